What follows belongs to an exercise in optimizing a design on an open flow for small area; a production flow would make more cautious choices.
At most, simulation tests tie the RTL to the original design; equivalence was not proved.
The runs stand in the order in which they began. Some may have run side by side, so a run need not build on the results above it, and the first need not be the original design.
Not every run is shown, and edits may drop behaviour that the tests do not exercise.
Only the layout flow was run in run 3; the RTL was not checked for function there.
In runs 6 to 10 the design's own scripts or RTL, not TritonCTS, make the clock network.
The clock input has no modelled driver; a real chip could not lean on it and would need a root buffer or a full tree.
No activity file was given, so power comes from the tool's default toggle rates.

### flow/run.sh
#!/bin/bash
# synth_recipe.tcl (not shown) runs the flow's synth.tcl, then flattens the netlist and writes it again
# the make line also repeats each setting of config.mk as NAME=value (left out here)
make -C /OpenROAD-flow-scripts/flow DESIGN_CONFIG=/design/flow/config.mk WORK_HOME=/design/flow/orfs CLKGATE_MAP_FILE= SYNTH_SCRIPT=/design/flow/synth_recipe.tcl finish
### flow/config.mk
export PLATFORM = sky130hd
export DESIGN_NAME = bombMatrixBitMap
export DESIGN_NICKNAME = bombMatrixBitMap
export VERILOG_FILES = /design/flow/design.v
export SDC_FILE = /design/flow/constraint.sdc
export NUM_CORES = 4
export LEC_CHECK = 0
export CAP_MARGIN = 20
export CORE_MARGIN = 2
export CORE_UTILIZATION = 40
export SLEW_MARGIN = 20
### flow/constraint.sdc
create_clock -name core_clock -period 10.0 [get_ports {clk}]
set_input_delay 2.0000 -clock core_clock [delete_from_list [all_inputs] [get_ports {clk}]]
set_output_delay 2.0000 -clock core_clock [all_outputs]
set_load 0.01 [all_outputs]
### flow/design.v
module	bombMatrixBitMap	(	
					input	logic	clk,
					input	logic	resetN,
					input logic	[10:0] offsetX, 
					input logic	[10:0] offsetY,
					input	logic	InsideRectangle,  
					input logic enter_hit,  
					input	 logic signed 	[10:0]	topLeftX,  
					input	 logic signed	[10:0]	topLeftY,   
					input logic OneSecPulse, 
					input logic addBombCollected,
					output logic [3:0] explosionIndexX,
					output logic [3:0] explosionIndexY,
					output logic explodeBomb,  
					output	logic	drawingRequest,  
					output	logic	[7:0] RGBout   
 ) ;
localparam logic [7:0] TRANSPARENT_ENCODING = 8'hFF ; 
	localparam logic [3:0] bomb_timer = 4'd3;
	logic [3:0] max_bomb_limit_p;  
	logic [3:0] max_bomb_limit_n;
   logic [3:0] bomb_counter_p;
	logic [3:0] bomb_counter_n;
	logic [3:0] remaining_time;
	logic bomb_placement_executed_p;
	logic bomb_placement_executed_n;
	logic [3:0] explosionIndexX_n;
	logic [3:0] explosionIndexY_n;
	logic explodeBomb_n;
	logic [0:15] [0:15] [3:0]  bombBitMapMask_p;
	logic [0:15] [0:15] [3:0]  bombBitMapMask_n;
	localparam logic [8191:0] bomb_a = {
	{8'hff,8'hff,8'hff,8'hff,8'hff,8'hff,8'hff,8'hff,8'hff,8'hff,8'hff,8'hff,8'hff,8'hff,8'hff,8'hff,8'hff,8'hff,8'hff,8'hff,8'hff,8'hff,8'hff,8'hff,8'hff,8'hff,8'hff,8'hff,8'hff,8'hff,8'hff,8'hff},
	{8'hff,8'hff,8'hff,8'hff,8'hff,8'hff,8'hff,8'hff,8'hff,8'hff,8'hff,8'hff,8'hff,8'hff,8'hff,8'hff,8'hff,8'hff,8'hff,8'hff,8'hff,8'hff,8'hff,8'hff,8'hff,8'hff,8'hff,8'hff,8'hff,8'hff,8'hff,8'hff},
	{8'hff,8'hff,8'hff,8'hff,8'hff,8'hff,8'hff,8'hff,8'hff,8'hff,8'hff,8'hff,8'hff,8'hff,8'hff,8'hff,8'hff,8'hff,8'hff,8'hf9,8'hfc,8'hfc,8'hf8,8'hff,8'hff,8'hff,8'hff,8'hff,8'hff,8'hff,8'hff,8'hff},
	{8'hff,8'hff,8'hff,8'hff,8'hff,8'hff,8'hff,8'hff,8'hff,8'hff,8'hff,8'hff,8'hff,8'hff,8'hff,8'hff,8'hff,8'hff,8'hff,8'hf9,8'he4,8'he0,8'hf8,8'hff,8'hff,8'hff,8'hff,8'hff,8'hff,8'hff,8'hff,8'hff},
	{8'hff,8'hff,8'hff,8'hff,8'hff,8'hff,8'hff,8'hff,8'hff,8'hff,8'hff,8'hff,8'hff,8'hff,8'hff,8'hff,8'hff,8'h00,8'hf9,8'hf8,8'hf4,8'hf4,8'hf8,8'hf8,8'hff,8'hff,8'hff,8'hff,8'hff,8'hff,8'hff,8'hff},
	{8'hff,8'hff,8'hff,8'hff,8'hff,8'hff,8'hff,8'hff,8'hff,8'hff,8'hff,8'hff,8'hff,8'hff,8'hff,8'hff,8'h00,8'hff,8'hff,8'hff,8'hf9,8'hf8,8'hff,8'hff,8'hff,8'hff,8'hff,8'hff,8'hff,8'hff,8'hff,8'hff},
	{8'hff,8'hff,8'hff,8'hff,8'hff,8'hff,8'hff,8'hff,8'hff,8'hff,8'hff,8'hff,8'hff,8'hff,8'hff,8'hff,8'hff,8'hff,8'hff,8'hff,8'hff,8'hff,8'hff,8'hff,8'hff,8'hff,8'hff,8'hff,8'hff,8'hff,8'hff,8'hff},
	{8'hff,8'hff,8'hff,8'hff,8'hff,8'hff,8'hff,8'hff,8'hff,8'hff,8'hff,8'hff,8'hff,8'hff,8'hff,8'h8d,8'hff,8'hff,8'hff,8'hff,8'hff,8'hff,8'hff,8'hff,8'hff,8'hff,8'hff,8'hff,8'hff,8'hff,8'hff,8'hff},
	{8'hff,8'hff,8'hff,8'hff,8'hff,8'hff,8'hff,8'hff,8'hff,8'hff,8'hff,8'hff,8'hff,8'hff,8'hff,8'h00,8'hff,8'hff,8'hff,8'hff,8'hff,8'hff,8'hff,8'hff,8'hff,8'hff,8'hff,8'hff,8'hff,8'hff,8'hff,8'hff},
	{8'hff,8'hff,8'hff,8'hff,8'hff,8'hff,8'hff,8'hff,8'hff,8'hff,8'hff,8'hff,8'hff,8'hff,8'hff,8'h00,8'hff,8'hff,8'hff,8'hff,8'hff,8'hff,8'hff,8'hff,8'hff,8'hff,8'hff,8'hff,8'hff,8'hff,8'hff,8'hff},
	{8'hff,8'hff,8'hff,8'hff,8'hff,8'hff,8'hff,8'hff,8'hff,8'hff,8'hff,8'hff,8'h20,8'h00,8'h00,8'h00,8'h00,8'h00,8'h00,8'h20,8'hff,8'hff,8'hff,8'hff,8'hff,8'hff,8'hff,8'hff,8'hff,8'hff,8'hff,8'hff},
	{8'hff,8'hff,8'hff,8'hff,8'hff,8'hff,8'hff,8'hff,8'hff,8'hff,8'hff,8'hff,8'h20,8'h00,8'h64,8'h64,8'h64,8'h64,8'h20,8'h20,8'hff,8'hff,8'hff,8'hff,8'hff,8'hff,8'hff,8'hff,8'hff,8'hff,8'hff,8'hff},
	{8'hff,8'hff,8'hff,8'hff,8'hff,8'hff,8'hff,8'hff,8'hff,8'hff,8'h20,8'h20,8'h00,8'h00,8'h00,8'h00,8'h00,8'h00,8'h00,8'h00,8'h00,8'h00,8'hff,8'hff,8'hff,8'hff,8'hff,8'hff,8'hff,8'hff,8'hff,8'hff},
	{8'hff,8'hff,8'hff,8'hff,8'hff,8'hff,8'hff,8'hff,8'h20,8'h20,8'h00,8'h64,8'h64,8'h64,8'h64,8'h64,8'h64,8'h64,8'h64,8'h64,8'h64,8'h00,8'h20,8'h20,8'hff,8'hff,8'hff,8'hff,8'hff,8'hff,8'hff,8'hff},
	{8'hff,8'hff,8'hff,8'hff,8'hff,8'hff,8'hff,8'h00,8'h00,8'h64,8'h64,8'h64,8'hff,8'hff,8'hff,8'h64,8'h64,8'h64,8'h64,8'h64,8'h64,8'h64,8'h00,8'h20,8'h00,8'hff,8'hff,8'hff,8'hff,8'hff,8'hff,8'hff},
	{8'hff,8'hff,8'hff,8'hff,8'hff,8'hff,8'h00,8'h20,8'h64,8'h64,8'h64,8'hff,8'hff,8'hff,8'hff,8'h64,8'h64,8'h64,8'h64,8'h64,8'h64,8'h64,8'h24,8'h24,8'h00,8'h00,8'hff,8'hff,8'hff,8'hff,8'hff,8'hff},
	{8'hff,8'hff,8'hff,8'hff,8'hff,8'hff,8'h20,8'h20,8'h64,8'h64,8'h24,8'hff,8'hff,8'hff,8'hff,8'h64,8'h64,8'h64,8'h64,8'h64,8'h64,8'h64,8'h24,8'h24,8'h00,8'h20,8'hff,8'hff,8'hff,8'hff,8'hff,8'hff},
	{8'hff,8'hff,8'hff,8'hff,8'hff,8'h20,8'h00,8'h64,8'h65,8'h24,8'hff,8'hff,8'hff,8'hff,8'h64,8'h64,8'h64,8'h64,8'h64,8'h64,8'h64,8'h64,8'h64,8'h24,8'h24,8'h00,8'h20,8'hff,8'hff,8'hff,8'hff,8'hff},
	{8'hff,8'hff,8'hff,8'hff,8'h00,8'h00,8'h64,8'h64,8'h64,8'hff,8'hff,8'hff,8'h64,8'h64,8'h64,8'h64,8'h64,8'h64,8'h64,8'h64,8'h64,8'h64,8'h64,8'h24,8'h24,8'h24,8'h00,8'h00,8'hff,8'hff,8'hff,8'hff},
	{8'hff,8'hff,8'hff,8'hff,8'h00,8'h00,8'h64,8'h64,8'h64,8'hff,8'hff,8'h64,8'h64,8'h64,8'h64,8'h64,8'h64,8'h64,8'h64,8'h64,8'h64,8'h64,8'h64,8'h24,8'h24,8'h24,8'h00,8'h00,8'hff,8'hff,8'hff,8'hff},
	{8'hff,8'hff,8'hff,8'hff,8'h00,8'h24,8'h64,8'h64,8'h64,8'h64,8'h64,8'h64,8'h64,8'h64,8'h64,8'h64,8'h64,8'h64,8'h64,8'h64,8'h64,8'h64,8'h64,8'h24,8'h24,8'h24,8'h00,8'h00,8'hff,8'hff,8'hff,8'hff},
	{8'hff,8'hff,8'hff,8'hff,8'h00,8'h00,8'h64,8'h64,8'hff,8'hff,8'h64,8'h64,8'h64,8'h64,8'h64,8'h64,8'h64,8'h64,8'h64,8'h64,8'h64,8'h64,8'h24,8'h24,8'h24,8'h24,8'h00,8'h00,8'hff,8'hff,8'hff,8'hff},
	{8'hff,8'hff,8'hff,8'hff,8'h20,8'h00,8'h64,8'hff,8'hff,8'hff,8'h64,8'h64,8'h64,8'h64,8'h64,8'h64,8'h64,8'h64,8'h64,8'h64,8'h64,8'h24,8'h24,8'h24,8'h24,8'h24,8'h00,8'h00,8'hff,8'hff,8'hff,8'hff},
	{8'hff,8'hff,8'hff,8'hff,8'hff,8'h20,8'h24,8'h64,8'h64,8'h64,8'h64,8'h64,8'h64,8'h64,8'h64,8'h64,8'h64,8'h64,8'h64,8'h64,8'h24,8'h24,8'h24,8'h24,8'h24,8'h24,8'h00,8'hff,8'hff,8'hff,8'hff,8'hff},
	{8'hff,8'hff,8'hff,8'hff,8'hff,8'h20,8'h24,8'h64,8'h64,8'h64,8'h64,8'h64,8'h64,8'h64,8'h64,8'h64,8'h64,8'h64,8'h64,8'h64,8'h24,8'h24,8'h24,8'h24,8'h24,8'h24,8'h20,8'hff,8'hff,8'hff,8'hff,8'hff},
	{8'hff,8'hff,8'hff,8'hff,8'hff,8'h00,8'h00,8'h64,8'h64,8'h64,8'h64,8'h64,8'h64,8'h64,8'h64,8'h64,8'h64,8'h64,8'h24,8'h24,8'h24,8'h24,8'h24,8'h24,8'h64,8'h00,8'h00,8'hff,8'hff,8'hff,8'hff,8'hff},
	{8'hff,8'hff,8'hff,8'hff,8'hff,8'hff,8'h20,8'h00,8'h24,8'h24,8'h24,8'h24,8'h64,8'h64,8'h64,8'h24,8'h24,8'h24,8'h24,8'h24,8'h24,8'h24,8'h24,8'h24,8'h00,8'h20,8'hff,8'hff,8'hff,8'hff,8'hff,8'hff},
	{8'hff,8'hff,8'hff,8'hff,8'hff,8'hff,8'hff,8'h20,8'h00,8'h24,8'h24,8'h24,8'h24,8'h24,8'h24,8'h24,8'h24,8'h24,8'h24,8'h24,8'h24,8'h24,8'h24,8'h00,8'h20,8'hff,8'hff,8'hff,8'hff,8'hff,8'hff,8'hff},
	{8'hff,8'hff,8'hff,8'hff,8'hff,8'hff,8'hff,8'hff,8'hff,8'h20,8'h20,8'h00,8'h24,8'h24,8'h24,8'h24,8'h24,8'h24,8'h24,8'h24,8'h20,8'h20,8'h20,8'hff,8'hff,8'hff,8'hff,8'hff,8'hff,8'hff,8'hff,8'hff},
	{8'hff,8'hff,8'hff,8'hff,8'hff,8'hff,8'hff,8'hff,8'hff,8'hff,8'hff,8'hff,8'h20,8'h00,8'h00,8'h00,8'h00,8'h00,8'h00,8'h20,8'hff,8'hff,8'hff,8'hff,8'hff,8'hff,8'hff,8'hff,8'hff,8'hff,8'hff,8'hff},
	{8'hff,8'hff,8'hff,8'hff,8'hff,8'hff,8'hff,8'hff,8'hff,8'hff,8'hff,8'hff,8'hff,8'hff,8'hff,8'hff,8'hff,8'hff,8'hff,8'hff,8'hff,8'hff,8'hff,8'hff,8'hff,8'hff,8'hff,8'hff,8'hff,8'hff,8'hff,8'hff},
	{8'hff,8'hff,8'hff,8'hff,8'hff,8'hff,8'hff,8'hff,8'hff,8'hff,8'hff,8'hff,8'hff,8'hff,8'hff,8'hff,8'hff,8'hff,8'hff,8'hff,8'hff,8'hff,8'hff,8'hff,8'hff,8'hff,8'hff,8'hff,8'hff,8'hff,8'hff,8'hff}
	};
	localparam logic [8191:0] bomb_b = {	
	{8'hff,8'hff,8'hff,8'hff,8'hff,8'hff,8'hff,8'hff,8'hff,8'hff,8'hff,8'hff,8'hff,8'hff,8'hff,8'hff,8'hff,8'hff,8'hff,8'hff,8'hff,8'hff,8'hff,8'hff,8'hff,8'hff,8'hff,8'hff,8'hff,8'hff,8'hff,8'hff},
	{8'hff,8'hff,8'hff,8'hff,8'hff,8'hff,8'hff,8'hff,8'hff,8'hff,8'hff,8'hff,8'hff,8'hff,8'hff,8'hff,8'hff,8'hff,8'hff,8'hff,8'hff,8'hff,8'hff,8'hff,8'hff,8'hff,8'hff,8'hff,8'hff,8'hff,8'hff,8'hff},
	{8'hff,8'hff,8'hff,8'hff,8'hff,8'hff,8'hff,8'hff,8'hff,8'hff,8'hff,8'hff,8'hff,8'hff,8'hff,8'hff,8'hff,8'hff,8'hff,8'hfd,8'hfc,8'hfc,8'hfc,8'hff,8'hff,8'hff,8'hff,8'hff,8'hff,8'hff,8'hff,8'hff},
	{8'hff,8'hff,8'hff,8'hff,8'hff,8'hff,8'hff,8'hff,8'hff,8'hff,8'hff,8'hff,8'hff,8'hff,8'hff,8'hff,8'hff,8'hff,8'hff,8'hfd,8'he4,8'he4,8'hfc,8'hff,8'hff,8'hff,8'hff,8'hff,8'hff,8'hff,8'hff,8'hff},
	{8'hff,8'hff,8'hff,8'hff,8'hff,8'hff,8'hff,8'hff,8'hff,8'hff,8'hff,8'hff,8'hff,8'hff,8'hff,8'hff,8'hff,8'h00,8'hfd,8'hfc,8'hf8,8'hf8,8'hfc,8'hfc,8'hff,8'hff,8'hff,8'hff,8'hff,8'hff,8'hff,8'hff},
	{8'hff,8'hff,8'hff,8'hff,8'hff,8'hff,8'hff,8'hff,8'hff,8'hff,8'hff,8'hff,8'hff,8'hff,8'hff,8'hff,8'h20,8'hff,8'hff,8'hff,8'hfd,8'hfc,8'hff,8'hff,8'hff,8'hff,8'hff,8'hff,8'hff,8'hff,8'hff,8'hff},
	{8'hff,8'hff,8'hff,8'hff,8'hff,8'hff,8'hff,8'hff,8'hff,8'hff,8'hff,8'hff,8'hff,8'hff,8'hff,8'hff,8'hff,8'hff,8'hff,8'hff,8'hff,8'hff,8'hff,8'hff,8'hff,8'hff,8'hff,8'hff,8'hff,8'hff,8'hff,8'hff},
	{8'hff,8'hff,8'hff,8'hff,8'hff,8'hff,8'hff,8'hff,8'hff,8'hff,8'hff,8'hff,8'hff,8'hff,8'hff,8'had,8'hff,8'hff,8'hff,8'hff,8'hff,8'hff,8'hff,8'hff,8'hff,8'hff,8'hff,8'hff,8'hff,8'hff,8'hff,8'hff},
	{8'hff,8'hff,8'hff,8'hff,8'hff,8'hff,8'hff,8'hff,8'hff,8'hff,8'hff,8'hff,8'hff,8'hff,8'hff,8'h20,8'hff,8'hff,8'hff,8'hff,8'hff,8'hff,8'hff,8'hff,8'hff,8'hff,8'hff,8'hff,8'hff,8'hff,8'hff,8'hff},
	{8'hff,8'hff,8'hff,8'hff,8'hff,8'hff,8'hff,8'hff,8'hff,8'hff,8'hff,8'hff,8'hff,8'hff,8'hff,8'h20,8'hff,8'hff,8'hff,8'hff,8'hff,8'hff,8'hff,8'hff,8'hff,8'hff,8'hff,8'hff,8'hff,8'hff,8'hff,8'hff},
	{8'hff,8'hff,8'hff,8'hff,8'hff,8'hff,8'hff,8'hff,8'hff,8'hff,8'hff,8'hff,8'h20,8'h20,8'h20,8'h20,8'h20,8'h20,8'h20,8'h20,8'hff,8'hff,8'hff,8'hff,8'hff,8'hff,8'hff,8'hff,8'hff,8'hff,8'hff,8'hff},
	{8'hff,8'hff,8'hff,8'hff,8'hff,8'hff,8'hff,8'hff,8'hff,8'hff,8'hff,8'hff,8'h20,8'h20,8'h84,8'h84,8'h84,8'h84,8'h20,8'h20,8'hff,8'hff,8'hff,8'hff,8'hff,8'hff,8'hff,8'hff,8'hff,8'hff,8'hff,8'hff},
	{8'hff,8'hff,8'hff,8'hff,8'hff,8'hff,8'hff,8'hff,8'hff,8'hff,8'h20,8'h20,8'h20,8'h20,8'h20,8'h20,8'h20,8'h20,8'h20,8'h20,8'h20,8'h20,8'hff,8'hff,8'hff,8'hff,8'hff,8'hff,8'hff,8'hff,8'hff,8'hff},
	{8'hff,8'hff,8'hff,8'hff,8'hff,8'hff,8'hff,8'hff,8'h20,8'h20,8'h20,8'h84,8'h84,8'h84,8'h84,8'h84,8'h84,8'h84,8'h84,8'h84,8'h84,8'h20,8'h20,8'h20,8'hff,8'hff,8'hff,8'hff,8'hff,8'hff,8'hff,8'hff},
	{8'hff,8'hff,8'hff,8'hff,8'hff,8'hff,8'hff,8'h20,8'h20,8'h84,8'h84,8'h84,8'hff,8'hff,8'hff,8'h84,8'h84,8'h84,8'h84,8'h84,8'h84,8'h85,8'h20,8'h20,8'h20,8'hff,8'hff,8'hff,8'hff,8'hff,8'hff,8'hff},
	{8'hff,8'hff,8'hff,8'hff,8'hff,8'hff,8'h00,8'h20,8'h84,8'h84,8'h84,8'hff,8'hff,8'hff,8'hff,8'h84,8'h84,8'h84,8'h84,8'h84,8'h84,8'h84,8'h64,8'h64,8'h20,8'h00,8'hff,8'hff,8'hff,8'hff,8'hff,8'hff},
	{8'hff,8'hff,8'hff,8'hff,8'hff,8'hff,8'h20,8'h20,8'h84,8'h85,8'h64,8'hff,8'hff,8'hff,8'hff,8'h84,8'h84,8'h84,8'h84,8'h84,8'h84,8'h84,8'h64,8'h64,8'h20,8'h20,8'hff,8'hff,8'hff,8'hff,8'hff,8'hff},
	{8'hff,8'hff,8'hff,8'hff,8'hff,8'h20,8'h20,8'h84,8'h8d,8'h64,8'hff,8'hff,8'hff,8'hff,8'h84,8'h84,8'h84,8'h84,8'h84,8'h84,8'h84,8'h84,8'h84,8'h64,8'h64,8'h20,8'h20,8'hff,8'hff,8'hff,8'hff,8'hff},
	{8'hff,8'hff,8'hff,8'hff,8'h20,8'h20,8'h84,8'h84,8'h84,8'hff,8'hff,8'hff,8'h85,8'h84,8'h84,8'h84,8'h84,8'h84,8'h84,8'h84,8'h84,8'h84,8'h84,8'h64,8'h64,8'h64,8'h20,8'h20,8'hff,8'hff,8'hff,8'hff},
	{8'hff,8'hff,8'hff,8'hff,8'h20,8'h20,8'h84,8'h84,8'h84,8'hff,8'hff,8'h84,8'h84,8'h84,8'h84,8'h84,8'h84,8'h84,8'h84,8'h84,8'h84,8'h84,8'h84,8'h64,8'h64,8'h64,8'h20,8'h20,8'hff,8'hff,8'hff,8'hff},
	{8'hff,8'hff,8'hff,8'hff,8'h20,8'h64,8'h84,8'h84,8'h84,8'h85,8'h84,8'h84,8'h84,8'h84,8'h84,8'h84,8'h84,8'h84,8'h84,8'h84,8'h84,8'h84,8'h84,8'h64,8'h64,8'h64,8'h20,8'h20,8'hff,8'hff,8'hff,8'hff},
	{8'hff,8'hff,8'hff,8'hff,8'h20,8'h20,8'h84,8'h84,8'hff,8'hff,8'h84,8'h84,8'h84,8'h84,8'h84,8'h84,8'h84,8'h84,8'h84,8'h84,8'h84,8'h84,8'h64,8'h64,8'h64,8'h64,8'h20,8'h20,8'hff,8'hff,8'hff,8'hff},
	{8'hff,8'hff,8'hff,8'hff,8'h20,8'h20,8'h84,8'hff,8'hff,8'hff,8'h84,8'h84,8'h84,8'h84,8'h84,8'h84,8'h84,8'h84,8'h84,8'h84,8'h84,8'h64,8'h64,8'h64,8'h64,8'h64,8'h20,8'h20,8'hff,8'hff,8'hff,8'hff},
	{8'hff,8'hff,8'hff,8'hff,8'hff,8'h20,8'h64,8'h84,8'h84,8'h84,8'h84,8'h84,8'h84,8'h84,8'h84,8'h84,8'h84,8'h84,8'h84,8'h84,8'h64,8'h64,8'h64,8'h64,8'h64,8'h64,8'h20,8'hff,8'hff,8'hff,8'hff,8'hff},
	{8'hff,8'hff,8'hff,8'hff,8'hff,8'h20,8'h64,8'h84,8'h84,8'h84,8'h84,8'h84,8'h84,8'h84,8'h84,8'h84,8'h84,8'h84,8'h84,8'h84,8'h64,8'h64,8'h64,8'h64,8'h64,8'h64,8'h20,8'hff,8'hff,8'hff,8'hff,8'hff},
	{8'hff,8'hff,8'hff,8'hff,8'hff,8'h00,8'h20,8'h84,8'h84,8'h84,8'h84,8'h84,8'h84,8'h84,8'h84,8'h84,8'h84,8'h84,8'h64,8'h64,8'h64,8'h64,8'h64,8'h64,8'h84,8'h20,8'h00,8'hff,8'hff,8'hff,8'hff,8'hff},
	{8'hff,8'hff,8'hff,8'hff,8'hff,8'hff,8'h20,8'h20,8'h64,8'h64,8'h64,8'h64,8'h84,8'h84,8'h84,8'h64,8'h64,8'h64,8'h64,8'h64,8'h64,8'h64,8'h64,8'h64,8'h20,8'h20,8'hff,8'hff,8'hff,8'hff,8'hff,8'hff},
	{8'hff,8'hff,8'hff,8'hff,8'hff,8'hff,8'hff,8'h20,8'h20,8'h64,8'h64,8'h64,8'h64,8'h64,8'h64,8'h64,8'h64,8'h64,8'h64,8'h64,8'h64,8'h64,8'h64,8'h20,8'h20,8'hff,8'hff,8'hff,8'hff,8'hff,8'hff,8'hff},
	{8'hff,8'hff,8'hff,8'hff,8'hff,8'hff,8'hff,8'hff,8'hff,8'h20,8'h20,8'h20,8'h64,8'h64,8'h64,8'h64,8'h64,8'h64,8'h64,8'h64,8'h20,8'h20,8'h20,8'hff,8'hff,8'hff,8'hff,8'hff,8'hff,8'hff,8'hff,8'hff},
	{8'hff,8'hff,8'hff,8'hff,8'hff,8'hff,8'hff,8'hff,8'hff,8'hff,8'hff,8'hff,8'h20,8'h20,8'h20,8'h20,8'h20,8'h20,8'h20,8'h64,8'hff,8'hff,8'hff,8'hff,8'hff,8'hff,8'hff,8'hff,8'hff,8'hff,8'hff,8'hff},
	{8'hff,8'hff,8'hff,8'hff,8'hff,8'hff,8'hff,8'hff,8'hff,8'hff,8'hff,8'hff,8'hff,8'hff,8'hff,8'hff,8'hff,8'hff,8'hff,8'hff,8'hff,8'hff,8'hff,8'hff,8'hff,8'hff,8'hff,8'hff,8'hff,8'hff,8'hff,8'hff},
	{8'hff,8'hff,8'hff,8'hff,8'hff,8'hff,8'hff,8'hff,8'hff,8'hff,8'hff,8'hff,8'hff,8'hff,8'hff,8'hff,8'hff,8'hff,8'hff,8'hff,8'hff,8'hff,8'hff,8'hff,8'hff,8'hff,8'hff,8'hff,8'hff,8'hff,8'hff,8'hff}
	};
	localparam logic [16383:0] object_colors = { bomb_b, bomb_a};
	logic [9:0] pixel_index;
	assign pixel_index = 10'd1023 - {offsetY[4:0], offsetX[4:0]};
	assign remaining_time = bombBitMapMask_p[offsetY[8:5] ][offsetX[8:5]];
always_ff@(posedge clk or negedge resetN)
begin
	if(!resetN) begin
		RGBout <= TRANSPARENT_ENCODING ;
		bomb_counter_p <= 0;
	   bombBitMapMask_p <= '0;
		bomb_placement_executed_p <= 0;
		explodeBomb <= 0;
		explosionIndexX <= 0;
		explosionIndexY <= 0;
		max_bomb_limit_p <= 3;
	end
	else begin
		RGBout <= TRANSPARENT_ENCODING ;  
      bomb_counter_p <= bomb_counter_n;
		bombBitMapMask_p <= bombBitMapMask_n;
		bomb_placement_executed_p <= bomb_placement_executed_n;
		explosionIndexX <= explosionIndexX_n;
		explosionIndexY <= explosionIndexY_n;
		explodeBomb <= explodeBomb_n;
		max_bomb_limit_p <= max_bomb_limit_n;
		if ((InsideRectangle == 1'b1 ) && (remaining_time > 4'h00 ))    
						RGBout <= object_colors[{remaining_time[0], pixel_index, 3'b000} +: 8] ; 
		end 
end
always_comb begin
	bomb_counter_n = bomb_counter_p;
	bombBitMapMask_n = bombBitMapMask_p;
	bomb_placement_executed_n = bomb_placement_executed_p;
	explosionIndexX_n = explosionIndexX;
	explosionIndexY_n = explosionIndexY;
	explodeBomb_n = explodeBomb;
	max_bomb_limit_n = max_bomb_limit_p;	
	if( (enter_hit == 1'b1) && (bomb_counter_p < max_bomb_limit_p) && (!bomb_placement_executed_p )
		  && (bombBitMapMask_n[topLeftY[8:5] ][topLeftX[8:5]] == 0)	)	begin 	
				bomb_counter_n = bomb_counter_p + 3'b001;
				bombBitMapMask_n[topLeftY[8:5] ][topLeftX[8:5]] = bomb_timer; 
				bomb_placement_executed_n = 1'b1;
	end
		if(addBombCollected) begin
			max_bomb_limit_n = 4;  
		end
		if ( OneSecPulse ) begin 
			explodeBomb_n = 0;
			bomb_placement_executed_n = 1'b0;
			for (int i = 0; i <= 15; i++) begin
				for (int j = 0; j <= 15; j++) begin
						if ( bombBitMapMask_p[i][j] == 4'b0001) begin  
								bomb_counter_n = bomb_counter_p - 3'b001;
								explosionIndexX_n = j;
								explosionIndexY_n = i;
								explodeBomb_n = 1;
						end 
						if( bombBitMapMask_p[i][j] > 4'b0000) begin
								bombBitMapMask_n[i][j] = bombBitMapMask_p[i][j] - 1;  
						end 
				end 
			end 
		end  
end  
assign drawingRequest = (RGBout != TRANSPARENT_ENCODING ) ? 1'b1 : 1'b0 ;  
endmodule
==> results of run 1 <==
## state kept, by name (all words and copies together) (netlist names)
signal and count:
RGBout 8, explosionIndexX 4, bomb_placement_executed_p 1, explosionIndexY 4, max_bomb_limit_p 2, bombBitMapMask_p 1024, bomb_counter_p 4, explodeBomb 1
## through the flow
stage | hold WS, ps | cell area [um^2] | std cells
floorplan | 440 | 79900 | 9533
global placement | 454 | 83700 | 12000
detailed placement | 459 | 83700 | 12000
CTS | 472 | 88200 | 12200
global route | 495 | 88300 | 12200
finish | 473 | 88300 | 12200
## cells by family after synthesis
logic type	count (synthesis)	synth area share (%)
AOI/OAI and AO/OA	2890	22.8
xor gates and xnor gates	269	2.95
and+or+nand+nor	3456	20.9
DFF	1048	32.8
adders and majority gates	533	8.35
buffers and inverters	1065	5.38
muxes	272	6.78
## worst reg2reg max path, cell delays in order, from the launching register on
cell       delay [ps]
dfrtp_1           600
or3_1             220
nor2_1             60
mux4_2            440
mux2i_1           540
o2111ai_1         280
and3_1            290
o31a_1            610
o21ai_4           960
buf_4             560
o21ai_0           250
## final timing paths
path | to | slack [ps] | depth (start not counted)
worst max-delay path | bombBitMapMask_p[509] | 3050 | 13
worst min-delay path | max_bomb_limit_p[2] | 470 | 1
worst max register to register | bombBitMapMask_p[509] | 5050 | 10
worst min register to register | max_bomb_limit_p[2] | 470 | 1
max in group asynchronous | bombBitMapMask_p[3] | 6660 | 3
min in group asynchronous | bombBitMapMask_p[807] | 1240 | 1
## per-layer routing
| metal | GRT usage, % | up-vias | wire length [um] |
|---|---|---|---|
| met5 | 0 | - | 111 |
| met4 | 16.9 | 18 | 20900 |
| met3 | 8.33 | 849 | 38600 |
| met2 | 46.4 | 4289 | 140000 |
| met1 | 44.5 | 38800 | 138000 |
| li1 | - | 34700 | - |
## layout by cell type, fill, tap and decap left out, types with 34 or more instances in the layout
cell type	count
nand2_1	1157
a31oi_1	151
nand3_1	108
buf_4	193
a32oi_1	34
a211oi_1	62
o21ai_0	493
or3_1	109
a22oi_1	83
mux2i_1	45
nor3b_1	157
nor3_1	273
nor2_1	821
and3_1	99
clkdlybuf4s50_1	37
a2111oi_0	52
a31o_2	181
mux4_2	214
o22ai_1	37
nor2b_1	44
inv_1	585
ha_1	533
nor4_1	150
a41oi_1	39
nand3b_1	36
a21oi_1	1101
o211ai_1	73
nand2b_1	201
dfrtp_1	1039
xnor2_1	266
or2_2	45
or4_1	106
clkbuf_16	138
o31ai_1	276
## cell type report
type / count / area (um^2)
diodes: 6 / 15.0
inverters: 591 / 2230
fillers: 19400 / 111000
well taps: 2656 / 3320
clock inverters: 50 / 524
multi-input cells: 7420 / 49600
clock buffers: 192 / 3980
repair buffers: 260 / 2330
flip-flops and latches: 1048 / 26200
## power by group through the flow
stage	logic, mW	clock network [mW]	registers, mW
3_3_place_gp	14.7	0	9.24
2_1_floorplan	10.8	0	8.45
3_5_place_dp	15.0	0	9.34
6_report	15.6	5.12	9.42
5_1_grt	17.0	5.34	9.80
4_1_cts	15.1	5.16	9.30
==> notes.md, run 1 <==
- Sw frac: between 40% and 50%
- Worst slack, placed: 2510 ps
- Die area: 203,000 um^2
- WP buf/inv: 4
- Clock latency on the worst-skew pair: 830 ps
- Yosys cell types: 92
- DP HPWL: 238 mm
- Yosys warns: 1
- Pwr Total: around 30 mW
- Crit path launch type: input port
- Largest net degree at the start of global routing: roughly 180
- DRC violations left: 0
- Unrepaired setup endpoints after global routing: false
- Worst path cell trace: buf_6 -> buf_4 -> nand2b_1 -> nor3_1 -> o311ai_0 -> a21oi_1 -> nor4_1 -> a21oi_1 -> and3_1 -> buf_4 -> o21ai_4 -> buf_4 -> o21ai_0
- Ys async rst share: 100%
- Ports: 68
- Area Overhead vs Synth: 10.5%
- Post-synth top area cell: dfrtp_1
- Post-CTS Setup Bufs: 0
- Peak supply drop: ~0.21 mV
- Worst r2r src: bombBitMapMask_p[400]
- Post-synth top area share: roughly a third
- Slew HR: about 13%
- CP Class: in -> reg
- Count leader, synth: nand2_1
- Worst hold start: max_bomb_limit_p[2]
- Clock sink count: roughly 1,000
- CP Max Fanout: 44
- Core ar.: 199,000 um^2
- Tot GR Track Use: about 32%
- Period utilization: a little over two thirds
- Vias in the first global route: 71,300
- Grt total ovfl: 0
- Clock Tree Buf Depth: 3
- Reg power frac: a little under a third
- Initial cell density of the core: 40.1%
- DRT iter0 DRCs: 10,300
- 1st-pass router iterations: 8
- Final ANT Viol Nets: 0
- Slowest-stage cell, CP: o311ai_0
- Cells after synthesis: 9,533
- Family with the most delay on the worst path: compound AO/OA/AOI/OAI gates
- Fmax: 144 MHz
- WL/cell: 27.7 um
- Vias: 78,700
- Worst setup margin: 3050 ps
- Max-cap violations: 0
- Clock share of power: 17.0%
- Top post-synthesis cells by count: nand2_1, a21oi_1, dfrtp_1
- Worst Setup SP: topLeftX[6]
- Hold-fix buffers, CTS: 0
- Worst slew pin tran: 1300 ps
- WP data required: 10,690 ps
- Final Util: 44.3%
- Buffers on Ports: 49
- Layout Nets: 10,000
- Post-CTS sizing: 0
- Crit. End Element: flop
- Fin crit period: 6950 ps
- Synthesized area: 79,900 um^2
- CTS tree: yes
- Setup-failing EPs final: 0
- Register area share after synthesis: between 30% and 40%
- Slowest cell delay on critical path: about 970 ps
- GPL Wtd Cong: 1.06
- Clock transition at path regs: 60 ps
- # rows: 164
- Status: finished clean
- First-pass GRT wire length: 491 mm
- DRT Wirelength: 338 mm
- Final hold vios: 0
- Net Sw Power: 14.2 mW
- Top_reg_cell synth: dfrtp_1
- Die H: 451 um
- Cells taking the most area after synthesis: dfrtp_1, ha_1, a21oi_1
- Flops & latches, synth: 1,048
- H-tree Lvls: 4
- Cts bufs inserted: 135
- Pleak: 36.4 nW
- Most common cell on crit path: buf_4
- Synthesized net count: 10,100
- Initial antenna violation count: 21
- Internal power: 15.8 mW
- Final-report max-slew violation count: 0
- Logic pwr share: 51.7%
- Share of cells above drive strength 1: 10.4%
- Arr. time, crit path: 7640 ps
- Avg Cell Area, Syn: roughly 8.4 um^2
- Clock Skew: 39.5 ps
- P per Cell Area: 341 nW/um^2
- Setup tns final: 0 ps
- Avg Vias per Cell: 6.44
- Clk root buf: clkbuf_16
- Post-synth EDFFs: 0
- Die W: 451 um
- Hold Crit Class: reg -> reg
==> run 2, diff against run 1 <==
--- a/flow/design.v
+++ b/flow/design.v
@@ -1,4 +1,4 @@
-module	bombMatrixBitMap	(	
+module	bombMatrixBitMap	(
 					input	logic	clk,
 					input	logic	resetN,
 					input logic	[10:0] offsetX, 
@@ -7,28 +7,15 @@
 					input logic enter_hit,  
 					input	 logic signed 	[10:0]	topLeftX,  
 					input	 logic signed	[10:0]	topLeftY,   
-					input logic OneSecPulse, 
+					input logic OneSecPulse,
 					input logic addBombCollected,
 					output logic [3:0] explosionIndexX,
 					output logic [3:0] explosionIndexY,
-					output logic explodeBomb,  
+					output logic explodeBomb,
 					output	logic	drawingRequest,  
 					output	logic	[7:0] RGBout   
  ) ;
-localparam logic [7:0] TRANSPARENT_ENCODING = 8'hFF ; 
-	localparam logic [3:0] bomb_timer = 4'd3;
-	logic [3:0] max_bomb_limit_p;  
-	logic [3:0] max_bomb_limit_n;
-   logic [3:0] bomb_counter_p;
-	logic [3:0] bomb_counter_n;
-	logic [3:0] remaining_time;
-	logic bomb_placement_executed_p;
-	logic bomb_placement_executed_n;
-	logic [3:0] explosionIndexX_n;
-	logic [3:0] explosionIndexY_n;
-	logic explodeBomb_n;
-	logic [0:15] [0:15] [3:0]  bombBitMapMask_p;
-	logic [0:15] [0:15] [3:0]  bombBitMapMask_n;
+localparam logic [7:0] TRANSPARENT_ENCODING = 8'hFF ;
 	localparam logic [8191:0] bomb_a = {
 	{8'hff,8'hff,8'hff,8'hff,8'hff,8'hff,8'hff,8'hff,8'hff,8'hff,8'hff,8'hff,8'hff,8'hff,8'hff,8'hff,8'hff,8'hff,8'hff,8'hff,8'hff,8'hff,8'hff,8'hff,8'hff,8'hff,8'hff,8'hff,8'hff,8'hff,8'hff,8'hff},
 	{8'hff,8'hff,8'hff,8'hff,8'hff,8'hff,8'hff,8'hff,8'hff,8'hff,8'hff,8'hff,8'hff,8'hff,8'hff,8'hff,8'hff,8'hff,8'hff,8'hff,8'hff,8'hff,8'hff,8'hff,8'hff,8'hff,8'hff,8'hff,8'hff,8'hff,8'hff,8'hff},
@@ -98,68 +85,80 @@
 	{8'hff,8'hff,8'hff,8'hff,8'hff,8'hff,8'hff,8'hff,8'hff,8'hff,8'hff,8'hff,8'hff,8'hff,8'hff,8'hff,8'hff,8'hff,8'hff,8'hff,8'hff,8'hff,8'hff,8'hff,8'hff,8'hff,8'hff,8'hff,8'hff,8'hff,8'hff,8'hff}
 	};
 	localparam logic [16383:0] object_colors = { bomb_b, bomb_a};
+	logic [7:0] pos0, pos1, pos2, pos3;  
+	logic v0, v1, v2, v3;                
+	logic a1, a2;                        
+	logic [3:0] bomb_counter;
+	logic limit4;                        
+	logic [7:0] player_sq, pixel_sq;
+	assign player_sq = {topLeftY[8:5], topLeftX[8:5]};
+	assign pixel_sq  = {offsetY[8:5], offsetX[8:5]};
+	logic occupied, below_limit, place;
+	assign occupied = (v0 && pos0 == player_sq) || (v1 && pos1 == player_sq) ||
+	                  (v2 && pos2 == player_sq) || (v3 && pos3 == player_sq);
+	assign below_limit = bomb_counter < (limit4 ? 4'd4 : 4'd3);
+	assign place = enter_hit && below_limit && !v3 && !occupied;
+	logic c0, c1, any_t1, pick0;
+	assign c0 = v0;
+	assign c1 = v1 && !a1;
+	assign any_t1 = c0 || c1;
+	assign pick0 = c0 && (!c1 || pos0 > pos1);
+	logic [7:0] pos3_n;
+	assign pos3_n = v3 ? pos3 : player_sq;
+	logic h0, h1, h2, h3, hit, even;
+	assign h0 = v0 && pos0 == pixel_sq;
+	assign h1 = v1 && pos1 == pixel_sq;
+	assign h2 = v2 && pos2 == pixel_sq;
+	assign h3 = v3 && pos3 == pixel_sq;
+	assign hit = h0 || h1 || h2 || h3;
+	assign even = (h1 && a1) || (h2 && !a2);
 	logic [9:0] pixel_index;
 	assign pixel_index = 10'd1023 - {offsetY[4:0], offsetX[4:0]};
-	assign remaining_time = bombBitMapMask_p[offsetY[8:5] ][offsetX[8:5]];
 always_ff@(posedge clk or negedge resetN)
 begin
 	if(!resetN) begin
-		RGBout <= TRANSPARENT_ENCODING ;
-		bomb_counter_p <= 0;
-	   bombBitMapMask_p <= '0;
-		bomb_placement_executed_p <= 0;
+		RGBout <= TRANSPARENT_ENCODING;
+		bomb_counter <= 0;
+		v0 <= 0; v1 <= 0; v2 <= 0; v3 <= 0;
 		explodeBomb <= 0;
 		explosionIndexX <= 0;
 		explosionIndexY <= 0;
-		max_bomb_limit_p <= 3;
+		limit4 <= 0;
 	end
 	else begin
-		RGBout <= TRANSPARENT_ENCODING ;  
-      bomb_counter_p <= bomb_counter_n;
-		bombBitMapMask_p <= bombBitMapMask_n;
-		bomb_placement_executed_p <= bomb_placement_executed_n;
-		explosionIndexX <= explosionIndexX_n;
-		explosionIndexY <= explosionIndexY_n;
-		explodeBomb <= explodeBomb_n;
-		max_bomb_limit_p <= max_bomb_limit_n;
-		if ((InsideRectangle == 1'b1 ) && (remaining_time > 4'h00 ))    
-						RGBout <= object_colors[{remaining_time[0], pixel_index, 3'b000} +: 8] ; 
-		end 
+		if (addBombCollected) limit4 <= 1'b1;
+		if (OneSecPulse) begin
+			v0 <= v1 && a1;
+			v1 <= v2;
+			v2 <= v3 || place;
+			v3 <= 1'b0;
+			explodeBomb <= any_t1;
+			if (any_t1) begin
+				{explosionIndexY, explosionIndexX} <= pick0 ? pos0 : pos1;
+				bomb_counter <= bomb_counter - 4'd1;
+			end
+			else if (place) bomb_counter <= bomb_counter + 4'd1;
+		end
+		else begin
+			v3 <= v3 || place;
+			if (place) bomb_counter <= bomb_counter + 4'd1;
+		end
+		if (InsideRectangle && hit)
+			RGBout <= object_colors[{!even, pixel_index, 3'b000} +: 8];
+		else
+			RGBout <= TRANSPARENT_ENCODING;
+	end
 end
-always_comb begin
-	bomb_counter_n = bomb_counter_p;
-	bombBitMapMask_n = bombBitMapMask_p;
-	bomb_placement_executed_n = bomb_placement_executed_p;
-	explosionIndexX_n = explosionIndexX;
-	explosionIndexY_n = explosionIndexY;
-	explodeBomb_n = explodeBomb;
-	max_bomb_limit_n = max_bomb_limit_p;	
-	if( (enter_hit == 1'b1) && (bomb_counter_p < max_bomb_limit_p) && (!bomb_placement_executed_p )
-		  && (bombBitMapMask_n[topLeftY[8:5] ][topLeftX[8:5]] == 0)	)	begin 	
-				bomb_counter_n = bomb_counter_p + 3'b001;
-				bombBitMapMask_n[topLeftY[8:5] ][topLeftX[8:5]] = bomb_timer; 
-				bomb_placement_executed_n = 1'b1;
+always_ff@(posedge clk)
+begin
+	pos3 <= pos3_n;
+	if (OneSecPulse) begin
+		pos0 <= pos1;
+		pos1 <= pos2;
+		pos2 <= pos3_n;
+		a1 <= a2;
+		a2 <= !v3;
 	end
-		if(addBombCollected) begin
-			max_bomb_limit_n = 4;  
-		end
-		if ( OneSecPulse ) begin 
-			explodeBomb_n = 0;
-			bomb_placement_executed_n = 1'b0;
-			for (int i = 0; i <= 15; i++) begin
-				for (int j = 0; j <= 15; j++) begin
-						if ( bombBitMapMask_p[i][j] == 4'b0001) begin  
-								bomb_counter_n = bomb_counter_p - 3'b001;
-								explosionIndexX_n = j;
-								explosionIndexY_n = i;
-								explodeBomb_n = 1;
-						end 
-						if( bombBitMapMask_p[i][j] > 4'b0000) begin
-								bombBitMapMask_n[i][j] = bombBitMapMask_p[i][j] - 1;  
-						end 
-				end 
-			end 
-		end  
-end  
-assign drawingRequest = (RGBout != TRANSPARENT_ENCODING ) ? 1'b1 : 1'b0 ;  
+end
+assign drawingRequest = (RGBout != TRANSPARENT_ENCODING);
 endmodule
==> run 2 against run 1 <==
  * Largest power group is now sequential cells
  * Non-clock buffer count is 203 lower
  * Combinational power is 98% lower
  * Clock skew is 33 ps lower
  * Sequential power is 96% lower
  * Core utilization is 1.6 points higher
  * Critical path type unchanged
==> notes.md, run 2 <==
- Status: finished clean
- Setup-failing EPs final: 0 (unchanged)
- Cells taking the most area after synthesis: edfxtp_1, dfrtp_1, xnor2_1
- Synthesized area: 5870 um^2 (-93%)
- Clock share of power: 31.6% (+15 points)
- Buffers on Ports: 49 (unchanged)
- # rows: 44 (-73%)
- Die H: 125 um (-72%)
- GPL Wtd Cong: 0.954 (-10%)
- Setup tns final: 0 ps (unchanged)
- Final non-filler cell total: 904 (-93%)
- DRT iter0 DRCs: 808 (-92%)
- Fillers: 1,440 (-93%)
- Yosys cell types: 83 (-9.8%)
- Hold Crit Class: reg -> reg
- Antenna cell count: 0 (-6)
- Clock Skew: 6.61 ps (-32.9 ps)
- Final-report max-slew violation count: 0 (unchanged)
- Clk root buf: clkbuf_16
- CP Max Fanout: 12 (-73%)
- Synth Area in XOR/XNOR: 8.95% (+6.0 points)
- Reg power frac: 35.6% (+4.3 points)
- Largest family of logic cells by synthesized area: compound AO/OA/AOI/OAI gates
- Most common cell after layout, fill and taps aside: o21ai_0
- Ys async rst share: 43.3% (-57 points)
- Core ar.: 14,400 um^2 (-93%)
- Top_reg_cell synth: edfxtp_1
- Vias: 5,918 (-92%)
- Largest net degree at the start of global routing: 70 (-60%)
- WL/cell: 22.3 um (-19%)
- Post-CTS sizing: 0 (unchanged)
- 1st-pass router iterations: 5 (-3)
- Worst r2r src: pos1[7]
- Die area: 15,700 um^2 (-92%)
- Arr. time, crit path: 5420 ps (-2220 ps)
- Period utilization: 52.3% (-17 points)
- Worst hold start: explosionIndexY[0]
- Cts bufs inserted: 9 (-93%)
- Most frequent cells in the layout: o21ai_0, nand2_1, clkdlybuf4s50_1
- Count leader, synth: o21ai_0
- First-pass GRT wire length: 31.7 mm (-94%)
- P per Cell Area: 157 nW/um^2 (-54%)
- Sw frac: 33.5% (-14 points)
- Clock Tree Buf Depth: 2 (-1)
- H-tree Lvls: 3 (-1)
- R2r setup slk: 7450 ps (+2400 ps)
- Peak supply drop: 0.109 mV (-48%)
- CP endpoint: RGBout[7]
- Slew HR: 45.6% (+33 points)
- Net Sw Power: 0.347 mW (-98%)
- Hold-fix buffers, CTS: 0 (unchanged)
- Synthesized net count: 782 (-92%)
- WP data required: 10,190 ps (-500 ps)
- Layout Nets: 789 (-92%)
- DRT Wirelength: 20.2 mm (-94%)
- Ports: 68 (unchanged)
- Post-synth top area share: 13.3% (-19 points)
- Logic pwr share: 32.8% (-19 points)
- CTS tree: yes
- Final ANT Viol Nets: 0 (unchanged)
- Fmax: 191 MHz (+33%)
- Worst r2r dst: RGBout[7]
- Die W: 125 um (-72%)
- Register area share after synthesis: 27.3% (-5.6 points)
- Dpl cells: 888 (-93%)
- DRC violations left: 0 (unchanged)
- Area Overhead vs Synth: 12.7%
- CP Class: in -> reg
- Avg Cell Area, Syn: 8.30 um^2 (-1.0%)
- Flops & latches, synth: 60 (-94%)
- Share of cells above drive strength 1: 8.06% (-2.4 points)
- Max-cap violations: 0 (unchanged)
- Avg Vias per Cell: 6.55 (+1.7%)
- Initial antenna violation count: 0 (-100%)
- Worst slew pin tran: 814 ps (-488 ps)
- Final hold vios: 0 (unchanged)
- Cells after synthesis: 708 (-93%)
- Crit path launch type: input port
- Tot GR Track Use: 25.2% (-7.1 points)
- Pleak: 2.46 nW (-93%)
- Crit. End Element: flop
- FF-to-FF path depth: 6 (-4)
- Post-Synth Simple-Gate Area: 19.4% (-1.6 points)
- DP HPWL: 14.3 mm (-94%)
- Post-synth EDFFs: 26 (+26)
- Internal power: 0.689 mW (-96%)
- Top post-synthesis cells by count: o21ai_0, nand2_1, a21oi_1, xnor2_1, nor2_1
- Yosys warns: 1 (unchanged)
- Post-synth top area cell: edfxtp_1
- Pwr Total: 1.04 mW (-97%)
- Grt total ovfl: 0 (unchanged)
- Vias in the first global route: 5,751 (-92%)
- Clock sink count: 60 (-94%)
- Fin crit period: 5230 ps (-1730 ps)
- Post-CTS Setup Bufs: 0 (unchanged)
- Initial cell density of the core: 40.7% (+0.58 points)
- Worst Setup SP: offsetX[1]
- Unrepaired setup endpoints after global routing: false
- Clock transition at path regs: 50 ps (about the same)
- Post-synthesis adder-cell area fraction: 5.11% (-3.2 points)
- Mux contribution to synthesized area: 3.94% (-2.8 points)
- Synth Area in Compound Gates: 27.7% (+4.9 points)
- Clock latency on the worst-skew pair: 330 ps (-500 ps)
-- run 2: worst max-delay path: stages --
cell	delay (ps)
clkdlybuf4s50_1	650
inv_1	340
ha_1	580
and2b_1	270
o22ai_1	290
a22oi_1	110
a21oi_1	420
o31a_4	240
nor2_1	60
a2111oi_1	460
-- run 2: cells by family (layout without fill, tap and decap cells) --
kind of cell / after synthesis / count (layout)
compound gates: 235 / 235
xor+xnor: 60 / 60
fa+ha+maj: 24 / 24
buf+inv: 94 / 106
flops: 60 / 60
mux: 22 / 22
simple gates: 213 / 213
-- run 2: worst min-delay path by stage --
stage / endpoint / slack (ps) / depth (start not counted)
after global routing: explosionIndexY[0] / 510 / 2
final: explosionIndexY[0] / 480 / 2
after detailed placement: explosionIndexY[0] / 470 / 2
after floorplan: a1 / 430 / 0
after global placement: bomb_counter[3] / 460 / 1
after CTS: explosionIndexY[0] / 480 / 2
-- run 2: stage by stage --
stage | worst slack, ps | hold WS (ps) | util, % | area [um^2]
2_1_floorplan | 5980 | 427 | - | 5870
3_3_place_gp | 4560 | 464 | 43.7 | 6310
3_5_place_dp | 4590 | 470 | 43.7 | 6300
4_1_cts | 4900 | 482 | 45.9 | 6620
5_1_grt | 4690 | 509 | 45.9 | 6620
6_report | 4770 | 477 | 45.9 | 6620
-- run 2: layout make-up --
type	count	area (um^2)	area share, %
clock buffers	10	239	3.61
clock inverters	6	77.6	1.17
inverters	33	124	1.87
multi-input cells	554	3820	57.7
flip-flops and latches	60	1600	24.2
well taps	184	230	3.48
repair buffers	57	526	7.94
-- run 2: power by group through the flow --
| stage | combinational (mW) | sequential, mW | clock, mW |
|---|---|---|---|
| after floorplan | 0.221 | 0.362 | 0 |
| after global placement | 0.331 | 0.369 | 0 |
| after detailed placement | 0.336 | 0.372 | 0 |
| after CTS | 0.336 | 0.369 | 0.332 |
| after global routing | 0.372 | 0.377 | 0.344 |
| final | 0.340 | 0.369 | 0.328 |
-- run 2: layer usage --
metal,vias up,track usage (%),part of all wire [%]
met3,57,5.61,11
met2,374,36.7,43
li1,2661,-,-
met4,0,9.54,3.2
met5,-,0,0
met1,2826,36.5,44
==> run 3, diff against run 2 <==
==> flow/design.v (replaced) <==
module	bombMatrixBitMap	(
					input	logic	clk,
					input	logic	resetN,
					input logic	[10:0] offsetX, 
					input logic	[10:0] offsetY,
					input	logic	InsideRectangle,  
					input logic enter_hit,  
					input	 logic signed 	[10:0]	topLeftX,  
					input	 logic signed	[10:0]	topLeftY,   
					input logic OneSecPulse,
					input logic addBombCollected,
					output logic [3:0] explosionIndexX,
					output logic [3:0] explosionIndexY,
					output logic explodeBomb,
					output	logic	drawingRequest,  
					output	logic	[7:0] RGBout   
 ) ;
	logic [7:0] pos0, pos1, pos2, pos3;  
	logic v0, v1, v2, v3;                
	logic a1, a2;                        
	logic [3:0] bomb_counter;
	logic limit4;                        
	logic [3:0] k_q;                     
	logic odd_q;                         
	logic [7:0] player_sq, pixel_sq;
	assign player_sq = {topLeftY[8:5], topLeftX[8:5]};
	assign pixel_sq  = {offsetY[8:5], offsetX[8:5]};
	logic occupied, below_limit, place;
	assign occupied = (v0 && pos0 == player_sq) || (v1 && pos1 == player_sq) ||
	                  (v2 && pos2 == player_sq);
	assign below_limit = bomb_counter < (limit4 ? 4'd4 : 4'd3);
	assign place = enter_hit && below_limit && !v3 && !occupied;
	logic c0, c1, any_t1, pick0;
	assign c0 = v0;
	assign c1 = v1 && !a1;
	assign any_t1 = c0 || c1;
	assign pick0 = c0 && (!c1 || pos0 > pos1);
	logic [7:0] pos3_n;
	assign pos3_n = v3 ? pos3 : player_sq;
	logic h0, h1, h2, h3, hit, even;
	assign h0 = v0 && pos0 == pixel_sq;
	assign h1 = v1 && pos1 == pixel_sq;
	assign h2 = v2 && pos2 == pixel_sq;
	assign h3 = v3 && pos3 == pixel_sq;
	assign hit = h0 || h1 || h2 || h3;
	assign even = (h1 && a1) || (h2 && !a2);
	logic [3:0] k;
	bomb_shape shape (.y(offsetY[4:0]), .x(offsetX[4:0]), .k(k));
always_ff@(posedge clk or negedge resetN)
begin
	if(!resetN) begin
		k_q <= 4'd0;
		odd_q <= 1'b0;
		bomb_counter <= 0;
		v0 <= 0; v1 <= 0; v2 <= 0; v3 <= 0;
		explodeBomb <= 0;
		explosionIndexX <= 0;
		explosionIndexY <= 0;
		limit4 <= 0;
	end
	else begin
		if (addBombCollected) limit4 <= 1'b1;
		if (OneSecPulse) begin
			v0 <= v1 && a1;
			v1 <= v2;
			v2 <= v3 || place;
			v3 <= 1'b0;
			explodeBomb <= any_t1;
			if (any_t1) begin
				{explosionIndexY, explosionIndexX} <= pick0 ? pos0 : pos1;
				bomb_counter <= bomb_counter - 4'd1;
			end
			else if (place) bomb_counter <= bomb_counter + 4'd1;
		end
		else begin
			v3 <= v3 || place;
			if (place) bomb_counter <= bomb_counter + 4'd1;
		end
		k_q <= (InsideRectangle && hit) ? k : 4'd0;
		odd_q <= !even;
	end
end
always_ff@(posedge clk)
begin
	pos3 <= pos3_n;
	if (OneSecPulse) begin
		pos0 <= pos1;
		pos1 <= pos2;
		pos2 <= pos3_n;
		a1 <= a2;
		a2 <= !v3;
	end
end
	always_comb
		case ({odd_q, k_q})
			5'd0: RGBout = 8'hff;
			5'd16: RGBout = 8'hff;
			5'd1: RGBout = 8'h64;
			5'd17: RGBout = 8'h85;
			5'd2: RGBout = 8'h24;
			5'd18: RGBout = 8'h64;
			5'd3: RGBout = 8'h8d;
			5'd19: RGBout = 8'had;
			5'd4: RGBout = 8'h20;
			5'd20: RGBout = 8'h64;
			5'd5: RGBout = 8'hf4;
			5'd21: RGBout = 8'hf8;
			5'd6: RGBout = 8'he4;
			5'd22: RGBout = 8'he4;
			5'd7: RGBout = 8'hf9;
			5'd23: RGBout = 8'hfd;
			5'd8: RGBout = 8'h00;
			5'd24: RGBout = 8'h20;
			5'd9: RGBout = 8'hfc;
			5'd25: RGBout = 8'hfc;
			5'd10: RGBout = 8'h65;
			5'd26: RGBout = 8'h8d;
			5'd11: RGBout = 8'h00;
			5'd27: RGBout = 8'h00;
			5'd12: RGBout = 8'he0;
			5'd28: RGBout = 8'he4;
			5'd13: RGBout = 8'hf8;
			5'd29: RGBout = 8'hfc;
			5'd14: RGBout = 8'h64;
			5'd30: RGBout = 8'h84;
			5'd15: RGBout = 8'h20;
			5'd31: RGBout = 8'h20;
			default: RGBout = 8'hff;
		endcase
assign drawingRequest = (k_q != 4'd0);
endmodule
module bomb_shape (input logic [4:0] y, input logic [4:0] x, output logic [3:0] k);
	always_comb
		case ({y, x})
			10'd83: k = 4'd7;
			10'd84: k = 4'd9;
			10'd85: k = 4'd9;
			10'd86: k = 4'd13;
			10'd115: k = 4'd7;
			10'd116: k = 4'd6;
			10'd117: k = 4'd12;
			10'd118: k = 4'd13;
			10'd145: k = 4'd11;
			10'd146: k = 4'd7;
			10'd147: k = 4'd13;
			10'd148: k = 4'd5;
			10'd149: k = 4'd5;
			10'd150: k = 4'd13;
			10'd151: k = 4'd13;
			10'd176: k = 4'd8;
			10'd180: k = 4'd7;
			10'd181: k = 4'd13;
			10'd239: k = 4'd3;
			10'd271: k = 4'd8;
			10'd303: k = 4'd8;
			10'd332: k = 4'd15;
			10'd333: k = 4'd8;
			10'd334: k = 4'd8;
			10'd335: k = 4'd8;
			10'd336: k = 4'd8;
			10'd337: k = 4'd8;
			10'd338: k = 4'd8;
			10'd339: k = 4'd15;
			10'd364: k = 4'd15;
			10'd365: k = 4'd8;
			10'd366: k = 4'd14;
			10'd367: k = 4'd14;
			10'd368: k = 4'd14;
			10'd369: k = 4'd14;
			10'd370: k = 4'd15;
			10'd371: k = 4'd15;
			10'd394: k = 4'd15;
			10'd395: k = 4'd15;
			10'd396: k = 4'd8;
			10'd397: k = 4'd8;
			10'd398: k = 4'd8;
			10'd399: k = 4'd8;
			10'd400: k = 4'd8;
			10'd401: k = 4'd8;
			10'd402: k = 4'd8;
			10'd403: k = 4'd8;
			10'd404: k = 4'd8;
			10'd405: k = 4'd8;
			10'd424: k = 4'd15;
			10'd425: k = 4'd15;
			10'd426: k = 4'd8;
			10'd427: k = 4'd14;
			10'd428: k = 4'd14;
			10'd429: k = 4'd14;
			10'd430: k = 4'd14;
			10'd431: k = 4'd14;
			10'd432: k = 4'd14;
			10'd433: k = 4'd14;
			10'd434: k = 4'd14;
			10'd435: k = 4'd14;
			10'd436: k = 4'd14;
			10'd437: k = 4'd8;
			10'd438: k = 4'd15;
			10'd439: k = 4'd15;
			10'd455: k = 4'd8;
			10'd456: k = 4'd8;
			10'd457: k = 4'd14;
			10'd458: k = 4'd14;
			10'd459: k = 4'd14;
			10'd463: k = 4'd14;
			10'd464: k = 4'd14;
			10'd465: k = 4'd14;
			10'd466: k = 4'd14;
			10'd467: k = 4'd14;
			10'd468: k = 4'd14;
			10'd469: k = 4'd1;
			10'd470: k = 4'd8;
			10'd471: k = 4'd15;
			10'd472: k = 4'd8;
			10'd486: k = 4'd11;
			10'd487: k = 4'd15;
			10'd488: k = 4'd14;
			10'd489: k = 4'd14;
			10'd490: k = 4'd14;
			10'd495: k = 4'd14;
			10'd496: k = 4'd14;
			10'd497: k = 4'd14;
			10'd498: k = 4'd14;
			10'd499: k = 4'd14;
			10'd500: k = 4'd14;
			10'd501: k = 4'd14;
			10'd502: k = 4'd2;
			10'd503: k = 4'd2;
			10'd504: k = 4'd8;
			10'd505: k = 4'd11;
			10'd518: k = 4'd15;
			10'd519: k = 4'd15;
			10'd520: k = 4'd14;
			10'd521: k = 4'd1;
			10'd522: k = 4'd2;
			10'd527: k = 4'd14;
			10'd528: k = 4'd14;
			10'd529: k = 4'd14;
			10'd530: k = 4'd14;
			10'd531: k = 4'd14;
			10'd532: k = 4'd14;
			10'd533: k = 4'd14;
			10'd534: k = 4'd2;
			10'd535: k = 4'd2;
			10'd536: k = 4'd8;
			10'd537: k = 4'd15;
			10'd549: k = 4'd15;
			10'd550: k = 4'd8;
			10'd551: k = 4'd14;
			10'd552: k = 4'd10;
			10'd553: k = 4'd2;
			10'd558: k = 4'd14;
			10'd559: k = 4'd14;
			10'd560: k = 4'd14;
			10'd561: k = 4'd14;
			10'd562: k = 4'd14;
			10'd563: k = 4'd14;
			10'd564: k = 4'd14;
			10'd565: k = 4'd14;
			10'd566: k = 4'd14;
			10'd567: k = 4'd2;
			10'd568: k = 4'd2;
			10'd569: k = 4'd8;
			10'd570: k = 4'd15;
			10'd580: k = 4'd8;
			10'd581: k = 4'd8;
			10'd582: k = 4'd14;
			10'd583: k = 4'd14;
			10'd584: k = 4'd14;
			10'd588: k = 4'd1;
			10'd589: k = 4'd14;
			10'd590: k = 4'd14;
			10'd591: k = 4'd14;
			10'd592: k = 4'd14;
			10'd593: k = 4'd14;
			10'd594: k = 4'd14;
			10'd595: k = 4'd14;
			10'd596: k = 4'd14;
			10'd597: k = 4'd14;
			10'd598: k = 4'd14;
			10'd599: k = 4'd2;
			10'd600: k = 4'd2;
			10'd601: k = 4'd2;
			10'd602: k = 4'd8;
			10'd603: k = 4'd8;
			10'd612: k = 4'd8;
			10'd613: k = 4'd8;
			10'd614: k = 4'd14;
			10'd615: k = 4'd14;
			10'd616: k = 4'd14;
			10'd619: k = 4'd14;
			10'd620: k = 4'd14;
			10'd621: k = 4'd14;
			10'd622: k = 4'd14;
			10'd623: k = 4'd14;
			10'd624: k = 4'd14;
			10'd625: k = 4'd14;
			10'd626: k = 4'd14;
			10'd627: k = 4'd14;
			10'd628: k = 4'd14;
			10'd629: k = 4'd14;
			10'd630: k = 4'd14;
			10'd631: k = 4'd2;
			10'd632: k = 4'd2;
			10'd633: k = 4'd2;
			10'd634: k = 4'd8;
			10'd635: k = 4'd8;
			10'd644: k = 4'd8;
			10'd645: k = 4'd2;
			10'd646: k = 4'd14;
			10'd647: k = 4'd14;
			10'd648: k = 4'd14;
			10'd649: k = 4'd1;
			10'd650: k = 4'd14;
			10'd651: k = 4'd14;
			10'd652: k = 4'd14;
			10'd653: k = 4'd14;
			10'd654: k = 4'd14;
			10'd655: k = 4'd14;
			10'd656: k = 4'd14;
			10'd657: k = 4'd14;
			10'd658: k = 4'd14;
			10'd659: k = 4'd14;
			10'd660: k = 4'd14;
			10'd661: k = 4'd14;
			10'd662: k = 4'd14;
			10'd663: k = 4'd2;
			10'd664: k = 4'd2;
			10'd665: k = 4'd2;
			10'd666: k = 4'd8;
			10'd667: k = 4'd8;
			10'd676: k = 4'd8;
			10'd677: k = 4'd8;
			10'd678: k = 4'd14;
			10'd679: k = 4'd14;
			10'd682: k = 4'd14;
			10'd683: k = 4'd14;
			10'd684: k = 4'd14;
			10'd685: k = 4'd14;
			10'd686: k = 4'd14;
			10'd687: k = 4'd14;
			10'd688: k = 4'd14;
			10'd689: k = 4'd14;
			10'd690: k = 4'd14;
			10'd691: k = 4'd14;
			10'd692: k = 4'd14;
			10'd693: k = 4'd14;
			10'd694: k = 4'd2;
			10'd695: k = 4'd2;
			10'd696: k = 4'd2;
			10'd697: k = 4'd2;
			10'd698: k = 4'd8;
			10'd699: k = 4'd8;
			10'd708: k = 4'd15;
			10'd709: k = 4'd8;
			10'd710: k = 4'd14;
			10'd714: k = 4'd14;
			10'd715: k = 4'd14;
			10'd716: k = 4'd14;
			10'd717: k = 4'd14;
			10'd718: k = 4'd14;
			10'd719: k = 4'd14;
			10'd720: k = 4'd14;
			10'd721: k = 4'd14;
			10'd722: k = 4'd14;
			10'd723: k = 4'd14;
			10'd724: k = 4'd14;
			10'd725: k = 4'd2;
			10'd726: k = 4'd2;
			10'd727: k = 4'd2;
			10'd728: k = 4'd2;
			10'd729: k = 4'd2;
			10'd730: k = 4'd8;
			10'd731: k = 4'd8;
			10'd741: k = 4'd15;
			10'd742: k = 4'd2;
			10'd743: k = 4'd14;
			10'd744: k = 4'd14;
			10'd745: k = 4'd14;
			10'd746: k = 4'd14;
			10'd747: k = 4'd14;
			10'd748: k = 4'd14;
			10'd749: k = 4'd14;
			10'd750: k = 4'd14;
			10'd751: k = 4'd14;
			10'd752: k = 4'd14;
			10'd753: k = 4'd14;
			10'd754: k = 4'd14;
			10'd755: k = 4'd14;
			10'd756: k = 4'd2;
			10'd757: k = 4'd2;
			10'd758: k = 4'd2;
			10'd759: k = 4'd2;
			10'd760: k = 4'd2;
			10'd761: k = 4'd2;
			10'd762: k = 4'd8;
			10'd773: k = 4'd15;
			10'd774: k = 4'd2;
			10'd775: k = 4'd14;
			10'd776: k = 4'd14;
			10'd777: k = 4'd14;
			10'd778: k = 4'd14;
			10'd779: k = 4'd14;
			10'd780: k = 4'd14;
			10'd781: k = 4'd14;
			10'd782: k = 4'd14;
			10'd783: k = 4'd14;
			10'd784: k = 4'd14;
			10'd785: k = 4'd14;
			10'd786: k = 4'd14;
			10'd787: k = 4'd14;
			10'd788: k = 4'd2;
			10'd789: k = 4'd2;
			10'd790: k = 4'd2;
			10'd791: k = 4'd2;
			10'd792: k = 4'd2;
			10'd793: k = 4'd2;
			10'd794: k = 4'd15;
			10'd805: k = 4'd11;
			10'd806: k = 4'd8;
			10'd807: k = 4'd14;
			10'd808: k = 4'd14;
			10'd809: k = 4'd14;
			10'd810: k = 4'd14;
			10'd811: k = 4'd14;
			10'd812: k = 4'd14;
			10'd813: k = 4'd14;
			10'd814: k = 4'd14;
			10'd815: k = 4'd14;
			10'd816: k = 4'd14;
			10'd817: k = 4'd14;
			10'd818: k = 4'd2;
			10'd819: k = 4'd2;
			10'd820: k = 4'd2;
			10'd821: k = 4'd2;
			10'd822: k = 4'd2;
			10'd823: k = 4'd2;
			10'd824: k = 4'd14;
			10'd825: k = 4'd8;
			10'd826: k = 4'd11;
			10'd838: k = 4'd15;
			10'd839: k = 4'd8;
			10'd840: k = 4'd2;
			10'd841: k = 4'd2;
			10'd842: k = 4'd2;
			10'd843: k = 4'd2;
			10'd844: k = 4'd14;
			10'd845: k = 4'd14;
			10'd846: k = 4'd14;
			10'd847: k = 4'd2;
			10'd848: k = 4'd2;
			10'd849: k = 4'd2;
			10'd850: k = 4'd2;
			10'd851: k = 4'd2;
			10'd852: k = 4'd2;
			10'd853: k = 4'd2;
			10'd854: k = 4'd2;
			10'd855: k = 4'd2;
			10'd856: k = 4'd8;
			10'd857: k = 4'd15;
			10'd871: k = 4'd15;
			10'd872: k = 4'd8;
			10'd873: k = 4'd2;
			10'd874: k = 4'd2;
			10'd875: k = 4'd2;
			10'd876: k = 4'd2;
			10'd877: k = 4'd2;
			10'd878: k = 4'd2;
			10'd879: k = 4'd2;
			10'd880: k = 4'd2;
			10'd881: k = 4'd2;
			10'd882: k = 4'd2;
			10'd883: k = 4'd2;
			10'd884: k = 4'd2;
			10'd885: k = 4'd2;
			10'd886: k = 4'd2;
			10'd887: k = 4'd8;
			10'd888: k = 4'd15;
			10'd905: k = 4'd15;
			10'd906: k = 4'd15;
			10'd907: k = 4'd8;
			10'd908: k = 4'd2;
			10'd909: k = 4'd2;
			10'd910: k = 4'd2;
			10'd911: k = 4'd2;
			10'd912: k = 4'd2;
			10'd913: k = 4'd2;
			10'd914: k = 4'd2;
			10'd915: k = 4'd2;
			10'd916: k = 4'd15;
			10'd917: k = 4'd15;
			10'd918: k = 4'd15;
			10'd940: k = 4'd15;
			10'd941: k = 4'd8;
			10'd942: k = 4'd8;
			10'd943: k = 4'd8;
			10'd944: k = 4'd8;
			10'd945: k = 4'd8;
			10'd946: k = 4'd8;
			10'd947: k = 4'd4;
			default: k = 4'd0;
		endcase
endmodule
==> flow/flow/run.sh (new file) <==
#!/bin/bash
set -e
export BUFFER_PORTS_ARGS="-buffer_cell sky130_fd_sc_hd__buf_1"
bash standard.sh > standard.log 2>&1
==> flow/standard.sh (new file) <==
#!/bin/bash
# synth_recipe.tcl (not shown) runs the flow's synth.tcl, then flattens the netlist and writes it again
# the make line also repeats each setting of config.mk as NAME=value (left out here)
make -C /OpenROAD-flow-scripts/flow DESIGN_CONFIG=/design/flow/config.mk WORK_HOME=/design/flow/orfs CLKGATE_MAP_FILE= SYNTH_SCRIPT=/design/flow/synth_recipe.tcl "${@:-finish}"
--- a/flow/config.mk
+++ b/flow/config.mk
@@ -7,5 +7,6 @@
 export LEC_CHECK = 0
 export CAP_MARGIN = 20
 export CORE_MARGIN = 2
-export CORE_UTILIZATION = 40
+export CORE_UTILIZATION = 60
+export CTS_BUF_LIST = sky130_fd_sc_hd__clkbuf_8
 export SLEW_MARGIN = 20
removed: flow/run.sh
==> run 3 against run 2 <==
  * Still clean on timing, DRC and antenna
  * Clock-buffer cell count unchanged
  * Synthesized area decreased by 8.2%
  * Clock power decreased by about 20%
  * Total power decreased by 14%
  * Largest power group unchanged
  * Global-route usage increased by 6.6 points
==> notes.md, run 3 <==
- Net Sw Power: 0.303 mW (-13%)
- GPL Wtd Cong: 1.02 (+7.3%)
- Clock sink count: 57 (-5.0%)
- DRC violations left: 0 (unchanged)
- Yosys warns: 2 (+1)
- Clock share of power: 29.7% (-1.9 points)
- Post-synth top area cell: edfxtp_1
- Crit. End Element: flop
- Cells after synthesis: 647 (-8.6%)
- Vias: 5,193 (-12%)
- Slew HR: 34.5% (-11 points)
- Vias in the first global route: 4,747 (-17%)
- Hold Crit Class: reg -> reg
- Max-cap violations: 0 (unchanged)
- Fillers: 753 (-48%)
- 1st-pass router iterations: 6 (+1)
- Worst hold margin: 463 ps (-14.0 ps)
- Top_reg_cell synth: edfxtp_1
- Unrepaired setup endpoints after global routing: false
- Hold Crit Depth: 0 (-2)
- Die W: 98.8 um (-21%)
- Core ar.: 8720 um^2 (-40%)
- CTS tree: yes
- R2r setup slk: 7700 ps (+250 ps)
- WL/cell: 19.8 um (-11%)
- Yosys cell types: 77 (-7.2%)
- Final ANT Viol Nets: 0 (unchanged)
- Peak supply drop: 0.155 mV (+43%)
- First-pass GRT wire length: 24.9 mm (-22%)
- Grt total ovfl: 0 (unchanged)
- Pleak: 2.20 nW (-11%)
- P per Cell Area: 154 nW/um^2 (-1.4%)
- Logic pwr share: 30.8% (-2.0 points)
- Buffers on Ports: 49 (unchanged)
- Pwr Total: 0.890 mW (-14%)
- Initial cell density of the core: 61.8% (+21 points)
- Worst r2r src: pos0[5]
- Top post-synthesis cells by count: nand2_1, o21ai_0, nor2_1
- Tot GR Track Use: 31.8% (+6.6 points)
- Most frequent cells in the layout: nand2_1, o21ai_0, buf_1
- Most common cell after layout, fill and taps aside: nand2_1
- DP HPWL: 10.9 mm (-24%)
- Dpl cells: 760 (-14%)
- Fin crit period: 4470 ps (-756 ps)
- DP Area: 5520 um^2 (-12%)
- Worst hold start: a2
- Avg Cell Area, Syn: 8.33 um^2 (+0.45%)
- Register area share after synthesis: 28.1% (+0.86 points)
- FF-to-FF path depth: 7 (+1)
- Cts bufs inserted: 9 (unchanged)
- Worst hold endpoint: a1
- Synthesized net count: 728 (-6.9%)
- Avg Vias per Cell: 6.69 (+2.2%)
- Synthesized area: 5390 um^2 (-8.2%)
- DRT Wirelength: 15.4 mm (-24%)
- # rows: 34 (-23%)
- Internal power: 0.587 mW (-15%)
- Worst r2r dst: explosionIndexX[3]
- Layout Nets: 744 (-5.7%)
- Post-CTS sizing: 0 (unchanged)
- Antenna cell count: 0 (unchanged)
- Clk root buf: clkbuf_8
- Die area: 9760 um^2 (-38%)
- Clock Skew: 10.7 ps (+4.07 ps)
- Largest net degree at the start of global routing: 60 (-14%)
- Clock Tree Buf Depth: 2 (unchanged)
- Clock transition at path regs: 70 ps (+20 ps)
- Final hold vios: 0 (unchanged)
- Post-CTS Setup Bufs: 0 (unchanged)
- WP data required: 10,240 ps (+50 ps)
- Count leader, synth: nand2_1
- Arr. time, crit path: 4710 ps (-710 ps)
- CP Class: in -> reg
- Worst slew pin tran: 982 ps (+167 ps)
- Hold-fix buffers, CTS: 0 (unchanged)
- Initial antenna violation count: 0 (unchanged)
- Ports: 68 (unchanged)
- Status: finished clean
- Reg power frac: 39.5% (+3.9 points)
- Share of cells above drive strength 1: 7.19% (-0.87 points)
- Area Overhead vs Synth: 6.89%
- H-tree Lvls: 3 (unchanged)
- Post-synth top area share: 14.5% (+1.2 points)
- Design area: 5760 um^2 (-13%)
- Post-synth EDFFs: 26 (unchanged)
- Ys async rst share: 40.4% (-3.0 points)
- CP Max Fanout: 11 (-1)
- Die H: 98.8 um (-21%)
- Cells taking the most area after synthesis: edfxtp_1, dfrtp_1, ha_1
- Fmax: 224 MHz (+17%)
- Setup-failing EPs final: 0 (unchanged)
- Crit path launch type: input port
- DRT iter0 DRCs: 745 (-7.8%)
- Final non-filler cell total: 776 (-14%)
- Setup tns final: 0 ps (unchanged)
- Clock latency on the worst-skew pair: 350 ps (+20 ps)
- Final-report max-slew violation count: 0 (unchanged)
- Flops & latches, synth: 57 (-5.0%)
- Period utilization: 44.7% (-7.6 points)
- Sw frac: 34.0% (+0.53 points)
-- run 3: changes by cell type in the layout (fill, tap and decap cells not counted), moves of 6 or more --
cell             change
nand2_1             +10
ha_1                 +7
nor4_1               -6
a211oi_1             -7
o221ai_1             -6
clkbuf_16            -9
dfstp_2              -8
a21oi_1             -17
xnor2_1              -9
clkbuf_8             +9
buf_1               +46
xor2_1               +9
clkdlybuf4s50_1     -44
-- run 3: area by class of cell --
type                    instances  area [um^2]  share of cell area [%]
well taps                     108          135                    2.34
inverters                      30          113                    1.95
clock inverters                 6          105                    1.82
clock buffers                  10          138                    2.39
flip-flops and latches         57         1520                    26.3
repair buffers                 57          248                    4.30
multi-input cells             508         3510                    60.9
-- run 3: stage by stage --
stage | utilization, % | worst slack (ps)
floorplan | - | 5900
global placement | 63.3 | 5350
detailed placement | 63.3 | 5260
CTS | 66.1 | 5610
global route | 66.1 | 5430
finish | 66.1 | 5530
-- run 3: critical path, stage by stage --
cell	delay, ps
buf_1	370
inv_1	240
ha_1	410
and2b_1	280
nor3_1	50
or4_1	500
a311o_1	300
a211o_1	320
a311oi_2	250
-- run 3: how the worst max path moves through the flow --
stage                        end  slack (ps)        from  depth (start not counted)
after floorplan           k_q[3]        5900  offsetX[2]                         10
after global placement    k_q[3]        5350  offsetX[1]                          9
after detailed placement  k_q[3]        5260  offsetX[1]                          9
after CTS                 k_q[3]        5610  offsetX[1]                          9
after global routing      k_q[3]        5430  offsetX[1]                          9
final                     k_q[3]        5530  offsetX[1]                          9
-- run 3: routing by layer --
| metal | up-vias | global-route usage [%] | wire length (um) |
|---|---|---|---|
| met2 | 364 | 45.3 | 6630 |
| met1 | 2386 | 46.2 | 6600 |
| met4 | 0 | 10.5 | 354 |
| met5 | - | 0 | 0 |
| met3 | 33 | 9.72 | 1770 |
| li1 | 2410 | - | - |
-- run 3: power by group through the flow --
| stage | clock (mW) | sequential (mW) | combinational (mW) |
|---|---|---|---|
| after floorplan | 0 | 0.349 | 0.193 |
| after global routing | 0.278 | 0.359 | 0.304 |
| final | 0.264 | 0.351 | 0.274 |
| after global placement | 0 | 0.352 | 0.258 |
| after detailed placement | 0 | 0.355 | 0.269 |
| after CTS | 0.268 | 0.350 | 0.272 |
-- run 3: cells by family after synthesis --
group / after synthesis / share of synthesized area, %
buffers and inverters: 82 / 6.80
and+or+nand+nor: 212 / 20.3
DFF: 57 / 28.1
xor gates and xnor gates: 60 / 9.74
adders and majority gates: 31 / 7.19
AOI/OAI and AO/OA: 182 / 23.1
muxes: 23 / 4.73
==> run 4, diff against run 3 <==
==> flow/design.v (replaced) <==
module	bombMatrixBitMap	(
					input	logic	clk,
					input	logic	resetN,
					input logic	[10:0] offsetX, 
					input logic	[10:0] offsetY,
					input	logic	InsideRectangle,  
					input logic enter_hit,  
					input	 logic signed 	[10:0]	topLeftX,  
					input	 logic signed	[10:0]	topLeftY,   
					input logic OneSecPulse,
					input logic addBombCollected,
					output logic [3:0] explosionIndexX,
					output logic [3:0] explosionIndexY,
					output logic explodeBomb,
					output	logic	drawingRequest,  
					output	logic	[7:0] RGBout   
 ) ;
	logic [7:0] pos0, pos1, pos2, pos3;  
	logic v0, v1, v2, v3;                
	logic a1, a2;                        
	logic [3:0] bomb_counter;
	logic limit4;                        
	logic [3:0] k_q;                     
	logic odd_q;                         
	logic [7:0] player_sq, pixel_sq;
	assign player_sq = {topLeftY[8:5], topLeftX[8:5]};
	assign pixel_sq  = {offsetY[8:5], offsetX[8:5]};
	logic occupied, below_limit, place;
	assign occupied = (v0 && pos0 == player_sq) || (v1 && pos1 == player_sq) ||
	                  (v2 && pos2 == player_sq);
	assign below_limit = bomb_counter < (limit4 ? 4'd4 : 4'd3);
	assign place = enter_hit && below_limit && !v3 && !occupied;
	logic c0, c1, any_t1, pick0;
	assign c0 = v0;
	assign c1 = v1 && !a1;
	assign any_t1 = c0 || c1;
	assign pick0 = c0 && (!c1 || pos0 > pos1);
	logic [7:0] pos3_n;
	assign pos3_n = v3 ? pos3 : player_sq;
	logic h0, h1, h2, h3, hit, even;
	assign h0 = v0 && pos0 == pixel_sq;
	assign h1 = v1 && pos1 == pixel_sq;
	assign h2 = v2 && pos2 == pixel_sq;
	assign h3 = v3 && pos3 == pixel_sq;
	assign hit = h0 || h1 || h2 || h3;
	assign even = (h1 && a1) || (h2 && !a2);
	logic [3:0] k;
	bomb_shape shape (.y(offsetY[4:0]), .x(offsetX[4:0]), .k(k));
always_ff@(posedge clk or negedge resetN)
begin
	if(!resetN) begin
		k_q <= 4'd0;
		odd_q <= 1'b0;
		bomb_counter <= 0;
		v0 <= 0; v1 <= 0; v2 <= 0; v3 <= 0;
		explodeBomb <= 0;
		explosionIndexX <= 0;
		explosionIndexY <= 0;
		limit4 <= 0;
	end
	else begin
		if (addBombCollected) limit4 <= 1'b1;
		if (OneSecPulse) begin
			v0 <= v1 && a1;
			v1 <= v2;
			v2 <= v3 || place;
			v3 <= 1'b0;
			explodeBomb <= any_t1;
			if (any_t1) begin
				{explosionIndexY, explosionIndexX} <= pick0 ? pos0 : pos1;
				bomb_counter <= bomb_counter - 4'd1;
			end
			else if (place) bomb_counter <= bomb_counter + 4'd1;
		end
		else begin
			v3 <= v3 || place;
			if (place) bomb_counter <= bomb_counter + 4'd1;
		end
		k_q <= (InsideRectangle && hit) ? k : 4'd0;
		odd_q <= !even;
	end
end
always_ff@(posedge clk)
begin
	pos3 <= pos3_n;
	if (OneSecPulse) begin
		pos0 <= pos1;
		pos1 <= pos2;
		pos2 <= pos3_n;
		a1 <= a2;
		a2 <= !v3;
	end
end
	always_comb
		case ({odd_q, k_q})
			5'd0: RGBout = 8'hff;
			5'd16: RGBout = 8'hff;
			5'd1: RGBout = 8'h00;
			5'd17: RGBout = 8'h00;
			5'd2: RGBout = 8'h8d;
			5'd18: RGBout = 8'had;
			5'd3: RGBout = 8'h64;
			5'd19: RGBout = 8'h85;
			5'd4: RGBout = 8'he0;
			5'd20: RGBout = 8'he4;
			5'd5: RGBout = 8'hf4;
			5'd21: RGBout = 8'hf8;
			5'd6: RGBout = 8'h20;
			5'd22: RGBout = 8'h64;
			5'd7: RGBout = 8'h24;
			5'd23: RGBout = 8'h64;
			5'd8: RGBout = 8'hf9;
			5'd24: RGBout = 8'hfd;
			5'd9: RGBout = 8'h65;
			5'd25: RGBout = 8'h8d;
			5'd10: RGBout = 8'h00;
			5'd26: RGBout = 8'h20;
			5'd11: RGBout = 8'hfc;
			5'd27: RGBout = 8'hfc;
			5'd12: RGBout = 8'hf8;
			5'd28: RGBout = 8'hfc;
			5'd13: RGBout = 8'he4;
			5'd29: RGBout = 8'he4;
			5'd14: RGBout = 8'h20;
			5'd30: RGBout = 8'h20;
			5'd15: RGBout = 8'h64;
			5'd31: RGBout = 8'h84;
			default: RGBout = 8'hff;
		endcase
assign drawingRequest = (k_q != 4'd0);
endmodule
module bomb_shape (input logic [4:0] y, input logic [4:0] x, output logic [3:0] k);
	logic _000_;
	logic _001_;
	logic _002_;
	logic _003_;
	logic _004_;
	logic _005_;
	logic _006_;
	logic _007_;
	logic _008_;
	logic _009_;
	logic _010_;
	logic _011_;
	logic _012_;
	logic _013_;
	logic _014_;
	logic _015_;
	logic _016_;
	logic _017_;
	logic _018_;
	logic _019_;
	logic _020_;
	logic _021_;
	logic _022_;
	logic _023_;
	logic _024_;
	logic _025_;
	logic _026_;
	logic _027_;
	logic _028_;
	logic _029_;
	logic _030_;
	logic _031_;
	logic _032_;
	logic _033_;
	logic _034_;
	logic _035_;
	logic _036_;
	logic _037_;
	logic _038_;
	logic _039_;
	logic _040_;
	logic _041_;
	logic _042_;
	logic _043_;
	logic _044_;
	logic _045_;
	logic _046_;
	logic _047_;
	logic _048_;
	logic _049_;
	logic _050_;
	logic _051_;
	logic _052_;
	logic _053_;
	logic _054_;
	logic _055_;
	logic _056_;
	logic _057_;
	logic _058_;
	logic _059_;
	logic _060_;
	logic _061_;
	logic _062_;
	logic _063_;
	logic _064_;
	logic _065_;
	logic _066_;
	logic _067_;
	logic _068_;
	logic _069_;
	logic _070_;
	logic _071_;
	logic _072_;
	logic _073_;
	logic _074_;
	logic _075_;
	logic _076_;
	logic _077_;
	logic _078_;
	logic _079_;
	logic _080_;
	logic _081_;
	logic _082_;
	logic _083_;
	logic _084_;
	logic _085_;
	logic _086_;
	logic _087_;
	logic _088_;
	logic _089_;
	logic _090_;
	logic _091_;
	logic _092_;
	logic _093_;
	logic _094_;
	logic _095_;
	logic _096_;
	logic _097_;
	logic _098_;
	logic _099_;
	logic _100_;
	logic _101_;
	logic _102_;
	logic _103_;
	logic _104_;
	logic _105_;
	logic _106_;
	logic _107_;
	logic _108_;
	logic _109_;
	logic _110_;
	logic _111_;
	logic _112_;
	logic _113_;
	logic _114_;
	logic _115_;
	logic _116_;
	logic _117_;
	logic _118_;
	logic _119_;
	logic _120_;
	logic _121_;
	logic _122_;
	logic _123_;
	logic _124_;
	logic _125_;
	logic _126_;
	logic _127_;
	logic _128_;
	logic _129_;
	logic _130_;
	logic _131_;
	logic _132_;
	logic _133_;
	logic _134_;
	logic _135_;
	logic _136_;
	logic _137_;
	logic _138_;
	logic _139_;
	logic _140_;
	logic _141_;
	logic _142_;
	logic _143_;
	logic _144_;
	logic _145_;
	logic _146_;
	logic _147_;
	logic _148_;
	logic _149_;
	logic _150_;
	logic _151_;
	logic _152_;
	logic _153_;
	logic _154_;
	logic _155_;
	logic _156_;
	logic _157_;
	logic _158_;
	logic _159_;
	logic _160_;
	logic _161_;
	logic _162_;
	logic _163_;
	logic _164_;
	logic _165_;
	logic _166_;
	logic _167_;
	logic _168_;
	logic _169_;
	logic _170_;
	logic _171_;
	logic _172_;
	logic _173_;
	logic _174_;
	logic _175_;
	logic _176_;
	logic _177_;
	logic _178_;
	logic _179_;
	logic _180_;
	logic _181_;
	logic _182_;
	logic _183_;
	logic _184_;
	logic _185_;
	logic _186_;
	logic _187_;
	logic _188_;
	logic _189_;
	logic _190_;
	logic _191_;
	logic _192_;
	logic _193_;
	logic _194_;
	logic _195_;
	logic _196_;
	logic _197_;
	logic _198_;
	logic _199_;
	logic _200_;
	logic _201_;
	logic _202_;
	logic _203_;
	logic _204_;
	logic _205_;
	logic _206_;
	logic _207_;
	logic _208_;
	logic _209_;
	logic _210_;
	logic _211_;
	logic _212_;
	logic _213_;
	logic _214_;
	logic _215_;
	logic _216_;
	logic _217_;
	logic _218_;
	logic _219_;
	logic _220_;
	logic _221_;
	logic _222_;
	logic _223_;
	logic _224_;
	logic _225_;
	logic _226_;
	logic _227_;
	logic _228_;
	logic _229_;
	logic _230_;
	logic _231_;
	logic _232_;
	logic _233_;
	assign _050_ = ~y[4];
	assign _060_ = ~y[3];
	assign _071_ = y[1] | ~(y[2]);
	assign _082_ = x[0] & x[1];
	assign _093_ = x[2] & ~(_082_);
	assign _104_ = ~x[4];
	assign _114_ = x[0] & ~(y[0]);
	assign _125_ = _114_ | _104_;
	assign _135_ = ~(x[0] & y[0]);
	assign _146_ = ~_135_;
	assign _157_ = x[4] | x[2];
	assign _160_ = x[1] & ~(_157_);
	assign _161_ = ~((_160_ & _146_) | (_125_ & _093_));
	assign _162_ = ~x[3];
	assign _163_ = ~y[0];
	assign _164_ = ~(x[0] | x[1]);
	assign _165_ = ~((_164_ & _163_) | x[4]);
	assign _166_ = ~y[2];
	assign _167_ = ~(x[0] | y[0]);
	assign _168_ = x[2] & x[1];
	assign _169_ = ~((_168_ & _167_) | _166_);
	assign _170_ = ~((_165_ | _162_) & _169_);
	assign _171_ = _170_ | ~(_161_);
	assign _172_ = ~y[1];
	assign _173_ = x[0] ? x[2] : x[3];
	assign _174_ = x[1] ? x[2] : x[3];
	assign _175_ = _173_ & ~(_174_);
	assign _176_ = ~(x[4] ^ x[3]);
	assign _177_ = _176_ | _163_;
	assign _178_ = ~((_177_ | _175_) & _172_);
	assign _179_ = ~_178_;
	assign _180_ = y[0] | ~(y[1]);
	assign _181_ = ~x[1];
	assign _182_ = x[0] | ~(x[2]);
	assign _183_ = x[4] & x[0];
	assign _184_ = _176_ & ~(_183_);
	assign _185_ = ~((_179_ | _184_) & (_182_ | _181_));
	assign _186_ = _185_ | _180_;
	assign _187_ = ~x[2];
	assign _188_ = _165_ | _187_;
	assign _189_ = x[2] ? _082_ : _164_;
	assign _190_ = ~(x[0] & x[1]);
	assign _191_ = x[3] & ~(_190_);
	assign _192_ = x[4] ? x[3] : x[2];
	assign _193_ = _192_ & ~(_191_);
	assign _194_ = ~((_189_ | _163_) & _193_);
	assign _195_ = _188_ & ~(_194_);
	assign _196_ = _176_ & ~(_195_);
	assign _197_ = _196_ | _060_;
	assign _198_ = _186_ & ~(_197_);
	assign _199_ = x[3] | ~(x[4]);
	assign _200_ = ~(x[2] | x[0]);
	assign _201_ = _200_ | _199_;
	assign _202_ = x[2] | x[1];
	assign _203_ = _202_ & ~(_201_);
	assign _204_ = ~((_203_ & _179_) | _198_);
	assign _205_ = ~((_171_ & _071_) | _204_);
	assign _206_ = y[1] & ~(y[2]);
	assign _207_ = x[3] & x[2];
	assign _208_ = ~_207_;
	assign _209_ = ~((_208_ & _082_) | (_164_ & x[3]));
	assign _210_ = x[4] | ~(x[2]);
	assign _211_ = _181_ & ~(_210_);
	assign _212_ = ~((_211_ | _163_) & _209_);
	assign _213_ = x[4] ^ x[2];
	assign _214_ = _213_ & ~(_176_);
	assign _215_ = _214_ & ~(_060_);
	assign _216_ = ~(_213_ | _189_);
	assign _217_ = ~(x[1] | y[0]);
	assign _218_ = _217_ | _199_;
	assign _219_ = _060_ & ~(_218_);
	assign _220_ = ~((_219_ & _216_) | (_215_ & _212_));
	assign _221_ = _206_ & ~(_220_);
	assign _222_ = y[0] | ~(x[1]);
	assign _223_ = ~((_222_ | _157_) & _179_);
	assign _224_ = ~((_223_ | _060_) & (_221_ | _205_));
	assign _225_ = x[3] & ~(x[4]);
	assign _226_ = x[4] & ~(x[3]);
	assign _227_ = _226_ | _225_;
	assign _228_ = ~((_210_ | _181_) & (_202_ | _104_));
	assign _229_ = x[2] & ~(x[0]);
	assign _230_ = ~((_228_ | _227_) & (_229_ | x[4]));
	assign _231_ = ~x[0];
	assign _232_ = y[1] | y[0];
	assign _233_ = ~(y[1] & y[0]);
	assign _000_ = ~(_233_ & _232_);
	assign _001_ = ~((_180_ & _231_) | _210_);
	assign _002_ = ~((_000_ | _231_) & _001_);
	assign _003_ = _002_ & _230_;
	assign _004_ = x[3] | ~(x[2]);
	assign _005_ = ~(x[4] | x[2]);
	assign _006_ = x[3] & ~(x[1]);
	assign _007_ = ~(_006_ & _005_);
	assign _008_ = ~(_007_ & _004_);
	assign _009_ = _114_ | _082_;
	assign _010_ = ~((_009_ & _228_) | (_008_ & _146_));
	assign _011_ = ~((_004_ | _222_) & _199_);
	assign _012_ = x[4] | ~(x[3]);
	assign _013_ = _182_ & ~(_012_);
	assign _014_ = ~((_013_ & _167_) | _011_);
	assign _015_ = ~((_200_ & x[4]) | (_225_ & _168_));
	assign _016_ = y[0] & ~(_015_);
	assign _017_ = _014_ & ~(_016_);
	assign _018_ = x[4] & x[3];
	assign _019_ = _018_ | _178_;
	assign _020_ = ~((_017_ & _010_) | _019_);
	assign _021_ = ~((_002_ & _230_) | _231_);
	assign _022_ = ~(x[2] & x[1]);
	assign _023_ = _022_ & ~(_006_);
	assign _024_ = _184_ & ~(_173_);
	assign _025_ = ~((_024_ | _023_) & _233_);
	assign _026_ = y[1] & y[0];
	assign _027_ = _182_ & ~(_183_);
	assign _028_ = _214_ | _166_;
	assign _029_ = ~((_027_ & _026_) | _028_);
	assign _030_ = ~((_025_ | _021_) & _029_);
	assign _031_ = ~((_030_ | _020_) & (_157_ | x[3]));
	assign _032_ = _208_ | _165_;
	assign _033_ = _164_ | x[2];
	assign _034_ = ~((_135_ & _104_) | _181_);
	assign _035_ = ~(_034_ | _033_);
	assign _036_ = y[1] & ~(_035_);
	assign _037_ = ~((_036_ & _032_) | y[2]);
	assign _038_ = ~((_031_ & _003_) | _037_);
	assign _039_ = x[4] & y[1];
	assign _040_ = ~((_039_ | _038_) & (_228_ | _227_));
	assign _041_ = ~(_017_ & _010_);
	assign _042_ = y[2] | y[1];
	assign _043_ = _042_ | ~(_041_);
	assign _044_ = y[2] & ~(_003_);
	assign _045_ = _044_ | ~(_043_);
	assign _046_ = _040_ & ~(_045_);
	assign _047_ = _046_ | y[3];
	assign _048_ = _233_ | _213_;
	assign _049_ = _189_ & ~(_048_);
	assign _051_ = _166_ & ~(_049_);
	assign _052_ = _232_ | _176_;
	assign _053_ = _214_ & ~(y[1]);
	assign _054_ = ~_053_;
	assign _055_ = _209_ ? _052_ : _054_;
	assign _056_ = _051_ | ~(_055_);
	assign _057_ = ~((_056_ & _198_) | _050_);
	assign k[2] = ~((_057_ & _047_) | (_224_ & _050_));
	assign _058_ = ~(x[3] | x[2]);
	assign _059_ = ~((_058_ | _207_) & (_206_ | _191_));
	assign _061_ = y[1] & ~(_161_);
	assign _062_ = _172_ & ~(_207_);
	assign _063_ = _062_ & _174_;
	assign _064_ = _063_ & _177_;
	assign _065_ = ~((_048_ | _022_) & y[2]);
	assign _066_ = _065_ | _064_;
	assign _067_ = ~((_066_ | _061_) & _059_);
	assign _068_ = _176_ & ~(_228_);
	assign _069_ = ~((_183_ & x[3]) | _068_);
	assign _070_ = ~((_069_ & _067_) | _060_);
	assign _072_ = _050_ & ~(_070_);
	assign _073_ = _114_ & ~(_210_);
	assign _074_ = _052_ & ~(_073_);
	assign _075_ = _074_ | _071_;
	assign _076_ = _068_ | ~(_206_);
	assign _077_ = ~((_076_ | _216_) & _060_);
	assign _078_ = _077_ | ~(_075_);
	assign _079_ = _160_ & ~(_167_);
	assign _080_ = _163_ & ~(_013_);
	assign _081_ = _042_ | _211_;
	assign _083_ = ~((_080_ & _199_) | _081_);
	assign _084_ = _083_ & ~(_079_);
	assign _085_ = _084_ & ~(_196_);
	assign _086_ = ~(_085_ | _078_);
	assign _087_ = ~((_086_ & _040_) | _050_);
	assign _088_ = _067_ | _162_;
	assign _089_ = x[4] & ~(_202_);
	assign _090_ = _168_ & ~(_012_);
	assign _091_ = ~((_090_ | _089_) & _026_);
	assign _092_ = ~(_004_ | _222_);
	assign _094_ = _063_ | _092_;
	assign _095_ = ~((_091_ & _170_) | _094_);
	assign _096_ = ~(_095_ & _185_);
	assign _097_ = _088_ & ~(_096_);
	assign _098_ = _089_ & ~(_232_);
	assign _099_ = _176_ & ~(_098_);
	assign _100_ = _051_ & ~(_099_);
	assign _101_ = _100_ | _060_;
	assign _102_ = _043_ & ~(_101_);
	assign _103_ = ~((_097_ | _054_) & _102_);
	assign _105_ = ~(y[3] | x[1]);
	assign _106_ = ~(_105_ & _135_);
	assign _107_ = ~(_106_ | _201_);
	assign _108_ = _107_ & ~(_037_);
	assign _109_ = _097_ ? y[3] : _108_;
	assign k[0] = _087_ ? _103_ : _109_;
	assign _110_ = ~((k[0] & _226_) | _072_);
	assign _111_ = ~(x[4] & x[2]);
	assign _112_ = _111_ | ~(_217_);
	assign _113_ = ~((_112_ | _076_) & _060_);
	assign _115_ = _058_ & ~(y[1]);
	assign _116_ = ~((_115_ & _164_) | _191_);
	assign _117_ = y[0] & ~(_116_);
	assign _118_ = ~((_117_ & _044_) | _113_);
	assign _119_ = _078_ | _064_;
	assign _120_ = _119_ | ~(_043_);
	assign _121_ = _068_ | y[2];
	assign _122_ = _121_ | _196_;
	assign _123_ = ~(x[2] | y[0]);
	assign _124_ = ~((_175_ | _226_) & _123_);
	assign _126_ = _073_ | _225_;
	assign _127_ = ~((_228_ & y[0]) | _126_);
	assign _128_ = ~((_127_ & _124_) | _042_);
	assign _129_ = _216_ & ~(_075_);
	assign _130_ = _129_ | _060_;
	assign _131_ = _130_ | _128_;
	assign _132_ = _054_ & ~(_131_);
	assign _133_ = ~((_132_ & _122_) | _050_);
	assign _134_ = ~((_120_ | _038_) & _133_);
	assign k[1] = ~((_118_ | _110_) & _134_);
	assign _136_ = ~_072_;
	assign _137_ = ~((_187_ | _231_) & _206_);
	assign _138_ = x[1] & y[0];
	assign _139_ = _138_ | _071_;
	assign _140_ = ~((_139_ | _218_) & (_137_ | _201_));
	assign _141_ = _035_ | ~(_140_);
	assign _142_ = _141_ & ~(_113_);
	assign _143_ = ~_031_;
	assign _144_ = ~_210_;
	assign _145_ = y[0] & ~(_082_);
	assign _147_ = ~(_145_ & _157_);
	assign _148_ = _164_ | ~(_062_);
	assign _149_ = ~((_226_ & _022_) | (_164_ & _005_));
	assign _150_ = ~((_148_ | _147_) & _149_);
	assign _151_ = _150_ | _098_;
	assign _152_ = ~((_041_ & _144_) | _151_);
	assign _153_ = ~((_037_ | _189_) & _152_);
	assign _154_ = ~((_153_ & _143_) | _113_);
	assign _155_ = _051_ & _194_;
	assign _156_ = ~((_145_ | _016_) & _214_);
	assign _158_ = ~((_156_ | _071_) & (_155_ | _076_));
	assign _159_ = ~((_158_ | _131_) & y[4]);
	assign k[3] = ~((_159_ | _154_) & (_142_ | _136_));
endmodule
==> flow/flow/run.sh (replaced) <==
#!/bin/bash
# The standard layout (standard.sh), with two changes:
# - ports are buffered with buf_1 instead of the default port buffer cell;
# - clock tree synthesis without dummy load cells.
set -e
export BUFFER_PORTS_ARGS="-buffer_cell sky130_fd_sc_hd__buf_1"
export CTS_ARGS="-sink_clustering_enable -repair_clock_nets -dont_use_dummy_load -buf_list sky130_fd_sc_hd__clkbuf_8"
bash standard.sh > standard.log 2>&1
--- a/flow/config.mk
+++ b/flow/config.mk
@@ -5,6 +5,7 @@
 export SDC_FILE = /design/flow/constraint.sdc
 export NUM_CORES = 4
 export LEC_CHECK = 0
+export ABC_AREA = 1
 export CAP_MARGIN = 20
 export CORE_MARGIN = 2
 export CORE_UTILIZATION = 60
==> run 4 against run 3 <==
  * Still clean on timing, DRC and antenna
  * Final cell count fell by 1.4%
  * Design area fell by 15%
  * Via count down 8.8%
  * Fmax is essentially flat
  * First-iteration DRC count shrank 13%
  * Register-to-register slack worse by 270 ps
  * Worst setup slack gained 3.9 ps
  * Synthesized area down 16%
  * Critical path depth grew 12
  * Total power fell by 13%
  * Non-clock buffer count fell by 6
  * Critical path type unchanged
  * Largest power group unchanged
==> notes.md, run 4 <==
- Status: finished clean
- Ys async rst share: 40.4% (unchanged)
- Initial cell density of the core: 62.0% (+0.14 points)
- Tot GR Track Use: 33.7% (+1.9 points)
- Cells after synthesis: 619 (-4.3%)
- Final ANT Viol Nets: 0 (unchanged)
- Post-synthesis adder-cell area fraction: 8.03% (+0.84 points)
- Cells taking the most area after synthesis: edfxtp_1, dfrtp_1, nand2_1
- Synthesized net count: 698 (-4.1%)
- Worst r2r src: pos1[3]
- Crit path launch type: input port
- GPL Wtd Cong: 0.975 (-4.8%)
- Ports: 68 (unchanged)
- H-tree Lvls: 3 (unchanged)
- Initial antenna violation count: 0 (unchanged)
- Yosys warns: 1 (-1)
- Arr. time, crit path: 4670 ps (-40 ps)
- Slowest-stage cell, CP: buf_1
- Worst r2r dst: explosionIndexY[1]
- Post-synth top area share: 17.3% (+2.8 points)
- Post-synth top area cell: edfxtp_1
- Area Overhead vs Synth: 8.14%
- Clk root buf: clkbuf_8
- DRC violations left: 0 (unchanged)
- Worst path cell trace: buf_1 -> inv_1 -> ha_1 -> inv_1 -> nor2_1 -> inv_1 -> nand3_1 -> inv_1 -> nand3_1 -> nand2_1 -> nand2_1 -> nand2_1 -> nand2_1 -> nand2_1 -> nand2_1 -> nand2_1 -> nand2_1 -> nand3_1 -> nand2_1 -> nand2_1 -> a21oi_1
- Worst slew pin tran: 899 ps (-83.3 ps)
- Mux contribution to synthesized area: 0% (-4.7 points)
- Design area: 4890 um^2 (-15%)
- Fin crit period: 4470 ps (-3.86 ps)
- Vias: 4,734 (-8.8%)
- WP data required: 10,200 ps (-40 ps)
- Worst hold start: pos2[3]
- Fmax: 224 MHz (about the same)
- Buffers on Ports: 49 (unchanged)
- 1st-pass router iterations: 6 (unchanged)
- Setup-failing EPs final: 0 (unchanged)
- Pleak: 2.29 nW (+3.9%)
- DRT iter0 DRCs: 648 (-13%)
- R2r setup slk: 7430 ps (-270 ps)
- DP Area: 4760 um^2 (-14%)
- Slowest cell delay on critical path: 640 ps (+140 ps)
- Layout Nets: 747 (+0.40%)
- Post-CTS Setup Bufs: 0 (unchanged)
- Avg Vias per Cell: 6.19 (-7.5%)
- Grt total ovfl: 0 (unchanged)
- CP Class: in -> reg
- Clock sink count: 57 (unchanged)
- Hold Crit Depth: 0 (unchanged)
- CTS tree: yes
- Count leader, synth: nand2_1
- Slew HR: 40.1% (+5.6 points)
- Worst hold endpoint: pos1[3]
- Clock Skew: 16.6 ps (+5.90 ps)
- Post-Synth Simple-Gate Area: 23.6% (+3.2 points)
- Synthesized area: 4520 um^2 (-16%)
- Sequential Area: 1520 um^2 (unchanged)
- Area of the multi-input gates: 2540 um^2 (-28%)
- Post-synth EDFFs: 26 (unchanged)
- P per Cell Area: 159 nW/um^2 (+3.2%)
- Peak supply drop: 0.148 mV (-5.0%)
- DRT Wirelength: 13.8 mm (-10%)
- Die H: 90.8 um (-8.1%)
- Share of cells above drive strength 1: 5.26% (-1.9 points)
- First-pass GRT wire length: 22.1 mm (-11%)
- Core ar.: 7290 um^2 (-16%)
- DP HPWL: 10.4 mm (-4.5%)
- Avg Cell Area, Syn: 7.30 um^2 (-12%)
- Top post-synthesis cells by count: nand2_1, inv_1, o21ai_0
- Vias in the first global route: 4,495 (-5.3%)
- Flops & latches, synth: 57 (unchanged)
- Crit. End Element: flop
- Most frequent cells in the layout: nand2_1, inv_1, o21ai_0
- Unrepaired setup endpoints after global routing: false
- Final hold vios: 0 (unchanged)
- Antenna cell count: 0 (unchanged)
- Pwr Total: 0.778 mW (-13%)
- Cts bufs inserted: 9 (unchanged)
- # rows: 31 (-8.8%)
- Hold-fix buffers, CTS: 0 (unchanged)
- Most common cell on crit path: nand2_1
- Largest net degree at the start of global routing: 33 (-45%)
- Clock latency on the worst-skew pair: 330 ps (-20 ps)
- WP buf/inv: 5 (+3)
- Register area share after synthesis: 33.6% (+5.4 points)
- Final-report max-slew violation count: 0 (unchanged)
- Yosys cell types: 47 (-39%)
- Hold Crit Class: reg -> reg
- Synth Area in XOR/XNOR: 3.68% (-6.1 points)
- Period utilization: 44.7% (about the same)
- FF-to-FF path depth: 12 (+5)
- Die W: 90.8 um (-8.1%)
- Max-cap violations: 0 (unchanged)
- Family with the most delay on the worst path: buffers and inverters
- Clock Tree Buf Depth: 2 (unchanged)
- Clock transition at path regs: 60 ps (about the same)
- Die area: 8240 um^2 (-16%)
- Top_reg_cell synth: edfxtp_1
- Fillers: 661 (-12%)
- Setup tns final: 0 ps (unchanged)
- Largest family of logic cells by synthesized area: simple AND/OR/NAND/NOR gates
- CP Max Fanout: 15 (+4)
- WL/cell: 18.0 um (-9.0%)
- Post-CTS sizing: 0 (unchanged)
- Synth Area in Compound Gates: 20.9% (-2.2 points)
- Most common cell after layout, fill and taps aside: nand2_1
run 4: changes by cell type in the layout (fill, tap and decap cells not counted), sizes merged, moves of 13 or more:
cell,change
nand2,+77
inv,+71
xnor2,-27
nor2,+20
nand2b,-19
o22ai,+17
nor2b,-14
xor2,-14
nand3,+13
run 4: cell type report:
cell class	count	share of cell area (%)
clock buffer	9	2.53
sequential	57	31.0
multi-input combinational	446	51.9
timing repair buffer	51	4.07
tap	99	2.53
inverter	103	7.91
run 4: power by group:
part	total (mW)	leakage [nW]	internal (mW)	switching, mW
clock	0.162	0.0647	0.0799	0.0822
combinational	0.254	1.62	0.0878	0.166
sequential	0.362	0.606	0.304	0.0585
total	0.778	2.29	0.472	0.307
run 4: worst max-delay path by stage:
| stage | cells after the start | endpoint | slack, ps | from |
|---|---|---|---|---|
| global route | 20 | k_q[1] | 5250 | offsetX[2] |
| global placement | 21 | k_q[1] | 5170 | offsetX[2] |
| floorplan | 22 | k_q[1] | 6130 | offsetY[0] |
| finish | 21 | k_q[1] | 5530 | offsetX[2] |
| CTS | 21 | k_q[1] | 5590 | offsetX[2] |
| detailed placement | 21 | k_q[1] | 5240 | offsetX[2] |
run 4: worst reg2reg max path: stages, from the launching register on:
cell,delay [ps]
edfxtp_1,470
inv_1,180
ha_1,270
a21oi_1,170
o21ai_0,110
a21oi_1,160
o211ai_1,110
o41ai_1,80
nand3_1,120
nand2_1,380
a21oi_1,150
o21ai_0,150
nand2_1,90
run 4: routing by layer:
metal | part of all wire (%) | wire length, um | global-route usage (%) | vias up
li1 | - | - | - | 2204
met1 | 41 | 5670 | 46.0 | 2133
met2 | 44 | 6090 | 52.9 | 337
met3 | 11 | 1570 | 8.51 | 60
met4 | 3.2 | 437 | 10.6 | 0
met5 | 0 | 0 | 0 | -
run 4: cells by family after synthesis:
family | count (synthesis)
buf+inv | 116
flops | 57
compound gates | 154
fa+ha+maj | 29
simple gates | 244
xor+xnor | 19
run 4: through the flow:
| stage | hold WS (ps) | utilization (%) | cells | setup slack [ps] |
|---|---|---|---|---|
| after floorplan | 421 | - | 619 | 6130 |
| after global placement | 444 | 65.3 | 756 | 5170 |
| after detailed placement | 452 | 65.3 | 756 | 5240 |
| after CTS | 468 | 67.0 | 765 | 5590 |
| after global routing | 493 | 67.0 | 765 | 5250 |
| final | 464 | 67.0 | 765 | 5530 |
==> run 5, diff against run 4 <==
--- a/flow/design.v
+++ b/flow/design.v
@@ -28,13 +28,23 @@
 	logic occupied, below_limit, place;
 	assign occupied = (v0 && pos0 == player_sq) || (v1 && pos1 == player_sq) ||
 	                  (v2 && pos2 == player_sq);
-	assign below_limit = bomb_counter < (limit4 ? 4'd4 : 4'd3);
+	assign below_limit = !bomb_counter[3] && !bomb_counter[2] &&
+	                     (limit4 || !(bomb_counter[1] && bomb_counter[0]));
 	assign place = enter_hit && below_limit && !v3 && !occupied;
+	logic pos0_gt_pos1;
+	always_comb begin
+		pos0_gt_pos1 = 1'b0;
+		for (int i = 0; i < 8; i++)
+			pos0_gt_pos1 = (pos0[i] ^ pos1[i]) ? pos0[i] : pos0_gt_pos1;
+	end
 	logic c0, c1, any_t1, pick0;
 	assign c0 = v0;
 	assign c1 = v1 && !a1;
 	assign any_t1 = c0 || c1;
-	assign pick0 = c0 && (!c1 || pos0 > pos1);
+	assign pick0 = c0 && (!c1 || pos0_gt_pos1);
+	logic [3:0] counter_inc, counter_dec;
+	assign counter_inc = bomb_counter ^ {&bomb_counter[2:0], &bomb_counter[1:0], bomb_counter[0], 1'b1};
+	assign counter_dec = bomb_counter ^ {~|bomb_counter[2:0], ~|bomb_counter[1:0], ~bomb_counter[0], 1'b1};
 	logic [7:0] pos3_n;
 	assign pos3_n = v3 ? pos3 : player_sq;
 	logic h0, h1, h2, h3, hit, even;
@@ -50,7 +60,6 @@
 begin
 	if(!resetN) begin
 		k_q <= 4'd0;
-		odd_q <= 1'b0;
 		bomb_counter <= 0;
 		v0 <= 0; v1 <= 0; v2 <= 0; v3 <= 0;
 		explodeBomb <= 0;
@@ -68,21 +77,21 @@
 			explodeBomb <= any_t1;
 			if (any_t1) begin
 				{explosionIndexY, explosionIndexX} <= pick0 ? pos0 : pos1;
-				bomb_counter <= bomb_counter - 4'd1;
+				bomb_counter <= counter_dec;
 			end
-			else if (place) bomb_counter <= bomb_counter + 4'd1;
+			else if (place) bomb_counter <= counter_inc;
 		end
 		else begin
 			v3 <= v3 || place;
-			if (place) bomb_counter <= bomb_counter + 4'd1;
+			if (place) bomb_counter <= counter_inc;
 		end
 		k_q <= (InsideRectangle && hit) ? k : 4'd0;
-		odd_q <= !even;
 	end
 end
 always_ff@(posedge clk)
 begin
 	pos3 <= pos3_n;
+	odd_q <= !even;   
 	if (OneSecPulse) begin
 		pos0 <= pos1;
 		pos1 <= pos2;
@@ -91,43 +100,7 @@
 		a2 <= !v3;
 	end
 end
-	always_comb
-		case ({odd_q, k_q})
-			5'd0: RGBout = 8'hff;
-			5'd16: RGBout = 8'hff;
-			5'd1: RGBout = 8'h00;
-			5'd17: RGBout = 8'h00;
-			5'd2: RGBout = 8'h8d;
-			5'd18: RGBout = 8'had;
-			5'd3: RGBout = 8'h64;
-			5'd19: RGBout = 8'h85;
-			5'd4: RGBout = 8'he0;
-			5'd20: RGBout = 8'he4;
-			5'd5: RGBout = 8'hf4;
-			5'd21: RGBout = 8'hf8;
-			5'd6: RGBout = 8'h20;
-			5'd22: RGBout = 8'h64;
-			5'd7: RGBout = 8'h24;
-			5'd23: RGBout = 8'h64;
-			5'd8: RGBout = 8'hf9;
-			5'd24: RGBout = 8'hfd;
-			5'd9: RGBout = 8'h65;
-			5'd25: RGBout = 8'h8d;
-			5'd10: RGBout = 8'h00;
-			5'd26: RGBout = 8'h20;
-			5'd11: RGBout = 8'hfc;
-			5'd27: RGBout = 8'hfc;
-			5'd12: RGBout = 8'hf8;
-			5'd28: RGBout = 8'hfc;
-			5'd13: RGBout = 8'he4;
-			5'd29: RGBout = 8'he4;
-			5'd14: RGBout = 8'h20;
-			5'd30: RGBout = 8'h20;
-			5'd15: RGBout = 8'h64;
-			5'd31: RGBout = 8'h84;
-			default: RGBout = 8'hff;
-		endcase
-assign drawingRequest = (k_q != 4'd0);
+	bomb_colour colour (.odd(odd_q), .k(k_q), .c(RGBout), .dr(drawingRequest));
 endmodule
 module bomb_shape (input logic [4:0] y, input logic [4:0] x, output logic [3:0] k);
 	logic _000_;
@@ -603,3 +576,72 @@
 	assign _159_ = ~((_158_ | _131_) & y[4]);
 	assign k[3] = ~((_159_ | _154_) & (_142_ | _136_));
 endmodule
+module bomb_colour (input logic odd, input logic [3:0] k, output logic [7:0] c, output logic dr);
+	logic _00_;
+	logic _01_;
+	logic _02_;
+	logic _03_;
+	logic _04_;
+	logic _05_;
+	logic _06_;
+	logic _07_;
+	logic _08_;
+	logic _09_;
+	logic _10_;
+	logic _11_;
+	logic _12_;
+	logic _13_;
+	logic _14_;
+	logic _15_;
+	logic _16_;
+	logic _17_;
+	logic _18_;
+	logic _19_;
+	logic _20_;
+	logic _21_;
+	logic _22_;
+	logic _23_;
+	logic _24_;
+	logic _25_;
+	logic _26_;
+	logic _27_;
+	logic _28_;
+	assign _00_ = ~k[1];
+	assign _01_ = k[2] | ~(k[0]);
+	assign _02_ = ~(_01_ & _00_);
+	assign _03_ = ~(k[3] & k[0]);
+	assign _04_ = ~((_03_ | odd) & (_01_ | _00_));
+	assign _05_ = k[3] | ~(odd);
+	assign _06_ = k[2] & ~(_05_);
+	assign _07_ = ~((_05_ & _04_) | _06_);
+	assign c[6] = ~(_07_ & _02_);
+	assign _08_ = k[0] | ~(odd);
+	assign _09_ = k[2] & ~(odd);
+	assign _10_ = _09_ | ~(_08_);
+	assign c[5] = _10_ | c[6];
+	assign _11_ = ~k[3];
+	assign _12_ = ~((_11_ & k[2]) | k[1]);
+	assign _13_ = k[3] & ~(k[2]);
+	assign _14_ = ~((_13_ | _00_) & k[0]);
+	assign _15_ = _12_ ? k[0] : _14_;
+	assign c[4] = ~_15_;
+	assign _16_ = ~(odd | k[3]);
+	assign _17_ = _09_ | k[3];
+	assign _18_ = _14_ & ~(_17_);
+	assign _19_ = ~((_18_ & _07_) | (_13_ & _00_));
+	assign c[3] = ~((_19_ | _04_) & (_16_ | _15_));
+	assign _20_ = _00_ & ~(_08_);
+	assign _21_ = _17_ ? k[0] : _14_;
+	assign c[2] = _21_ | _20_;
+	assign _22_ = k[0] | ~(_12_);
+	assign c[1] = _11_ & ~(_22_);
+	assign _23_ = ~(_18_ & _07_);
+	assign _24_ = ~(_13_ & _00_);
+	assign c[0] = ~(_24_ & _23_);
+	assign _25_ = ~odd;
+	assign _26_ = _01_ | _00_;
+	assign _27_ = ~((_26_ & _25_) | _03_);
+	assign _28_ = _02_ & ~(_27_);
+	assign c[7] = ~(_28_ & _23_);
+	assign dr = _22_ | k[3];
+endmodule
==> run 5 against run 4 <==
  * Still clean on timing, DRC and antenna
  * Fmax is 1.9% higher
  * Critical endpoint unchanged
  * Sequential cell count unchanged
  * First-iteration DRC count shrank 26%
  * Clock-buffer cell count unchanged
  * Die area is 5.2% lower
  * Global-route usage up 1.0 points
  * Largest power group unchanged
  * Critical path type unchanged
  * Critical path depth unchanged
  * Via count is 6.4% lower
==> notes.md, run 5 <==
- Post-synth EDFFs: 26 (unchanged)
- Clk root buf: clkbuf_8
- Routed length on met1: 5.62 mm (-0.95%)
- Clock Skew: 24.3 ps (+7.73 ps)
- DP Area: 4520 um^2 (-5.2%)
- Top post-synthesis cells by count: nand2_1, inv_1, nand3_1
- Unrepaired setup endpoints after global routing: false
- Buffers on Ports: 49 (unchanged)
- Final hold vios: 0 (unchanged)
- Synthesized net count: 664 (-4.9%)
- DRT Wirelength: 13.0 mm (-5.7%)
- DRC violations left: 0 (unchanged)
- Crit. End Element: flop
- Ys async rst share: 38.6% (-1.8 points)
- Vias in the first global route: 4,134 (-8.0%)
- Crit path launch type: input port
- WL/cell: 17.6 um (-2.3%)
- Top_reg_cell synth: edfxtp_1
- Cells taking the most area after synthesis: edfxtp_1, nand2_1, dfrtp_1
- H-tree Lvls: 3 (unchanged)
- Avg Vias per Cell: 5.99 (-3.1%)
- Peak supply drop: 0.136 mV (-7.6%)
- 1st-pass router iterations: 5 (-1)
- Clock transition at path regs: 60 ps (about the same)
- Clock share of power: 22.4% (+1.6 points)
- Sw frac: 36.7% (-2.7 points)
- DP HPWL: 9.95 mm (-4.6%)
- GPL Wtd Cong: 0.977 (+0.24%)
- Vias: 4,430 (-6.4%)
- Final-report max-slew violation count: 0 (unchanged)
- Internal power: 0.441 mW (-6.4%)
- Length of routed met3 wiring: 1.53 mm (-2.3%)
- Arr. time, crit path: 4590 ps (-80 ps)
- Period utilization: 43.8% (-0.83 points)
- Cells after synthesis: 598 (-3.4%)
- Count leader, synth: nand2_1
- Grt total ovfl: 0 (unchanged)
- Area Overhead vs Synth: 8.55%
- DRT iter0 DRCs: 477 (-26%)
- Avg Cell Area, Syn: 7.15 um^2 (-2.1%)
- Clock Tree Buf Depth: 2 (unchanged)
- Clock sink count: 57 (unchanged)
- CTS tree: yes
- Met2 wire length: 5.57 mm (-8.6%)
- Pwr Total: 0.697 mW (-10%)
- Logic pwr share: 30.9% (-1.7 points)
- Most common cell after layout, fill and taps aside: nand2_1
- Die area: 7810 um^2 (-5.2%)
- Fmax: 228 MHz (+1.9%)
- Register area share after synthesis: 35.4% (+1.8 points)
- Hold Crit Class: reg -> reg
- CP Max Fanout: 15 (unchanged)
- Top Metal Used: met5
- Ports: 68 (unchanged)
- Largest net degree at the start of global routing: 36 (+9.1%)
- Synthesized area: 4270 um^2 (-5.4%)
- Worst hold margin: 448 ps (-16.5 ps)
- Layout Nets: 711 (-4.8%)
- Reg power frac: 46.7% (about the same)
- Design area: 4640 um^2 (-5.1%)
- Final Util: 67.9% (+0.89 points)
- Pleak: 2.15 nW (-5.9%)
- P per Cell Area: 150 nW/um^2 (-5.7%)
- Setup tns final: 0 ps (unchanged)
- Yosys warns: 1 (unchanged)
- Final ANT Viol Nets: 0 (unchanged)
- Most frequent cells in the layout: nand2_1, inv_1, buf_1
- Tot GR Track Use: 34.7% (+1.0 points)
- Status: finished clean
- Initial cell density of the core: 62.6% (+0.59 points)
- Post-synth top area share: 18.3% (+0.99 points)
- Flops & latches, synth: 57 (unchanged)
- CP Class: in -> reg
- Max-cap violations: 0 (unchanged)
- WP data required: 10,200 ps (about the same)
- Net Sw Power: 0.256 mW (-17%)
- Hold-fix buffers, CTS: 0 (unchanged)
- Post-synth top area cell: edfxtp_1
- Post-CTS Setup Bufs: 0 (unchanged)
- Fin crit period: 4380 ps (-83.2 ps)
- Yosys cell types: 45 (-4.3%)
- Core ar.: 6830 um^2 (-6.3%)
- Die H: 88.4 um (-2.6%)
- Post-CTS sizing: 0 (unchanged)
- # rows: 30 (-3.2%)
- Clock latency on the worst-skew pair: 330 ps (about the same)
- Antenna cell count: 0 (unchanged)
- Cts bufs inserted: 9 (unchanged)
- Slew HR: 44.2% (+4.1 points)
- Setup-failing EPs final: 0 (unchanged)
- Worst slew pin tran: 837 ps (-61.4 ps)
- First-pass GRT wire length: 20.6 mm (-6.7%)
- Initial antenna violation count: 1 (+1)
- Die W: 88.4 um (-2.6%)
- Share of cells above drive strength 1: 5.91% (+0.65 points)
run 5: cell types whose count changed after synthesis, sizes merged, moves of 5 or more:
cell	delta
ha	-13
inv	-10
nand2	+24
nand3	+10
nor2	-9
nor3	-6
o2111ai	+5
o21ai	-14
xnor2	+6
run 5: final cells by class:
cell class	count	area [um^2]
well taps	96	120
fillers	581	2190
multi-input cells	432	2330
repair buffers	51	200
flip-flops and latches	57	1510
inverters	94	353
clock buffers	9	124
run 5: path summary, 6_finish.rpt:
path	from	to	slack [ps]	cells past startpoint
setup / recovery	offsetX[2]	k_q[1]	5620	21
hold / removal	a2	a1	450	0
setup reg to reg	pos2[2]	v2	7540	9
hold reg to reg	a2	a1	450	0
max in group asynchronous	resetN	v2	8100	2
min in group asynchronous	resetN	explosionIndexY[1]	1640	2
run 5: routing by layer:
layer / up-vias / GRT usage, %
li1: 2097 / -
met1: 1987 / 50.1
met2: 306 / 50.6
met3: 38 / 9.79
met4: 2 / 11.2
met5: - / 0
run 5: critical path, stage by stage:
cell and delay, ps:
buf_1 560, inv_1 270, ha_1 340, nand3_1 110
a21oi_1 70, nor2_1 100, nand2_1 150, nand2_1 110
nand3_1 70, nand2_1 100, nand2_1 60, nand2_1 70
nand2_1 60, nand2_1 70, nand2_1 70, nand2_1 70
nand2_1 60, nand3_1 70, nand2_1 50, nand2_1 70
a21oi_2 50
run 5: through the flow:
| stage | cells | setup slack [ps] |
|---|---|---|
| finish | 739 | 5620 |
| global route | 739 | 5330 |
| CTS | 739 | 5670 |
| detailed placement | 730 | 5320 |
| global placement | 730 | 5320 |
| floorplan | 598 | 6240 |
run 5: power by group through the flow:
stage,logic (mW),registers [mW],clock network (mW)
after CTS,0.211,0.324,0.158
after global placement,0.195,0.325,0
after detailed placement,0.208,0.327,0
final,0.215,0.326,0.156
after global routing,0.240,0.329,0.167
after floorplan,0.138,0.322,0
run 5: logic make-up after synthesis:
kind of cell | synth area share (%)
buffers and inverters | 10.1
AND/OR/NAND/NOR | 26.8
XOR/XNOR | 4.92
adder cells (fa/ha/maj) | 4.68
flip-flops | 35.4
AO/OA/AOI/OAI | 18.2
==> run 6, diff against run 5 <==
==> flow/flow/run.sh (replaced) <==
#!/bin/bash
# The standard layout (standard.sh), with two changes:
# - ports are buffered with buf_1 instead of the default port buffer cell;
# - the clock tree is two clkbuf_16 buffers fed by the clock port (clock_buffers.tcl,
#   run as ORFS's PRE_CTS_TCL hook) instead of TritonCTS's H-tree.
set -e
export BUFFER_PORTS_ARGS="-buffer_cell sky130_fd_sc_hd__buf_1"
export PRE_CTS_TCL="$(pwd)/flow/clock_buffers.tcl"
bash standard.sh > standard.log 2>&1
==> flow/flow/clock_buffers.tcl (new file) <==
# PRE_CTS_TCL hook: a flat clock distribution in place of TritonCTS's H-tree.
# The clock port drives two clkbuf_16 buffers; each drives half of the flip-flops
# (split by x position) and is placed at their centre (detailed placement, run
# after CTS in cts.tcl, legalizes it). Both buffers are alike and load-balanced, so
# every register's clock arrives at (nearly) the same time.
proc insert_clock_buffers { cell nbuf } {
  set block [ord::get_db_block]
  set master [[ord::get_db] findMaster $cell]
  set clknet [$block findNet clk]
  set sinks {}
  foreach it [$clknet getITerms] {
    set bb [[$it getInst] getBBox]
    lappend sinks [list [expr {([$bb xMin] + [$bb xMax]) / 2}] [expr {([$bb yMin] + [$bb yMax]) / 2}] $it]
  }
  set sinks [lsort -integer -index 0 $sinks]
  set n [llength $sinks]
  for {set g 0} {$g < $nbuf} {incr g} {
    set lo [expr {$g * $n / $nbuf}]
    set hi [expr {($g + 1) * $n / $nbuf - 1}]
    set grp [lrange $sinks $lo $hi]
    set inst [odb::dbInst_create $block $master clkbuf_leaf_$g]
    set net [odb::dbNet_create $block clknet_leaf_$g]
    $net setSigType CLOCK
    set xs 0; set ys 0
    foreach s $grp {
      set it [lindex $s 2]
      $it disconnect
      $it connect $net
      set xs [expr {$xs + [lindex $s 0]}]
      set ys [expr {$ys + [lindex $s 1]}]
    }
    [$inst findITerm A] connect $clknet
    [$inst findITerm X] connect $net
    set m [llength $grp]
    $inst setLocation [expr {$xs / $m}] [expr {$ys / $m}]
    $inst setPlacementStatus PLACED
    puts "clock buffer clkbuf_leaf_$g ($cell) drives $m clock pins"
  }
}

insert_clock_buffers sky130_fd_sc_hd__clkbuf_16 2

# cts.tcl calls clock_tree_synthesis next; the tree is already built.
rename clock_tree_synthesis tritoncts_clock_tree_synthesis
proc clock_tree_synthesis { args } {
  puts "clock_tree_synthesis skipped: clock buffers inserted by clock_buffers.tcl"
  set_propagated_clock [all_clocks]
}
--- a/flow/config.mk
+++ b/flow/config.mk
@@ -9,5 +9,4 @@
 export CAP_MARGIN = 20
 export CORE_MARGIN = 2
 export CORE_UTILIZATION = 60
-export CTS_BUF_LIST = sky130_fd_sc_hd__clkbuf_8
 export SLEW_MARGIN = 20
==> run 6 against run 5 <==
  * Still clean
  * Global-route usage is 1.9 points lower
  * Sequential cell count did not move
  * Worst hold slack better by 24 ps
  * Clock power down 39%
  * Routed wire length decreased by 2.1%
  * Synthesized area stayed put
  * Worst setup slack lost 170 ps
  * Clock skew down 14 ps
  * First-iteration DRC count rose by 21%
  * Design area down 1.6%
  * Core utilization is 1.1 points lower
  * Critical path type unchanged
  * Highest routed layer unchanged
==> notes.md, run 6 <==
- Status: finished clean
- Die area: 7810 um^2 (unchanged)
- Worst r2r dst: v2
- Avg Cell Area, Syn: 7.15 um^2 (unchanged)
- Final ANT Viol Nets: 0 (unchanged)
- Most common cell on crit path: nand2_1
- Internal power: 0.397 mW (-10%)
- Top post-synthesis cells by count: nand2_1, inv_1, nand3_1
- Arr. time, crit path: 4600 ps (about the same)
- Net Sw Power: 0.235 mW (-8.2%)
- 1st-pass router iterations: 6 (+1)
- Clock latency on the worst-skew pair: 170 ps (-160 ps)
- Count leader, synth: nand2_1
- Largest net degree at the start of global routing: 36 (unchanged)
- Sequential Area: 1510 um^2 (unchanged)
- Die W: 88.4 um (unchanged)
- Most common cell after layout, fill and taps aside: nand2_1
- Buffers on Ports: 49 (unchanged)
- Peak supply drop: 0.175 mV (+28%)
- Most frequent cells in the layout: nand2_1, inv_1, buf_1
- Slew HR: 44.4% (+0.22 points)
- Initial cell density of the core: 62.6% (unchanged)
- Die H: 88.4 um (unchanged)
- Ports: 68 (unchanged)
- Hold Crit Class: reg -> reg
- Clock transition at path regs: 110 ps (+50 ps)
- # rows: 30 (unchanged)
- GPL Wtd Cong: 0.977 (unchanged)
- Fillers: 598 (+2.9%)
- Yosys warns: 1 (unchanged)
- Ys async rst share: 38.6% (unchanged)
- WP buf/inv: 2 (unchanged)
- Slowest cell delay on critical path: 570 ps (about the same)
- CP Max Fanout: 15 (unchanged)
- R2r setup slk: 7620 ps (+80 ps)
- Grt total ovfl: 0 (unchanged)
- Family with the most delay on the worst path: simple AND/OR/NAND/NOR gates
- Area Overhead vs Synth: 6.82%
- Initial antenna violation count: 1 (unchanged)
- Crit. End Element: flop
- Worst slew pin tran: 834 ps (-3.30 ps)
- Worst r2r src: pos2[2]
- WL/cell: 17.4 um (-1.1%)
- Worst hold margin: 472 ps (+24.0 ps)
- Setup-failing EPs final: 0 (unchanged)
- P per Cell Area: 138 nW/um^2 (-7.8%)
- Fin crit period: 4550 ps (+169 ps)
- Fmax: 220 MHz (-3.7%)
- Unrepaired setup endpoints after global routing: false
- Cells after synthesis: 598 (unchanged)
- Sw frac: 37.1% (+0.47 points)
- Final-report max-slew violation count: 0 (unchanged)
- Final hold vios: 0 (unchanged)
- Worst setup margin: 5450 ps (-169 ps)
- Worst path cell trace: buf_1 -> inv_1 -> ha_1 -> nand3_1 -> a21oi_1 -> nor2_1 -> nand2_1 -> nand2_1 -> nand3_1 -> nand2_1 -> nand2_1 -> nand2_1 -> nand2_1 -> nand2_1 -> nand2_1 -> nand2_1 -> nand2_1 -> nand3_1 -> nand2_1 -> nand2_1 -> a21oi_2
- Flops & latches, synth: 57 (unchanged)
- Area of the multi-input gates: 2330 um^2 (unchanged)
- Max-cap violations: 0 (unchanged)
- Layout Nets: 704 (-0.98%)
- Tot GR Track Use: 32.9% (-1.9 points)
- Yosys cell types: 45 (unchanged)
- DRC violations left: 0 (unchanged)
- Synthesized area: 4270 um^2 (unchanged)
- Avg Vias per Cell: 6.04 (+0.82%)
- First-pass GRT wire length: 20.3 mm (-1.7%)
- Reg power frac: 51.4% (+4.7 points)
- CP endpoint: k_q[1]
- Post-synth top area cell: edfxtp_1
- Vias in the first global route: 4,100 (-0.82%)
- DRT Wirelength: 12.7 mm (-2.1%)
- Logic pwr share: 33.6% (+2.7 points)
- FF-to-FF path depth: 9 (unchanged)
- Register area share after synthesis: 35.4% (unchanged)
- Critical Path Stages: 21 (unchanged)
- Core ar.: 6830 um^2 (unchanged)
- WP data required: 10,050 ps (-150 ps)
- DP HPWL: 9.95 mm (unchanged)
- Worst Setup SP: offsetX[2]
- CP Class: in -> reg
- Worst hold start: a2
- Share of cells above drive strength 1: 4.87% (-1.0 points)
- Slowest-stage cell, CP: buf_1
- Clock share of power: 15.0% (-7.4 points)
- Setup tns final: 0 ps (unchanged)
- Post-CTS sizing: 0 (unchanged)
- Antenna cell count: 0 (unchanged)
- Synthesized net count: 664 (unchanged)
- Period utilization: 45.5% (+1.7 points)
- Worst slack, placed: 5320 ps (unchanged)
- Pleak: 2.11 nW (-1.9%)
- Post-CTS Setup Bufs: 0 (unchanged)
- Final non-filler cell total: 732 (-0.95%)
- Vias: 4,424 (-0.14%)
- Hold-fix buffers, CTS: 0 (unchanged)
- Top_reg_cell synth: edfxtp_1
- Post-synth top area share: 18.3% (unchanged)
- Post-synth EDFFs: 26 (unchanged)
- DRT iter0 DRCs: 577 (+21%)
- Crit path launch type: input port
- Dpl cells: 730 (unchanged)
- Clock Skew: 10.0 ps (-14.3 ps)
- Cells taking the most area after synthesis: edfxtp_1, nand2_1, dfrtp_1
==> run 6: logic make-up after synthesis <==
kind of cell	after synthesis	synth area share [%]
AND/OR/NAND/NOR	267	26.8
AO/OA/AOI/OAI	125	18.2
buffers and inverters	109	10.1
flip-flops	57	35.4
XOR/XNOR	24	4.92
adder cells (fa/ha/maj)	16	4.68
==> run 6: power groups by stage <==
stage	clock, mW	combinational (mW)	sequential (mW)
after floorplan	0	0.138	0.322
after CTS	0.0942	0.209	0.323
after global placement	0	0.195	0.325
after global routing	0.102	0.238	0.329
after detailed placement	0	0.208	0.327
final	0.0949	0.212	0.325
==> run 6: layout make-up <==
type / count / share of cell area, %
repair buffers: 51 / 4.38
flip-flops and latches: 57 / 33.1
multi-input cells: 432 / 51.1
inverters: 94 / 7.73
well taps: 96 / 2.63
plain buffers: 2 / 1.10
==> run 6: through the flow <==
| step | util (%) | instance area, um^2 | power (mW) |
|---|---|---|---|
| 6_report | 66.8 | 4570 | 0.632 |
| 5_1_grt | 66.8 | 4570 | 0.669 |
| 4_1_cts | 66.8 | 4570 | 0.626 |
| 3_5_place_dp | 66.1 | 4520 | 0.535 |
| 3_3_place_gp | 66.1 | 4520 | 0.520 |
| 2_1_floorplan | - | 4270 | 0.460 |
==> run 6: how the worst min path moves through the flow <==
stage / end / slack (ps) / cells past startpoint
after floorplan: a1 / 420 / 0
after global placement: a1 / 430 / 0
after detailed placement: a1 / 440 / 0
after CTS: a1 / 460 / 0
after global routing: a1 / 490 / 0
final: a1 / 470 / 0
==> run 6: metal layers <==
metal | vias up | part of all wire, % | GRT usage, %
met5 | - | 0.10 | 0
met4 | 2 | 1.3 | 6.20
met3 | 29 | 11 | 6.25
met2 | 274 | 43 | 49.8
met1 | 2035 | 44 | 49.4
li1 | 2084 | - | -
==> run 7, diff against run 6 <==
==> flow/design.v (replaced) <==
module	bombMatrixBitMap	(
					input	logic	clk,
					input	logic	resetN,
					input logic	[10:0] offsetX, 
					input logic	[10:0] offsetY,
					input	logic	InsideRectangle,  
					input logic enter_hit,  
					input	 logic signed 	[10:0]	topLeftX,  
					input	 logic signed	[10:0]	topLeftY,   
					input logic OneSecPulse,
					input logic addBombCollected,
					output logic [3:0] explosionIndexX,
					output logic [3:0] explosionIndexY,
					output logic explodeBomb,
					output	logic	drawingRequest,  
					output	logic	[7:0] RGBout   
 ) ;
	logic [7:0] pos0, pos1, pos2, pos3;  
	logic v0, v1, v2, v3;                
	logic a1, a2;                        
	logic [3:0] bomb_counter;
	logic limit4;                        
	logic [3:0] k_q;                     
	logic odd_q;                         
	logic [7:0] player_sq, pixel_sq;
	assign player_sq = {topLeftY[8:5], topLeftX[8:5]};
	assign pixel_sq  = {offsetY[8:5], offsetX[8:5]};
	logic occupied, below_limit, place;
	assign occupied = (v0 && pos0 == player_sq) || (v1 && pos1 == player_sq) ||
	                  (v2 && pos2 == player_sq);
	assign below_limit = !bomb_counter[3] && !bomb_counter[2] &&
	                     (limit4 || !(bomb_counter[1] && bomb_counter[0]));
	assign place = enter_hit && below_limit && !v3 && !occupied;
	logic pos0_gt_pos1;
	always_comb begin
		pos0_gt_pos1 = 1'b0;
		for (int i = 0; i < 8; i++)
			pos0_gt_pos1 = (pos0[i] ^ pos1[i]) ? pos0[i] : pos0_gt_pos1;
	end
	logic c0, c1, any_t1, pick0;
	assign c0 = v0;
	assign c1 = v1 && !a1;
	assign any_t1 = c0 || c1;
	assign pick0 = c0 && (!c1 || pos0_gt_pos1);
	logic [3:0] counter_inc, counter_dec;
	assign counter_inc = bomb_counter ^ {&bomb_counter[2:0], &bomb_counter[1:0], bomb_counter[0], 1'b1};
	assign counter_dec = bomb_counter ^ {~|bomb_counter[2:0], ~|bomb_counter[1:0], ~bomb_counter[0], 1'b1};
	logic [7:0] pos3_n;
	assign pos3_n = v3 ? pos3 : player_sq;
	logic h0, h1, h2, h3, hit, even;
	assign h0 = v0 && pos0 == pixel_sq;
	assign h1 = v1 && pos1 == pixel_sq;
	assign h2 = v2 && pos2 == pixel_sq;
	assign h3 = v3 && pos3 == pixel_sq;
	assign hit = h0 || h1 || h2 || h3;
	assign even = (h1 && a1) || (h2 && !a2);
	logic [3:0] k;
	bomb_shape shape (.y(offsetY[4:0]), .x(offsetX[4:0]), .k(k));
always_ff@(posedge clk or negedge resetN)
begin
	if(!resetN) begin
		k_q <= 4'd0;
		bomb_counter <= 0;
		v0 <= 0; v1 <= 0; v2 <= 0; v3 <= 0;
		explodeBomb <= 0;
		explosionIndexX <= 0;
		explosionIndexY <= 0;
		limit4 <= 0;
	end
	else begin
		if (addBombCollected) limit4 <= 1'b1;
		if (OneSecPulse) begin
			v0 <= v1 && a1;
			v1 <= v2;
			v2 <= v3 || place;
			v3 <= 1'b0;
			explodeBomb <= any_t1;
			if (any_t1) begin
				{explosionIndexY, explosionIndexX} <= pick0 ? pos0 : pos1;
				bomb_counter <= counter_dec;
			end
			else if (place) bomb_counter <= counter_inc;
		end
		else begin
			v3 <= v3 || place;
			if (place) bomb_counter <= counter_inc;
		end
		k_q <= (InsideRectangle && hit) ? k : 4'd0;
	end
end
always_ff@(posedge clk)
begin
	pos3 <= pos3_n;
	odd_q <= !even;   
	if (OneSecPulse) begin
		pos0 <= pos1;
		pos1 <= pos2;
		pos2 <= pos3_n;
		a1 <= a2;
		a2 <= !v3;
	end
end
	bomb_colour colour (.odd(odd_q), .k(k_q), .c(RGBout), .dr(drawingRequest));
endmodule
module bomb_shape (input logic [4:0] y, input logic [4:0] x, output logic [3:0] k);
	logic _000_;
	logic _001_;
	logic _002_;
	logic _003_;
	logic _004_;
	logic _005_;
	logic _006_;
	logic _007_;
	logic _008_;
	logic _009_;
	logic _010_;
	logic _011_;
	logic _012_;
	logic _013_;
	logic _014_;
	logic _015_;
	logic _016_;
	logic _017_;
	logic _018_;
	logic _019_;
	logic _020_;
	logic _021_;
	logic _022_;
	logic _023_;
	logic _024_;
	logic _025_;
	logic _026_;
	logic _027_;
	logic _028_;
	logic _029_;
	logic _030_;
	logic _031_;
	logic _032_;
	logic _033_;
	logic _034_;
	logic _035_;
	logic _036_;
	logic _037_;
	logic _038_;
	logic _039_;
	logic _040_;
	logic _041_;
	logic _042_;
	logic _043_;
	logic _044_;
	logic _045_;
	logic _046_;
	logic _047_;
	logic _048_;
	logic _049_;
	logic _050_;
	logic _051_;
	logic _052_;
	logic _053_;
	logic _054_;
	logic _055_;
	logic _056_;
	logic _057_;
	logic _058_;
	logic _059_;
	logic _060_;
	logic _061_;
	logic _062_;
	logic _063_;
	logic _064_;
	logic _065_;
	logic _066_;
	logic _067_;
	logic _068_;
	logic _069_;
	logic _070_;
	logic _071_;
	logic _072_;
	logic _073_;
	logic _074_;
	logic _075_;
	logic _076_;
	logic _077_;
	logic _078_;
	logic _079_;
	logic _080_;
	logic _081_;
	logic _082_;
	logic _083_;
	logic _084_;
	logic _085_;
	logic _086_;
	logic _087_;
	logic _088_;
	logic _089_;
	logic _090_;
	logic _091_;
	logic _092_;
	logic _093_;
	logic _094_;
	logic _095_;
	logic _096_;
	logic _097_;
	logic _098_;
	logic _099_;
	logic _100_;
	logic _101_;
	logic _102_;
	logic _103_;
	logic _104_;
	logic _105_;
	logic _106_;
	logic _107_;
	logic _108_;
	logic _109_;
	logic _110_;
	logic _111_;
	logic _112_;
	logic _113_;
	logic _114_;
	logic _115_;
	logic _116_;
	logic _117_;
	logic _118_;
	logic _119_;
	logic _120_;
	logic _121_;
	logic _122_;
	logic _123_;
	logic _124_;
	logic _125_;
	logic _126_;
	logic _127_;
	logic _128_;
	logic _129_;
	logic _130_;
	logic _131_;
	logic _132_;
	logic _133_;
	logic _134_;
	logic _135_;
	logic _136_;
	logic _137_;
	logic _138_;
	logic _139_;
	logic _140_;
	logic _141_;
	logic _142_;
	logic _143_;
	logic _144_;
	logic _145_;
	logic _146_;
	logic _147_;
	logic _148_;
	logic _149_;
	logic _150_;
	logic _151_;
	logic _152_;
	logic _153_;
	logic _154_;
	logic _155_;
	logic _156_;
	logic _157_;
	logic _158_;
	logic _159_;
	logic _160_;
	logic _161_;
	logic _162_;
	logic _163_;
	logic _164_;
	logic _165_;
	logic _166_;
	logic _167_;
	logic _168_;
	logic _169_;
	logic _170_;
	logic _171_;
	logic _172_;
	logic _173_;
	logic _174_;
	logic _175_;
	logic _176_;
	logic _177_;
	logic _178_;
	logic _179_;
	logic _180_;
	logic _181_;
	logic _182_;
	logic _183_;
	logic _184_;
	logic _185_;
	logic _186_;
	logic _187_;
	logic _188_;
	logic _189_;
	logic _190_;
	logic _191_;
	logic _192_;
	logic _193_;
	logic _194_;
	logic _195_;
	logic _196_;
	logic _197_;
	logic _198_;
	logic _199_;
	logic _200_;
	logic _201_;
	logic _202_;
	logic _203_;
	logic _204_;
	logic _205_;
	logic _206_;
	logic _207_;
	logic _208_;
	logic _209_;
	logic _210_;
	logic _211_;
	logic _212_;
	logic _213_;
	logic _214_;
	logic _215_;
	logic _216_;
	logic _217_;
	assign _050_ = ~(y[2] | y[1]);
	assign _060_ = x[1] | y[0];
	assign _071_ = x[2] & ~(x[3]);
	assign _082_ = _071_ & _060_;
	assign _093_ = x[4] ^ x[2];
	assign _103_ = x[1] | x[0];
	assign _114_ = ~(x[1] & x[0]);
	assign _125_ = _114_ & _103_;
	assign _136_ = ~(x[1] ^ x[2]);
	assign _143_ = ~((_136_ | _125_) & _093_);
	assign _144_ = _082_ & ~(_143_);
	assign _145_ = ~(x[1] | x[0]);
	assign _146_ = ~x[1];
	assign _147_ = y[0] & ~(x[0]);
	assign _148_ = _147_ | _146_;
	assign _149_ = x[4] | ~(y[0]);
	assign _150_ = ~((_149_ & _148_) | _145_);
	assign _151_ = x[3] & ~(x[2]);
	assign _152_ = _151_ & ~(_150_);
	assign _153_ = ~((_152_ | _144_) & _050_);
	assign _154_ = ~(x[4] & x[1]);
	assign _155_ = ~_154_;
	assign _156_ = y[4] & y[3];
	assign _157_ = ~(y[3] ^ x[0]);
	assign _158_ = y[4] & ~(x[1]);
	assign _159_ = _158_ & ~(_149_);
	assign _160_ = ~((_159_ & _157_) | (_156_ & _155_));
	assign _161_ = ~y[3];
	assign _162_ = y[2] & y[1];
	assign _163_ = ~y[0];
	assign _164_ = x[4] | ~(x[3]);
	assign _165_ = x[4] & ~(x[3]);
	assign _166_ = _164_ & ~(_165_);
	assign _167_ = ~((x[1] & x[0]) | y[0]);
	assign _168_ = _136_ | ~(_167_);
	assign _169_ = y[0] & x[0];
	assign _170_ = x[2] ? _147_ : _169_;
	assign _171_ = _170_ | ~(_168_);
	assign _172_ = ~((_171_ | _143_) & _166_);
	assign _173_ = _172_ | _143_;
	assign _174_ = _173_ | _163_;
	assign _175_ = _162_ & ~(_174_);
	assign _176_ = x[3] | ~(x[4]);
	assign _177_ = y[1] | ~(y[2]);
	assign _178_ = x[2] & ~(x[1]);
	assign _179_ = ~_178_;
	assign _180_ = _163_ & ~(_145_);
	assign _181_ = _179_ & ~(_180_);
	assign _182_ = _181_ | _177_;
	assign _183_ = ~x[2];
	assign _184_ = _147_ & ~(_183_);
	assign _185_ = y[2] | ~(y[1]);
	assign _186_ = ~_185_;
	assign _187_ = _167_ & ~(_183_);
	assign _188_ = ~((_187_ | _184_) & _186_);
	assign _189_ = ~((_188_ & _182_) | _176_);
	assign _190_ = ~y[2];
	assign _191_ = _164_ | _183_;
	assign _192_ = ~_191_;
	assign _193_ = y[2] & y[0];
	assign _194_ = _183_ & ~(_176_);
	assign _195_ = ~((_194_ & _190_) | (_193_ & _192_));
	assign _196_ = ~y[1];
	assign _197_ = _114_ | _196_;
	assign _198_ = ~((_197_ | _195_) & _161_);
	assign _199_ = ~((_198_ | _189_) & (_175_ | _161_));
	assign k[2] = ~((_199_ | y[4]) & (_160_ | _153_));
	assign _200_ = ~y[4];
	assign _201_ = _146_ & ~(_193_);
	assign _202_ = ~((y[2] | y[0]) & _201_);
	assign _203_ = ~((_202_ | _199_) & _200_);
	assign _204_ = ~_050_;
	assign _205_ = x[1] & y[0];
	assign _206_ = _183_ & ~(_205_);
	assign _207_ = ~(_114_ & _103_);
	assign _208_ = _207_ & ~(_136_);
	assign _209_ = _208_ | _093_;
	assign _210_ = _103_ | _163_;
	assign _211_ = _210_ & _209_;
	assign _212_ = _206_ & ~(_211_);
	assign _213_ = x[2] & ~(x[4]);
	assign _214_ = _114_ & ~(_205_);
	assign _215_ = _213_ & ~(_214_);
	assign _216_ = ~((_215_ | _212_) & x[3]);
	assign _217_ = y[0] & ~(_114_);
	assign _000_ = ~((_217_ & _071_) | _165_);
	assign _001_ = ~((_000_ & _216_) | _204_);
	assign _002_ = ~(x[1] | x[2]);
	assign _003_ = x[4] & x[3];
	assign _004_ = ~_003_;
	assign _005_ = ~x[4];
	assign _006_ = ~((_002_ & x[3]) | (_071_ & x[0]));
	assign _007_ = _006_ | y[0];
	assign _008_ = _007_ | _190_;
	assign _009_ = x[1] & x[2];
	assign _010_ = ~x[3];
	assign _011_ = y[0] & ~(y[1]);
	assign _012_ = ~((_011_ & _002_) | _010_);
	assign _013_ = _185_ | _145_;
	assign _014_ = _013_ | _217_;
	assign _015_ = ~((_014_ | x[2]) & (_012_ | _009_));
	assign _016_ = _008_ ? _015_ : y[1];
	assign _017_ = ~((_016_ & _005_) | _050_);
	assign _018_ = ~((_004_ | _002_) & _017_);
	assign _019_ = ~(_018_ & _161_);
	assign _020_ = ~((_019_ | _001_) & _203_);
	assign _021_ = ~(_209_ & y[0]);
	assign _022_ = _187_ | _164_;
	assign _023_ = _021_ & ~(_022_);
	assign _024_ = x[1] & x[0];
	assign _025_ = _024_ & ~(_191_);
	assign _026_ = _162_ & ~(_025_);
	assign _027_ = _023_ | ~(_026_);
	assign _028_ = ~(_174_ & _176_);
	assign _029_ = x[2] ? _164_ : _176_;
	assign _030_ = y[1] & ~(_029_);
	assign _031_ = _030_ | _025_;
	assign _032_ = _206_ & ~(_176_);
	assign _033_ = _164_ & ~(_032_);
	assign _034_ = _033_ | _208_;
	assign _035_ = _031_ & ~(_034_);
	assign _036_ = ~((_035_ | y[2]) & y[3]);
	assign _037_ = ~(_031_ & _190_);
	assign _038_ = ~(y[1] & y[0]);
	assign _039_ = _136_ & ~(_038_);
	assign _040_ = _039_ | _037_;
	assign _041_ = _103_ | x[4];
	assign _042_ = _154_ | _183_;
	assign _043_ = ~((_042_ & _041_) | y[0]);
	assign _044_ = ~((_043_ | _196_) & (_021_ | _166_));
	assign _045_ = ~(_044_ & _040_);
	assign _046_ = ~(_045_ | _036_);
	assign _047_ = ~((_028_ | _027_) & _046_);
	assign _048_ = _163_ & ~(_029_);
	assign _049_ = x[2] | x[3];
	assign _051_ = ~((_049_ | _114_) & y[2]);
	assign _052_ = _051_ & _172_;
	assign _053_ = _052_ | _048_;
	assign _054_ = _207_ & ~(_006_);
	assign _055_ = ~((_054_ & y[0]) | _166_);
	assign _056_ = ~((_055_ & _190_) | (_053_ & _196_));
	assign _057_ = _056_ & _203_;
	assign k[1] = ~((_057_ & y[3]) | (_047_ & _020_));
	assign _058_ = y[0] & ~(_093_);
	assign _059_ = ~_162_;
	assign _061_ = ~_054_;
	assign _062_ = _165_ & ~(_209_);
	assign _063_ = _061_ & ~(_062_);
	assign _064_ = ~((_063_ | _059_) & _040_);
	assign _065_ = _064_ & ~(_058_);
	assign _066_ = _177_ | _166_;
	assign _067_ = _093_ | y[0];
	assign _068_ = _067_ | ~(_136_);
	assign _069_ = ~(_068_ & _021_);
	assign _070_ = ~((_069_ | _066_) & y[3]);
	assign _072_ = ~((_210_ & _168_) | _177_);
	assign _073_ = _072_ & ~(_176_);
	assign _074_ = ~((_073_ | _198_) & (_070_ | _065_));
	assign _075_ = x[0] & ~(_209_);
	assign _076_ = ~((_075_ & _017_) | _155_);
	assign _077_ = ~((_076_ | x[2]) & (_017_ | _179_));
	assign _078_ = _050_ | ~(_049_);
	assign _079_ = ~((_170_ & _162_) | _078_);
	assign _080_ = _041_ | y[0];
	assign _081_ = _080_ & _153_;
	assign _083_ = _210_ | _005_;
	assign _084_ = ~((_083_ & _080_) | (_031_ & _190_));
	assign _085_ = _084_ | _217_;
	assign _086_ = ~((_085_ | _081_) & _161_);
	assign _087_ = ~((_079_ & _077_) | _086_);
	assign _088_ = ~((_018_ | _185_) & _173_);
	assign _089_ = _173_ | ~(_204_);
	assign _090_ = _089_ & ~(_055_);
	assign _091_ = _066_ | _048_;
	assign _092_ = _058_ | _054_;
	assign _094_ = _092_ | _091_;
	assign _095_ = ~(_094_ & y[3]);
	assign _096_ = ~((_090_ & _088_) | _095_);
	assign _097_ = _096_ | _200_;
	assign k[0] = ~((_097_ | _087_) & (_074_ | y[4]));
	assign _098_ = ~((_079_ & _077_) | _004_);
	assign _099_ = _017_ | x[2];
	assign _100_ = ~(_173_ & _154_);
	assign _101_ = _193_ | x[0];
	assign _102_ = ~((_101_ & _100_) | (_185_ & _177_));
	assign _104_ = _007_ & ~(_082_);
	assign _105_ = ~((_104_ & _017_) | (_102_ & _099_));
	assign _106_ = ~_060_;
	assign _107_ = ~((_054_ | _023_) & _106_);
	assign _108_ = ~((_150_ & x[2]) | _176_);
	assign _109_ = _108_ | _025_;
	assign _110_ = _174_ & ~(_109_);
	assign _111_ = ~((_110_ & _107_) | _204_);
	assign _112_ = y[1] & ~(_024_);
	assign _113_ = _112_ ? _180_ : _205_;
	assign _115_ = ~((_113_ & _213_) | y[3]);
	assign _116_ = _115_ & ~(_111_);
	assign _117_ = ~((_105_ | _098_) & _116_);
	assign _118_ = ~(_054_ & _186_);
	assign _119_ = ~((_118_ | _069_) & _156_);
	assign _120_ = _114_ ? _163_ : x[4];
	assign _121_ = _094_ | ~(_041_);
	assign _122_ = ~(_002_ & x[3]);
	assign _123_ = y[0] & ~(_122_);
	assign _124_ = _215_ | ~(_033_);
	assign _126_ = ~((_124_ | _123_) & (_187_ | _196_));
	assign _127_ = ~((_126_ | y[2]) & (_121_ | _120_));
	assign _128_ = x[2] | ~(y[1]);
	assign _129_ = _112_ & _180_;
	assign _130_ = _009_ & ~(_129_);
	assign _131_ = ~((_130_ | x[3]) & (_128_ | _103_));
	assign _132_ = ~(_131_ & x[4]);
	assign _133_ = ~(_131_ | _017_);
	assign _134_ = ~(_206_ | _164_);
	assign _135_ = ~((_134_ | y[1]) & (_133_ | _027_));
	assign _137_ = ~((_135_ & _132_) | _036_);
	assign _138_ = x[1] ? x[0] : x[2];
	assign _139_ = ~((_138_ & _186_) | _072_);
	assign _140_ = _176_ | y[3];
	assign _141_ = ~((_140_ | _139_) & _200_);
	assign _142_ = ~((_141_ | _137_) & (_127_ | _119_));
	assign k[3] = _117_ & ~(_142_);
endmodule
module bomb_colour (input logic odd, input logic [3:0] k, output logic [7:0] c, output logic dr);
	logic _00_;
	logic _01_;
	logic _02_;
	logic _03_;
	logic _04_;
	logic _05_;
	logic _06_;
	logic _07_;
	logic _08_;
	logic _09_;
	logic _10_;
	logic _11_;
	logic _12_;
	logic _13_;
	logic _14_;
	logic _15_;
	logic _16_;
	logic _17_;
	logic _18_;
	logic _19_;
	logic _20_;
	logic _21_;
	logic _22_;
	logic _23_;
	assign _00_ = k[3] | k[2];
	assign _01_ = ~(k[1] & odd);
	assign _02_ = ~(_01_ | _00_);
	assign _03_ = k[3] & k[2];
	assign _04_ = k[0] | k[1];
	assign _05_ = _04_ & ~(_03_);
	assign _06_ = odd | ~(k[1]);
	assign _07_ = ~odd;
	assign _08_ = ~(k[3] | k[0]);
	assign _09_ = ~((_08_ | _03_) & (k[1] | _07_));
	assign _10_ = ~(k[2] | odd);
	assign _11_ = ~((_10_ | k[0]) & _06_);
	assign _12_ = ~((_11_ & k[3]) | (_09_ & k[2]));
	assign _13_ = ~((_12_ | _06_) & _05_);
	assign c[6] = _13_ | _02_;
	assign _14_ = ~((k[1] | _07_) & _00_);
	assign c[5] = _14_ | _13_;
	assign _15_ = ~k[1];
	assign _16_ = ~((_08_ | _03_) & (k[0] | _15_));
	assign c[4] = ~_16_;
	assign _17_ = ~(_09_ & k[2]);
	assign c[3] = ~((_16_ & _17_) | (k[1] & _07_));
	assign _18_ = _01_ & ~(_08_);
	assign c[2] = ~((_18_ | k[2]) & _12_);
	assign c[1] = ~(_04_ | _00_);
	assign dr = ~c[1];
	assign _19_ = k[3] & ~(_01_);
	assign _20_ = ~(_19_ | k[2]);
	assign _21_ = ~(k[3] & k[2]);
	assign _22_ = ~((_21_ | _15_) & k[0]);
	assign c[0] = ~((_22_ | _20_) & dr);
	assign _23_ = _19_ | ~(_05_);
	assign c[7] = _23_ | c[3];
endmodule
==> flow/flow/run.sh (replaced) <==
#!/bin/bash
# The standard layout (standard.sh), with two changes:
# - ports are buffered with buf_1 instead of the default port buffer cell;
# - the clock tree is two clkbuf_16 buffers fed by the clock port (clock_buffers.tcl,
#   run as ORFS's PRE_CTS_TCL hook) instead of TritonCTS's H-tree;
# - before that, cells are downsized where slew and capacitance limits allow (downsize.tcl).
set -e
export BUFFER_PORTS_ARGS="-buffer_cell sky130_fd_sc_hd__buf_1"
export PRE_CTS_TCL="$(pwd)/flow/clock_buffers.tcl"
bash standard.sh > standard.log 2>&1
--- a/flow/flow/clock_buffers.tcl
+++ b/flow/flow/clock_buffers.tcl
@@ -1,4 +1,5 @@
-# PRE_CTS_TCL hook: a flat clock distribution in place of TritonCTS's H-tree.
+# PRE_CTS_TCL hook: area recovery (downsize.tcl), then a flat clock distribution
+# in place of TritonCTS's H-tree.
 # The clock port drives two clkbuf_16 buffers; each drives half of the flip-flops
 # (split by x position) and is placed at their centre (detailed placement, run
 # after CTS in cts.tcl, legalizes it). Both buffers are alike and load-balanced, so
@@ -38,6 +39,9 @@
   }
 }
 
+source [file join [file dirname [info script]] downsize.tcl]
+downsize_all
+
 insert_clock_buffers sky130_fd_sc_hd__clkbuf_16 2
 
 # cts.tcl calls clock_tree_synthesis next; the tree is already built.
==> flow/flow/downsize.tcl (new file) <==
# Area recovery before CTS: swap each combinational cell to the smallest drive
# strength of its function, then undo the swap on the driver of every pin that has a
# max-slew or max-capacitance violation, until none is left. Port buffers, clock
# buffers and flip-flops are left as they are.
proc downsize_violators { } {
  set rpt [report_check_types -max_slew -max_capacitance -violators]
  set drivers {}
  foreach line [split $rpt "\n"] {
    if {[regexp {^(\S+/\S+)\s+[-0-9.]+\s+[-0-9.]+\s+[-0-9.]+\s+\(VIOLATED\)} $line -> p]} {
      set pin [get_pins -quiet $p]
      if {$pin eq ""} { continue }
      foreach net [get_nets -quiet -of_objects $pin] {
        foreach d [get_pins -quiet -of_objects $net -filter "direction==output"] {
          lappend drivers [get_full_name [get_cells -of_objects $d]]
        }
      }
    }
  }
  return [lsort -unique $drivers]
}
proc downsize_all { } {
  set swapped [dict create]
  foreach inst [get_cells *] {
    set name [get_full_name $inst]
    if {[string match clkbuf_leaf_* $name] || [string match input* $name] || [string match output* $name]} { continue }
    set lc [get_property $inst ref_name]
    if {![regexp {^(sky130_fd_sc_hd__[a-z0-9]+)_([0-9]+)$} $lc -> base drv]} { continue }
    if {[string match *df* $base] || [string match *clk* $base] || [string match *dly* $base]} { continue }
    foreach d {0 1} {
      if {$d >= $drv} { break }
      set cand ${base}_$d
      if {[llength [get_lib_cells -quiet */$cand]] == 0} { continue }
      replace_cell $inst $cand
      dict set swapped $name $lc
      break
    }
  }
  puts "downsize: swapped [dict size $swapped] cells"
  for {set iter 0} {$iter < 20} {incr iter} {
    estimate_parasitics -placement
    set undo 0
    foreach name [downsize_violators] {
      if {[dict exists $swapped $name]} {
        replace_cell [get_cells $name] [dict get $swapped $name]
        dict unset swapped $name
        incr undo
      }
    }
    puts "downsize: pass $iter restored $undo cells"
    if {$undo == 0} { break }
  }
  puts "downsize: kept [dict size $swapped] swaps"
}
==> run 7 against run 6 <==
  * Sequential cell count did not move
  * Clock skew about the same
  * Clock power decreased by 3.1%
  * Synthesized area is 0.88% higher
  * Highest routed layer is now met4
  * Final cell count up 1.4%
  * Sequential share of layout area rose by 0.49 points
  * First-iteration DRC count down 5.4%
  * Critical endpoint unchanged
  * Core utilization decreased by 1.3 points
  * Worst hold slack worse by 24 ps
  * Critical path depth is 7 lower
==> notes.md, run 7 <==
- Die area: 7880 um^2 (+0.84%)
- CP Class: in -> reg
- Tot GR Track Use: 31.6% (-1.2 points)
- Count leader, synth: nand2_1
- Pleak: 2.09 nW (-1.2%)
- Unrepaired setup endpoints after global routing: false
- DRT Wirelength: 12.3 mm (-3.7%)
- Clock transition at path regs: 100 ps (about the same)
- Hold Crit Class: reg -> reg
- Grt total ovfl: 0 (unchanged)
- Setup tns final: 0 ps (unchanged)
- Post-CTS Setup Bufs: 0 (unchanged)
- Arr. time, crit path: 4590 ps (about the same)
- Worst slew pin tran: 812 ps (-22.1 ps)
- Post-CTS sizing: 0 (unchanged)
- Dpl cells: 740 (+1.4%)
- Worst hold margin: 448 ps (-23.7 ps)
- Design area: 4500 um^2 (-1.5%)
- Yosys cell types: 43 (-4.4%)
- FF-to-FF path depth: 8 (-1)
- Register area share after synthesis: 35.1% (-0.31 points)
- DRC violations left: 0 (unchanged)
- Initial cell density of the core: 62.8% (+0.20 points)
- Synthesized net count: 674 (+1.5%)
- Hold Crit Depth: 0 (unchanged)
- Cells taking the most area after synthesis: edfxtp_1, nand2_1, dfrtp_1
- 1st-pass router iterations: 5 (-1)
- Period utilization: 44.8% (-0.76 points)
- Ports: 68 (unchanged)
- Vias in the first global route: 4,002 (-2.4%)
- Largest net degree at the start of global routing: 36 (unchanged)
- Top post-synthesis cells by count: nand2_1, inv_1, nand3_1
- Slew HR: 45.9% (+1.5 points)
- Worst r2r src: v3
- Most common cell after layout, fill and taps aside: nand2_1
- Peak supply drop: 0.132 mV (-24%)
- Layout Nets: 716 (+1.7%)
- Fmax: 223 MHz (+1.7%)
- Final ANT Viol Nets: 0 (unchanged)
- Avg Cell Area, Syn: 7.11 um^2 (-0.45%)
- WP data required: 10,110 ps (+60 ps)
- Setup-failing EPs final: 0 (unchanged)
- GR Layer Usage met2: 48.2% (-1.6 points)
- Yosys warns: 1 (unchanged)
- Die H: 88.8 um (+0.42%)
- Cells after synthesis: 606 (+1.3%)
- Status: finished clean
- GPL Wtd Cong: 1.04 (+6.6%)
- Flops & latches, synth: 57 (unchanged)
- Initial antenna violation count: 0 (-1)
- Crit. End Element: flop
- CP Max Fanout: 16 (+1)
- Final non-filler cell total: 742 (+1.4%)
- Most frequent cells in the layout: nand2_1, inv_1, nand3_1
- DP Area: 4550 um^2 (+0.67%)
- Final-report max-slew violation count: 0 (unchanged)
- Crit path launch type: input port
- DP HPWL: 9.61 mm (-3.4%)
- Post-synth top area cell: edfxtp_1
- First-pass GRT wire length: 19.7 mm (-3.1%)
- Worst hold endpoint: a1
- Core ar.: 6870 um^2 (+0.55%)
- Share of cells above drive strength 1: 0.619% (-4.3 points)
- DRT iter0 DRCs: 546 (-5.4%)
- # rows: 30 (unchanged)
- Max-cap violations: 0 (unchanged)
- Top_reg_cell synth: edfxtp_1
- Met3 GRT Util: 4.48% (-1.8 points)
- Area of the multi-input gates: 2280 um^2 (-2.3%)
- Vias: 4,459 (+0.79%)
- Synthesized area: 4310 um^2 (+0.88%)
- Clock Skew: 10.2 ps (+0.160 ps)
- Area Overhead vs Synth: 4.35%
- Pwr Total: 0.646 mW (+2.2%)
- WL/cell: 16.5 um (-5.0%)
- Post-synth EDFFs: 26 (unchanged)
- R2r setup slk: 7920 ps (+300 ps)
- Hold-fix buffers, CTS: 0 (unchanged)
- Buffers on Ports: 49 (unchanged)
- Clock latency on the worst-skew pair: 170 ps (about the same)
- Ys async rst share: 38.6% (unchanged)
- Fillers: 684 (+14%)
- Sequential Area: 1510 um^2 (unchanged)
- Worst hold start: a2
- Fin crit period: 4480 ps (-76.1 ps)
- Post-synth top area share: 18.1% (-0.16 points)
- GR Util met1: 47.6% (-1.8 points)
- Most used routing layer: met2
- Antenna cell count: 0 (unchanged)
- Worst r2r dst: k_q[3]
- Die W: 88.8 um (+0.42%)
- Final hold vios: 0 (unchanged)
- Avg Vias per Cell: 6.01 (-0.57%)
- P per Cell Area: 144 nW/um^2 (+3.7%)
==> run 7: cell count changes in the layout (fill, tap and decap cells not counted), sizes merged, moves of 6 or more <==
cell	change
o21ai	+7
a21oi	+6
xor2	-10
nor3	+10
o22ai	+9
nand3	+9
==> run 7: worst max-delay path: stages <==
cell and delay [ps]:
buf_1 520, inv_1 430, nor2_1 250, nand2_1 120
nand3_1 140, nand3b_1 170, nor2_1 200, nand2_1 80
nand2_1 80, nand2_1 60, o21ai_0 190, o21ai_0 110
o21ai_0 80, and2_0 150
==> run 7: routing by layer <==
layer / wire, um / share of wire, %
met1: 5310 / 43
met2: 5430 / 44
met5: 0 / 0
met4: 235 / 1.9
met3: 1280 / 10
==> run 7: final cells by class <==
type,instances,share of cell area [%]
Buffer,2,1.11
Sequential cell,57,33.6
Tap cell,96,2.67
Multi-Input combinational cell,444,50.6
Timing Repair Buffer,50,4.23
Inverter,93,7.76
==> run 7: kinds of logic (layout without fill, tap and decap cells) <==
| kind of cell | Yosys count | count (layout) | share of synthesized area, % |
|---|---|---|---|
| and+or+nand+nor | 280 | 280 | 28.8 |
| AOI/OAI and AO/OA | 130 | 130 | 17.6 |
| buffers and inverters | 105 | 145 | 9.98 |
| DFF | 57 | 57 | 35.1 |
| adders and majority gates | 18 | 18 | 5.22 |
| xor gates and xnor gates | 16 | 16 | 3.25 |
==> run 7: power breakdown <==
part	switching, mW	leakage [nW]	internal [mW]
combinational	0.140	1.46	0.0777
clock	0.0550	0.0246	0.0370
sequential	0.0410	0.600	0.296
total	0.236	2.09	0.411
==> run 7: how the worst max path moves through the flow <==
stage / endpoint / from / cells after the start / slack, ps
floorplan: k_q[1] / offsetX[2] / 13 / 6480
global placement: k_q[3] / offsetX[2] / 12 / 5700
detailed placement: k_q[3] / offsetX[2] / 12 / 5700
CTS: k_q[1] / offsetX[2] / 14 / 5600
global route: k_q[1] / offsetY[0] / 14 / 5160
finish: k_q[1] / offsetY[0] / 14 / 5520
==> run 7: through the flow <==
| stage | utilization, % | setup WS, ps |
|---|---|---|
| 2_1_floorplan | - | 6480 |
| 3_3_place_gp | 66.2 | 5700 |
| 3_5_place_dp | 66.2 | 5700 |
| 4_1_cts | 65.5 | 5600 |
| 5_1_grt | 65.5 | 5160 |
| 6_report | 65.5 | 5520 |
==> run 8, diff against run 7 <==
==> flow/design.v (replaced) <==
module	bombMatrixBitMap	(
					input	logic	clk,
					input	logic	resetN,
					input logic	[10:0] offsetX, 
					input logic	[10:0] offsetY,
					input	logic	InsideRectangle,  
					input logic enter_hit,  
					input	 logic signed 	[10:0]	topLeftX,  
					input	 logic signed	[10:0]	topLeftY,   
					input logic OneSecPulse,
					input logic addBombCollected,
					output logic [3:0] explosionIndexX,
					output logic [3:0] explosionIndexY,
					output logic explodeBomb,
					output	logic	drawingRequest,  
					output	logic	[7:0] RGBout   
 ) ;
	logic [7:0] pos0, pos1, pos2, pos3;  
	logic v0, v1, v2, v3;                
	logic a1, a2;                        
	logic [3:0] bomb_counter;
	logic limit4;                        
	logic [3:0] k_q;                     
	logic odd_q;                         
	logic [7:0] player_sq, pixel_sq;
	assign player_sq = {topLeftY[8:5], topLeftX[8:5]};
	assign pixel_sq  = {offsetY[8:5], offsetX[8:5]};
	logic occupied, below_limit, place;
	assign occupied = (v0 && pos0 == player_sq) || (v1 && pos1 == player_sq) ||
	                  (v2 && pos2 == player_sq);
	assign below_limit = !bomb_counter[3] && !bomb_counter[2] &&
	                     (limit4 || !(bomb_counter[1] && bomb_counter[0]));
	assign place = enter_hit && below_limit && !v3 && !occupied;
	logic pos0_gt_pos1;
	always_comb begin
		pos0_gt_pos1 = 1'b0;
		for (int i = 0; i < 8; i++)
			pos0_gt_pos1 = (pos0[i] ^ pos1[i]) ? pos0[i] : pos0_gt_pos1;
	end
	logic c0, c1, any_t1, pick0;
	assign c0 = v0;
	assign c1 = v1 && !a1;
	assign any_t1 = c0 || c1;
	assign pick0 = c0 && (!c1 || pos0_gt_pos1);
	logic [3:0] counter_inc, counter_dec;
	assign counter_inc = bomb_counter ^ {&bomb_counter[2:0], &bomb_counter[1:0], bomb_counter[0], 1'b1};
	assign counter_dec = bomb_counter ^ {~|bomb_counter[2:0], ~|bomb_counter[1:0], ~bomb_counter[0], 1'b1};
	logic [7:0] pos3_n;
	assign pos3_n = v3 ? pos3 : player_sq;
	logic h0, h1, h2, h3, hit, even;
	assign h0 = v0 && pos0 == pixel_sq;
	assign h1 = v1 && pos1 == pixel_sq;
	assign h2 = v2 && pos2 == pixel_sq;
	assign h3 = v3 && pos3 == pixel_sq;
	assign hit = h0 || h1 || h2 || h3;
	assign even = (h1 && a1) || (h2 && !a2);
	logic [3:0] k;
	bomb_shape shape (.y(offsetY[4:0]), .x(offsetX[4:0]), .k(k));
always_ff@(posedge clk or negedge resetN)
begin
	if(!resetN) begin
		k_q <= 4'd0;
		bomb_counter <= 0;
		v0 <= 0; v1 <= 0; v2 <= 0; v3 <= 0;
		explodeBomb <= 0;
		explosionIndexX <= 0;
		explosionIndexY <= 0;
		limit4 <= 0;
	end
	else begin
		if (addBombCollected) limit4 <= 1'b1;
		if (OneSecPulse) begin
			v0 <= v1 && a1;
			v1 <= v2;
			v2 <= v3 || place;
			v3 <= 1'b0;
			explodeBomb <= any_t1;
			if (any_t1) begin
				{explosionIndexY, explosionIndexX} <= pick0 ? pos0 : pos1;
				bomb_counter <= counter_dec;
			end
			else if (place) bomb_counter <= counter_inc;
		end
		else begin
			v3 <= v3 || place;
			if (place) bomb_counter <= counter_inc;
		end
		k_q <= (InsideRectangle && hit) ? k : 4'd0;
	end
end
always_ff@(posedge clk)
begin
	pos3 <= pos3_n;
	odd_q <= !even;   
	if (OneSecPulse) begin
		pos0 <= pos1;
		pos1 <= pos2;
		pos2 <= pos3_n;
		a1 <= a2;
		a2 <= !v3;
	end
end
	bomb_colour colour (.odd(odd_q), .k(k_q), .c(RGBout), .dr(drawingRequest));
endmodule
module bomb_shape (input logic [4:0] y, input logic [4:0] x, output logic [3:0] k);
	logic _000_;
	logic _001_;
	logic _002_;
	logic _003_;
	logic _004_;
	logic _005_;
	logic _006_;
	logic _007_;
	logic _008_;
	logic _009_;
	logic _010_;
	logic _011_;
	logic _012_;
	logic _013_;
	logic _014_;
	logic _015_;
	logic _016_;
	logic _017_;
	logic _018_;
	logic _019_;
	logic _020_;
	logic _021_;
	logic _022_;
	logic _023_;
	logic _024_;
	logic _025_;
	logic _026_;
	logic _027_;
	logic _028_;
	logic _029_;
	logic _030_;
	logic _031_;
	logic _032_;
	logic _033_;
	logic _034_;
	logic _035_;
	logic _036_;
	logic _037_;
	logic _038_;
	logic _039_;
	logic _040_;
	logic _041_;
	logic _042_;
	logic _043_;
	logic _044_;
	logic _045_;
	logic _046_;
	logic _047_;
	logic _048_;
	logic _049_;
	logic _050_;
	logic _051_;
	logic _052_;
	logic _053_;
	logic _054_;
	logic _055_;
	logic _056_;
	logic _057_;
	logic _058_;
	logic _059_;
	logic _060_;
	logic _061_;
	logic _062_;
	logic _063_;
	logic _064_;
	logic _065_;
	logic _066_;
	logic _067_;
	logic _068_;
	logic _069_;
	logic _070_;
	logic _071_;
	logic _072_;
	logic _073_;
	logic _074_;
	logic _075_;
	logic _076_;
	logic _077_;
	logic _078_;
	logic _079_;
	logic _080_;
	logic _081_;
	logic _082_;
	logic _083_;
	logic _084_;
	logic _085_;
	logic _086_;
	logic _087_;
	logic _088_;
	logic _089_;
	logic _090_;
	logic _091_;
	logic _092_;
	logic _093_;
	logic _094_;
	logic _095_;
	logic _096_;
	logic _097_;
	logic _098_;
	logic _099_;
	logic _100_;
	logic _101_;
	logic _102_;
	logic _103_;
	logic _104_;
	logic _105_;
	logic _106_;
	logic _107_;
	logic _108_;
	logic _109_;
	logic _110_;
	logic _111_;
	logic _112_;
	logic _113_;
	logic _114_;
	logic _115_;
	logic _116_;
	logic _117_;
	logic _118_;
	logic _119_;
	logic _120_;
	logic _121_;
	logic _122_;
	logic _123_;
	logic _124_;
	logic _125_;
	logic _126_;
	logic _127_;
	logic _128_;
	logic _129_;
	logic _130_;
	logic _131_;
	logic _132_;
	logic _133_;
	logic _134_;
	logic _135_;
	logic _136_;
	logic _137_;
	logic _138_;
	logic _139_;
	logic _140_;
	logic _141_;
	logic _142_;
	logic _143_;
	logic _144_;
	logic _145_;
	logic _146_;
	logic _147_;
	logic _148_;
	logic _149_;
	logic _150_;
	logic _151_;
	logic _152_;
	logic _153_;
	logic _154_;
	logic _155_;
	logic _156_;
	logic _157_;
	logic _158_;
	logic _159_;
	logic _160_;
	logic _161_;
	logic _162_;
	logic _163_;
	logic _164_;
	logic _165_;
	logic _166_;
	logic _167_;
	logic _168_;
	logic _169_;
	logic _170_;
	logic _171_;
	logic _172_;
	logic _173_;
	logic _174_;
	logic _175_;
	logic _176_;
	logic _177_;
	logic _178_;
	logic _179_;
	logic _180_;
	logic _181_;
	logic _182_;
	logic _183_;
	logic _184_;
	logic _185_;
	logic _186_;
	logic _187_;
	logic _188_;
	logic _189_;
	logic _190_;
	logic _191_;
	logic _192_;
	logic _193_;
	logic _194_;
	logic _195_;
	logic _196_;
	logic _197_;
	logic _198_;
	logic _199_;
	logic _200_;
	logic _201_;
	logic _202_;
	logic _203_;
	logic _204_;
	logic _205_;
	logic _206_;
	logic _207_;
	logic _208_;
	logic _209_;
	logic _210_;
	logic _211_;
	logic _212_;
	logic _213_;
	logic _214_;
	logic _215_;
	logic _216_;
	logic _217_;
	logic _218_;
	logic _219_;
	logic _220_;
	assign _050_ = ~y[4];
	assign _061_ = ~(y[2] | y[1]);
	assign _071_ = ~y[0];
	assign _082_ = ~x[4];
	assign _093_ = x[1] & x[0];
	assign _104_ = ~(x[1] | x[0]);
	assign _114_ = _104_ | _093_;
	assign _125_ = ~(x[4] ^ x[2]);
	assign _136_ = x[4] | ~(x[3]);
	assign _146_ = x[3] | ~(x[4]);
	assign _147_ = ~(_146_ & _136_);
	assign _148_ = _147_ | _125_;
	assign _149_ = ~(_148_ | _114_);
	assign _150_ = ~x[1];
	assign _151_ = ~x[3];
	assign _152_ = x[2] | x[0];
	assign _153_ = _152_ | _151_;
	assign _154_ = _150_ & ~(_153_);
	assign _155_ = ~((_154_ & _082_) | _149_);
	assign _156_ = x[4] | ~(x[2]);
	assign _157_ = x[2] | ~(x[4]);
	assign _158_ = ~(_157_ & _156_);
	assign _159_ = x[3] & ~(x[4]);
	assign _160_ = _146_ & ~(_159_);
	assign _161_ = _158_ & ~(_160_);
	assign _162_ = _071_ & ~(_161_);
	assign _163_ = _157_ | x[1];
	assign _164_ = ~(x[1] & x[2]);
	assign _165_ = _164_ | x[4];
	assign _166_ = ~(_165_ & _163_);
	assign _167_ = _166_ & _162_;
	assign _168_ = ~(x[1] | x[2]);
	assign _169_ = ~(_168_ & x[0]);
	assign _170_ = ~(y[0] & x[0]);
	assign _171_ = ~(_170_ & _159_);
	assign _172_ = ~(_171_ | _169_);
	assign _173_ = ~(_172_ | _167_);
	assign _174_ = ~((_155_ | _071_) & _173_);
	assign _175_ = ~((_174_ & _061_) | _050_);
	assign _176_ = x[1] ^ x[2];
	assign _177_ = y[3] & ~(_176_);
	assign _178_ = ~_177_;
	assign _179_ = ~y[3];
	assign _180_ = _160_ | _071_;
	assign _181_ = ~((_180_ & _179_) | _050_);
	assign _182_ = ~(y[2] & y[1]);
	assign _183_ = _182_ | _071_;
	assign _184_ = _177_ & ~(_183_);
	assign _185_ = ~((_184_ & _149_) | (_181_ & _178_));
	assign _186_ = ~(x[1] | y[0]);
	assign _187_ = ~_186_;
	assign _188_ = x[2] & x[0];
	assign _189_ = x[4] ? _093_ : _104_;
	assign _190_ = _161_ & ~(_189_);
	assign _191_ = y[2] | ~(y[1]);
	assign _192_ = _191_ | _146_;
	assign _193_ = _192_ | _190_;
	assign _194_ = ~((_188_ & _187_) | _193_);
	assign _195_ = ~_164_;
	assign _196_ = x[0] | ~(x[1]);
	assign _197_ = ~(_196_ & _159_);
	assign _198_ = _195_ & ~(_197_);
	assign _199_ = _183_ | ~(_198_);
	assign _200_ = y[1] | ~(y[2]);
	assign _201_ = ~(_200_ | _146_);
	assign _202_ = ~(_186_ & _152_);
	assign _203_ = x[1] ^ y[0];
	assign _204_ = _203_ & ~(_168_);
	assign _205_ = _202_ & ~(_204_);
	assign _206_ = _205_ | ~(_201_);
	assign _207_ = ~(_206_ & _199_);
	assign _208_ = ~((_207_ | _194_) & _179_);
	assign k[2] = ~((_208_ & _185_) | _175_);
	assign _209_ = _125_ & ~(_176_);
	assign _210_ = ~((_209_ & y[0]) | _200_);
	assign _211_ = _210_ | ~(_183_);
	assign _212_ = y[0] | ~(x[1]);
	assign _213_ = ~((_104_ | _093_) & _212_);
	assign _214_ = _213_ | _136_;
	assign _215_ = _157_ | _150_;
	assign _216_ = x[4] & ~(x[3]);
	assign _217_ = _216_ & ~(_188_);
	assign _218_ = _215_ & ~(_217_);
	assign _219_ = ~(_218_ & _156_);
	assign _220_ = _214_ & ~(_219_);
	assign _000_ = _170_ & ~(_215_);
	assign _001_ = _000_ | _161_;
	assign _002_ = _146_ | y[0];
	assign _003_ = ~((_002_ & _165_) | _213_);
	assign _004_ = _156_ | y[0];
	assign _005_ = ~((_004_ | _114_) & (_186_ | _136_));
	assign _006_ = _005_ | _003_;
	assign _007_ = ~(_006_ | _001_);
	assign _008_ = ~((_007_ | _182_) & (_220_ | _191_));
	assign _009_ = ~((_006_ | _001_) & _211_);
	assign _010_ = _164_ & ~(x[3]);
	assign _011_ = ~((_010_ & _009_) | x[4]);
	assign _012_ = ~((_008_ | _211_) & _011_);
	assign _013_ = ~_061_;
	assign _014_ = x[3] | ~(x[2]);
	assign _015_ = _014_ | ~(_093_);
	assign _016_ = _015_ & ~(_154_);
	assign _017_ = _016_ | _071_;
	assign _018_ = ~(_197_ | _176_);
	assign _019_ = _176_ | _071_;
	assign _020_ = _212_ | _152_;
	assign _021_ = ~((_020_ & _019_) | _136_);
	assign _022_ = _021_ | _018_;
	assign _023_ = _017_ & ~(_022_);
	assign _024_ = _013_ & ~(_163_);
	assign _025_ = _179_ & ~(_216_);
	assign _026_ = _025_ & ~(_024_);
	assign _027_ = ~((_023_ | _013_) & _026_);
	assign _028_ = _027_ | ~(_012_);
	assign _029_ = ~_182_;
	assign _030_ = ~_152_;
	assign _031_ = x[3] ? _030_ : _188_;
	assign _032_ = ~((_031_ & y[0]) | _167_);
	assign _033_ = _149_ & ~(_013_);
	assign _034_ = ~(_191_ | _176_);
	assign _035_ = _032_ ? _033_ : _034_;
	assign _036_ = ~((_035_ | y[2]) & (_029_ | _125_));
	assign _037_ = ~(y[2] & y[0]);
	assign _038_ = ~((_093_ & x[4]) | _037_);
	assign _039_ = _147_ & ~(_038_);
	assign _040_ = _039_ & _036_;
	assign _041_ = y[4] & y[3];
	assign _042_ = ~((_032_ | _013_) & _041_);
	assign _043_ = _201_ & ~(_202_);
	assign _044_ = ~((_169_ & x[3]) | _082_);
	assign _045_ = ~(_171_ | x[2]);
	assign _046_ = ~((_014_ | _196_) & y[1]);
	assign _047_ = _046_ | _045_;
	assign _048_ = _047_ | _018_;
	assign _049_ = _048_ | _044_;
	assign _051_ = ~(y[3] & y[2]);
	assign _052_ = _049_ & ~(_051_);
	assign _053_ = ~(_209_ | _180_);
	assign _054_ = _053_ & ~(_220_);
	assign _055_ = ~y[1];
	assign _056_ = ~(_164_ & _216_);
	assign _057_ = _056_ & ~(y[0]);
	assign _058_ = _136_ | _104_;
	assign _059_ = _058_ & _057_;
	assign _060_ = ~((_059_ | _055_) & y[3]);
	assign _062_ = ~((_060_ | _054_) & (_052_ | _043_));
	assign _063_ = y[3] ? _176_ : _014_;
	assign _064_ = _063_ | _191_;
	assign _065_ = _054_ & ~(_064_);
	assign _066_ = _065_ | ~(_062_);
	assign _067_ = ~((_066_ | y[4]) & (_042_ | _040_));
	assign k[1] = _028_ & ~(_067_);
	assign _068_ = x[3] & ~(_215_);
	assign _069_ = ~y[2];
	assign _070_ = y[0] | x[0];
	assign _072_ = _069_ & ~(_070_);
	assign _073_ = _150_ & ~(_156_);
	assign _074_ = ~((_072_ | _012_) & _073_);
	assign _075_ = _074_ & ~(_068_);
	assign _076_ = _188_ | ~(_152_);
	assign _077_ = ~((_076_ | _183_) & _013_);
	assign _078_ = _172_ & ~(_200_);
	assign _079_ = _078_ | y[3];
	assign _080_ = _175_ & ~(_079_);
	assign _081_ = ~((_077_ | _075_) & _080_);
	assign _083_ = ~(_161_ & _071_);
	assign _084_ = ~(_083_ & _016_);
	assign _085_ = ~(_200_ | _160_);
	assign _086_ = ~((_158_ | _071_) & _085_);
	assign _087_ = ~(_086_ | _084_);
	assign _088_ = _087_ | ~(_041_);
	assign _089_ = ~(_209_ & _071_);
	assign _090_ = _159_ & ~(_186_);
	assign _091_ = _006_ | _001_;
	assign _092_ = _016_ | _216_;
	assign _094_ = ~((_092_ | _090_) & (_091_ | _002_));
	assign _095_ = ~((_094_ & _029_) | (_089_ & _085_));
	assign _096_ = _095_ | _054_;
	assign _097_ = _161_ & ~(_191_);
	assign _098_ = ~((_097_ & _019_) | (_198_ & _061_));
	assign _099_ = ~((_098_ & _096_) | (_193_ & _179_));
	assign _100_ = _164_ & ~(x[0]);
	assign _101_ = ~((_100_ & _203_) | (_186_ & x[2]));
	assign _102_ = _201_ & ~(_101_);
	assign _103_ = _199_ & ~(_102_);
	assign _105_ = ~((_103_ | y[3]) & _050_);
	assign _106_ = ~((_105_ | _099_) & (_088_ | _035_));
	assign k[0] = _081_ & ~(_106_);
	assign _107_ = _010_ | ~(_218_);
	assign _108_ = _107_ & ~(x[4]);
	assign _109_ = ~((_107_ | _082_) & _210_);
	assign _110_ = ~((_108_ & _074_) | _109_);
	assign _111_ = _018_ | _154_;
	assign _112_ = _057_ & ~(_111_);
	assign _113_ = ~(_165_ & y[0]);
	assign _115_ = ~((_113_ | _044_) & (_015_ | _082_));
	assign _116_ = _115_ | _013_;
	assign _117_ = ~(_116_ | _112_);
	assign _118_ = _117_ | _008_;
	assign _119_ = ~((_118_ | _110_) & y[4]);
	assign _120_ = _159_ | _071_;
	assign _121_ = ~(_120_ | _166_);
	assign _122_ = ~((_190_ & y[1]) | _198_);
	assign _123_ = ~((_122_ | _121_) & _069_);
	assign _124_ = _179_ & ~(_102_);
	assign _126_ = _168_ | _136_;
	assign _127_ = ~(_126_ | _162_);
	assign _128_ = _093_ & ~(_004_);
	assign _129_ = ~(_128_ | _045_);
	assign _130_ = ~((_070_ | _146_) & _029_);
	assign _131_ = _130_ | ~(_129_);
	assign _132_ = ~((_131_ | _111_) & (_127_ | y[1]));
	assign _133_ = ~((_132_ & _056_) | _124_);
	assign _134_ = ~(_164_ & _179_);
	assign _135_ = ~((_134_ | _193_) & (_050_ | _179_));
	assign _137_ = ~((_133_ & _123_) | _135_);
	assign _138_ = ~_180_;
	assign _139_ = _023_ & _146_;
	assign _140_ = _087_ & ~(_189_);
	assign _141_ = _084_ & ~(_191_);
	assign _142_ = ~((_141_ | _140_) & (_139_ | _138_));
	assign _143_ = _121_ | _013_;
	assign _144_ = ~((_129_ & _162_) | _143_);
	assign _145_ = _041_ & ~(_144_);
	assign k[3] = ~((_145_ & _142_) | (_137_ & _119_));
endmodule
module bomb_colour (input logic odd, input logic [3:0] k, output logic [7:0] c, output logic dr);
	logic _00_;
	logic _01_;
	logic _02_;
	logic _03_;
	logic _04_;
	logic _05_;
	logic _06_;
	logic _07_;
	logic _08_;
	logic _09_;
	logic _10_;
	logic _11_;
	logic _12_;
	logic _13_;
	logic _14_;
	logic _15_;
	logic _16_;
	logic _17_;
	logic _18_;
	logic _19_;
	logic _20_;
	logic _21_;
	logic _22_;
	logic _23_;
	assign _00_ = k[3] | k[2];
	assign _01_ = ~(k[1] & odd);
	assign _02_ = ~(_01_ | _00_);
	assign _03_ = k[3] & k[2];
	assign _04_ = k[0] | k[1];
	assign _05_ = _04_ & ~(_03_);
	assign _06_ = odd | ~(k[1]);
	assign _07_ = ~odd;
	assign _08_ = ~(k[3] | k[0]);
	assign _09_ = ~((_08_ | _03_) & (k[1] | _07_));
	assign _10_ = ~(k[2] | odd);
	assign _11_ = ~((_10_ | k[0]) & _06_);
	assign _12_ = ~((_11_ & k[3]) | (_09_ & k[2]));
	assign _13_ = ~((_12_ | _06_) & _05_);
	assign c[6] = _13_ | _02_;
	assign _14_ = ~((k[1] | _07_) & _00_);
	assign c[5] = _14_ | _13_;
	assign _15_ = ~k[1];
	assign _16_ = ~((_08_ | _03_) & (k[0] | _15_));
	assign c[4] = ~_16_;
	assign _17_ = ~(_09_ & k[2]);
	assign c[3] = ~((_16_ & _17_) | (k[1] & _07_));
	assign _18_ = _01_ & ~(_08_);
	assign c[2] = ~((_18_ | k[2]) & _12_);
	assign c[1] = ~(_04_ | _00_);
	assign dr = ~c[1];
	assign _19_ = k[3] & ~(_01_);
	assign _20_ = ~(_19_ | k[2]);
	assign _21_ = ~(k[3] & k[2]);
	assign _22_ = ~((_21_ | _15_) & k[0]);
	assign c[0] = ~((_22_ | _20_) & dr);
	assign _23_ = _19_ | ~(_05_);
	assign c[7] = _23_ | c[3];
endmodule
==> run 8 against run 7 <==
  * Combinational power rose by 2%
  * Critical endpoint is now k_q[0]
  * Synthesized area fell by 1.8%
  * Still clean
  * Via count fell by 2.2%
  * Sequential power barely moved
  * Critical path type unchanged
  * Highest routed layer unchanged
  * Sequential cell count did not move
  * Final cell count fell by 1.8%
  * Die area fell by 1.7%
  * Sequential share of layout area barely moved
  * Largest power group unchanged
  * Register-to-register slack barely moved
  * Clock power rose by 2%
  * Clock skew fell by 4.1 ps
  * Worst setup slack improved by 180 ps
==> notes.md, run 8 <==
- Status: finished clean
- Vias: 4,363 (-2.2%)
- Setup tns final: 0 ps (unchanged)
- Final-report max-slew violation count: 0 (unchanged)
- Worst r2r dst: k_q[0]
- DP HPWL: 9.94 mm (+3.5%)
- WL/cell: 17.0 um (+3.2%)
- Worst hold start: a2
- Largest net degree at the start of global routing: 36 (unchanged)
- Cells taking the most area after synthesis: edfxtp_1, dfrtp_1, nand2_1
- Reg power frac: 51.8% (-0.3 points)
- Internal power: 0.413 mW (+0.56%)
- First-pass GRT wire length: 20.0 mm (+1.8%)
- CP Max Fanout: 13 (-3)
- FF-to-FF path depth: 10 (+2)
- Crit path launch type: input port
- Vias in the first global route: 3,954 (-1.2%)
- Die area: 7750 um^2 (-1.7%)
- Arr. time, crit path: 4360 ps (-230 ps)
- Core ar.: 6790 um^2 (-1.1%)
- Pleak: 2.07 nW (-0.72%)
- Initial cell density of the core: 62.3% (-0.43 points)
- Post-synth top area share: 18.4% (+0.33 points)
- Period utilization: 43.0% (-1.8 points)
- Register area share after synthesis: 35.7% (+0.63 points)
- Hold-fix buffers, CTS: 0 (unchanged)
- Flops & latches, synth: 57 (unchanged)
- Logic pwr share: 33.9% (+0.3 points)
- Post-CTS Setup Bufs: 0 (unchanged)
- DRT Wirelength: 12.4 mm (+1.4%)
- Synthesized net count: 655 (-2.8%)
- WP data required: 10,060 ps (-50 ps)
- P per Cell Area: 145 nW/um^2 (+1.3%)
- Avg Cell Area, Syn: 7.22 um^2 (+1.4%)
- Layout Nets: 703 (-1.8%)
- Clock Skew: 6.11 ps (-4.05 ps)
- Area Overhead vs Synth: 6.09%
- Avg Vias per Cell: 5.98 (-0.41%)
- GPL Wtd Cong: 0.998 (-4.2%)
- Cells after synthesis: 587 (-3.1%)
- Top post-synthesis cells by count: nand2_1, inv_1, nor2_1
- Worst hold endpoint: a1
- Buffers on Ports: 49 (unchanged)
- Post-synth EDFFs: 26 (unchanged)
- Share of cells above drive strength 1: 0.948% (+0.33 points)
- Peak supply drop: 0.103 mV (-22%)
- Most frequent cells in the layout: nand2_1, inv_1, nor2_1
- Antenna cell count: 0 (unchanged)
- Hold Crit Depth: 0 (unchanged)
- 1st-pass router iterations: 6 (+1)
- Fin crit period: 4300 ps (-179 ps)
- # rows: 30 (unchanged)
- Synthesized area: 4240 um^2 (-1.8%)
- Post-CTS sizing: 0 (unchanged)
- Die W: 88.0 um (-0.85%)
- Ys async rst share: 38.6% (unchanged)
- Die H: 88.0 um (-0.85%)
- Fillers: 610 (-11%)
- Slew HR: 52.2% (+6.3 points)
- CP Class: in -> reg
- Clock share of power: 14.3% (about the same)
- Yosys cell types: 46 (+7.0%)
- Sequential Area: 1510 um^2 (unchanged)
- DRC violations left: 0 (unchanged)
- Clock transition at path regs: 110 ps (about the same)
- Net Sw Power: 0.241 mW (+2.2%)
- Crit. End Element: flop
- Tot GR Track Use: 32.8% (+1.1 points)
- Worst slew pin tran: 716 ps (-95.2 ps)
- Dpl cells: 725 (-2.0%)
- Hold Crit Class: reg -> reg
- Grt total ovfl: 0 (unchanged)
- Ports: 68 (unchanged)
- Post-synth top area cell: edfxtp_1
- Count leader, synth: nand2_1
- Area of the multi-input gates: 2240 um^2 (-1.8%)
- Final hold vios: 0 (unchanged)
- Fmax: 233 MHz (+4.2%)
- Worst r2r src: v3
- DRT iter0 DRCs: 448 (-18%)
- R2r setup slk: 7930 ps (about the same)
- Sw frac: 36.8% (+0.37 points)
- Max-cap violations: 0 (unchanged)
- Top_reg_cell synth: edfxtp_1
- Final non-filler cell total: 729 (-1.8%)
- Yosys warns: 1 (unchanged)
- Most common cell after layout, fill and taps aside: nand2_1
- Unrepaired setup endpoints after global routing: false
- Final ANT Viol Nets: 0 (unchanged)
- Setup-failing EPs final: 0 (unchanged)
- Initial antenna violation count: 0 (unchanged)
- Clock latency on the worst-skew pair: 170 ps (about the same)
==> run 8: logic make-up (layout without fill, tap and decap cells) <==
logic type,count (synthesis),after routing,synth area share [%]
adders and majority gates,18,18,5.32
and+or+nand+nor,268,268,27.9
buffers and inverters,103,149,9.34
xor gates and xnor gates,20,20,4.14
DFF,57,57,35.7
AOI/OAI and AO/OA,121,121,17.7
==> run 8: layer usage <==
layer / up-vias / track usage, % / part of all wire [%]
li1: 2067 / - / -
met1: 2044 / 50.3 / 46
met2: 229 / 50.9 / 44
met3: 23 / 4.34 / 8.9
met4: 0 / 4.13 / 1.4
met5: - / 0 / 0
==> run 8: per-stage QoR <==
stage                     cell area (um^2)  hold slack (ps)  worst slack (ps)  total power, mW  util [%]
after global placement                4510              430              5740            0.552      66.3
after CTS                             4460              471              4720            0.648      65.7
after global routing                  4490              491              5490            0.701      66.1
after detailed placement              4520              447              5780            0.565      66.5
after floorplan                       4240              426              6510            0.489         -
final                                 4490              474              5700            0.654      66.1
==> run 8: power groups by stage <==
stage / logic [mW] / clock network, mW / registers, mW
after floorplan: 0.153 / 0 / 0.336
after CTS: 0.217 / 0.0939 / 0.337
after global placement: 0.213 / 0 / 0.339
after global routing: 0.253 / 0.104 / 0.344
after detailed placement: 0.222 / 0 / 0.343
final: 0.222 / 0.0934 / 0.339
==> run 8: how the worst max path moves through the flow <==
stage           startpoint         endpoint  slack, ps  cells past startpoint
5_1_grt         offsetX[3]           k_q[0]       5490                     15
4_1_cts        OneSecPulse  bomb_counter[3]       4720                      9
2_1_floorplan   offsetX[2]           k_q[0]       6510                     14
3_5_place_dp    offsetY[0]           k_q[0]       5780                     13
6_report        offsetY[0]           k_q[0]       5700                     13
3_3_place_gp    offsetY[0]           k_q[0]       5740                     13
==> run 8: layout make-up <==
cell class	instances	area share [%]
multi-input cells	427	49.8
flip-flops and latches	57	33.6
inverters	94	7.85
repair buffers	53	4.93
well taps	96	2.67
plain buffers	2	1.11
==> run 8: worst max-delay path, stage by stage <==
cell	delay, ps
buf_1	450
inv_1	360
ha_1	330
nor2_1	190
a21oi_1	80
nand3_1	110
nand2_1	60
a21oi_1	170
nand3_1	100
nand2_1	80
o21ai_0	170
a21oi_1	190
nor2_1	60
==> run 9, diff against run 8 <==
==> flow/flow/run.sh (replaced) <==
#!/bin/bash
# The standard layout (standard.sh), with these changes:
# - after floorplanning, the combinational logic is re-mapped for area with OpenROAD's
#   restructure (restructure.tcl, ORFS's POST_FLOORPLAN_TCL hook); registers are kept;
# - ports are buffered with buf_1 instead of the default port buffer cell;
# - before CTS, cells are downsized where slew and capacitance limits allow
#   (downsize.tcl), and the clock tree is two clkbuf_16 buffers fed by the clock port
#   (clock_buffers.tcl, ORFS's PRE_CTS_TCL hook) instead of TritonCTS's H-tree.
set -e
export BUFFER_PORTS_ARGS="-buffer_cell sky130_fd_sc_hd__buf_1"
export POST_FLOORPLAN_TCL="$(pwd)/flow/restructure.tcl"
export RMP_DIR="$(pwd)/rmp"
export PRE_CTS_TCL="$(pwd)/flow/clock_buffers.tcl"
bash standard.sh > standard.log 2>&1
==> flow/flow/libfilter.py (new file) <==
#!/usr/bin/env python3
# libfilter.py IN.lib OUT.lib CELL...
# Copies a Liberty file without the cell groups named on the command line (the
# platform's DONT_USE_CELLS), so that restructure's ABC run cannot map to them.
import sys
src, dst, drop = sys.argv[1], sys.argv[2], set(sys.argv[3:])
out = []
lines = open(src).read().split('\n')
i = 0
while i < len(lines):
    l = lines[i]
    s = l.strip()
    if s.startswith('cell ') or s.startswith('cell('):
        name = s[s.index('(') + 1:s.index(')')].strip().strip('"')
        if name in drop:
            depth = l.count('{') - l.count('}')
            i += 1
            while depth > 0 and i < len(lines):
                depth += lines[i].count('{') - lines[i].count('}')
                i += 1
            continue
    out.append(l)
    i += 1
open(dst, 'w').write('\n'.join(out))
==> flow/flow/restructure.tcl (new file) <==
# POST_FLOORPLAN_TCL hook: area-driven re-mapping of the combinational logic with
# OpenROAD's restructure (ABC), before placement. Registers are not touched.
# ABC gets the platform library without its don't-use cells (libfilter.py).
set rmp_dir $::env(RMP_DIR)
file mkdir $rmp_dir
set rmp_lib [file join $rmp_dir lib_no_dont_use.lib]
set src_lib [lindex $::env(LIB_FILES) 0]
exec python3 [file join [file dirname [info script]] libfilter.py] $src_lib $rmp_lib {*}$::env(DONT_USE_CELLS)
puts "restructure: design area before"
report_design_area
set tielo [lindex $::env(TIELO_CELL_AND_PORT) 0]/[lindex $::env(TIELO_CELL_AND_PORT) 1]
set tiehi [lindex $::env(TIEHI_CELL_AND_PORT) 0]/[lindex $::env(TIEHI_CELL_AND_PORT) 1]
set cwd [pwd]
cd $rmp_dir
restructure -target area -liberty_file $rmp_lib -tielo_port $tielo -tiehi_port $tiehi \
  -work_dir $rmp_dir -abc_logfile [file join $rmp_dir abc.log]
cd $cwd
puts "restructure: design area after"
report_design_area
==> run 9 against run 8 <==
  * Synthesized cell count unchanged
  * Routed wire length is 4.7% lower
  * Design area fell by 8.9%
  * Combinational power about the same
  * Clock skew down 1.1 ps
  * Total power rose by 0.62%
  * Final cell count shrank 18%
  * Synthesized area is the same
  * Global-route usage fell by 2.1 points
  * Clock power is 2.2% lower
  * Critical path depth increased by 2
  * Highest routed layer unchanged
==> notes.md, run 9 <==
- Vias: 3,986 (-8.6%)
- R2r setup slk: 7270 ps (-660 ps)
- Post-synth EDFFs: 26 (unchanged)
- Count leader, synth: nand2_1
- Fillers: 638 (+4.6%)
- Area Overhead vs Synth: -3.40%
- 1st-pass router iterations: 6 (unchanged)
- Hold Crit Depth: 0 (unchanged)
- Cells taking the most area after synthesis: edfxtp_1, dfrtp_1, nand2_1
- Final hold vios: 0 (unchanged)
- Cells after synthesis: 587 (unchanged)
- Most common cell after layout, fill and taps aside: clkinv_1
- Top_reg_cell synth: edfxtp_1
- # rows: 30 (unchanged)
- Tot GR Track Use: 30.7% (-2.1 points)
- Flops & latches, synth: 57 (unchanged)
- Clock transition at path regs: 100 ps (about the same)
- Top post-synthesis cells by count: nand2_1, inv_1, nor2_1
- Hold-fix buffers, CTS: 0 (unchanged)
- Post-CTS sizing: 0 (unchanged)
- Antenna cell count: 0 (unchanged)
- Slew HR: 40.3% (-12 points)
- Most frequent cells in the layout: clkinv_1, nor2_1, buf_1
- Clock latency on the worst-skew pair: 160 ps (about the same)
- Core ar.: 6790 um^2 (unchanged)
- CP Max Fanout: 8 (-5)
- Peak supply drop: 0.112 mV (+8.4%)
- Design area: 4090 um^2 (-8.9%)
- Worst r2r src: v3
- Fmax: 177 MHz (-24%)
- DRT iter0 DRCs: 649 (+45%)
- Ports: 68 (unchanged)
- Grt total ovfl: 0 (unchanged)
- Clock Skew: 4.98 ps (-1.13 ps)
- Avg Vias per Cell: 6.65 (+11%)
- Vias in the first global route: 3,666 (-7.3%)
- CP Class: in -> reg
- Unrepaired setup endpoints after global routing: false
- Share of cells above drive strength 1: 0.795% (-0.15 points)
- Post-synth top area share: 18.4% (unchanged)
- Layout Nets: 555 (-21%)
- DP Area: 4040 um^2 (-10%)
- DRC violations left: 0 (unchanged)
- FF-to-FF path depth: 9 (-1)
- Post-synth top area cell: edfxtp_1
- Die W: 88.0 um (unchanged)
- Final ANT Viol Nets: 0 (unchanged)
- Yosys warns: 1 (unchanged)
- Crit path launch type: input port
- Hold Crit Class: reg -> reg
- Sequential Area: 1510 um^2 (unchanged)
- Arr. time, crit path: 5700 ps (+1340 ps)
- First-pass GRT wire length: 18.8 mm (-6.0%)
- Largest net degree at the start of global routing: 32 (-11%)
- P per Cell Area: 161 nW/um^2 (+11%)
- Synthesized net count: 655 (unchanged)
- Post-CTS Setup Bufs: 0 (unchanged)
- Worst slew pin tran: 892 ps (+175 ps)
- Area of the multi-input gates: 1900 um^2 (-15%)
- Setup tns final: 0 ps (unchanged)
- Buffers on Ports: 49 (unchanged)
- Die H: 88.0 um (unchanged)
- Final-report max-slew violation count: 0 (unchanged)
- WL/cell: 19.8 um (+16%)
- Yosys cell types: 46 (unchanged)
- Ys async rst share: 38.6% (unchanged)
- Initial cell density of the core: 62.3% (unchanged)
- Die area: 7750 um^2 (unchanged)
- Setup-failing EPs final: 0 (unchanged)
- Crit. End Element: flop
- Pleak: 1.34 nW (-35%)
- Max-cap violations: 0 (unchanged)
- Avg Cell Area, Syn: 7.22 um^2 (unchanged)
- Worst hold endpoint: pos1[3]
- Period utilization: 56.5% (+14 points)
- DP HPWL: 9.22 mm (-7.3%)
- DRT Wirelength: 11.8 mm (-4.7%)
- Fin crit period: 5650 ps (+1350 ps)
- WP data required: 10,050 ps (about the same)
- Initial antenna violation count: 0 (unchanged)
- GPL Wtd Cong: 1.01 (+1.3%)
- Status: finished clean
- Worst r2r dst: bomb_counter[3]
- Worst hold start: pos2[3]
- Synthesized area: 4240 um^2 (unchanged)
- Register area share after synthesis: 35.7% (unchanged)
## run 9: cell counts after synthesis
Identical to the previous run, type by type.
## run 9: logic make-up after synthesis
logic type / count (synthesis) / synth area share, %
and+or+nand+nor: 268 / 27.9
xor gates and xnor gates: 20 / 4.14
AOI/OAI and AO/OA: 121 / 17.7
adders and majority gates: 18 / 5.32
buffers and inverters: 103 / 9.34
DFF: 57 / 35.7
## run 9: final cells by class
| cell class | count | area share, % |
|---|---|---|
| Sequential cell | 57 | 36.9 |
| Buffer | 2 | 1.22 |
| Tap cell | 96 | 2.94 |
| Inverter | 85 | 7.80 |
| Multi-Input combinational cell | 309 | 46.5 |
| Timing Repair Buffer | 50 | 4.65 |
## run 9: worst max path at each step
stage	slack (ps)	cells past startpoint	start	end
final	4350	15	offsetX[4]	k_q[3]
after global routing	4080	15	offsetX[4]	k_q[3]
after CTS	4150	10	OneSecPulse	bomb_counter[3]
after detailed placement	4380	15	offsetX[1]	k_q[3]
after global placement	4190	15	offsetX[4]	k_q[3]
after floorplan	6510	14	offsetX[2]	k_q[0]
## run 9: worst max-delay path: stages
cell	delay, ps
buf_1	300
clkinv_1	300
o21ai_0	690
clkinv_1	200
nor2_1	280
nor3_1	90
o21ai_0	140
a32oi_1	190
nand2_1	110
o311ai_0	270
a31oi_1	250
nor3_1	80
o221ai_1	270
a31oi_1	150
o311a_1	380
## run 9: through the flow
stage / hold WS (ps) / power [mW] / std cells / worst slack (ps) / utilization [%]
final: 473 / 0.658 / 599 / 4350 / 60.2
after global routing: 481 / 0.703 / 599 / 4080 / 60.2
after CTS: 474 / 0.655 / 599 / 4150 / 60.2
after detailed placement: 448 / 0.565 / 597 / 4380 / 59.5
after global placement: 443 / 0.559 / 597 / 4190 / 59.5
after floorplan: 426 / 0.489 / 587 / 6510 / -
## run 9: metal layers
layer  track usage, %  wire length [um]
met5                0                 0
met4             5.51               186
met1             45.7              5240
met3             6.31              1270
met2             46.9              5140
## run 9: where the power goes
group | leakage [nW] | internal [mW] | switching, mW | total, mW
Clock | 0.0246 | 0.0370 | 0.0543 | 0.0913
Combinational | 0.719 | 0.0810 | 0.138 | 0.219
Sequential | 0.600 | 0.302 | 0.0453 | 0.347
Total | 1.34 | 0.420 | 0.238 | 0.658
==> run 10, diff against run 9 <==
==> flow/design.v (replaced) <==
module	bombMatrixBitMap	(
					input	logic	clk,
					input	logic	resetN,
					input logic	[10:0] offsetX, 
					input logic	[10:0] offsetY,
					input	logic	InsideRectangle,  
					input logic enter_hit,  
					input	 logic signed 	[10:0]	topLeftX,  
					input	 logic signed	[10:0]	topLeftY,   
					input logic OneSecPulse,
					input logic addBombCollected,
					output logic [3:0] explosionIndexX,
					output logic [3:0] explosionIndexY,
					output logic explodeBomb,
					output	logic	drawingRequest,  
					output	logic	[7:0] RGBout   
 ) ;
	logic [7:0] pos0, pos1, pos2, pos3;  
	logic v0, v1, v2, v3;                
	logic a1, a2;                        
	logic [3:0] bomb_counter;
	logic limit4;                        
	logic [3:0] k_q;                     
	logic odd_q;                         
	logic [7:0] player_sq, pixel_sq;
	assign player_sq = {topLeftY[8:5], topLeftX[8:5]};
	assign pixel_sq  = {offsetY[8:5], offsetX[8:5]};
	logic occupied, below_limit, place;
	assign occupied = (v0 && pos0 == player_sq) || (v1 && pos1 == player_sq) ||
	                  (v2 && pos2 == player_sq);
	assign below_limit = !bomb_counter[3] && !bomb_counter[2] &&
	                     (limit4 || !(bomb_counter[1] && bomb_counter[0]));
	assign place = enter_hit && below_limit && !v3 && !occupied;
	logic pos0_gt_pos1;
	always_comb begin
		pos0_gt_pos1 = 1'b0;
		for (int i = 0; i < 8; i++)
			pos0_gt_pos1 = (pos0[i] ^ pos1[i]) ? pos0[i] : pos0_gt_pos1;
	end
	logic c0, c1, any_t1, pick0;
	assign c0 = v0;
	assign c1 = v1 && !a1;
	assign any_t1 = c0 || c1;
	assign pick0 = c0 && (!c1 || pos0_gt_pos1);
	logic [3:0] counter_inc, counter_dec;
	assign counter_inc = bomb_counter ^ {&bomb_counter[2:0], &bomb_counter[1:0], bomb_counter[0], 1'b1};
	assign counter_dec = bomb_counter ^ {~|bomb_counter[2:0], ~|bomb_counter[1:0], ~bomb_counter[0], 1'b1};
	logic [7:0] pos3_n;
	assign pos3_n = v3 ? pos3 : player_sq;
	logic h0, h1, h2, h3, hit, even;
	assign h0 = v0 && pos0 == pixel_sq;
	assign h1 = v1 && pos1 == pixel_sq;
	assign h2 = v2 && pos2 == pixel_sq;
	assign h3 = v3 && pos3 == pixel_sq;
	assign hit = h0 || h1 || h2 || h3;
	assign even = (h1 && a1) || (h2 && !a2);
	logic [3:0] k;
	bomb_shape shape (.y(offsetY[4:0]), .x(offsetX[4:0]), .k(k));
always_ff@(posedge clk or negedge resetN)
begin
	if(!resetN) begin
		k_q <= 4'd0;
		bomb_counter <= 0;
		v0 <= 0; v1 <= 0; v2 <= 0; v3 <= 0;
		explodeBomb <= 0;
		explosionIndexX <= 0;
		explosionIndexY <= 0;
		limit4 <= 0;
	end
	else begin
		if (addBombCollected) limit4 <= 1'b1;
		if (OneSecPulse) begin
			v0 <= v1 && a1;
			v1 <= v2;
			v2 <= v3 || place;
			v3 <= 1'b0;
			explodeBomb <= any_t1;
			if (any_t1) begin
				{explosionIndexY, explosionIndexX} <= pick0 ? pos0 : pos1;
				bomb_counter <= counter_dec;
			end
			else if (place) bomb_counter <= counter_inc;
		end
		else begin
			v3 <= v3 || place;
			if (place) bomb_counter <= counter_inc;
		end
		k_q <= (InsideRectangle && hit) ? k : 4'd0;
	end
end
always_ff@(posedge clk)
begin
	pos3 <= pos3_n;
	odd_q <= !even;   
	if (OneSecPulse) begin
		pos0 <= pos1;
		pos1 <= pos2;
		pos2 <= pos3_n;
		a1 <= a2;
		a2 <= !v3;
	end
end
	bomb_colour colour (.odd(odd_q), .k(k_q), .c(RGBout), .dr(drawingRequest));
endmodule
module bomb_shape (input logic [4:0] y, input logic [4:0] x, output logic [3:0] k);
	logic _000_;
	logic _001_;
	logic _002_;
	logic _003_;
	logic _004_;
	logic _005_;
	logic _006_;
	logic _007_;
	logic _008_;
	logic _009_;
	logic _010_;
	logic _011_;
	logic _012_;
	logic _013_;
	logic _014_;
	logic _015_;
	logic _016_;
	logic _017_;
	logic _018_;
	logic _019_;
	logic _020_;
	logic _021_;
	logic _022_;
	logic _023_;
	logic _024_;
	logic _025_;
	logic _026_;
	logic _027_;
	logic _028_;
	logic _029_;
	logic _030_;
	logic _031_;
	logic _032_;
	logic _033_;
	logic _034_;
	logic _035_;
	logic _036_;
	logic _037_;
	logic _038_;
	logic _039_;
	logic _040_;
	logic _041_;
	logic _042_;
	logic _043_;
	logic _044_;
	logic _045_;
	logic _046_;
	logic _047_;
	logic _048_;
	logic _049_;
	logic _050_;
	logic _051_;
	logic _052_;
	logic _053_;
	logic _054_;
	logic _055_;
	logic _056_;
	logic _057_;
	logic _058_;
	logic _059_;
	logic _060_;
	logic _061_;
	logic _062_;
	logic _063_;
	logic _064_;
	logic _065_;
	logic _066_;
	logic _067_;
	logic _068_;
	logic _069_;
	logic _070_;
	logic _071_;
	logic _072_;
	logic _073_;
	logic _074_;
	logic _075_;
	logic _076_;
	logic _077_;
	logic _078_;
	logic _079_;
	logic _080_;
	logic _081_;
	logic _082_;
	logic _083_;
	logic _084_;
	logic _085_;
	logic _086_;
	logic _087_;
	logic _088_;
	logic _089_;
	logic _090_;
	logic _091_;
	logic _092_;
	logic _093_;
	logic _094_;
	logic _095_;
	logic _096_;
	logic _097_;
	logic _098_;
	logic _099_;
	logic _100_;
	logic _101_;
	logic _102_;
	logic _103_;
	logic _104_;
	logic _105_;
	logic _106_;
	logic _107_;
	logic _108_;
	logic _109_;
	logic _110_;
	logic _111_;
	logic _112_;
	logic _113_;
	logic _114_;
	logic _115_;
	logic _116_;
	logic _117_;
	logic _118_;
	logic _119_;
	logic _120_;
	logic _121_;
	logic _122_;
	logic _123_;
	logic _124_;
	logic _125_;
	logic _126_;
	logic _127_;
	logic _128_;
	logic _129_;
	logic _130_;
	logic _131_;
	logic _132_;
	logic _133_;
	logic _134_;
	logic _135_;
	logic _136_;
	logic _137_;
	logic _138_;
	logic _139_;
	logic _140_;
	logic _141_;
	logic _142_;
	logic _143_;
	logic _144_;
	logic _145_;
	logic _146_;
	logic _147_;
	logic _148_;
	logic _149_;
	logic _150_;
	logic _151_;
	logic _152_;
	logic _153_;
	logic _154_;
	logic _155_;
	logic _156_;
	logic _157_;
	logic _158_;
	logic _159_;
	logic _160_;
	logic _161_;
	logic _162_;
	logic _163_;
	logic _164_;
	logic _165_;
	logic _166_;
	logic _167_;
	logic _168_;
	logic _169_;
	logic _170_;
	logic _171_;
	logic _172_;
	logic _173_;
	logic _174_;
	logic _175_;
	logic _176_;
	logic _177_;
	logic _178_;
	logic _179_;
	logic _180_;
	logic _181_;
	logic _182_;
	logic _183_;
	logic _184_;
	logic _185_;
	logic _186_;
	logic _187_;
	logic _188_;
	logic _189_;
	logic _190_;
	logic _191_;
	logic _192_;
	logic _193_;
	logic _194_;
	logic _195_;
	logic _196_;
	logic _197_;
	logic _198_;
	logic _199_;
	logic _200_;
	logic _201_;
	logic _202_;
	logic _203_;
	logic _204_;
	logic _205_;
	logic _206_;
	logic _207_;
	logic _208_;
	logic _209_;
	logic _210_;
	logic _211_;
	logic _212_;
	logic _213_;
	logic _214_;
	logic _215_;
	logic _216_;
	assign _049_ = x[3] | ~(x[4]);
	assign _060_ = x[3] & ~(x[4]);
	assign _071_ = _049_ & ~(_060_);
	assign _081_ = ~y[1];
	assign _092_ = y[1] & ~(y[2]);
	assign _103_ = ~_092_;
	assign _113_ = ~(x[1] & x[0]);
	assign _124_ = x[2] & ~(_113_);
	assign _135_ = _103_ & ~(_124_);
	assign _141_ = x[4] | x[2];
	assign _142_ = x[4] & x[2];
	assign _143_ = _142_ | ~(_141_);
	assign _144_ = _143_ | _071_;
	assign _145_ = ~(_144_ | _135_);
	assign _146_ = ~(_145_ & x[1]);
	assign _147_ = x[4] & ~(x[3]);
	assign _148_ = ~(x[2] & x[0]);
	assign _149_ = ~(_148_ & _147_);
	assign _150_ = ~x[4];
	assign _151_ = x[4] & x[1];
	assign _152_ = x[2] ? _150_ : _151_;
	assign _153_ = _149_ & ~(_152_);
	assign _154_ = ~_153_;
	assign _155_ = ~y[0];
	assign _156_ = ~x[3];
	assign _157_ = ~(x[1] | x[0]);
	assign _158_ = x[2] | ~(x[3]);
	assign _159_ = _157_ & ~(_158_);
	assign _160_ = ~((_124_ & _156_) | _159_);
	assign _161_ = _142_ & ~(_157_);
	assign _162_ = _161_ & ~(x[3]);
	assign _163_ = _160_ & ~(_162_);
	assign _164_ = _155_ & ~(_163_);
	assign _165_ = ~_060_;
	assign _166_ = ~_157_;
	assign _167_ = ~x[1];
	assign _168_ = ~(y[0] & x[0]);
	assign _169_ = _167_ ? x[0] : _168_;
	assign _170_ = ~((_169_ | _165_) & _153_);
	assign _171_ = ~((_170_ | _165_) & (_158_ | _166_));
	assign _172_ = ~((_164_ & _154_) | _171_);
	assign _173_ = ~(x[2] | x[0]);
	assign _174_ = y[0] | ~(x[1]);
	assign _175_ = _173_ & ~(_174_);
	assign _176_ = ~(y[0] | x[2]);
	assign _177_ = _176_ | x[1];
	assign _178_ = _177_ & ~(_175_);
	assign _179_ = ~(_178_ | _158_);
	assign _180_ = _168_ & ~(_157_);
	assign _181_ = x[4] | ~(x[2]);
	assign _182_ = _181_ | x[3];
	assign _183_ = _174_ & ~(_182_);
	assign _184_ = ~((_183_ & _180_) | (_179_ & _172_));
	assign _185_ = ~((_124_ | _049_) & y[0]);
	assign _186_ = _184_ & ~(_185_);
	assign _187_ = ~((_186_ & _146_) | _081_);
	assign _188_ = x[1] & ~(_168_);
	assign _189_ = _060_ | ~(_049_);
	assign _190_ = _141_ & ~(_142_);
	assign _191_ = x[1] | y[0];
	assign _192_ = ~((_191_ & _060_) | (_190_ & _189_));
	assign _193_ = _192_ | _188_;
	assign _194_ = x[4] & ~(_157_);
	assign _195_ = ~(_157_ & _150_);
	assign _196_ = ~(_195_ & _191_);
	assign _197_ = ~((_194_ & y[0]) | _196_);
	assign _198_ = ~((_197_ & _142_) | (_193_ & _049_));
	assign _199_ = ~((_143_ | _155_) & _198_);
	assign _200_ = ~((x[1] & x[2]) | _049_);
	assign _201_ = y[1] | ~(y[2]);
	assign _202_ = x[1] | ~(y[0]);
	assign _203_ = ~((_202_ & x[3]) | _141_);
	assign _204_ = ~(_203_ | _201_);
	assign _205_ = _060_ & ~(_176_);
	assign _206_ = ~((_205_ & _204_) | (_200_ & y[2]));
	assign _207_ = ~(_206_ & _199_);
	assign _208_ = ~(y[0] | x[0]);
	assign _209_ = _151_ & ~(_208_);
	assign _210_ = ~(_195_ & _145_);
	assign _211_ = ~((_210_ | _209_) & _206_);
	assign _212_ = _211_ | y[2];
	assign _213_ = ~(y[2] & y[1]);
	assign _214_ = ~_213_;
	assign _215_ = _200_ | y[0];
	assign _216_ = ~(_113_ & x[2]);
	assign _000_ = _216_ & ~(_157_);
	assign _001_ = ~((_000_ & _060_) | _215_);
	assign _002_ = y[3] & ~(_001_);
	assign _003_ = ~((_214_ | _199_) & _002_);
	assign _004_ = _212_ & ~(_003_);
	assign _005_ = ~((_207_ | _187_) & _004_);
	assign _006_ = _005_ | ~(_071_);
	assign _007_ = _196_ | _182_;
	assign _008_ = _197_ | _158_;
	assign _009_ = _155_ & ~(_195_);
	assign _010_ = y[2] | y[1];
	assign _011_ = ~_010_;
	assign _012_ = _011_ & ~(_188_);
	assign _013_ = _009_ | ~(_012_);
	assign _014_ = ~((_008_ & _007_) | _013_);
	assign _015_ = _213_ | _155_;
	assign _016_ = _173_ | _049_;
	assign _017_ = x[1] ^ x[2];
	assign _018_ = ~(_017_ & _092_);
	assign _019_ = _018_ | _016_;
	assign _020_ = _019_ & _015_;
	assign _021_ = _145_ & ~(_020_);
	assign _022_ = ~_168_;
	assign _023_ = _216_ | _103_;
	assign _024_ = ~((_166_ & _155_) | (_167_ & x[2]));
	assign _025_ = ~((_024_ | _201_) & (_023_ | _022_));
	assign _026_ = _025_ & ~(_049_);
	assign _027_ = _026_ | _021_;
	assign _028_ = _027_ & ~(y[3]);
	assign _029_ = ~((_014_ & y[4]) | _028_);
	assign _030_ = y[4] & y[3];
	assign _031_ = ~_030_;
	assign _032_ = y[4] & ~(y[3]);
	assign _033_ = ~(_032_ & _195_);
	assign _034_ = ~((_031_ | _017_) & _033_);
	assign k[2] = ~((_029_ & _006_) | _034_);
	assign _035_ = _092_ & ~(_155_);
	assign _036_ = _035_ & ~(_160_);
	assign _037_ = ~_113_;
	assign _038_ = _160_ & _143_;
	assign _039_ = y[0] ? _190_ : _038_;
	assign _040_ = _201_ | _071_;
	assign _041_ = _040_ | ~(_039_);
	assign _042_ = ~((_037_ & x[4]) | _041_);
	assign _043_ = _143_ | y[1];
	assign _044_ = ~((_043_ | _042_) & (_036_ | _103_));
	assign _045_ = _044_ & ~(_071_);
	assign _046_ = _045_ | _031_;
	assign _047_ = ~((x[4] & y[1]) | _204_);
	assign _048_ = _190_ & ~(_017_);
	assign _050_ = _048_ | _189_;
	assign _051_ = ~x[2];
	assign _052_ = ~((_167_ & _051_) | (x[0] & _156_));
	assign _053_ = _155_ & ~(_052_);
	assign _054_ = ~(_053_ | _050_);
	assign _055_ = _170_ & ~(_103_);
	assign _056_ = _055_ | y[3];
	assign _057_ = _214_ & ~(_053_);
	assign _058_ = ~((_057_ | _056_) & _050_);
	assign _059_ = ~((_054_ | _047_) & _058_);
	assign _061_ = _167_ ? x[2] : _148_;
	assign _062_ = _061_ | _165_;
	assign _063_ = _049_ & ~(_175_);
	assign _064_ = ~((_017_ | _155_) & _063_);
	assign _065_ = _062_ & ~(_064_);
	assign _066_ = ~((_045_ | _031_) & _065_);
	assign _067_ = ~((_050_ & _011_) | _014_);
	assign _068_ = _184_ & ~(_067_);
	assign _069_ = ~((_068_ & _066_) | (_059_ & _046_));
	assign _070_ = ~(_092_ & _155_);
	assign _072_ = ~((_092_ | _155_) & _167_);
	assign _073_ = _070_ & ~(_072_);
	assign _074_ = ~((_073_ & _028_) | y[4]);
	assign k[1] = ~((_074_ & _005_) | _069_);
	assign _075_ = _213_ | _163_;
	assign _076_ = ~((_164_ | _081_) & y[2]);
	assign _077_ = _199_ ? _075_ : _076_;
	assign _078_ = ~(_077_ & y[3]);
	assign _079_ = ~((_005_ & _145_) | _078_);
	assign _080_ = ~y[4];
	assign _082_ = ~y[3];
	assign _083_ = _168_ & ~(_049_);
	assign _084_ = _201_ | ~(_083_);
	assign _085_ = ~((_084_ | _178_) & _082_);
	assign _086_ = ~((_085_ | _021_) & _080_);
	assign _087_ = ~_182_;
	assign _088_ = ~((_041_ & _167_) | _158_);
	assign _089_ = ~((_148_ | y[0]) & y[2]);
	assign _090_ = _173_ | ~(_148_);
	assign _091_ = ~((_090_ | _015_) & (x[4] | _167_));
	assign _093_ = ~((_089_ & _081_) | _091_);
	assign _094_ = ~((_088_ | _087_) & _093_);
	assign _095_ = _023_ | ~(_009_);
	assign _096_ = _095_ & ~(_014_);
	assign _097_ = ~(_096_ & _094_);
	assign _098_ = _048_ & ~(_070_);
	assign _099_ = ~((_098_ & _071_) | _036_);
	assign _100_ = _099_ & _041_;
	assign _101_ = ~((_010_ | _184_) & _100_);
	assign _102_ = ~((_101_ & _030_) | (_097_ & _032_));
	assign k[0] = ~((_086_ | _079_) & _102_);
	assign _104_ = ~_019_;
	assign _105_ = _214_ & ~(_172_);
	assign _106_ = _211_ | ~(_085_);
	assign _107_ = ~((_106_ | _105_) & (_085_ | _104_));
	assign _108_ = _181_ | _167_;
	assign _109_ = ~_062_;
	assign _110_ = _215_ | _159_;
	assign _111_ = ~((_110_ | _109_) & _011_);
	assign _112_ = ~((_108_ & _186_) | _111_);
	assign _114_ = ~((x[4] | _167_) & _071_);
	assign _115_ = _094_ & ~(_114_);
	assign _116_ = ~(_209_ & x[2]);
	assign _117_ = ~(_116_ & _204_);
	assign _118_ = _157_ | y[0];
	assign _119_ = _037_ ? _155_ : _118_;
	assign _120_ = _191_ | _149_;
	assign _121_ = ~(_151_ & _051_);
	assign _122_ = ~((_022_ | _121_) & _192_);
	assign _123_ = _120_ & ~(_122_);
	assign _125_ = ~((_119_ | _181_) & _123_);
	assign _126_ = ~((_125_ & _214_) | _056_);
	assign _127_ = ~((_117_ | _115_) & _126_);
	assign _128_ = ~((_127_ | _112_) & y[4]);
	assign _129_ = _048_ & ~(_010_);
	assign _130_ = ~(_208_ | _196_);
	assign _131_ = ~((_129_ | _042_) & _130_);
	assign _132_ = _176_ | _150_;
	assign _133_ = _132_ & ~(_010_);
	assign _134_ = ~((_133_ | _036_) & _189_);
	assign _136_ = ~_124_;
	assign _137_ = _156_ ? _136_ : _000_;
	assign _138_ = _070_ | _143_;
	assign _139_ = ~((_138_ | _137_) & _030_);
	assign _140_ = _134_ & ~(_139_);
	assign k[3] = ~((_140_ & _131_) | (_128_ & _107_));
endmodule
module bomb_colour (input logic odd, input logic [3:0] k, output logic [7:0] c, output logic dr);
	logic _00_;
	logic _01_;
	logic _02_;
	logic _03_;
	logic _04_;
	logic _05_;
	logic _06_;
	logic _07_;
	logic _08_;
	logic _09_;
	logic _10_;
	logic _11_;
	logic _12_;
	logic _13_;
	logic _14_;
	logic _15_;
	logic _16_;
	logic _17_;
	logic _18_;
	logic _19_;
	logic _20_;
	logic _21_;
	logic _22_;
	logic _23_;
	assign _00_ = k[3] | k[2];
	assign _01_ = ~(k[1] & odd);
	assign _02_ = ~(_01_ | _00_);
	assign _03_ = k[3] & k[2];
	assign _04_ = k[0] | k[1];
	assign _05_ = _04_ & ~(_03_);
	assign _06_ = odd | ~(k[1]);
	assign _07_ = ~odd;
	assign _08_ = ~(k[3] | k[0]);
	assign _09_ = ~((_08_ | _03_) & (k[1] | _07_));
	assign _10_ = ~(k[2] | odd);
	assign _11_ = ~((_10_ | k[0]) & _06_);
	assign _12_ = ~((_11_ & k[3]) | (_09_ & k[2]));
	assign _13_ = ~((_12_ | _06_) & _05_);
	assign c[6] = _13_ | _02_;
	assign _14_ = ~((k[1] | _07_) & _00_);
	assign c[5] = _14_ | _13_;
	assign _15_ = ~k[1];
	assign _16_ = ~((_08_ | _03_) & (k[0] | _15_));
	assign c[4] = ~_16_;
	assign _17_ = ~(_09_ & k[2]);
	assign c[3] = ~((_16_ & _17_) | (k[1] & _07_));
	assign _18_ = _01_ & ~(_08_);
	assign c[2] = ~((_18_ | k[2]) & _12_);
	assign c[1] = ~(_04_ | _00_);
	assign dr = ~c[1];
	assign _19_ = k[3] & ~(_01_);
	assign _20_ = ~(_19_ | k[2]);
	assign _21_ = ~(k[3] & k[2]);
	assign _22_ = ~((_21_ | _15_) & k[0]);
	assign c[0] = ~((_22_ | _20_) & dr);
	assign _23_ = _19_ | ~(_05_);
	assign c[7] = _23_ | c[3];
endmodule
==> run 10 against run 9 <==
  * Still clean on timing, DRC and antenna
  * First-iteration DRC count shrank 6.3%
  * Critical path depth unchanged
  * Register-to-register slack lost 30 ps
  * Final cell count decreased by 1.5%
  * Highest routed layer unchanged
==> notes.md, run 10 <==
- Initial cell density of the core: 62.1% (-0.20 points)
- Register area share after synthesis: 35.8% (+0.12 points)
- Final ANT Viol Nets: 0 (unchanged)
- Synthesized area: 4220 um^2 (-0.32%)
- Post-synth top area share: 18.5% (+0.060 points)
- Buffers on Ports: 49 (unchanged)
- Peak supply drop: 0.0690 mV (-38%)
- DP HPWL: 8.81 mm (-4.5%)
- DRC violations left: 0 (unchanged)
- Post-CTS Setup Bufs: 0 (unchanged)
- GPL Wtd Cong: 1.02 (+1.3%)
- Yosys cell types: 47 (+2.2%)
- Avg Cell Area, Syn: 7.16 um^2 (-0.83%)
- Area of the multi-input gates: 1860 um^2 (-2.3%)
- Fillers: 604 (-5.3%)
- Max-cap violations: 0 (unchanged)
- CP Max Fanout: 15 (+7)
- Worst r2r src: pos1[1]
- Ys async rst share: 38.6% (unchanged)
- Fmax: 175 MHz (-1.0%)
- Tot GR Track Use: 29.6% (-1.1 points)
- Core ar.: 6790 um^2 (unchanged)
- Die area: 7720 um^2 (-0.31%)
- DRT Wirelength: 11.6 mm (-1.7%)
- First-pass GRT wire length: 18.5 mm (-1.9%)
- Hold Crit Class: reg -> reg
- Unrepaired setup endpoints after global routing: false
- Dpl cells: 588 (-1.5%)
- Area Overhead vs Synth: -4.12%
- Sequential Area: 1510 um^2 (unchanged)
- Post-synthesis adder-cell area fraction: 4.15% (-1.2 points)
- P per Cell Area: 128 nW/um^2 (-20%)
- DP Area: 4010 um^2 (-0.90%)
- Top post-synthesis cells by count: nand2_1, inv_1, nand3_1
- Initial antenna violation count: 0 (unchanged)
- Final-report max-slew violation count: 0 (unchanged)
- Arr. time, crit path: 5820 ps (+120 ps)
- Post-synth EDFFs: 26 (unchanged)
- Count leader, synth: nand2_1
- Layout Nets: 546 (-1.6%)
- Design area: 4050 um^2 (-1.1%)
- Most frequent cells in the layout: clkinv_1, o22ai_1, nor2_1
- Fin crit period: 5700 ps (+56.9 ps)
- Cells after synthesis: 590 (+0.51%)
- Synth Area in Compound Gates: 19.3% (+1.6 points)
- WP data required: 10,110 ps (+60 ps)
- Setup tns final: 0 ps (unchanged)
- Worst slew pin tran: 778 ps (-114 ps)
- Antenna cell count: 0 (unchanged)
- Setup-failing EPs final: 0 (unchanged)
- Hold-fix buffers, CTS: 0 (unchanged)
- Die W: 87.9 um (-0.15%)
- Final hold vios: 0 (unchanged)
- Top_reg_cell synth: edfxtp_1
- Synthesized net count: 654 (-0.15%)
- Yosys warns: 1 (unchanged)
- Largest family of logic cells by synthesized area: simple AND/OR/NAND/NOR gates
- Status: finished clean
- Largest net degree at the start of global routing: 32 (unchanged)
- Clock latency on the worst-skew pair: 170 ps (about the same)
- Vias in the first global route: 3,697 (+0.85%)
- 1st-pass router iterations: 8 (+2)
- Worst hold margin: 469 ps (-3.69 ps)
- Crit. End Element: flop
- WL/cell: 19.7 um (-0.24%)
- Worst r2r dst: explosionIndexX[0]
- Grt total ovfl: 0 (unchanged)
- Period utilization: 57.0% (+0.57 points)
- Post-CTS sizing: 0 (unchanged)
- Post-synth top area cell: edfxtp_1
- # rows: 30 (unchanged)
- DRT iter0 DRCs: 608 (-6.3%)
- Worst hold endpoint: a1
- Most common cell after layout, fill and taps aside: clkinv_1
- Post-Synth Simple-Gate Area: 26.9% (-0.95 points)
- Flops & latches, synth: 57 (unchanged)
- Synth Area in XOR/XNOR: 3.73% (-0.40 points)
- Crit path launch type: input port
- Vias: 4,067 (+2.0%)
- R2r setup slk: 7240 ps (-30 ps)
- Cells taking the most area after synthesis: edfxtp_1, nand2_1, dfrtp_1
- Slew HR: 48.2% (+7.8 points)
- Die H: 87.9 um (-0.15%)
- Clock Skew: 8.41 ps (+3.43 ps)
- Share of cells above drive strength 1: 0.810% (+0.014 points)
- Final non-filler cell total: 590 (-1.5%)
- Pleak: 1.31 nW (-2.7%)
- Mux contribution to synthesized area: 0% (unchanged)
- CP Class: in -> reg
- Ports: 68 (unchanged)
- Avg Vias per Cell: 6.89 (+3.6%)
- FF-to-FF path depth: 10 (+1)
- Pwr Total: 0.518 mW (-21%)
- Clock transition at path regs: 100 ps (about the same)
- Hold Crit Depth: 0 (unchanged)
- Worst hold start: a2
-- run 10: power by group --
part	internal [mW]	switching, mW	leakage (nW)
clock	0.0371	0.0558	0.0246
sequential	0.271	0.0207	0.596
combinational	0.0489	0.0846	0.686
total	0.357	0.161	1.31
-- run 10: cell families (layout without fill, tap and decap cells) --
group	count (synthesis)	after routing
simple gates	263	105
compound gates	134	193
buf+inv	104	137
flops	57	57
xor+xnor	18	1
fa+ha+maj	14	0
mux	0	1
-- run 10: how the worst max path moves through the flow --
stage | from | endpoint
finish | offsetY[0] | k_q[3]
global route | offsetY[0] | k_q[3]
CTS | offsetY[0] | k_q[3]
detailed placement | offsetY[0] | k_q[3]
global placement | offsetY[0] | k_q[3]
floorplan | offsetX[2] | k_q[0]
-- run 10: critical path, cell delays in order --
cell      delay [ps]
buf_1            490
clkinv_1         600
nor2_1           500
clkinv_1         210
nor2_1           240
nor2_1            90
a31oi_1          180
o31ai_1          130
nor3_1           210
or2_0            280
o32ai_1          180
o21ai_0          210
a21oi_1           90
o21ai_0          220
o311a_1          200
-- run 10: layout make-up --
type                            instances  share of cell area [%]
Multi-Input combinational cell        300                    45.9
Sequential cell                        57                    37.3
Inverter                               83                    7.70
Timing Repair Buffer                   52                    4.88
Tap cell                               96                    2.97
Buffer                                  2                    1.24
-- run 10: routing by layer --
metal / wire [um] / track usage (%) / part of all wire, % / vias up
li1: - / - / - / 1837
met1: 4780 / 42.8 / 41 / 1844
met2: 5080 / 46.3 / 44 / 337
met3: 1460 / 5.28 / 13 / 49
met4: 316 / 6.71 / 2.7 / 0
met5: 0 / 0 / 0 / -
-- run 10: stage by stage --
step | worst slack (ps) | util [%]
after floorplan | 6400 | -
after global placement | 4240 | 59.0
after detailed placement | 4370 | 59.0
after CTS | 4550 | 59.5
after global routing | 4150 | 59.6
final | 4300 | 59.6

## static timing again, ports no longer ideal
The results above use ideal ports. As a check the final layouts listed here were re-extracted and re-timed, cells and wires unchanged. Step 1 (the two cells are an assumption about what drives the block):
set clk [get_ports {clk}]
set_driving_cell -lib_cell sky130_fd_sc_hd__clkbuf_16 $clk
set_driving_cell -lib_cell sky130_fd_sc_hd__buf_2 [delete_from_list [all_inputs] $clk]
Step 2 adds t to the input delays and takes it off the output delays; t is the mean of the earliest and latest rising clock arrival at the registers after step 1. Input paths then give back, and output paths get back, about the clock's delay inside the block. Slacks: no drivers / after step 1 / after step 2; pairs: no drivers / after step 1.
run | shift t [ns] | slack for setup (ns) | worst setup path after step 2 | cell pins on the clock port's net
run 1 | 0.901 | 3.047 / 3.095 / 2.195 | input to register | 1
run 2 | 0.360 | 4.775 / 4.788 / 4.427 | input to register | 1
run 3 | 0.373 | 5.530 / 5.541 / 5.168 | input to register | 1
run 4 | 0.356 | 5.534 / 5.537 / 5.181 | input to register | 1
run 5 | 0.353 | 5.617 / 5.622 / 5.269 | input to register | 1
run 6 | 0.218 | 5.449 / 5.475 / 5.257 | input to register | 2
run 7 | 0.216 | 5.525 / 5.553 / 5.337 | input to register | 2
run 8 | 0.220 | 5.704 / 5.737 / 5.517 | input to register | 2
run 9 | 0.215 | 4.352 / 4.385 / 4.170 | input to register | 2
run 10 | 0.219 | 4.296 / 4.327 / 4.108 | input to register | 2
After both steps every run listed still meets setup and hold. The setup slack of run 1, which loses most, moves by +0.048 ns with the drivers and by -0.852 ns with both steps.
